From an optimization exercise on the open Yosys and OpenROAD flow, aimed at small area; shortcuts taken in it are not production practice.
In this exercise RTL edits were held to simulation tests only and were not proved equivalent to the original.
Order is by start time. A run may have started before the one above it ended, and the first run may already hold edits.
The series may have gaps, and a smaller design here may also do less where the tests do not look.
In runs 8 to 19 the design's own scripts or RTL, not TritonCTS, make the clock network.
The clock port is modelled as an ideal driver, which makes a skipped or thinned clock tree look cheaper than it is; a real chip needs a root buffer or a tree.
No activity file was given, so power comes from the tool's default toggle rates.

`flow/run.sh`:
```
#!/bin/bash
# synth_recipe.tcl (not shown) runs the flow's synth.tcl, then flattens the netlist and writes it again
# the make line also repeats each setting of config.mk as NAME=value (left out here)
make -C /OpenROAD-flow-scripts/flow DESIGN_CONFIG=/design/flow/config.mk WORK_HOME=/design/flow/orfs CLKGATE_MAP_FILE= SYNTH_SCRIPT=/design/flow/synth_recipe.tcl finish
```
`flow/config.mk`:
```
export PLATFORM = sky130hd
export DESIGN_NAME = signalProcess
export DESIGN_NICKNAME = signalProcess
export VERILOG_FILES = /design/flow/design.v
export SDC_FILE = /design/flow/constraint.sdc
export NUM_CORES = 4
export LEC_CHECK = 0
export CAP_MARGIN = 20
export CORE_MARGIN = 2
export CORE_UTILIZATION = 40
export SLEW_MARGIN = 20
```
`flow/constraint.sdc`:
```
create_clock -name core_clock -period 10.0 [get_ports {clk}]
set_input_delay 2.0000 -clock core_clock [delete_from_list [all_inputs] [get_ports {clk}]]
set_output_delay 2.0000 -clock core_clock [all_outputs]
set_load 0.01 [all_outputs]
```
`flow/design.v`:
```
`timescale 1ns / 1ps
module signalReceive(clk, rst, SCK, MOSI, byteReceived, dataByte, SSEL);
input clk;
input rst;
input SCK, SSEL, MOSI;
output byteReceived;
output [7:0] dataByte;
reg [2:0] bitcnt;
reg byte_received;   
reg [7:0] byte_data_received;
assign byteReceived = byte_received;
assign dataByte = byte_data_received;
reg [2:0] SCKr;  
reg [2:0] SSELr;  
reg [1:0] MOSIr; 
always @(posedge clk) 
begin
  if (rst)
    SCKr <= 3'b000;
  else
    SCKr <= {SCKr[1:0], SCK};
end
wire SCK_risingedge = (SCKr[2:1]==2'b01);   
wire SCK_fallingedge = (SCKr[2:1]==2'b10);   
always @(posedge clk) 
begin
  if (rst)
    SSELr <= 3'b111;
  else
    SSELr <= {SSELr[1:0], SSEL};
end
wire SSEL_active = ~SSELr[1];   
wire SSEL_startmessage = (SSELr[2:1]==2'b10);   
wire SSEL_endmessage = (SSELr[2:1]==2'b01);   
always @(posedge clk) 
begin
  MOSIr <= {MOSIr[0], MOSI};
end
wire MOSI_data = MOSIr[1];
always @(posedge clk)
begin
  if(rst)
  begin
    bitcnt <= 3'b000;
  end
  else if(~SSEL_active)
  begin
    bitcnt <= 3'b000;
  end
  else
  begin
    if(SCK_risingedge)
    begin
      bitcnt <= bitcnt + 3'b001;
      byte_data_received <= {byte_data_received[6:0], MOSI_data};
    end
  end
end
always @(posedge clk)
begin    
  if (rst)
    byte_received <= 1'b0;
  else
    byte_received <= SSEL_active && SCK_risingedge && (bitcnt==3'b111);
end 
endmodule
module sending(clk, rst, SCK, MISO, SSEL, data, signalReceived, byteSent);
input clk;
input rst;
input SCK;
output MISO;
input SSEL;
input [7:0] data;
input signalReceived;
output byteSent;
reg byte_sent;
assign byteSent = byte_sent;
reg [7:0] byte_data_sent;
reg byte_sent_2clk;
reg [2:0] cnt;
reg [2:0] SCKr;  
always @(posedge clk) 
begin
 if (rst)
   SCKr <= 3'b000;
 else
   SCKr <= {SCKr[1:0], SCK};
end
wire SCK_risingedge = (SCKr[2:1]==2'b01);   
wire SCK_fallingedge = (SCKr[2:1]==2'b10);   
reg [2:0] SSELr;  
always @(posedge clk) 
begin
  if (rst)
    SSELr <= 3'b111;
  else
    SSELr <= {SSELr[1:0], SSEL};
end
wire SSEL_active = ~SSELr[1];   
wire SSEL_startmessage = (SSELr[2:1]==2'b10);   
wire SSEL_endmessage = (SSELr[2:1]==2'b01);   
always @(posedge clk) 
begin
  if(rst)
  begin
    cnt <= 3'b000;
    byte_data_sent <= 8'h00;
  end
  else if(signalReceived)
  begin
    if(~SSEL_active) 
    begin
      cnt<=3'b000;   
    end
    else
    begin
      if(byte_sent_2clk)
      begin
        byte_data_sent <= data;
      end
      if(SCK_risingedge)
      begin
        cnt <= cnt + 3'b001;
        byte_data_sent <= {byte_data_sent[6:0], 1'b0};
      end
    end
  end
end
always @(posedge clk)
begin
  if(rst)
  begin
    byte_sent_2clk <= 1'b0;
    byte_sent <= 1'b0;
  end
  else if(signalReceived)
  begin
    if (byte_sent_2clk)
    begin
      byte_sent_2clk <= 1'b0;
    end
    if (byte_sent)
    begin
      byte_sent_2clk <= 1'b1;
      byte_sent <= SSEL_active && SCK_risingedge && (cnt==3'b111);
    end
    else
    begin
      byte_sent <= SSEL_active && SCK_risingedge && (cnt==3'b111);
    end
  end
end
assign MISO = byte_data_sent[7];   
endmodule
`timescale 1ns / 1ps
module signalProcess(clk, rst, SCK, MOSI, MISO, SSEL);
input clk;
input rst;
input SCK, SSEL, MOSI;
output MISO;
wire [7:0] dataByte;
wire [7:0] sendByte;
reg [7:0] compressedX [63:0];
reg [6:0] inputCounter;
wire byte_received;
reg signalReceived;
wire byteSent;
integer i;
integer j;
assign sendByte = compressedX[j[5:0]];
signalReceive srA(.clk(clk), .rst(rst), .SCK(SCK), .MOSI(MOSI), .byteReceived(byte_received), .dataByte(dataByte), .SSEL(SSEL));
always @(posedge clk)
begin 
  if(rst)
  begin
    i <= 0;
    inputCounter <= 7'b0000000;
  end
  else if(~signalReceived)
  begin
    if(byte_received)
    begin
      i <= i+1;
      inputCounter <= inputCounter + 7'b0000001; 
    end
  end
end
always @(posedge clk)
begin 
  if(~rst && ~signalReceived && byte_received && i >= 0 && i < 64)
    compressedX[i[5:0]] <= dataByte;
end
always @(posedge clk)
begin
  if(rst)
    signalReceived <= 1'b0;
  else
    signalReceived <= (inputCounter == 7'b1000000);
end
sending sB(.clk(clk), .rst(rst), .SCK(SCK), .MISO(MISO), .SSEL(SSEL), .data(sendByte), .signalReceived(signalReceived), .byteSent(byteSent));
always @(posedge clk)
begin
  if(rst)
    j <= -1;
  else if(signalReceived)
  begin
    if(byteSent)
    begin
      j <= j+1;
    end 
  end
end
endmodule
```
==> summary.md, run 1 <==
| Metric | Value |
|---|---|
| Worst-Skew Late Latency | `around 0.64 ns` |
| # hold bufs at CTS | `0` |
| Hold crit path type | `reg2reg` |
| Diodes inserted | `0` |
| Die height | `~250 um` |
| Post-synth EDFFs | `520` |
| Synth warn | `3` |
| Main synth FF type | `edfxtp_1` |
| First-pass GRT wire length | `83930 um` |
| Synthesis-stage register bit count | `596` |
| Worst Hold Depth | `0` |
| Final GP Congestion | `around 0.84` |
| Data arrival, critical path | `between 4 and 5 ns` |
| Final hold violation count | `0` |
| Reg2Reg Depth | `6` |
| FFs w/ async S/R, synth | `0%` |
| Hold_sp | `srA.MOSIr[0]` |
| Die width | `between 200 and 250 um` |
| Crit Reg-Reg Startpoint | `signalReceived` |
| Period utilization | `44.82%` |
| Kind of critical path | `in2reg` |
| Status | `no timing/DRC/antenna violations` |
| Max cap viols | `0` |
| Initial antenna violation count | `0` |
| Post-CTS Repair Setup Buffers | `0` |
| Register area share after synthesis | `between 70% and 80%` |
| Unrepaired setup endpoints after global routing | `false` |
| Cell variety after synth | `54` |
| DR WL/cell | `roughly 27 um` |
| End of the worst register-to-register path | `compressedX[53][4]` |
| Post-Syn Area | `23390 um2` |
| Reg area | `roughly 17000 um2` |
| Setup Skew | `0.02816 ns` |
| Post-Syn Nets | `~1.3k` |
| DR vias/cell | `between 5 and 6` |
| DR iter-0 viols | `approximately 1.1k` |
| Final min period | `roughly 4.5 ns` |
| Slew @ Worst Pin | `about 1 ns` |
| Share of layout cells above drive strength 1 | `between 15 and 20%` |
| CTS max path bufs | `3` |
| Clock root buffer | `clkbuf_16` |
| Starting Density | `between 40% and 50%` |
| Final ANT Viol Nets | `0` |
| CTS-repair resized insts | `0` |
| Pin count of the biggest net entering global routing | `119` |
| Gr usage total | `between 10% and 20%` |
| DRT Wirelength | `approximately 57000 um` |
| CTS tree | `yes` |
| Setup_tns | `0 ns` |
| DRC | `0` |
| TritonCTS Buffers | `58` |
| Hold EP | `srA.MOSIr[1]` |
| Worst Path Required | `a little over 10 ns` |
| # fillers | `between 4k and 5k` |
| Worst setup SP type | `input port` |
| Multi-input logic area | `5841 um2` |
| Most common cell after layout, fill and taps aside | `edfxtp_1` |
| Most frequent cells in the layout | `edfxtp_1 (520), nor2_1 (131), mux4_2 (126), nand2_1 (83), dfxtp_1 (72)` |
| Via count | `12.32k` |
| Fmax | `roughly 220 MHz` |
| Final setup viols | `0` |
| Core region area | `around 58000 um2` |
| Post-Syn Instances | `between 1k and 1.5k` |
| Pre-antenna DRT Iters | `5` |
| Rel. slew slack | `33.13%` |
| Clock-pin slew on the worst setup and hold paths | `around 0.060 ns` |
| H-tree depth | `2` |
| Dpl hpwl | `33110 um` |
| Max-slew violations | `0` |
| Number of global-route vias before repair | `12.30k` |
| Num Clock Sinks | `between 500 and 600` |
| Input/output buffers | `5` |
| Core Rows | `88` |
| IO Count | `6` |
| Average cell area after synthesis | `between 15 and 20 um2` |
| Reg2reg setup slack | `about 6.4 ns` |
| Die ar. | `approximately 60000 um2` |
| Setup crit end kind | `register` |
| Layout area overhead | `11.72%` |
| Max FO, Critical Path | `8` |
| Final #Nets | `around 1.3k` |
| Gr ovfl total | `0` |
==> logic make-up after synthesis <==
kind of cell / Yosys count / synth area share, %
compound gates: 90 / 2.686
xor+xnor: 34 / 1.273
fa+ha+maj: 9 / 0.4815
buf+inv: 80 / 1.760
flops: 596 / 73.27
mux: 156 / 13.43
simple gates: 352 / 7.099
==> cell usage after synthesis (all sizes together) (2+ instances only) <==
cell type  count  area (um2)
edfxtp       520       15610
nor2         131       491.7
mux4         126        2838
nand2         83       311.6
dfxtp         76        1521
buf           40       260.2
nand3         30       155.1
clkbuf        29       110.1
mux2i         27       270.3
o21ai         25       125.1
a21oi         20       100.1
xnor2         19       166.4
nand4         16       100.1
nor4          16       100.1
xor2          15       131.4
nor2b         12       75.07
nor3          12       60.06
or3           12       75.07
and3           9       56.30
ha             9       112.6
inv            9       33.78
o221ai         8       70.07
a221o          7       70.07
a221oi         7       61.31
a311o          7       70.07
a311oi         7       61.31
nand2b         7       43.79
nand3b         5       37.54
and4           4       35.03
or4            4       33.78
mux2           3       33.78
or2            3       18.77
or3b           3       26.28
a211o          2       17.52
and2           2       12.51
clkinv         2       7.510
o211ai         2       15.01
==> sequential cells by signal (all words and copies together), names as in the netlist, named ones only <==
register                flops
sB.byte_sent                1
sB.byte_data_sent           8
srA.byte_received           1
srA.MOSIr                   2
srA.SCKr                    3
srA.bitcnt                  3
inputCounter                7
srA.byte_data_received      8
sB.cnt                      3
signalReceived              1
srA.SSELr                   2
compressedX               512
sB.byte_sent_2clk           1
j                           6
i                          32
==> worst max path at each step <==
stage	start	endpoint	cells past startpoint
after floorplan	rst	compressedX[58][0]	5
after global placement	rst	compressedX[36][6]	6
after detailed placement	rst	compressedX[53][3]	6
after CTS	rst	compressedX[53][3]	6
after global routing	rst	compressedX[45][6]	6
final	rst	compressedX[53][4]	6
==> area by class of cell <==
cell class,instances,area share (%)
clock inverters,33,1.642
flip-flops and latches,596,65.62
repair buffers,23,0.7374
clock buffers,71,5.823
multi-input cells,641,22.35
well taps,765,3.663
inverters,11,0.1580
==> per-layer routing <==
metal / routed length (um) / GRT usage (%) / up-vias
met5: 0 / 0 / -
met4: 1531 / 6.203 / 0
met3: 4769 / 4.049 / 96
met2: 26830 / 29.98 / 579
met1: 23860 / 26.80 / 6400
li1: - / - / 5249
==> stage by stage <==
stage	hold WS, ns	setup WS, ns	util [%]	std cells	cell area, um2
after floorplan	0.3096	6.307	-	1317	23390
after global placement	0.3107	5.024	41.83	2036	24180
after detailed placement	0.3185	4.961	41.83	2036	24180
after CTS	0.3325	5.608	45.20	2140	26130
after global routing	0.3350	5.343	45.20	2140	26130
final	0.3300	5.518	45.20	2140	26130
==> critical path, cell delays in order <==
cell	delay, ns
buf_2	0.13
nor4_1	0.17
nand4_1	0.12
nor2_1	0.53
nand3_1	0.88
nor2_1	0.89
Power of run 1 is not shown: the default activity estimate is doubtful for this run.
==> inputs of run 2 (changes only) <==
==> flow/design.v (replaced) <==
module signalProcess(clk, rst, SCK, MOSI, MISO, SSEL);
input clk;
input rst;
input SCK, SSEL, MOSI;
output MISO;
reg [2:0] sck_r;
reg [1:0] ssel_r;
reg [1:0] mosi_r;
always @(posedge clk) begin
  sck_r  <= {sck_r[1:0], SCK};
  ssel_r <= {ssel_r[0], SSEL};
  mosi_r <= {mosi_r[0], MOSI};
end
wire act  = ~ssel_r[1];
wire mosi = mosi_r[1];
wire rise = act & sck_r[1] & ~sck_r[2];
reg [2:0] bitcnt;
always @(posedge clk)
  if (rst | ~act)
    bitcnt <= 3'd0;
  else if (rise)
    bitcnt <= bitcnt + 3'd1;
wire last = rise & (&bitcnt);    
reg rd;           
reg wpend;        
reg rfull;        
reg ld;           
reg [5:0] ptr;    
reg [5:0] d;      
reg [7:0] sr;     
reg [7:0] bf;
reg [511:0] ring;   
wire hit   = (d == 6'd0);    
wire fetch = hit & (wpend | (rd & (~rfull | ld)));
wire ins   = hit & wpend;
wire [5:0] ptr_n = ptr + {5'd0, fetch};
wire recv  = last & ~rd;
wire recv_last = recv & (&ptr_n);    
always @(posedge clk) begin
  ring <= {ring[503:0], ins ? bf : ring[511:504]};
  if (!fetch)
    d <= d - 6'd1;
  if (recv)
    bf <= {sr[6:0], mosi};
  else if (fetch)
    bf <= ring[503:496];
  if (ld)
    sr <= bf;
  else if (recv_last)
    sr <= 8'h00;                        
  else if (rise)
    sr <= {sr[6:0], mosi & ~rd};
end
always @(posedge clk)
  if (rst) begin
    rd    <= 1'b0;
    wpend <= 1'b0;
    rfull <= 1'b0;
    ld    <= 1'b0;
    ptr   <= 6'd0;
  end else begin
    ptr   <= ptr_n;
    if (recv_last)
      rd <= 1'b1;
    wpend <= recv | (wpend & ~hit);
    rfull <= (fetch & rd) | (rfull & ~ld);
    ld    <= last & rd;
  end
assign MISO = sr[7];   
endmodule
==> run 2 against run 1 <==
Against the previous run: via count fell by 66%; sequential share of layout area is 14 points higher; critical path depth is 5 lower; highest routed layer unchanged; utilization up 2.4 points; first-iteration DRC count shrank 85%; synthesized cell count down 51%; critical path type is now reg2out; still clean on timing, DRC and antenna; final cell count down 48%; area after synthesis fell by 49%.
==> summary.md, run 2 <==
| Metric | Value |
|---|---|
| Final Cell Area | `14120 um2 (-46%)` |
| DR vias/cell | `3.774 (-34%)` |
| Fmax | `295.6 MHz (+32%)` |
| Die ar. | `31500 um2 (-48%)` |
| Post-Synth Simple-Gate Area | `1.580% (-5.5 points)` |
| Main synth FF type | `dfxtp_1` |
| Die height | `177.5 um (-28%)` |
| # hold bufs at CTS | `0 (unchanged)` |
| Pre-antenna DRT Iters | `3 (-2)` |
| Yosys top cell area share | `88.45% (+22 points)` |
| Hold crit path type | `reg2reg` |
| Layout area overhead | `17.28%` |
| Power per cell area | `approximately 290 nW/um2` |
| Most common cell after layout, fill and taps aside | `dfxtp_1` |
| Complex-gate fraction of the synthesized area | `0.8521% (-1.8 points)` |
| Slew @ Worst Pin | `0.6038 ns (-0.3993 ns)` |
| Crit-path cells | `clkdlybuf4s50_1` |
| Most frequent cells in the layout | `dfxtp_1 (532), clkbuf_16 (46), edfxtp_1 (22), mux2_2 (16), clkbuf_8 (14)` |
| XOR/XNOR share of the synthesized area | `0.5819% (-0.69 points)` |
| Max-slew violations | `0 (unchanged)` |
| Setup_tns | `0 ns (unchanged)` |
| Worst setup SP type | `register` |
| Post-Place Setup Slack | `6.730 ns (+1.769 ns)` |
| Area leader, netlist | `dfxtp_1` |
| Setup Skew | `0.01371 ns (-0.01445 ns)` |
| Crit path largest cell delay | `0.53 ns (-0.36 ns)` |
| Final WS setup | `6.617 ns (+1.099 ns)` |
| Gr usage total | `8.292% (-11 points)` |
| Max cap viols | `0 (unchanged)` |
| Worst-Skew Late Latency | `0.53 ns (-0.11 ns)` |
| DR WL/cell | `11.09 um (-58%)` |
| DRC | `0 (unchanged)` |
| Via count | `4238 (-66%)` |
| Placed cells | `1043 (-49%)` |
| Diodes inserted | `0 (unchanged)` |
| Area of placed instances | `12570 um2 (-48%)` |
| FFs w/ async S/R, synth | `0% (unchanged)` |
| Dpl hpwl | `5826 um (-82%)` |
| Synth Area in Adders | `0.5196% (+0.038 points)` |
| Synthesis-stage register bit count | `554 (-7.0%)` |
| Area contributors post-synth | `dfxtp_1 (88%), edfxtp_1 (5.5%), mux2_2 (1.5%)` |
| DR iter-0 viols | `167 (-85%)` |
| Die width | `177.5 um (-28%)` |
| Input/output buffers | `5 (unchanged)` |
| CTS max path bufs | `3 (unchanged)` |
| Core region area | `29640 um2 (-49%)` |
| Peak VDD IR | `0.1836 mV` |
| Fin cells | `1123 (-48%)` |
| TritonCTS Buffers | `45 (-22%)` |
| Initial antenna violation count | `0 (unchanged)` |
| Static Leak | `between 5 and 6 nW` |
| Setup crit end kind | `output port` |
| Final Util | `47.64% (+2.4 points)` |
| Synth warn | `1 (-2)` |
| Num Clock Sinks | `554 (-7.0%)` |
| Cell variety after synth | `25 (-54%)` |
| Final min period | `3.383 ns (-1.099 ns)` |
| Share of layout cells above drive strength 1 | `12.82% (-4.8 points)` |
| Unrepaired setup endpoints after global routing | `false` |
| Most common cell in the netlist | `dfxtp_1` |
| Data arrival, critical path | `1.38 ns (-3.35 ns)` |
| DRT Wirelength | `12450 um (-78%)` |
| Status | `no timing/DRC/antenna violations` |
| Post-Syn Area | `12040 um2 (-49%)` |
| Pin count of the biggest net entering global routing | `18 (-85%)` |
| Tot Pwr | `slightly above 4 mW` |
| Post-Syn Instances | `651 (-51%)` |
| Final ANT Viol Nets | `0 (unchanged)` |
| Final #Nets | `710 (-47%)` |
| Average cell area after synthesis | `18.50 um2 (+4.1%)` |
| Gr ovfl total | `0 (unchanged)` |
| Rel. slew slack | `59.75% (+27 points)` |
| Post-synth EDFFs | `22 (-96%)` |
| Final setup viols | `0 (unchanged)` |
| Hold Slack | `0.3191 ns (-0.01090 ns)` |
| First-pass GRT wire length | `20980 um (-75%)` |
| Top delay family on crit path | `buffers and inverters` |
| Final hold violation count | `0 (unchanged)` |
| Max FO, Critical Path | `1 (-7)` |
| Main combinational cell family by area after synthesis | `multiplexers` |
| Mux share of post-synthesis cell area | `2.245% (-11 points)` |
| CTS tree | `yes` |
| Period utilization | `33.83% (-11 points)` |
| CTS-repair resized insts | `0 (unchanged)` |
| Final GP Congestion | `0.6483 (-23%)` |
| Kind of critical path | `reg2out` |
| Most instantiated cells after synthesis | `dfxtp_1 (532), edfxtp_1 (22), mux2_2 (16)` |
| Crit-path slowest cell | `clkdlybuf4s50_1` |
| Register area share after synthesis | `93.94% (+21 points)` |
| Core Rows | `63 (-28%)` |
| Max reg flops | `512 (unchanged)` |
| Post-Syn Nets | `661 (-50%)` |
| IO Count | `6 (unchanged)` |
| Crit path buf inv count | `1 (unchanged)` |
| Post-CTS Repair Setup Buffers | `0 (unchanged)` |
| Clock-pin slew on the worst setup and hold paths | `0.06 ns (about the same)` |
| Number of global-route vias before repair | `4279 (-65%)` |
| Clock root buffer | `clkbuf_16` |
| H-tree depth | `2 (unchanged)` |
| Starting Density | `40.62% (+0.16 points)` |
| Worst Path Required | `8.00 ns (-2.25 ns)` |
==> run 2: report_power, final <==
part | switching [mW] | internal [mW] | leakage, nW
logic | 0.0136 | 0.0141 | 0.329
clock network | 0.729 | 1.05 | 0.775
registers | 0.0101 | 2.24 | 4.48
==> run 2: kinds of logic (layout without fill, tap and decap cells) <==
group / after synthesis / count (layout)
AO/OA/AOI/OAI: 15 / 15
flip-flops: 554 / 554
AND/OR/NAND/NOR: 35 / 35
XOR/XNOR: 8 / 8
multiplexers: 25 / 25
adder cells (fa/ha/maj): 5 / 5
buffers and inverters: 9 / 91
==> run 2: worst paths after layout <==
check / from / to / slack [ns] / cells after the start
setup / recovery: sr[7] / MISO / 6.62 / 1
hold / removal: ring[469] / ring[477] / 0.32 / 0
setup reg to reg: ld / sr[4] / 6.74 / 10
hold reg to reg: ring[469] / ring[477] / 0.32 / 0
==> run 2: per-layer routing <==
layer / wire length [um] / global-route usage [%]
met1: 7074 / 12.53
met2: 4467 / 10.47
met3: 533 / 2.763
met4: 377 / 3.928
met5: 0 / 0
==> run 2: area by class of cell <==
| type | count | area, um2 |
|---|---|---|
| Clock buffer | 65 | 1363 |
| Timing Repair Buffer | 5 | 50.05 |
| Tap cell | 390 | 488.0 |
| Fill cell | 2520 | 15520 |
| Sequential cell | 554 | 11310 |
| Multi-Input combinational cell | 88 | 695.7 |
| Clock inverter | 15 | 191.4 |
| Inverter | 6 | 22.52 |
==> run 2: worst reg2reg max path: stages (launching register included) <==
cell,delay (ns)
dfxtp_1,0.47
nand2b_1,0.25
a21oi_1,0.13
nand2b_1,0.33
inv_1,0.08
ha_1,0.21
ha_1,0.21
xnor2_1,0.14
or4b_4,0.54
a2111oi_4,0.49
a21oi_1,0.14
==> inputs of run 3 (changes only) <==
==> flow/flow/run.sh (new file) <==
#!/bin/bash
set -euo pipefail
export CTS_ARGS="-sink_clustering_enable -repair_clock_nets -dont_use_dummy_load -buf_list sky130_fd_sc_hd__clkbuf_8 -sink_clustering_size 20 -sink_clustering_max_diameter 80"
bash standard.sh > flow.log 2>&1
==> flow/standard.sh (new file) <==
#!/bin/bash
# synth_recipe.tcl (not shown) runs the flow's synth.tcl, then flattens the netlist and writes it again
# the make line also repeats each setting of config.mk as NAME=value (left out here)
make -C /OpenROAD-flow-scripts/flow DESIGN_CONFIG=/design/flow/config.mk WORK_HOME=/design/flow/orfs CLKGATE_MAP_FILE= SYNTH_SCRIPT=/design/flow/synth_recipe.tcl "${@:-finish}"
--- a/flow/config.mk
+++ b/flow/config.mk
@@ -7,5 +7,5 @@
 export LEC_CHECK = 0
 export CAP_MARGIN = 20
 export CORE_MARGIN = 2
-export CORE_UTILIZATION = 40
+export CORE_UTILIZATION = 60
 export SLEW_MARGIN = 20
removed: flow/run.sh
==> run 3 against run 2 <==
Against the previous run: via count fell by 2.2%; first-iteration DRC count fell by 15%; die area shrank 33%; wire length decreased by 3.0%; largest power group unchanged; non-clock buffer count is the same; critical path type unchanged; register-to-register slack lost 0.07 ns; count of clock-buffer cells in the layout fell by 34; critical path depth is the same; synthesized cell count unchanged.
==> summary.md, run 3 <==
| Metric | Value |
|---|---|
| Most instantiated cells after synthesis | `dfxtp_1 (532), edfxtp_1 (22), mux2_2 (16)` |
| Final #Nets | `696 (-2.0%)` |
| Main synth FF type | `dfxtp_1` |
| Input/output buffers | `5 (unchanged)` |
| Kind of critical path | `reg2out` |
| Most common cell after layout, fill and taps aside | `dfxtp_1` |
| Hold crit path type | `reg2reg` |
| Peak VDD IR | `0.1485 mV (-19%)` |
| First-pass GRT wire length | `21000 um (about the same)` |
| Clock-pin slew on the worst setup and hold paths | `0.11 ns (+0.05 ns)` |
| Layout area overhead | `6.619%` |
| Area leader, netlist | `dfxtp_1` |
| Top delay family on crit path | `buffers and inverters` |
| Setup Skew | `0.02765 ns (+0.01393 ns)` |
| Most frequent cells in the layout | `dfxtp_1 (532), clkbuf_8 (31), edfxtp_1 (22), mux2_2 (16), a21oi_1 (11)` |
| Max-slew violations | `0 (unchanged)` |
| Max reg flops | `512 (unchanged)` |
| Register area share after synthesis | `93.94% (unchanged)` |
| IO Count | `6 (unchanged)` |
| Final GP Congestion | `0.6893 (+6.3%)` |
| Pin count of the biggest net entering global routing | `21 (+3)` |
| Data arrival, critical path | `1.48 ns (+0.10 ns)` |
| Core region area | `19590 um2 (-34%)` |
| Gr usage total | `11.97% (+3.7 points)` |
| Setup crit end kind | `output port` |
| DR vias/cell | `4.368 (+16%)` |
| Area contributors post-synth | `dfxtp_1 (88%), edfxtp_1 (5.5%), mux2_2 (1.5%)` |
| Max cap viols | `0 (unchanged)` |
| Share of layout cells above drive strength 1 | `7.310% (-5.5 points)` |
| Final setup viols | `0 (unchanged)` |
| Hold Slack | `0.3075 ns (-0.01162 ns)` |
| Die height | `145.7 um (-18%)` |
| Post-Syn Nets | `661 (unchanged)` |
| Crit path buf inv count | `1 (unchanged)` |
| DRT Wirelength | `12080 um (-3.0%)` |
| Synth warn | `1 (unchanged)` |
| Crit-path slowest cell | `clkdlybuf4s50_1` |
| Clock root buffer | `clkbuf_8` |
| Dpl hpwl | `6442 um (+11%)` |
| CTS max path bufs | `3 (unchanged)` |
| Unrepaired setup endpoints after global routing | `false` |
| Worst-Skew Late Latency | `0.59 ns (+0.06 ns)` |
| Final min period | `3.481 ns (+0.09757 ns)` |
| Power per cell area | `243.0 nW/um2 (-15%)` |
| Initial antenna violation count | `0 (unchanged)` |
| CTS tree | `yes` |
| Fin cells | `949 (-15%)` |
| Post-CTS Repair Setup Buffers | `0 (unchanged)` |
| FFs w/ async S/R, synth | `0% (unchanged)` |
| Post-synth EDFFs | `22 (unchanged)` |
| TritonCTS Buffers | `31 (-31%)` |
| Crit path largest cell delay | `0.54 ns (about the same)` |
| Most common cell in the netlist | `dfxtp_1` |
| CTS-repair resized insts | `0 (unchanged)` |
| Static Leak | `5.034 nW (-9.9%)` |
| Setup_tns | `0 ns (unchanged)` |
| Status | `no timing/DRC/antenna violations` |
| Diodes inserted | `0 (unchanged)` |
| Slew @ Worst Pin | `0.5880 ns (-0.01577 ns)` |
| Die ar. | `21220 um2 (-33%)` |
| Average cell area after synthesis | `18.50 um2 (unchanged)` |
| Final hold violation count | `0 (unchanged)` |
| # fillers | `1383 (-45%)` |
| DR iter-0 viols | `142 (-15%)` |
| Core Rows | `51 (-19%)` |
| Reg area | `11310 um2 (unchanged)` |
| Starting Density | `61.46% (+21 points)` |
| Die width | `145.7 um (-18%)` |
| H-tree depth | `1 (-1)` |
| Synthesis-stage register bit count | `554 (unchanged)` |
| Number of global-route vias before repair | `4287 (+0.19%)` |
| Period utilization | `34.81% (+0.98 points)` |
| # hold bufs at CTS | `0 (unchanged)` |
| Cell variety after synth | `25 (unchanged)` |
| Crit-path cells | `clkdlybuf4s50_1` |
| Multi-input logic area | `695.7 um2 (unchanged)` |
| Rel. slew slack | `60.80% (+1.1 points)` |
| Max FO, Critical Path | `1 (unchanged)` |
| Worst setup SP type | `register` |
| Worst Path Required | `8.00 ns (about the same)` |
| DRC | `0 (unchanged)` |
| Pre-antenna DRT Iters | `4 (+1)` |
| Tot Pwr | `3.119 mW (-23%)` |
| Gr ovfl total | `0 (unchanged)` |
| Final ANT Viol Nets | `0 (unchanged)` |
| Yosys top cell area share | `88.45% (unchanged)` |
| Post-Syn Instances | `651 (unchanged)` |
| Placed cells | `918 (-12%)` |
| Final Util | `65.53% (+18 points)` |
| Post-Syn Area | `12040 um2 (unchanged)` |
| Via count | `4145 (-2.2%)` |
| Num Clock Sinks | `554 (unchanged)` |
| Fmax | `287.3 MHz (-2.8%)` |
| DR WL/cell | `12.72 um (+15%)` |
==> run 3: cell counts after synthesis <==
Identical to the previous run, type by type.
==> run 3: logic make-up after synthesis <==
kind of cell	after synthesis	share of synthesized area [%]
muxes	25	2.245
buffers and inverters	9	0.2806
AOI/OAI and AO/OA	15	0.8521
adders and majority gates	5	0.5196
and+or+nand+nor	35	1.580
xor gates and xnor gates	8	0.5819
DFF	554	93.94
==> run 3: area by class of cell <==
type / count / share of cell area, %
Clock buffer: 31 / 3.324
Timing Repair Buffer: 5 / 0.3899
Sequential cell: 554 / 88.11
Multi-Input combinational cell: 88 / 5.419
Tap cell: 265 / 2.583
Inverter: 6 / 0.1754
==> run 3: layer usage <==
layer	vias to the layer above	wire length [um]	GRT usage, %
li1	2109	-	-
met1	1963	6586	18.06
met2	40	4698	16.98
met3	33	425	2.790
met4	0	364	4.559
met5	-	0	0
==> run 3: path summary, 6_finish.rpt <==
kind | startpoint | end | slack [ns] | depth (start not counted)
max | sr[7] | MISO | 6.52 | 1
min | ring[250] | ring[258] | 0.31 | 0
max reg2reg | d[2] | sr[7] | 6.67 | 10
min reg2reg | ring[250] | ring[258] | 0.31 | 0
==> run 3: report_power, final <==
group / internal (mW) / switching, mW / leakage, nW
clock network: 0.279 / 0.561 / 0.223
logic: 0.0141 / 0.0147 / 0.329
registers: 2.24 / 0.0118 / 4.48
total: 2.53 / 0.588 / 5.03
==> run 3: stage by stage <==
step                setup slack [ns]  instance area (um2)
floorplan                      7.022                12040
global placement               6.868                12410
detailed placement             6.695                12410
CTS                            6.453                12840
global route                   6.406                12840
finish                         6.519                12840
==> inputs of run 4 (changes only) <==
==> flow/flow/run.sh (replaced) <==
#!/bin/bash
set -euo pipefail
export CTS_ARGS="-sink_clustering_enable -repair_clock_nets -dont_use_dummy_load -buf_list sky130_fd_sc_hd__clkbuf_16 -sink_clustering_size 25 -sink_clustering_max_diameter 80"
bash standard.sh > flow.log 2>&1
==> run 4 against run 3 <==
Against the previous run: critical path depth unchanged; power up 6.4%; design area up 1.7%; via count up 0.43%; setup slack better by 0.081 ns; wire length down 0.33%; clock skew up 0.019 ns; area after synthesis unchanged; global-route usage about the same; critical endpoint unchanged; highest routed layer unchanged.
==> summary.md, run 4 <==
| Metric | Value |
|---|---|
| Status | `no timing/DRC/antenna violations` |
| H-tree depth | `1 (unchanged)` |
| Cell variety after synth | `25 (unchanged)` |
| Num Clock Sinks | `554 (unchanged)` |
| DR iter-0 viols | `144 (+1.4%)` |
| Synth warn | `1 (unchanged)` |
| Max FO, Critical Path | `1 (unchanged)` |
| Final Cell Area | `13060 um2 (+1.7%)` |
| Pin count of the biggest net entering global routing | `26 (+24%)` |
| Main synth FF type | `dfxtp_1` |
| Crit-path cells | `clkdlybuf4s50_1` |
| DRC | `0 (unchanged)` |
| Layout area overhead | `8.480%` |
| Post-Syn Area | `12040 um2 (unchanged)` |
| Share of layout cells above drive strength 1 | `6.627% (-0.68 points)` |
| Setup_tns | `0 ns (unchanged)` |
| Crit path largest cell delay | `0.54 ns (about the same)` |
| Kind of critical path | `reg2out` |
| CTS max path bufs | `3 (unchanged)` |
| Area contributors post-synth | `dfxtp_1 (88%), edfxtp_1 (5.5%), mux2_2 (1.5%)` |
| Gr ovfl total | `0 (unchanged)` |
| Top delay family on crit path | `buffers and inverters` |
| Period utilization | `34.00% (-0.81 points)` |
| Gr usage total | `11.99% (+0.015 points)` |
| Die ar. | `21220 um2 (unchanged)` |
| Post-Syn Instances | `651 (unchanged)` |
| Most common cell after layout, fill and taps aside | `dfxtp_1` |
| Final setup viols | `0 (unchanged)` |
| CTS tree | `yes` |
| Unrepaired setup endpoints after global routing | `false` |
| DR WL/cell | `12.75 um (+0.20%)` |
| CTS-repair resized insts | `0 (unchanged)` |
| Rel. slew slack | `60.79% (about the same)` |
| Starting Density | `61.46% (unchanged)` |
| Area of placed instances | `12410 um2 (unchanged)` |
| FFs w/ async S/R, synth | `0% (unchanged)` |
| Peak VDD IR | `0.1738 mV (+17%)` |
| Fmax | `294.1 MHz (+2.4%)` |
| Max-slew violations | `0 (unchanged)` |
| Diodes inserted | `0 (unchanged)` |
| Dpl hpwl | `6442 um (unchanged)` |
| Setup crit end kind | `output port` |
| Hold crit path type | `reg2reg` |
| Post-Syn Nets | `661 (unchanged)` |
| Setup Skew | `0.04647 ns (+0.01882 ns)` |
| Crit-path slowest cell | `clkdlybuf4s50_1` |
| Data arrival, critical path | `1.40 ns (-0.08 ns)` |
| Most common cell in the netlist | `dfxtp_1` |
| Worst-Skew Late Latency | `0.54 ns (-0.05 ns)` |
| Final min period | `3.400 ns (-0.08058 ns)` |
| # hold bufs at CTS | `0 (unchanged)` |
| Input/output buffers | `5 (unchanged)` |
| Worst Path Required | `8.00 ns (about the same)` |
| Final ANT Viol Nets | `0 (unchanged)` |
| Post-synth EDFFs | `22 (unchanged)` |
| Most instantiated cells after synthesis | `dfxtp_1 (532), edfxtp_1 (22), mux2_2 (16)` |
| Clock-pin slew on the worst setup and hold paths | `0.09 ns (-0.02 ns)` |
| Final GP Congestion | `0.6893 (unchanged)` |
| Max reg flops | `512 (unchanged)` |
| Max cap viols | `0 (unchanged)` |
| Core Rows | `51 (unchanged)` |
| Final hold violation count | `0 (unchanged)` |
| Die width | `145.7 um (unchanged)` |
| Yosys top cell area share | `88.45% (unchanged)` |
| TritonCTS Buffers | `26 (-16%)` |
| Clock root buffer | `clkbuf_16` |
| DR vias/cell | `4.410 (+0.97%)` |
| Static Leak | `5.131 nW (+1.9%)` |
| Number of global-route vias before repair | `4328 (+0.96%)` |
| Core region area | `19590 um2 (unchanged)` |
| Final WS setup | `6.600 ns (+0.08058 ns)` |
| IO Count | `6 (unchanged)` |
| Die height | `145.7 um (unchanged)` |
| Hold Slack | `0.2709 ns (-0.03660 ns)` |
| DRT Wirelength | `12040 um (-0.33%)` |
| Post-CTS Repair Setup Buffers | `0 (unchanged)` |
| Power per cell area | `254.1 nW/um2 (+4.6%)` |
| Final Util | `66.67% (+1.1 points)` |
| Register area share after synthesis | `93.94% (unchanged)` |
| Synthesis-stage register bit count | `554 (unchanged)` |
| Initial antenna violation count | `0 (unchanged)` |
| Most frequent cells in the layout | `dfxtp_1 (532), clkbuf_16 (26), edfxtp_1 (22), mux2_2 (16), a21oi_1 (11)` |
| First-pass GRT wire length | `21130 um (+0.62%)` |
| Via count | `4163 (+0.43%)` |
| Final #Nets | `691 (-0.72%)` |
| Area leader, netlist | `dfxtp_1` |
| Post-Place Setup Slack | `6.695 ns (unchanged)` |
| Worst setup SP type | `register` |
| Crit path buf inv count | `1 (unchanged)` |
| Average cell area after synthesis | `18.50 um2 (unchanged)` |
| Pre-antenna DRT Iters | `4 (unchanged)` |
| Slew @ Worst Pin | `0.5881 ns (+0.00008792 ns)` |
## run 4: final cells by class
| cell class | instances | area, um2 |
|---|---|---|
| Sequential cell | 554 | 11310 |
| Fill cell | 1366 | 6529 |
| Multi-Input combinational cell | 88 | 695.7 |
| Clock buffer | 26 | 650.6 |
| Tap cell | 265 | 331.6 |
| Timing Repair Buffer | 5 | 50.05 |
| Inverter | 6 | 22.52 |
## run 4: path summary, 6_finish.rpt
path,from,to,slack [ns],cells past startpoint
min reg2reg,ring[378],ring[386],0.27,0
min,ring[378],ring[386],0.27,0
max reg2reg,d[2],sr[4],6.66,10
max,sr[7],MISO,6.60,1
## run 4: logic make-up after synthesis
kind of cell	after synthesis	share of synthesized area, %
DFF	554	93.94
and+or+nand+nor	35	1.580
muxes	25	2.245
AOI/OAI and AO/OA	15	0.8521
buffers and inverters	9	0.2806
xor gates and xnor gates	8	0.5819
adders and majority gates	5	0.5196
## run 4: stage by stage
stage,std cells,power (mW)
6_report,944,3.319
5_1_grt,944,3.442
4_1_cts,944,3.355
3_5_place_dp,918,2.330
3_3_place_gp,918,2.324
2_1_floorplan,651,2.318
## run 4: where the power goes
group | switching [mW] | internal (mW)
clock | 0.577 | 0.464
sequential | 0.0117 | 2.24
combinational | 0.0146 | 0.0141
## run 4: routing by layer
layer	vias to the layer above	track usage [%]	part of all wire, %
li1	2108	-	-
met1	1990	18.36	54
met2	37	17.22	40
met3	28	2.633	3.2
met4	0	3.725	2.5
met5	-	0	0
==> inputs of run 5 (changes only) <==
==> flow/flow/run.sh (replaced) <==
#!/bin/bash
set -euo pipefail
export CTS_ARGS="-sink_clustering_enable -repair_clock_nets -dont_use_dummy_load -buf_list sky130_fd_sc_hd__clkbuf_8 -sink_clustering_size 20 -sink_clustering_max_diameter 80"
export BUFFER_PORTS_ARGS="-buffer_cell sky130_fd_sc_hd__buf_1"
bash standard.sh > flow.log 2>&1
--- a/flow/config.mk
+++ b/flow/config.mk
@@ -7,5 +7,5 @@
 export LEC_CHECK = 0
 export CAP_MARGIN = 20
 export CORE_MARGIN = 2
-export CORE_UTILIZATION = 60
+export CORE_UTILIZATION = 80
 export SLEW_MARGIN = 20
==> run 5 against run 4 <==
Against the previous run: the run now fails in 3_5_place_dp; synthesized cell count stayed put; area after synthesis unchanged.
==> summary.md, run 5 <==
| Metric | Value |
|---|---|
| Status | `did not finish` |
| Fail Step | `3_5_place_dp` |
| Log Error | `[ERROR DPL-0033] detailed placement checks failed during check placement.` |
| Most instantiated cells after synthesis | `dfxtp_1 (532), edfxtp_1 (22), mux2_2 (16)` |
| Area leader, netlist | `dfxtp_1` |
| Final GP Congestion | `0.7465 (+8.3%)` |
| FFs w/ async S/R, synth | `0% (unchanged)` |
| Synth warn | `1 (unchanged)` |
| Input/output buffers | `5 (unchanged)` |
| Post-Syn Nets | `661 (unchanged)` |
| Core Rows | `44 (-14%)` |
| Average cell area after synthesis | `18.50 um2 (unchanged)` |
| Register area share after synthesis | `93.94% (unchanged)` |
| IO Count | `6 (unchanged)` |
| Area contributors post-synth | `dfxtp_1 (88%), edfxtp_1 (5.5%), mux2_2 (1.5%)` |
| Die width | `126.7 um (-13%)` |
| Synthesis-stage register bit count | `554 (unchanged)` |
| Most common cell in the netlist | `dfxtp_1` |
| Dpl hpwl | `10490 um (+63%)` |
| Starting Density | `82.22% (+21 points)` |
| Yosys top cell area share | `88.45% (unchanged)` |
| Post-synth EDFFs | `22 (unchanged)` |
| Post-Syn Instances | `651 (unchanged)` |
| Main synth FF type | `dfxtp_1` |
| Die height | `126.7 um (-13%)` |
| Cell variety after synth | `25 (unchanged)` |
| Post-Syn Area | `12040 um2 (unchanged)` |
[run 5: cell counts after synthesis]
Identical to the previous run, type by type.
[run 5: power by group through the flow]
stage	clock network [mW]	registers, mW	logic [mW]
floorplan	0	2.30	0.0213
global placement	0	2.30	0.0245
[run 5: stage by stage]
step	std cells	hold WS (ns)	setup WS (ns)	cell area (um2)	power, mW
2_1_floorplan	651	0.3096	7.022	12040	2.318
3_3_place_gp	837	0.3116	6.922	12280	2.323
[run 5: worst max path at each step]
stage	to	slack, ns	cells past startpoint
floorplan	sr[1]	7.02	11
global placement	sr[7]	6.92	11
[run 5: kinds of logic after synthesis]
| group | synth area share (%) |
|---|---|
| buf+inv | 0.2806 |
| xor+xnor | 0.5819 |
| compound gates | 0.8521 |
| fa+ha+maj | 0.5196 |
| simple gates | 1.580 |
| flops | 93.94 |
| mux | 2.245 |
==> inputs of run 6 (changes only) <==
==> flow/flow/run.sh (replaced) <==
#!/bin/bash
set -euo pipefail
export CTS_ARGS="-sink_clustering_enable -repair_clock_nets -dont_use_dummy_load -buf_list sky130_fd_sc_hd__clkbuf_4 -sink_clustering_size 12 -sink_clustering_max_diameter 60"
export BUFFER_PORTS_ARGS="-buffer_cell sky130_fd_sc_hd__buf_1"
bash standard.sh > flow.log 2>&1
--- a/flow/config.mk
+++ b/flow/config.mk
@@ -7,5 +7,5 @@
 export LEC_CHECK = 0
 export CAP_MARGIN = 20
 export CORE_MARGIN = 2
-export CORE_UTILIZATION = 80
+export CORE_UTILIZATION = 60
 export SLEW_MARGIN = 20
==> run 6 against run 5 <==
Against the previous run: now clean on timing, DRC and antenna; area after synthesis unchanged; synthesized cell count stayed put.
==> summary.md, run 6 <==
| Metric | Value |
|---|---|
| Post-Syn Instances | `651 (unchanged)` |
| Final min period | `3.283 ns` |
| Unrepaired setup endpoints after global routing | `false` |
| Core region area | `just under 20000 um2` |
| Average cell area after synthesis | `18.50 um2 (unchanged)` |
| Input/output buffers | `5 (unchanged)` |
| Die width | `145.7 um (+15%)` |
| Final GP Congestion | `0.7164 (-4.0%)` |
| Complex-gate fraction of the synthesized area | `0.8521% (unchanged)` |
| Post-CTS Repair Setup Buffers | `0` |
| DR WL/cell | `between 10 and 15 um` |
| Crit path largest cell delay | `roughly 0.53 ns` |
| Die ar. | `~21000 um2` |
| Area leader, netlist | `dfxtp_1` |
| Seq pwr share | `approximately 73%` |
| Num Clock Sinks | `roughly 550` |
| Period utilization | `roughly a third` |
| Final ANT Viol Nets | `0` |
| DRT Wirelength | `12180 um` |
| Pin count of the biggest net entering global routing | `14` |
| Clock-pin slew on the worst setup and hold paths | `0.12 ns` |
| Fin cells | `971` |
| Fmax | `approximately 300 MHz` |
| Static Leak | `roughly 5.0 nW` |
| Final setup viols | `0` |
| Final Cell Area | `roughly 13000 um2` |
| Main synth FF type | `dfxtp_1` |
| Post-synth EDFFs | `22 (unchanged)` |
| Pre-antenna DRT Iters | `4` |
| # hold bufs at CTS | `0` |
| Via count | `between 4k and 5k` |
| Worst Hold Depth | `0` |
| Max reg flops | `approximately 500` |
| Gr ovfl total | `0` |
| Mux share of post-synthesis cell area | `2.245% (unchanged)` |
| Post-Syn Area | `12040 um2 (unchanged)` |
| Sw Share | `19.20%` |
| Top delay family on crit path | `simple AND/OR/NAND/NOR gates` |
| Final hold violation count | `0` |
| Rel. slew slack | `~62%` |
| XOR/XNOR share of the synthesized area | `0.5819% (unchanged)` |
| Initial antenna violation count | `1` |
| Area contributors post-synth | `dfxtp_1 (88%), edfxtp_1 (5.5%), mux2_2 (1.5%)` |
| Core Rows | `51 (+16%)` |
| Power per cell area | `241.5 nW/um2` |
| Share of layout cells above drive strength 1 | `slightly above 10%` |
| Crit path depth | `11` |
| Dpl hpwl | `6234 um (-41%)` |
| Synthesis-stage register bit count | `554 (unchanged)` |
| Slew @ Worst Pin | `0.5670 ns` |
| CTS-repair resized insts | `0` |
| TritonCTS Buffers | `52` |
| Most common cell in the netlist | `dfxtp_1` |
| Number of global-route vias before repair | `approximately 4.5k` |
| Yosys top cell area share | `88.45% (unchanged)` |
| Post-Syn Nets | `661 (unchanged)` |
| Status | `no timing/DRC/antenna violations` |
| Data arrival, critical path | `about 3.6 ns` |
| First-pass GRT wire length | `approximately 22000 um` |
| Setup_tns | `0 ns` |
| Peak VDD IR | `between 0.1 and 0.15 mV` |
| FFs w/ async S/R, synth | `0% (unchanged)` |
| # fillers | `between 1k and 1.5k` |
| Setup Skew | `0.05983 ns` |
| DRC | `0` |
| Max cap viols | `0` |
| Die height | `145.7 um (+15%)` |
| Hold crit path type | `reg2reg` |
| Clk pwr share | `26.2%` |
| Area of placed instances | `12380 um2` |
| Crit-path slowest cell | `or4b_4` |
| Max FO, Critical Path | `9` |
| Synth Area in Adders | `0.5196% (unchanged)` |
| DR iter-0 viols | `171` |
| Worst-Skew Late Latency | `about 0.65 ns` |
| Reg2Reg Depth | `11` |
| Most frequent cells in the layout | `dfxtp_1 (532), clkbuf_4 (52), edfxtp_1 (22), mux2_2 (16), a21oi_1 (11)` |
| H-tree depth | `2` |
| Crit path buf inv count | `2` |
| Layout area overhead | `6.079%` |
| Top sig layer | `met4` |
| Part of the power in combinational logic | `less than 1%` |
| Setup crit end kind | `register` |
| Internal power | `2.492 mW` |
| Crit-path cells | `inv_1, ha_1, and3b_1, nand2b_1, inv_1, ha_1, ha_1, xnor2_1, or4b_4, a2111oi_4, a21oi_1` |
| DR vias/cell | `about 4.3` |
| Placed cells | `918` |
| Most instantiated cells after synthesis | `dfxtp_1 (532), edfxtp_1 (22), mux2_2 (16)` |
| Clock root buffer | `clkbuf_4` |
| Register area share after synthesis | `93.94% (unchanged)` |
| Most common cell after layout, fill and taps aside | `dfxtp_1` |
| Cell variety after synth | `25 (unchanged)` |
| Starting Density | `61.46% (-21 points)` |
| Met2 WL | `approximately 4800 um` |
| Worst setup SP type | `register` |
| Sw power | `~590 uW` |
| Max-slew violations | `0` |
| CTS max path bufs | `3` |
| Synth warn | `1 (unchanged)` |
| CTS tree | `yes` |
| Metal-1 WL | `~6500 um` |
| Crit-path most repeated cell | `ha_1` |
| Main combinational cell family by area after synthesis | `multiplexers` |
| IO Count | `6 (unchanged)` |
| Met3 wire len | `around 570 um` |
| Kind of critical path | `reg2reg` |
| Final WS setup | `roughly 6.7 ns` |
| Final #Nets | `about 720` |
| Gr usage total | `roughly an eighth` |
| Post-Place Setup Slack | `6.714 ns` |
| Post-Synth Simple-Gate Area | `1.580% (unchanged)` |
| Worst Path Required | `between 10 and 15 ns` |
-- run 6: cell counts after synthesis --
Identical to the previous run, type by type.
-- run 6: cell type report --
type                       instances  area, um2  share of cell area (%)
sequential                       554      11310                   88.56
multi-input combinational         88      695.7                   5.447
clock buffer                      52      390.4                   3.056
tap                              265      331.6                   2.596
inverter                           6      22.52                  0.1763
timing repair buffer               5      18.77                  0.1469
antenna                            1      2.502                 0.01959
-- run 6: final timing paths --
path / from / end / slack (ns)
worst max-delay path: d[0] / sr[7] / 6.72
worst min-delay path: ring[257] / ring[265] / 0.26
worst max register to register: d[0] / sr[7] / 6.72
worst min register to register: ring[257] / ring[265] / 0.26
-- run 6: power by group through the flow --
stage                     combinational (mW)  clock, mW  sequential (mW)
after global placement                0.0248          0             2.30
after detailed placement              0.0274          0             2.30
after floorplan                       0.0213          0             2.30
after CTS                             0.0277      0.854             2.25
after global routing                  0.0311      0.946             2.25
final                                 0.0270      0.809             2.25
-- run 6: logic make-up after synthesis --
group,Yosys count
muxes,25
AOI/OAI and AO/OA,15
xor gates and xnor gates,8
adders and majority gates,5
buffers and inverters,9
and+or+nand+nor,35
DFF,554
-- run 6: metal layers --
layer	global-route usage [%]	vias to the layer above
met1	18.73	1976
met3	3.981	26
met4	5.490	0
met2	16.67	57
met5	0	-
li1	-	2160
-- run 6: through the flow --
stage               power [mW]  hold WS, ns  util [%]
global placement         2.323       0.3108     63.19
detailed placement       2.327       0.3121     63.19
floorplan                2.318       0.3096         -
global route             3.230       0.2583     65.20
finish                   3.085       0.2616     65.20
CTS                      3.132       0.2634     65.18
==> inputs of run 7 (changes only) <==
==> flow/design.v (replaced) <==
module signalProcess(clk, rst, SCK, MOSI, MISO, SSEL);
input clk;
input rst;
input SCK, SSEL, MOSI;
output MISO;
reg [2:0] sck_r;
reg [1:0] ssel_r;
reg [1:0] mosi_r;
always @(posedge clk) begin
  sck_r  <= {sck_r[1:0], SCK};
  ssel_r <= {ssel_r[0], SSEL};
  mosi_r <= {mosi_r[0], MOSI};
end
wire act  = ~ssel_r[1];
wire mosi = mosi_r[1];
wire rise = act & sck_r[1] & ~sck_r[2];
reg [2:0] bitcnt;
always @(posedge clk)
  if (rst | ~act)
    bitcnt <= 3'd1;
  else if (rise)
    bitcnt <= {bitcnt[1:0], bitcnt[2] ^ bitcnt[1] ^ (bitcnt[1:0] == 2'd0)};
wire last = rise & (bitcnt == 3'd0);    
reg rd;           
reg wpend;        
reg ld;           
reg [5:0] ptr;    
reg [5:0] d;      
reg [7:0] sr;     
reg [7:0] bf;
reg [511:0] ring;   
wire d_low = (d[4:0] == 5'd0);
wire hit  = d_low & ~d[5];         
wire ins  = hit & wpend;
wire step = rd ? last : ins;     
wire p_low = (ptr[4:0] == 5'd0);
wire [5:0] ptr_n = step ? {ptr[4:0], ptr[5] ^ ptr[4] ^ p_low} : ptr;   
wire recv = last & ~rd;
wire recv_last = recv & (ptr_n == 6'd0);    
always @(posedge clk) begin
  ring <= {ring[503:0], ins ? bf : ring[511:504]};
  if (!step)
    d <= {d[4:0], d[5] ^ d[4] ^ d_low};    
  if (recv)
    bf <= {sr[6:0], mosi};
  else if (hit)
    bf <= ring[503:496];
  if (ld)
    sr <= bf;
  else if (recv_last)
    sr <= 8'h00;                        
  else if (rise)
    sr <= {sr[6:0], mosi & ~rd};
end
always @(posedge clk)
  if (rst) begin
    rd    <= 1'b0;
    wpend <= 1'b0;
    ld    <= 1'b0;
    ptr   <= 6'd1;
  end else begin
    ptr <= ptr_n;
    if (recv_last)
      rd <= 1'b1;
    wpend <= recv | (wpend & ~hit);
    ld    <= last & rd;
  end
assign MISO = sr[7];   
endmodule
==> run 7 against run 6 <==
Against the previous run: still clean; utilization is 0.22 points lower; final cell count is 0.41% higher; wire length is 2.8% higher; critical endpoint is now MISO; largest cell class unchanged; highest routed layer unchanged.
==> summary.md, run 7 <==
| Metric | Value |
|---|---|
| Clock root buffer | `clkbuf_4` |
| Final GP Congestion | `0.7016 (-2.1%)` |
| H-tree depth | `2 (unchanged)` |
| CTS tree | `yes` |
| Die width | `145.2 um (-0.34%)` |
| Crit path buf inv count | `1 (-1)` |
| CTS max path bufs | `3 (unchanged)` |
| Crit path largest cell delay | `0.38 ns (-0.15 ns)` |
| Share of layout cells above drive strength 1 | `10.58% (+0.51 points)` |
| Setup_tns | `0 ns (unchanged)` |
| Register area share after synthesis | `94.43% (+0.49 points)` |
| Gr usage total | `12.69% (+0.19 points)` |
| Max-slew violations | `0 (unchanged)` |
| Max reg flops | `512 (unchanged)` |
| Setup Skew | `0.07393 ns (+0.01409 ns)` |
| Most common cell after layout, fill and taps aside | `dfxtp_1` |
| Number of global-route vias before repair | `4511 (+1.2%)` |
| Max cap viols | `0 (unchanged)` |
| Clock-pin slew on the worst setup and hold paths | `0.11 ns (about the same)` |
| Rel. slew slack | `57.28% (-4.9 points)` |
| Main synth FF type | `dfxtp_1` |
| Hold crit path type | `reg2reg` |
| DR iter-0 viols | `186 (+8.8%)` |
| Core Rows | `51 (unchanged)` |
| Top delay family on crit path | `flip-flops` |
| Cell variety after synth | `27 (+8.0%)` |
| Final ANT Viol Nets | `0 (unchanged)` |
| Post-Syn Area | `11960 um2 (-0.70%)` |
| CTS-repair resized insts | `0 (unchanged)` |
| Post-CTS Repair Setup Buffers | `0 (unchanged)` |
| Final hold violation count | `0 (unchanged)` |
| Yosys top cell area share | `88.91% (+0.45 points)` |
| Pin count of the biggest net entering global routing | `18 (+4)` |
| Post-synth EDFFs | `22 (unchanged)` |
| Layout area overhead | `6.122% (about the same)` |
| Worst setup SP type | `register` |
| Max FO, Critical Path | `1 (-8)` |
| Final #Nets | `716 (-0.14%)` |
| Slew @ Worst Pin | `0.6389 ns (+0.07189 ns)` |
| Most common cell in the netlist | `dfxtp_1` |
| Gr ovfl total | `0 (unchanged)` |
| Num Clock Sinks | `553 (-0.18%)` |
| Most frequent cells in the layout | `dfxtp_1 (531), clkbuf_4 (52), nand2_1 (25), edfxtp_1 (22), mux2_2 (17)` |
| Worst-Skew Late Latency | `0.69 ns (+0.04 ns)` |
| TritonCTS Buffers | `52 (unchanged)` |
| DR WL/cell | `12.84 um (+2.4%)` |
| Area contributors post-synth | `dfxtp_1 (89%), edfxtp_1 (5.5%), mux2_2 (1.6%)` |
| Period utilization | `31.85% (-0.98 points)` |
| Die height | `145.2 um (-0.34%)` |
| Data arrival, critical path | `1.18 ns (-2.46 ns)` |
| Crit-path slowest cell | `edfxtp_1` |
| Via count | `4333 (+2.7%)` |
| Average cell area after synthesis | `18.25 um2 (-1.3%)` |
| Synthesis-stage register bit count | `553 (-0.18%)` |
| Unrepaired setup endpoints after global routing | `false` |
| Worst Path Required | `8.00 ns (-2.36 ns)` |
| DRT Wirelength | `12520 um (+2.8%)` |
| Post-Syn Nets | `660 (-0.15%)` |
| Setup crit end kind | `output port` |
| Die ar. | `21070 um2 (-0.68%)` |
| Area leader, netlist | `dfxtp_1` |
| Status | `no timing/DRC/antenna violations` |
| Fmax | `314.0 MHz (+3.1%)` |
| Pre-antenna DRT Iters | `5 (+1)` |
| Kind of critical path | `reg2out` |
| Initial antenna violation count | `1 (unchanged)` |
| # hold bufs at CTS | `0 (unchanged)` |
| IO Count | `6 (unchanged)` |
| DR vias/cell | `4.444 (+2.3%)` |
| Synth warn | `1 (unchanged)` |
| Crit-path cells | `buf_1` |
| Final min period | `3.185 ns (-0.09842 ns)` |
| First-pass GRT wire length | `21940 um (+1.5%)` |
| FFs w/ async S/R, synth | `0% (unchanged)` |
| Dpl hpwl | `6133 um (-1.6%)` |
| Post-Syn Instances | `655 (+0.61%)` |
| Core region area | `19530 um2 (-0.33%)` |
| DRC | `0 (unchanged)` |
| Input/output buffers | `5 (unchanged)` |
| Starting Density | `61.23% (-0.23 points)` |
| Most instantiated cells after synthesis | `dfxtp_1 (531), nand2_1 (25), edfxtp_1 (22)` |
| Final setup viols | `0 (unchanged)` |
run 7: metrics by stage:
stage	hold slack, ns	util (%)	std cells	instance area (um2)	setup slack, ns
after floorplan	0.3096	-	655	11960	7.516
after CTS	0.2556	64.97	974	12690	6.748
after detailed placement	0.3121	62.97	922	12300	7.256
final	0.2617	64.98	975	12690	6.815
after global routing	0.2635	64.98	975	12690	6.730
after global placement	0.3113	62.97	922	12300	7.290
run 7: layout make-up:
type	instances	area, um2
Antenna cell	1	2.502
Clock buffer	52	390.4
Fill cell	1413	6838
Inverter	1	3.754
Multi-Input combinational cell	98	650.6
Sequential cell	553	11290
Tap cell	265	331.6
Timing Repair Buffer	5	18.77
run 7: kinds of logic (layout without fill, tap and decap cells):
family | Yosys count | count (layout) | share of synthesized area [%]
flops | 553 | 553 | 94.43
simple gates | 55 | 55 | 2.407
compound gates | 22 | 22 | 1.130
mux | 18 | 18 | 1.685
buf+inv | 4 | 58 | 0.1255
xor+xnor | 3 | 3 | 0.2198
other cells | 0 | 1 | 0
run 7: path summary, 6_finish.rpt:
path,from,end,slack (ns),depth (start not counted)
max,sr[7],MISO,6.82,1
min,ring[329],ring[337],0.26,0
max reg2reg,d[1],sr[3],7.61,5
min reg2reg,ring[329],ring[337],0.26,0
run 7: metal layers:
metal / routed length (um) / vias to the layer above / part of all wire (%) / global-route usage (%)
met4: 378 / 0 / 3.0 / 6.422
met1: 6597 / 2042 / 53 / 18.88
met3: 611 / 34 / 4.9 / 3.742
met2: 4933 / 82 / 39 / 16.88
li1: - / 2175 / - / -
met5: 0 / - / 0 / 0
Power of run 7 is not shown: the default activity estimate is doubtful for this run.
==> inputs of run 8 (changes only) <==
==> flow/flow/run.sh (replaced) <==
#!/bin/bash
# The standard layout, except for the clock tree: after placement, flow/tree.tcl
# builds a two-level inverter tree over clusters of flip-flops (flow/cluster.py) in place
# of ORFS's CTS, and the standard flow then routes and finishes the design.
# Each tool's output goes to its own log file here; ORFS's per-step logs stay in orfs/logs.
set -euo pipefail
export BUFFER_PORTS_ARGS="-buffer_cell sky130_fd_sc_hd__buf_1"
R=orfs/results/sky130hd/signalProcess/base
bash standard.sh place > flow_place.log 2>&1
ODB=$R/3_place.odb OUT=flops.txt openroad -no_init -exit flow/dump.tcl > dump.log 2>&1
python3 flow/cluster.py flops.txt 23 sky130_fd_sc_hd__inv_8 sky130_fd_sc_hd__inv_12 2 > plan.txt 2> cluster.log
ODB=$R/3_place.odb SDC=$R/3_place.sdc PLAN=plan.txt OUTODB=$R/4_1_cts.odb OUTSDC=$R/4_cts.sdc \
  openroad -no_init -exit flow/tree.tcl > tree.log 2>&1
bash standard.sh finish > flow_finish.log 2>&1
==> flow/flow/cluster.py (new file) <==
import sys, math, random
# usage: cluster.py flops.txt K leafmaster rootmaster nroot > plan.txt
fl=[l.split() for l in open(sys.argv[1]) if not l.startswith('DIE')]
die=[l.split() for l in open(sys.argv[1]) if l.startswith('DIE')][0]
K=int(sys.argv[2]); leafm=sys.argv[3]; rootm=sys.argv[4]; nroot=int(sys.argv[5]) if len(sys.argv)>5 else 1
pts=[(int(f[2]),int(f[3]),f[0]) for f in fl]
N=len(pts); cap=math.ceil(N/K)
random.seed(1)
# k-means++ init
cent=[pts[random.randrange(N)][:2]]
while len(cent)<K:
    d=[min((p[0]-c[0])**2+(p[1]-c[1])**2 for c in cent) for p in pts]
    s=sum(d); r=random.random()*s; a=0
    for i,x in enumerate(d):
        a+=x
        if a>=r: cent.append(pts[i][:2]); break
for it in range(60):
    # capacitated assignment: greedy by distance
    pairs=sorted(((abs(p[0]-c[0])+abs(p[1]-c[1]),i,j) for i,p in enumerate(pts) for j,c in enumerate(cent)))
    asg=[-1]*N; cnt=[0]*K
    for d,i,j in pairs:
        if asg[i]<0 and cnt[j]<cap:
            asg[i]=j; cnt[j]+=1
    new=[]
    for j in range(K):
        m=[pts[i] for i in range(N) if asg[i]==j]
        new.append((sorted(p[0] for p in m)[len(m)//2], sorted(p[1] for p in m)[len(m)//2]) if m else cent[j])
    if new==cent: break
    cent=new
# roots: split leaves into nroot groups by angle around center
# roots: k-means of the leaves into nroot groups
rc=[cent[int(i*K/nroot)] for i in range(nroot)]
for it in range(50):
    ra=[min(range(nroot),key=lambda r:abs(c[0]-rc[r][0])+abs(c[1]-rc[r][1])) for c in cent]
    rc=[(int(sum(c[0] for c,a in zip(cent,ra) if a==r)/max(1,ra.count(r))),int(sum(c[1] for c,a in zip(cent,ra) if a==r)/max(1,ra.count(r)))) for r in range(nroot)]
for r in range(nroot):
    print(f"ROOT root{r} {rc[r][0]} {rc[r][1]} {rootm}")
for j,c in enumerate(cent):
    print(f"LEAF leaf{j} {c[0]} {c[1]} {leafm} root{ra[j]}")
for i,p in enumerate(pts):
    print(f"SINK leaf{asg[i]} {p[2]}")
import collections
rad=collections.defaultdict(int)
for i,p in enumerate(pts):
    c=cent[asg[i]]; rad[asg[i]]=max(rad[asg[i]],abs(p[0]-c[0])+abs(p[1]-c[1]))
print("# max cluster radius um", max(rad.values())/1000, "cap", cap, file=sys.stderr)
==> flow/flow/dump.tcl (new file) <==
set P $::env(FLOW_HOME)/platforms/sky130hd
read_lef $P/lef/sky130_fd_sc_hd.tlef
read_lef $P/lef/sky130_fd_sc_hd_merged.lef
read_db $::env(ODB)
set block [ord::get_db_block]
set f [open $::env(OUT) w]
set die [$block getDieArea]
puts $f "DIE [$die xMin] [$die yMin] [$die xMax] [$die yMax]"
foreach it [[$block findNet clk] getITerms] {
  set inst [$it getInst]
  set bb [$inst getBBox]
  puts $f "[$inst getName] [$it getMTerm] [expr {([$bb xMin]+[$bb xMax])/2}] [expr {([$bb yMin]+[$bb yMax])/2}] [[$inst getMaster] getName]"
}
close $f
==> flow/flow/tree.tcl (new file) <==
# Clock tree in place of ORFS's CTS step: two root inverters on clk, each driving
# leaf inverters placed at the centres of flip-flop clusters (plan from cluster.py),
# so every flip-flop sees clk through two inversions. Writes 4_1_cts.odb and 4_cts.sdc.
set P $::env(FLOW_HOME)/platforms/sky130hd
read_lef $P/lef/sky130_fd_sc_hd.tlef
read_lef $P/lef/sky130_fd_sc_hd_merged.lef
read_liberty $P/lib/sky130_fd_sc_hd__tt_025C_1v80.lib
read_db $::env(ODB)
read_sdc $::env(SDC)
source $P/setRC.tcl
set db [ord::get_db]
set block [ord::get_db_block]
set clknet [$block findNet clk]
set f [open $::env(PLAN)]
while {[gets $f line] >= 0} {
  if {[string index $line 0] eq "#"} continue
  set w [split $line " "]
  switch [lindex $w 0] {
    ROOT - LEAF {
      lassign $w kind name x y m parent
      set inst [odb::dbInst_create $block [$db findMaster $m] $name]
      $inst setLocation $x $y
      $inst setPlacementStatus PLACED
      if {$kind eq "ROOT"} { [$inst findITerm A] connect $clknet } else { [$inst findITerm A] connect $nets($parent) }
      set n [odb::dbNet_create $block "clknet_${name}"]
      $n setSigType CLOCK
      [$inst findITerm Y] connect $n
      set nets($name) $n
    }
    SINK {
      lassign $w _ leaf iname
      set it [[$block findInst $iname] findITerm CLK]
      $it disconnect
      $it connect $nets($leaf)
    }
  }
}
close $f
detailed_placement
check_placement -verbose
set_propagated_clock [all_clocks]
estimate_parasitics -placement
report_clock_skew
report_check_types -max_slew -max_capacitance -violators
report_worst_slack -min
report_worst_slack -max
write_db $::env(OUTODB)
write_sdc -no_timestamp $::env(OUTSDC)
==> run 8 against run 7 <==
Against the previous run: wire length down 5.6%; maximum frequency up 17%; register-to-register slack about the same; critical path type unchanged; critical endpoint unchanged; clock skew down 0.035 ns; still clean; utilization down 0.52 points.
==> summary.md, run 8 <==
| Metric | Value |
|---|---|
| Status | `no timing/DRC/antenna violations` |
| Fmax | `366.4 MHz (+17%)` |
| Initial antenna violation count | `0 (-1)` |
| Die ar. | `21070 um2 (unchanged)` |
| Max cap viols | `0 (unchanged)` |
| Crit-path cells | `buf_1` |
| Final hold violation count | `0 (unchanged)` |
| Rel. slew slack | `56.99% (-0.29 points)` |
| Pre-antenna DRT Iters | `4 (-1)` |
| Number of global-route vias before repair | `4091 (-9.3%)` |
| Gr usage total | `11.24% (-1.5 points)` |
| Top delay family on crit path | `flip-flops` |
| Most frequent cells in the layout | `dfxtp_1 (531), nand2_1 (25), inv_8 (23), edfxtp_1 (22), mux2_2 (17)` |
| Crit path largest cell delay | `0.37 ns (about the same)` |
| Max reg flops | `512 (unchanged)` |
| Worst setup SP type | `register` |
| Via count | `4142 (-4.4%)` |
| DRT Wirelength | `11820 um (-5.6%)` |
| Most common cell after layout, fill and taps aside | `dfxtp_1` |
| Final GP Congestion | `0.7016 (unchanged)` |
| Starting Density | `61.23% (unchanged)` |
| DRC | `0 (unchanged)` |
| Complex-gate fraction of the synthesized area | `1.130% (unchanged)` |
| Final min period | `2.729 ns (-0.4556 ns)` |
| Most common cell in the netlist | `dfxtp_1` |
| Setup crit end kind | `output port` |
| Final Util | `64.46% (-0.52 points)` |
| Final #Nets | `689 (-3.8%)` |
| Crit-path slowest cell | `edfxtp_1` |
| Gr ovfl total | `0 (unchanged)` |
| Crit path buf inv count | `1 (unchanged)` |
| Synth Area in Adders | `0% (unchanged)` |
| Clock-pin slew on the worst setup and hold paths | `0.11 ns (about the same)` |
| Core Rows | `51 (unchanged)` |
| Area contributors post-synth | `dfxtp_1 (89%), edfxtp_1 (5.5%), mux2_2 (1.6%)` |
| Worst-Skew Late Latency | `0.24 ns (-0.45 ns)` |
| XOR/XNOR share of the synthesized area | `0.2198% (unchanged)` |
| Cell variety after synth | `27 (unchanged)` |
| Worst Path Required | `8.00 ns (about the same)` |
| Mux share of post-synthesis cell area | `1.685% (unchanged)` |
| Area leader, netlist | `dfxtp_1` |
| Diodes inserted | `0 (-1)` |
| Data arrival, critical path | `0.73 ns (-0.45 ns)` |
| Final setup viols | `0 (unchanged)` |
| Post-Syn Nets | `660 (unchanged)` |
| Unrepaired setup endpoints after global routing | `false` |
| Kind of critical path | `reg2out` |
| Post-Synth Simple-Gate Area | `2.407% (unchanged)` |
| Max FO, Critical Path | `1 (unchanged)` |
| Reg2reg setup slack | `7.60 ns (about the same)` |
| Post-Syn Instances | `655 (unchanged)` |
| Average cell area after synthesis | `18.25 um2 (unchanged)` |
| # fillers | `1399 (-0.99%)` |
| First-pass GRT wire length | `20260 um (-7.7%)` |
| Synth warn | `1 (unchanged)` |
| Pin count of the biggest net entering global routing | `26 (+8)` |
| Dpl hpwl | `6133 um (unchanged)` |
| Register area share after synthesis | `94.43% (unchanged)` |
| Core region area | `19530 um2 (unchanged)` |
| Hold crit path type | `reg2reg` |
| Post-synth EDFFs | `22 (unchanged)` |
| Final ANT Viol Nets | `0 (unchanged)` |
| Die width | `145.2 um (unchanged)` |
| DR iter-0 viols | `170 (-8.6%)` |
| Yosys top cell area share | `88.91% (unchanged)` |
| Max-slew violations | `0 (unchanged)` |
| Share of layout cells above drive strength 1 | `7.038% (-3.5 points)` |
| Hold Slack | `0.2997 ns (+0.03797 ns)` |
| Main combinational cell family by area after synthesis | `simple AND/OR/NAND/NOR gates` |
| Input/output buffers | `5 (unchanged)` |
| Die height | `145.2 um (unchanged)` |
| Post-Syn Area | `11960 um2 (unchanged)` |
| Setup_tns | `0 ns (unchanged)` |
| Main synth FF type | `dfxtp_1` |
| DR vias/cell | `4.374 (-1.6%)` |
| Period utilization | `27.29% (-4.6 points)` |
| Slew @ Worst Pin | `0.6432 ns (+0.004319 ns)` |
| Synthesis-stage register bit count | `553 (unchanged)` |
| Layout area overhead | `5.274%` |
| DR WL/cell | `12.48 um (-2.8%)` |
| Most instantiated cells after synthesis | `dfxtp_1 (531), nand2_1 (25), edfxtp_1 (22)` |
| FFs w/ async S/R, synth | `0% (unchanged)` |
| IO Count | `6 (unchanged)` |
| Setup Skew | `0.03908 ns (-0.03485 ns)` |
==> run 8: cell counts after synthesis <==
Identical to the previous run, type by type.
==> run 8: cells by family (layout without fill, tap and decap cells) <==
logic type             Yosys count  count (layout)
multiplexers                    18              18
buffers and inverters            4              31
AO/OA/AOI/OAI                   22              22
XOR/XNOR                         3               3
AND/OR/NAND/NOR                 55              55
flip-flops                     553             553
==> run 8: layout make-up <==
class / count / area, um2 / area share, %
inverters: 26 / 295.3 / 2.346
multi-input cells: 98 / 650.6 / 5.169
flip-flops and latches: 553 / 11290 / 89.70
well taps: 265 / 331.6 / 2.634
repair buffers: 5 / 18.77 / 0.1491
==> run 8: worst paths after layout <==
| check | start | endpoint | cells after the start |
|---|---|---|---|
| worst max-delay path | sr[7] | MISO | 1 |
| worst min-delay path | ring[460] | ring[468] | 0 |
| worst min register to register | ring[460] | ring[468] | 0 |
| worst max register to register | d[1] | sr[7] | 5 |
==> run 8: layer usage <==
layer	part of all wire, %	track usage (%)	wire length [um]	vias up
li1	-	-	-	2116
met2	39	16.10	4633	47
met3	3.8	1.887	454	28
met1	54	17.81	6392	1951
met5	0	0	0	-
met4	2.9	3.088	340	0
==> run 8: through the flow <==
stage / setup slack [ns] / instance area [um2] / std cells
6_report: 7.271 / 12590 / 947
3_3_place_gp: 7.290 / 12300 / 922
3_5_place_dp: 7.256 / 12300 / 922
2_1_floorplan: 7.516 / 11960 / 655
5_1_grt: 7.225 / 12590 / 947
Power of run 8 is not shown: the default activity estimate is doubtful for this run.
==> inputs of run 9 (changes only) <==
==> flow/flow/run.sh (replaced) <==
#!/bin/bash
# The standard layout with two changes:
#  - synthesis maps the logic with an area-oriented ABC script (flow/my_synth.tcl,
#    flow/area.abc); the flip-flops are mapped as in the standard synthesis;
#  - after placement, flow/tree.tcl builds a two-level inverter clock tree over
#    clusters of flip-flops (flow/cluster.py) in place of ORFS's CTS.
# Each tool's output goes to its own log file here; ORFS's per-step logs stay in orfs/logs.
set -euo pipefail
export FLOW_WORK=$PWD
export FLOW_ABC_SCRIPT=$PWD/flow/area.abc
export BUFFER_PORTS_ARGS="-buffer_cell sky130_fd_sc_hd__buf_1"
SYN="SYNTH_SCRIPT=$PWD/flow/my_synth.tcl"
R=orfs/results/sky130hd/signalProcess/base
bash standard.sh "$SYN" place > flow_place.log 2>&1
ODB=$R/3_place.odb OUT=flops.txt openroad -no_init -exit flow/dump.tcl > dump.log 2>&1
python3 flow/cluster.py flops.txt 23 sky130_fd_sc_hd__inv_8 sky130_fd_sc_hd__inv_12 2 > plan.txt 2> cluster.log
ODB=$R/3_place.odb SDC=$R/3_place.sdc PLAN=plan.txt OUTODB=$R/4_1_cts.odb OUTSDC=$R/4_cts.sdc \
  openroad -no_init -exit flow/tree.tcl > tree.log 2>&1
bash standard.sh "$SYN" finish > flow_finish.log 2>&1
==> flow/flow/area.abc (new file) <==
strash
dch -f
amap
==> flow/flow/my_synth.tcl (new file) <==
# The standard flow's synthesis script (synth_recipe.tcl, in the work folder), with ABC's
# technology mapping run by flow/area.abc (an area-oriented mapping) in place of
# ORFS's speed script. Flip-flops are mapped before ABC runs, so they are the same.
proc abc {args} {
  set i [lsearch -exact $args -script]
  if {$i >= 0} { lset args [expr {$i + 1}] $::env(FLOW_ABC_SCRIPT) }
  puts "abc with script $::env(FLOW_ABC_SCRIPT)"
  yosys abc {*}$args
}
source $::env(FLOW_WORK)/synth_recipe.tcl
==> run 9 against run 8 <==
Against the previous run: wire length decreased by 2.8%; critical path depth increased by 8; area after synthesis decreased by 1.5%; register-to-register slack got worse by 2.0 ns; setup slack got worse by 1.7 ns; maximum frequency decreased by 39%; worst hold slack improved by 0.0096 ns; utilization decreased by 0.23 points; flip-flop and latch count unchanged; first-iteration DRC count decreased by 9.4%; still clean; critical path type is now reg2reg; critical endpoint is now sr[4]; global-route usage decreased by 0.056 points; final cell count decreased by 2.0%.
==> summary.md, run 9 <==
| Metric | Value |
|---|---|
| DRC | `0 (unchanged)` |
| Power per cell area | `241.8 nW/um2` |
| Setup_tns | `0 ns (unchanged)` |
| Core region area | `19330 um2 (-0.98%)` |
| Hold crit path type | `reg2reg` |
| Max reg flops | `512 (unchanged)` |
| Final ANT Viol Nets | `0 (unchanged)` |
| Share of layout cells above drive strength 1 | `3.771% (-3.3 points)` |
| Post-synth EDFFs | `22 (unchanged)` |
| DRT Wirelength | `11490 um (-2.8%)` |
| Data arrival, critical path | `4.44 ns (+3.71 ns)` |
| Kind of critical path | `reg2reg` |
| Crit-path slowest cell | `o21ai_0` |
| Setup Skew | `0.02170 ns (-0.01738 ns)` |
| Tot Pwr | `3.003 mW` |
| Gr ovfl total | `0 (unchanged)` |
| Peak VDD IR | `0.1807 mV` |
| Worst Path Required | `9.99 ns (+1.99 ns)` |
| Main synth FF type | `dfxtp_1` |
| DR iter-0 viols | `154 (-9.4%)` |
| Hold Slack | `0.3093 ns (+0.009563 ns)` |
| Crit path largest cell delay | `0.75 ns (+0.38 ns)` |
| Rel. slew slack | `44.76% (-12 points)` |
| Fmax | `224.8 MHz (-39%)` |
| Die ar. | `20770 um2 (-1.5%)` |
| DR vias/cell | `4.394 (+0.47%)` |
| Final #Nets | `670 (-2.8%)` |
| Pre-antenna DRT Iters | `4 (unchanged)` |
| Synthesis-stage register bit count | `553 (unchanged)` |
| Most frequent cells in the layout | `dfxtp_1 (531), inv_8 (23), edfxtp_1 (22), nor2_1 (17), o22a_1 (17)` |
| Status | `no timing/DRC/antenna violations` |
| Average cell area after synthesis | `18.61 um2 (+1.9%)` |
| First-pass GRT wire length | `19060 um (-5.9%)` |
| Die height | `144.1 um (-0.73%)` |
| Core Rows | `51 (unchanged)` |
| Starting Density | `60.91% (-0.32 points)` |
| Pin count of the biggest net entering global routing | `26 (unchanged)` |
| Final Util | `64.23% (-0.23 points)` |
| Final min period | `4.449 ns (+1.720 ns)` |
| # fillers | `1427 (+2.0%)` |
| Area contributors post-synth | `dfxtp_1 (90%), edfxtp_1 (5.6%), o22a_1 (1.3%)` |
| Input/output buffers | `5 (unchanged)` |
| Post-Syn Instances | `633 (-3.4%)` |
| Area leader, netlist | `dfxtp_1` |
| Diodes inserted | `0 (unchanged)` |
| Synth warn | `1 (unchanged)` |
| Slew @ Worst Pin | `0.8256 ns (+0.1824 ns)` |
| Gr usage total | `11.18% (-0.056 points)` |
| Dpl hpwl | `5933 um (-3.3%)` |
| Post-Place Setup Slack | `5.520 ns (-1.736 ns)` |
| Yosys top cell area share | `90.26% (+1.4 points)` |
| Worst-Skew Late Latency | `0.23 ns (about the same)` |
| DR WL/cell | `12.38 um (-0.78%)` |
| Layout area overhead | `5.450%` |
| Top delay family on crit path | `compound AO/OA/AOI/OAI gates` |
| Final hold violation count | `0 (unchanged)` |
| Register area share after synthesis | `95.87% (+1.4 points)` |
| Most common cell in the netlist | `dfxtp_1` |
| Unrepaired setup endpoints after global routing | `false` |
| Clock-pin slew on the worst setup and hold paths | `0.11 ns (about the same)` |
| Number of global-route vias before repair | `3877 (-5.2%)` |
| Post-Syn Area | `11780 um2 (-1.5%)` |
| Initial antenna violation count | `0 (unchanged)` |
| FFs w/ async S/R, synth | `0% (unchanged)` |
| Max-slew violations | `0 (unchanged)` |
| Period utilization | `44.49% (+17 points)` |
| Cell variety after synth | `17 (-37%)` |
| Post-Syn Nets | `638 (-3.3%)` |
| Worst setup SP type | `register` |
| Most common cell after layout, fill and taps aside | `dfxtp_1` |
| Via count | `4078 (-1.5%)` |
| Crit path buf inv count | `2 (+1)` |
| Final WS setup | `5.551 ns (-1.720 ns)` |
| Max FO, Critical Path | `12 (+11)` |
| Most instantiated cells after synthesis | `dfxtp_1 (531), edfxtp_1 (22), nor2_1 (17), o22a_1 (17)` |
| Setup crit end kind | `register` |
| Final setup viols | `0 (unchanged)` |
| Final GP Congestion | `0.7241 (+3.2%)` |
| Static Leak | `around 4.8 nW` |
| Die width | `144.1 um (-0.73%)` |
| Crit-path cells | `nor4_1, nand3_1, o21ai_0, clkinv_1, o22ai_1, nand3_1, nor4b_1, clkinv_1, a32o_1` |
| Max cap viols | `0 (unchanged)` |
| IO Count | `6 (unchanged)` |
[run 9: changes by cell type after synthesis, sizes merged, moves of 2 or more]
cell,change
clkbuf,-3
o22ai,+5
a21oi,-6
nor3,-3
or3,-3
clkinv,+6
nor2,+11
nand2b,-8
mux2,-17
a32o,+8
o22a,+17
o21ai,-5
xnor2,-2
nand2,-17
[run 9: path summary, 6_finish.rpt]
path                            slack, ns  cells after the start       end  startpoint
worst min register to register       0.31                      0  ring[99]    ring[91]
worst max-delay path                 5.55                      9     sr[4]        d[3]
worst min-delay path                 0.31                      0  ring[99]    ring[91]
worst max register to register       5.55                      9     sr[4]        d[3]
[run 9: cell type report]
type | count | area [um2] | share of cell area (%)
Sequential cell | 553 | 11290 | 90.91
Multi-Input combinational cell | 73 | 460.4 | 3.707
Tap cell | 265 | 331.6 | 2.670
Inverter | 32 | 317.8 | 2.559
Timing Repair Buffer | 5 | 18.77 | 0.1511
[run 9: cell families (layout without fill, tap and decap cells)]
logic type | Yosys count | after routing | share of synthesized area, %
buffers and inverters | 7 | 37 | 0.2231
AO/OA/AOI/OAI | 39 | 39 | 2.635
flip-flops | 553 | 553 | 95.87
AND/OR/NAND/NOR | 34 | 34 | 1.275
[run 9: through the flow]
step,cells,area (um2)
after global routing,928,12420
final,928,12420
after floorplan,633,11780
after detailed placement,903,12130
after global placement,903,12130
[run 9: per-layer routing]
layer	GRT usage (%)	routed length, um
met3	1.854	473
met5	0	0
met1	17.66	6181
met2	16.09	4526
met4	3.044	311
[run 9: worst reg2reg max path: cells and delay by family, from the launching register on]
family          cells  cell delay, ns
compound gates      3            1.47
simple gates        4            1.44
buf+inv             2            0.89
flops               1            0.42
[run 9: where the power goes]
group          internal (mW)  total, mW  switching [mW]
Clock                 0.0928      0.735           0.643
Combinational        0.00526     0.0151         0.00980
Sequential              2.24       2.25          0.0114
Total                   2.34       3.00           0.664
==> inputs of run 10 (changes only) <==
==> flow/flow/run.sh (replaced) <==
#!/bin/bash
# The standard layout with two changes:
#  - synthesis maps the logic with an area-oriented ABC script (flow/my_synth.tcl,
#    flow/area.abc); the flip-flops are mapped as in the standard synthesis;
#  - after placement, flow/tree.tcl builds a two-level inverter clock tree over
#    clusters of flip-flops (flow/cluster.py) in place of ORFS's CTS. Several cluster
#    counts are tried on the placed design; the smallest tree whose worst clock-pin
#    slew (placement estimate) is at most SLEW_PS is built.
# Each tool's output goes to its own log file here; ORFS's per-step logs stay in orfs/logs.
set -euo pipefail
export FLOW_WORK=$PWD
export FLOW_ABC_SCRIPT=$PWD/flow/area.abc
export BUFFER_PORTS_ARGS="-buffer_cell sky130_fd_sc_hd__buf_1"
SYN="SYNTH_SCRIPT=$PWD/flow/my_synth.tcl"
SLEW_PS=120
R=orfs/results/sky130hd/signalProcess/base
bash standard.sh "$SYN" place > flow_place.log 2>&1
ODB=$R/3_place.odb OUT=flops.txt openroad -no_init -exit flow/dump.tcl > dump.log 2>&1
mkdir -p trees
cands=()
for m in bisect kmeans; do
  for k in 20 21 22 23 24 26; do
    cands+=("$m $k sky130_fd_sc_hd__inv_8 sky130_fd_sc_hd__inv_12 2")
  done
done
i=0
for c in "${cands[@]}"; do
  (
    python3 flow/cluster.py flops.txt $c > trees/plan$i.txt 2> trees/cluster$i.log
    ODB=$R/3_place.odb SDC=$R/3_place.sdc PLAN=trees/plan$i.txt \
      openroad -no_init -exit flow/tree.tcl > trees/tree$i.log 2>&1
  ) &
  i=$((i + 1))
  if (( i % 4 == 0 )); then wait; fi
done
wait
best=$(for j in $(seq 0 $((i - 1))); do
  awk -v j=$j -v lim=$SLEW_PS '/^TREE area/ { if ($5 <= lim) print $3, j }' trees/tree$j.log
done | sort -n | head -1 | cut -d' ' -f2)
echo "chosen plan $best: $(cat trees/cluster$best.log) $(grep '^TREE' trees/tree$best.log)" > tree_choice.log
ODB=$R/3_place.odb SDC=$R/3_place.sdc PLAN=trees/plan$best.txt OUTODB=$R/4_1_cts.odb OUTSDC=$R/4_cts.sdc \
  openroad -no_init -exit flow/tree.tcl > tree.log 2>&1
bash standard.sh "$SYN" finish > flow_finish.log 2>&1
==> flow/flow/cluster.py (replaced) <==
"""Clock tree plan: flip-flops split into K clusters, a leaf inverter at each
cluster's median point, the leaves split into nroot groups each driven by a root
inverter on clk.

usage: cluster.py flops.txt METHOD K LEAF_MASTER ROOT_MASTER NROOT > plan.txt
METHOD is bisect (recursive bisection into near-equal clusters) or kmeans
(k-means with clusters capped at ceil(N/K) flip-flops).
"""
import math
import random
import sys

lines = [l.split() for l in open(sys.argv[1])]
method, K = sys.argv[2], int(sys.argv[3])
leafm, rootm, nroot = sys.argv[4], sys.argv[5], int(sys.argv[6])
pts = [(int(f[2]), int(f[3]), f[0]) for f in lines if f[0] != "DIE"]
N = len(pts)


def med(p):
    return (sorted(q[0] for q in p)[len(p) // 2], sorted(q[1] for q in p)[len(p) // 2])


def bisect(p, k):
    if k == 1:
        return [p]
    xs = [q[0] for q in p]
    ys = [q[1] for q in p]
    ax = 0 if max(xs) - min(xs) >= max(ys) - min(ys) else 1
    p = sorted(p, key=lambda q: (q[ax], q[1 - ax]))
    k1 = k // 2
    n1 = round(len(p) * k1 / k)
    return bisect(p[:n1], k1) + bisect(p[n1:], k - k1)


def kmeans(p, k):
    cap = math.ceil(len(p) / k)
    random.seed(1)
    cent = [p[random.randrange(len(p))][:2]]
    while len(cent) < k:
        d = [min((q[0] - c[0]) ** 2 + (q[1] - c[1]) ** 2 for c in cent) for q in p]
        r = random.random() * sum(d)
        a = 0
        for i, x in enumerate(d):
            a += x
            if a >= r:
                cent.append(p[i][:2])
                break
    for _ in range(60):
        pairs = sorted((abs(q[0] - c[0]) + abs(q[1] - c[1]), i, j)
                       for i, q in enumerate(p) for j, c in enumerate(cent))
        asg = [-1] * len(p)
        cnt = [0] * k
        for _, i, j in pairs:
            if asg[i] < 0 and cnt[j] < cap:
                asg[i] = j
                cnt[j] += 1
        cl = [[p[i] for i in range(len(p)) if asg[i] == j] for j in range(k)]
        new = [med(c) if c else cent[j] for j, c in enumerate(cl)]
        if new == cent:
            break
        cent = new
    return [c for c in cl if c]


cl = bisect(pts, K) if method == "bisect" else kmeans(pts, K)
cent = [med(c) for c in cl]
groups = bisect([(c[0], c[1], j) for j, c in enumerate(cent)], nroot)
parent = {}
for r, g in enumerate(groups):
    x, y = med(g)
    print(f"ROOT root{r} {x} {y} {rootm}")
    for q in g:
        parent[q[2]] = r
for j, c in enumerate(cent):
    print(f"LEAF leaf{j} {c[0]} {c[1]} {leafm} root{parent[j]}")
for j, c in enumerate(cl):
    for q in c:
        print(f"SINK leaf{j} {q[2]}")
rad = max(max(abs(q[0] - cent[j][0]) + abs(q[1] - cent[j][1]) for q in c) for j, c in enumerate(cl))
print(f"# {method} K={len(cl)} sizes {min(map(len, cl))}-{max(map(len, cl))} max radius {rad / 1000} um",
      file=sys.stderr)
--- a/flow/flow/tree.tcl
+++ b/flow/flow/tree.tcl
@@ -1,6 +1,8 @@
-# Clock tree in place of ORFS's CTS step: two root inverters on clk, each driving
+# Clock tree in place of ORFS's CTS step: root inverters on clk, each driving
 # leaf inverters placed at the centres of flip-flop clusters (plan from cluster.py),
-# so every flip-flop sees clk through two inversions. Writes 4_1_cts.odb and 4_cts.sdc.
+# so every flip-flop sees clk through two inversions. Reports the tree's cell area
+# and the worst flip-flop clock-pin slew (placement parasitics); with OUTODB and
+# OUTSDC set, writes 4_1_cts.odb and 4_cts.sdc.
 set P $::env(FLOW_HOME)/platforms/sky130hd
 read_lef $P/lef/sky130_fd_sc_hd.tlef
 read_lef $P/lef/sky130_fd_sc_hd_merged.lef
@@ -11,6 +13,15 @@
 set db [ord::get_db]
 set block [ord::get_db_block]
 set clknet [$block findNet clk]
+proc core_area {block} {
+  set a 0
+  foreach inst [$block getInsts] {
+    set m [$inst getMaster]
+    if {[$m getType] eq "CORE"} { set a [expr {$a + [$m getWidth] * [$m getHeight]}] }
+  }
+  return $a
+}
+set area0 [core_area $block]
 set f [open $::env(PLAN)]
 while {[gets $f line] >= 0} {
   if {[string index $line 0] eq "#"} continue
@@ -40,9 +51,19 @@
 check_placement -verbose
 set_propagated_clock [all_clocks]
 estimate_parasitics -placement
+set worst 0
+foreach pin [get_pins -hierarchical */CLK] {
+  foreach e {rise fall} {
+    foreach a {min max} { set worst [expr {max($worst, [get_property $pin slew_${a}_$e])}] }
+  }
+}
+set dbu [$block getDbUnitsPerMicron]
+puts "TREE area [expr {([core_area $block] - $area0) / double($dbu * $dbu)}] slew_ps [expr {$worst * 1000}]"
 report_clock_skew
 report_check_types -max_slew -max_capacitance -violators
 report_worst_slack -min
 report_worst_slack -max
-write_db $::env(OUTODB)
-write_sdc -no_timestamp $::env(OUTSDC)
+if {[info exists ::env(OUTODB)]} {
+  write_db $::env(OUTODB)
+  write_sdc -no_timestamp $::env(OUTSDC)
+}
==> run 10 against run 9 <==
Against the previous run: still clean on timing, DRC and antenna; clock power about the same; critical path depth did not move; maximum frequency grew 0.30%; first-iteration DRC count is 7.1% lower; largest cell class unchanged.
==> summary.md, run 10 <==
| Metric | Value |
|---|---|
| Yosys top cell area share | `90.26% (unchanged)` |
| IO Count | `6 (unchanged)` |
| Fin cells | `928 (unchanged)` |
| Period utilization | `44.35% (-0.13 points)` |
| Hold_sp | `ring[178]` |
| Status | `no timing/DRC/antenna violations` |
| Main synth FF type | `dfxtp_1` |
| Final hold violation count | `0 (unchanged)` |
| Rel. slew slack | `45.63% (+0.87 points)` |
| Setup crit start | `d[0]` |
| Die width | `144.1 um (unchanged)` |
| Core region area | `19330 um2 (unchanged)` |
| Post-Syn Nets | `638 (unchanged)` |
| Most frequent cells in the layout | `dfxtp_1 (531), inv_8 (23), edfxtp_1 (22), nor2_1 (17), o22a_1 (17)` |
| Data arrival, critical path | `4.43 ns (about the same)` |
| M1 GR Usage | `17.76% (+0.098 points)` |
| Met3 Use GR | `1.722% (-0.13 points)` |
| Static Leak | `4.792 nW (unchanged)` |
| Worst-Skew Late Latency | `0.23 ns (about the same)` |
| Power per cell area | `241.7 nW/um2 (about the same)` |
| Initial antenna violation count | `0 (unchanged)` |
| DR vias/cell | `4.355 (-0.91%)` |
| Synth warn | `1 (unchanged)` |
| Post-synth EDFFs | `22 (unchanged)` |
| Max FO, Critical Path | `12 (unchanged)` |
| Fmax | `225.5 MHz (+0.30%)` |
| DR WL/cell | `12.32 um (-0.53%)` |
| Diodes inserted | `0 (unchanged)` |
| Reg2reg setup slack | `5.56 ns (about the same)` |
| Area leader, netlist | `dfxtp_1` |
| Kind of critical path | `reg2reg` |
| Setup crit end kind | `register` |
| Max cap viols | `0 (unchanged)` |
| Final #Nets | `670 (unchanged)` |
| Number of global-route vias before repair | `3833 (-1.1%)` |
| M2 GR Usage | `15.16% (-0.93 points)` |
| Peak VDD IR | `0.1667 mV (-7.8%)` |
| Max-slew violations | `0 (unchanged)` |
| Gr usage total | `10.89% (-0.30 points)` |
| First-pass GRT wire length | `18670 um (-2.0%)` |
| Crit Reg-Reg Startpoint | `d[0]` |
| Die height | `144.1 um (unchanged)` |
| Placed cells | `903 (unchanged)` |
| Final GP Congestion | `0.7241 (unchanged)` |
| # fillers | `1418 (-0.63%)` |
| Register area share after synthesis | `95.87% (unchanged)` |
| Input/output buffers | `5 (unchanged)` |
| Most common cell after layout, fill and taps aside | `dfxtp_1` |
| Post-Syn Area | `11780 um2 (unchanged)` |
| Area contributors post-synth | `dfxtp_1 (90%), edfxtp_1 (5.6%), o22a_1 (1.3%)` |
| Slew @ Worst Pin | `0.8126 ns (-0.01300 ns)` |
| Gr ovfl total | `0 (unchanged)` |
| Via count | `4041 (-0.91%)` |
| FFs w/ async S/R, synth | `0% (unchanged)` |
| Clock-pin slew on the worst setup and hold paths | `0.11 ns (about the same)` |
| Final setup viols | `0 (unchanged)` |
| Final min period | `4.435 ns (-0.01349 ns)` |
| Max reg flops | `512 (unchanged)` |
| DRT Wirelength | `11430 um (-0.53%)` |
| DR iter-0 viols | `143 (-7.1%)` |
| Pin count of the biggest net entering global routing | `26 (unchanged)` |
| Synthesis-stage register bit count | `553 (unchanged)` |
| Setup Skew | `0.01718 ns (-0.004521 ns)` |
| Starting Density | `60.91% (unchanged)` |
| Post-Syn Instances | `633 (unchanged)` |
| DRC | `0 (unchanged)` |
| Hold crit path type | `reg2reg` |
| Cell variety after synth | `17 (unchanged)` |
| Most instantiated cells after synthesis | `dfxtp_1 (531), edfxtp_1 (22), nor2_1 (17), o22a_1 (17)` |
| Average cell area after synthesis | `18.61 um2 (unchanged)` |
| Worst Path Required | `9.99 ns (about the same)` |
| Dpl hpwl | `5933 um (unchanged)` |
| Die ar. | `20770 um2 (unchanged)` |
| Most common cell in the netlist | `dfxtp_1` |
| Worst setup SP type | `register` |
| Grt peak-use layer | `met1` |
| Share of layout cells above drive strength 1 | `3.771% (unchanged)` |
| Setup_tns | `0 ns (unchanged)` |
| Layout area overhead | `5.450% (unchanged)` |
| Pre-antenna DRT Iters | `4 (unchanged)` |
| Final ANT Viol Nets | `0 (unchanged)` |
| Unrepaired setup endpoints after global routing | `false` |
| Core Rows | `51 (unchanged)` |
run 10: cells by family (layout without fill, tap and decap cells):
| kind of cell | count (synthesis) | count (layout) | synth area share, % |
|---|---|---|---|
| simple gates | 34 | 34 | 1.275 |
| compound gates | 39 | 39 | 2.635 |
| buf+inv | 7 | 37 | 0.2231 |
| flops | 553 | 553 | 95.87 |
run 10: final timing paths:
check / endpoint / depth (start not counted)
max: sr[4] / 9
min reg2reg: ring[186] / 0
min: ring[186] / 0
max reg2reg: sr[4] / 9
run 10: where the power goes:
group          total, mW  internal, mW  switching, mW
Combinational     0.0153       0.00526         0.0101
Sequential          2.25          2.24         0.0113
Clock              0.734        0.0929          0.641
run 10: layout make-up:
cell class | instances | area, um2 | share of cell area (%)
inverters | 32 | 317.8 | 2.559
multi-input cells | 73 | 460.4 | 3.707
flip-flops and latches | 553 | 11290 | 90.91
well taps | 265 | 331.6 | 2.670
repair buffers | 5 | 18.77 | 0.1511
run 10: through the flow:
| stage | area [um2] | utilization, % | power [mW] | setup slack (ns) | hold slack (ns) |
|---|---|---|---|---|---|
| global placement | 12130 | 62.73 | 2.315 | 5.775 | 0.3121 |
| detailed placement | 12130 | 62.73 | 2.318 | 5.520 | 0.3121 |
| finish | 12420 | 64.23 | 3.001 | 5.565 | 0.3234 |
| floorplan | 11780 | - | 2.309 | 6.436 | 0.3096 |
| global route | 12420 | 64.23 | 3.115 | 4.982 | 0.3341 |
run 10: critical path, cell delays in order, from the launching register on:
cell	delay, ns
edfxtp_1	0.41
nor4_1	0.45
nand3_1	0.44
o21ai_0	0.76
clkinv_1	0.55
o22ai_1	0.36
nand3_1	0.13
nor4b_1	0.43
clkinv_1	0.34
a32o_1	0.35
run 10: metal layers:
| metal | part of all wire (%) | vias up |
|---|---|---|
| met2 | 38 | 40 |
| met3 | 4.0 | 23 |
| met4 | 2.2 | 0 |
| met5 | 0 | - |
| met1 | 56 | 1888 |
| li1 | - | 2090 |
==> inputs of run 11 (changes only) <==
--- a/flow/config.mk
+++ b/flow/config.mk
@@ -7,5 +7,5 @@
 export LEC_CHECK = 0
 export CAP_MARGIN = 20
 export CORE_MARGIN = 2
-export CORE_UTILIZATION = 60
+export CORE_UTILIZATION = 70
 export SLEW_MARGIN = 20
==> run 11 against run 10 <==
Against the previous run: setup slack worse by 0.096 ns; largest cell class unchanged; via count about the same; wire length up 9.5%; critical path depth unchanged.
==> summary.md, run 11 <==
| Metric | Value |
|---|---|
| Seq pwr share | `74.9% (about the same)` |
| End of the worst register-to-register path | `sr[7]` |
| Hold_sp | `ring[285]` |
| Final #Nets | `670 (unchanged)` |
| Final GP Congestion | `0.6882 (-5.0%)` |
| Hold crit path type | `reg2reg` |
| Setup Skew | `0.01383 ns (-0.003352 ns)` |
| Yosys top cell area share | `90.26% (unchanged)` |
| Post-Syn Nets | `638 (unchanged)` |
| IO Count | `6 (unchanged)` |
| Rel. slew slack | `48.08% (+2.5 points)` |
| Crit path buf inv count | `2 (unchanged)` |
| Slew @ Worst Pin | `0.7759 ns (-0.03668 ns)` |
| Worst Hold Depth | `0 (unchanged)` |
| Crit-path cells | `nor4_1, nand3_1, o21ai_0, clkinv_1, o22ai_1, nand3_1, nor4b_1, clkinv_1, a32o_1` |
| Cell variety after synth | `17 (unchanged)` |
| Power per cell area | `243.4 nW/um2 (+0.71%)` |
| Worst-Skew Late Latency | `0.22 ns (about the same)` |
| Fmax | `220.7 MHz (-2.1%)` |
| DR vias/cell | `4.580 (+5.2%)` |
| DR WL/cell | `14.18 um (+15%)` |
| Number of global-route vias before repair | `4136 (+7.9%)` |
| Gr usage total | `14.18% (+3.3 points)` |
| Final Util | `74.82% (+11 points)` |
| Pin count of the biggest net entering global routing | `26 (unchanged)` |
| Peak VDD IR | `0.1599 mV (-4.1%)` |
| Unrepaired setup endpoints after global routing | `false` |
| Most common cell after layout, fill and taps aside | `dfxtp_1` |
| Core region area | `16520 um2 (-15%)` |
| Worst setup SP type | `register` |
| Metal-1 WL | `6629 um (+3.8%)` |
| Main synth FF type | `dfxtp_1` |
| Final setup viols | `0 (unchanged)` |
| Max-slew violations | `0 (unchanged)` |
| Area contributors post-synth | `dfxtp_1 (90%), edfxtp_1 (5.6%), o22a_1 (1.3%)` |
| Die height | `133.7 um (-7.2%)` |
| Diodes inserted | `0 (unchanged)` |
| Most frequent cells in the layout | `dfxtp_1 (531), inv_8 (23), edfxtp_1 (22), nor2_1 (17), o22a_1 (17)` |
| Post-Syn Area | `11780 um2 (unchanged)` |
| Die width | `133.7 um (-7.2%)` |
| Kind of critical path | `reg2reg` |
| Final min period | `4.532 ns (+0.09619 ns)` |
| Initial antenna violation count | `0 (unchanged)` |
| Synthesis-stage register bit count | `553 (unchanged)` |
| Gr ovfl total | `0 (unchanged)` |
| Met3 wire len | `420 um (-8.1%)` |
| Final hold violation count | `0 (unchanged)` |
| Worst Path Required | `9.98 ns (about the same)` |
| Met2 WL | `5163 um (+19%)` |
| Share of layout cells above drive strength 1 | `3.771% (unchanged)` |
| Reg2reg setup slack | `5.47 ns (-0.10 ns)` |
| Top delay family on crit path | `simple AND/OR/NAND/NOR gates` |
| Part of the power in combinational logic | `0.5% (about the same)` |
| Max reg flops | `512 (unchanged)` |
| Post-Place Setup Slack | `5.496 ns (-0.02422 ns)` |
| Most common cell in the netlist | `dfxtp_1` |
| Max cap viols | `0 (unchanged)` |
| Crit path largest cell delay | `0.74 ns (-0.02 ns)` |
| First-pass GRT wire length | `20590 um (+10%)` |
| Dpl hpwl | `7061 um (+19%)` |
| FFs w/ async S/R, synth | `0% (unchanged)` |
| Data arrival, critical path | `4.52 ns (+0.09 ns)` |
| Status | `no timing/DRC/antenna violations` |
| Layout area overhead | `4.972%` |
| Sw power | `669.5 uW (+1.1%)` |
| Final ANT Viol Nets | `0 (unchanged)` |
| Post-Syn Instances | `633 (unchanged)` |
| Area leader, netlist | `dfxtp_1` |
| Starting Density | `71.27% (+10 points)` |
| Clk pwr share | `24.6% (+0.2 points)` |
| Reg2Reg Depth | `9 (unchanged)` |
| Final WS setup | `5.468 ns (-0.09619 ns)` |
| Top sig layer | `met4` |
| Max FO, Critical Path | `12 (unchanged)` |
| Post-synth EDFFs | `22 (unchanged)` |
| Clock-pin slew on the worst setup and hold paths | `0.11 ns (about the same)` |
| Setup crit end kind | `register` |
| Tot Pwr | `3.009 mW (+0.26%)` |
| Crit Reg-Reg Startpoint | `d[0]` |
| Register area share after synthesis | `95.87% (unchanged)` |
| Period utilization | `45.32% (+0.96 points)` |
| Die ar. | `17880 um2 (-14%)` |
| Most instantiated cells after synthesis | `dfxtp_1 (531), edfxtp_1 (22), nor2_1 (17), o22a_1 (17)` |
| Average cell area after synthesis | `18.61 um2 (unchanged)` |
| Sw Share | `22.25% (+0.19 points)` |
| Crit-path slowest cell | `o21ai_0` |
| Input/output buffers | `5 (unchanged)` |
| DR iter-0 viols | `134 (-6.3%)` |
| Synth warn | `1 (unchanged)` |
| DRC | `0 (unchanged)` |
| Internal power | `2.340 mW (about the same)` |
| Hold EP | `ring[293]` |
| Via count | `4044 (+0.074%)` |
| Setup_tns | `0 ns (unchanged)` |
| Static Leak | `4.792 nW (unchanged)` |
| Core Rows | `47 (-7.8%)` |
| Pre-antenna DRT Iters | `4 (unchanged)` |
| DRT Wirelength | `12520 um (+9.5%)` |
[run 11: cell counts in the layout (fill, tap and decap cells not counted)]
Identical to the previous run, type by type.
[run 11: final cells by class]
class                           count  area, um2
Inverter                           32      317.8
Multi-Input combinational cell     73      460.4
Timing Repair Buffer                5      18.77
Fill cell                         942       4161
Tap cell                          220      275.3
Sequential cell                   553      11290
[run 11: how the worst max path moves through the flow]
stage,cells after the start,slack [ns],endpoint,from
2_1_floorplan,9,6.44,sr[0],d[0]
3_3_place_gp,9,5.88,sr[7],d[0]
3_5_place_dp,9,5.50,sr[2],d[0]
5_1_grt,9,4.88,sr[7],d[0]
6_report,9,5.47,sr[7],d[0]
[run 11: kinds of logic (layout without fill, tap and decap cells)]
kind of cell	count (synthesis)	in the layout	synth area share, %
flops	553	553	95.87
compound gates	39	39	2.635
simple gates	34	34	1.275
buf+inv	7	37	0.2231
[run 11: per-stage QoR]
stage	area (um2)	hold slack [ns]	cells
after global placement	12070	0.3125	858
after detailed placement	12070	0.3121	858
after global routing	12360	0.3334	883
after floorplan	11780	0.3096	633
final	12360	0.3282	883
[run 11: power by group through the flow]
stage	Sequential, mW	Clock, mW	Combinational (mW)
after global placement	2.30	0	0.0146
after floorplan	2.30	0	0.0112
final	2.25	0.740	0.0160
after detailed placement	2.30	0	0.0157
after global routing	2.26	0.833	0.0178
[run 11: per-layer routing]
| layer | track usage, % | vias to the layer above |
|---|---|---|
| li1 | - | 2092 |
| met1 | 22.42 | 1871 |
| met2 | 21.17 | 54 |
| met3 | 1.865 | 27 |
| met4 | 3.605 | 0 |
| met5 | 0 | - |
==> inputs of run 12 (changes only) <==
--- a/flow/flow/run.sh
+++ b/flow/flow/run.sh
@@ -12,15 +12,15 @@
 export FLOW_ABC_SCRIPT=$PWD/flow/area.abc
 export BUFFER_PORTS_ARGS="-buffer_cell sky130_fd_sc_hd__buf_1"
 SYN="SYNTH_SCRIPT=$PWD/flow/my_synth.tcl"
-SLEW_PS=120
+SLEW_PS=123.5
 R=orfs/results/sky130hd/signalProcess/base
 bash standard.sh "$SYN" place > flow_place.log 2>&1
 ODB=$R/3_place.odb OUT=flops.txt openroad -no_init -exit flow/dump.tcl > dump.log 2>&1
 mkdir -p trees
 cands=()
-for m in bisect kmeans; do
+for p in med box; do
   for k in 20 21 22 23 24 26; do
-    cands+=("$m $k sky130_fd_sc_hd__inv_8 sky130_fd_sc_hd__inv_12 2")
+    cands+=("bisect $k sky130_fd_sc_hd__inv_8 sky130_fd_sc_hd__inv_12 2 $p")
   done
 done
 i=0
@@ -37,6 +37,7 @@
 best=$(for j in $(seq 0 $((i - 1))); do
   awk -v j=$j -v lim=$SLEW_PS '/^TREE area/ { if ($5 <= lim) print $3, j }' trees/tree$j.log
 done | sort -n | head -1 | cut -d' ' -f2)
+best=${best:-5}   # none within SLEW_PS: the most leaves
 echo "chosen plan $best: $(cat trees/cluster$best.log) $(grep '^TREE' trees/tree$best.log)" > tree_choice.log
 ODB=$R/3_place.odb SDC=$R/3_place.sdc PLAN=trees/plan$best.txt OUTODB=$R/4_1_cts.odb OUTSDC=$R/4_cts.sdc \
   openroad -no_init -exit flow/tree.tcl > tree.log 2>&1
--- a/flow/flow/cluster.py
+++ b/flow/flow/cluster.py
@@ -2,9 +2,10 @@
 cluster's median point, the leaves split into nroot groups each driven by a root
 inverter on clk.
 
-usage: cluster.py flops.txt METHOD K LEAF_MASTER ROOT_MASTER NROOT > plan.txt
+usage: cluster.py flops.txt METHOD K LEAF_MASTER ROOT_MASTER NROOT [PLACE] > plan.txt
 METHOD is bisect (recursive bisection into near-equal clusters) or kmeans
-(k-means with clusters capped at ceil(N/K) flip-flops).
+(k-means with clusters capped at ceil(N/K) flip-flops). PLACE puts each leaf at
+its cluster's median point (med, the default) or bounding-box centre (box).
 """
 import math
 import random
@@ -13,6 +14,7 @@
 lines = [l.split() for l in open(sys.argv[1])]
 method, K = sys.argv[2], int(sys.argv[3])
 leafm, rootm, nroot = sys.argv[4], sys.argv[5], int(sys.argv[6])
+place = sys.argv[7] if len(sys.argv) > 7 else "med"
 pts = [(int(f[2]), int(f[3]), f[0]) for f in lines if f[0] != "DIE"]
 N = len(pts)
 
@@ -64,7 +66,14 @@
 
 
 cl = bisect(pts, K) if method == "bisect" else kmeans(pts, K)
-cent = [med(c) for c in cl]
+
+
+def box(p):
+    return ((min(q[0] for q in p) + max(q[0] for q in p)) // 2,
+            (min(q[1] for q in p) + max(q[1] for q in p)) // 2)
+
+
+cent = [box(c) if place == "box" else med(c) for c in cl]
 groups = bisect([(c[0], c[1], j) for j, c in enumerate(cent)], nroot)
 parent = {}
 for r, g in enumerate(groups):
@@ -78,5 +87,5 @@
     for q in c:
         print(f"SINK leaf{j} {q[2]}")
 rad = max(max(abs(q[0] - cent[j][0]) + abs(q[1] - cent[j][1]) for q in c) for j, c in enumerate(cl))
-print(f"# {method} K={len(cl)} sizes {min(map(len, cl))}-{max(map(len, cl))} max radius {rad / 1000} um",
+print(f"# {method} {place} K={len(cl)} sizes {min(map(len, cl))}-{max(map(len, cl))} max radius {rad / 1000} um",
       file=sys.stderr)
==> run 12 against run 11 <==
Against the previous run: setup slack lost 0.049 ns; global-route usage grew 0.14 points; first-iteration DRC count grew 48%.
==> summary.md, run 12 <==
| Metric | Value |
|---|---|
| Status | `no timing/DRC/antenna violations` |
| Slew @ Worst Pin | `0.7817 ns (+0.005742 ns)` |
| Met3 wire len | `413 um (-1.7%)` |
| Worst setup SP type | `register` |
| Starting Density | `71.27% (unchanged)` |
| Max reg flops | `512 (unchanged)` |
| Rel. slew slack | `47.70% (-0.38 points)` |
| Kind of critical path | `reg2reg` |
| Number of global-route vias before repair | `4131 (-0.12%)` |
| Peak VDD IR | `0.1980 mV (+24%)` |
| Input/output buffers | `5 (unchanged)` |
| Register area share after synthesis | `95.87% (unchanged)` |
| Core Rows | `47 (unchanged)` |
| Part of the power in combinational logic | `0.5% (about the same)` |
| Most common cell after layout, fill and taps aside | `dfxtp_1` |
| Hold Slack | `0.3275 ns (-0.0007380 ns)` |
| Final Util | `74.68% (-0.14 points)` |
| Area leader, netlist | `dfxtp_1` |
| DR iter-0 viols | `198 (+48%)` |
| Synth warn | `1 (unchanged)` |
| FFs w/ async S/R, synth | `0% (unchanged)` |
| Layout area overhead | `4.781%` |
| Setup crit end kind | `register` |
| Post-Place Setup Slack | `5.496 ns (unchanged)` |
| Hold crit path type | `reg2reg` |
| Die width | `133.7 um (unchanged)` |
| Met2 WL | `5194 um (+0.60%)` |
| Gr ovfl total | `0 (unchanged)` |
| Final GP Congestion | `0.6882 (unchanged)` |
| Final min period | `4.581 ns (+0.04924 ns)` |
| Final setup viols | `0 (unchanged)` |
| Diodes inserted | `0 (unchanged)` |
| Data arrival, critical path | `4.56 ns (+0.04 ns)` |
| Unrepaired setup endpoints after global routing | `false` |
| Power per cell area | `242.9 nW/um2 (-0.20%)` |
| Final #Nets | `668 (-0.30%)` |
| Final WS setup | `5.419 ns (-0.04924 ns)` |
| Crit Reg-Reg Startpoint | `d[0]` |
| Pin count of the biggest net entering global routing | `28 (+7.7%)` |
| Post-synth EDFFs | `22 (unchanged)` |
| Worst-Skew Late Latency | `0.23 ns (about the same)` |
| Internal power | `2.335 mW (-0.20%)` |
| Fmax | `218.3 MHz (-1.1%)` |
| Sw Share | `22.11% (-0.14 points)` |
| Average cell area after synthesis | `18.61 um2 (unchanged)` |
| Seq pwr share | `75.2% (+0.3 points)` |
| Setup_tns | `0 ns (unchanged)` |
| Core region area | `16520 um2 (unchanged)` |
| Most instantiated cells after synthesis | `dfxtp_1 (531), edfxtp_1 (22), nor2_1 (17), o22a_1 (17)` |
| Fin cells | `881 (-0.23%)` |
| DRT Wirelength | `12660 um (+1.1%)` |
| Sw power | `662.7 uW (-1.0%)` |
| Final hold violation count | `0 (unchanged)` |
| Hold_sp | `ring[37]` |
| Static Leak | `4.779 nW (-0.25%)` |
| Main synth FF type | `dfxtp_1` |
| Max cap viols | `0 (unchanged)` |
| Dpl hpwl | `7061 um (unchanged)` |
| Setup Skew | `0.01571 ns (+0.001881 ns)` |
| Max-slew violations | `0 (unchanged)` |
| Yosys top cell area share | `90.26% (unchanged)` |
| Period utilization | `45.81% (+0.49 points)` |
| Die ar. | `17880 um2 (unchanged)` |
| First-pass GRT wire length | `20790 um (+0.97%)` |
| Most common cell in the netlist | `dfxtp_1` |
| Placed cells | `858 (unchanged)` |
| Post-Syn Nets | `638 (unchanged)` |
| Via count | `4044 (unchanged)` |
| DRC | `0 (unchanged)` |
| Max FO, Critical Path | `12 (unchanged)` |
| Area contributors post-synth | `dfxtp_1 (90%), edfxtp_1 (5.6%), o22a_1 (1.3%)` |
| Pre-antenna DRT Iters | `4 (unchanged)` |
| IO Count | `6 (unchanged)` |
| Top sig layer | `met4` |
| DR WL/cell | `14.36 um (+1.3%)` |
| Initial antenna violation count | `0 (unchanged)` |
| Most frequent cells in the layout | `dfxtp_1 (531), edfxtp_1 (22), inv_8 (21), nor2_1 (17), o22a_1 (17)` |
| Final ANT Viol Nets | `0 (unchanged)` |
| Post-Syn Instances | `633 (unchanged)` |
| Share of layout cells above drive strength 1 | `3.480% (-0.29 points)` |
| Clock-pin slew on the worst setup and hold paths | `0.12 ns (about the same)` |
| Synthesis-stage register bit count | `553 (unchanged)` |
| Post-Syn Area | `11780 um2 (unchanged)` |
| Setup crit start | `d[0]` |
| Die height | `133.7 um (unchanged)` |
| Metal-1 WL | `6829 um (+3.0%)` |
| Worst Path Required | `9.98 ns (about the same)` |
| DR vias/cell | `4.590 (+0.23%)` |
| Cell variety after synth | `17 (unchanged)` |
| Clk pwr share | `24.3% (-0.3 points)` |
| Gr usage total | `14.32% (+0.14 points)` |
[run 12: power groups by stage]
stage / Sequential [mW] / Combinational [mW] / Clock, mW
finish: 2.25 / 0.0162 / 0.728
global route: 2.26 / 0.0178 / 0.820
detailed placement: 2.30 / 0.0157 / 0
global placement: 2.30 / 0.0146 / 0
floorplan: 2.30 / 0.0112 / 0
[run 12: critical path, stage by stage (launching register included)]
cell and delay, ns:
edfxtp_1 0.41, nor4_1 0.45, nand3_1 0.47, o21ai_0 0.76
clkinv_1 0.56, o22ai_1 0.39, nand3_1 0.11, nor4b_1 0.49
clkinv_1 0.35, a32o_1 0.35
[run 12: cell families (layout without fill, tap and decap cells)]
| logic type | after synthesis | after routing | synth area share, % |
|---|---|---|---|
| flip-flops | 553 | 553 | 95.87 |
| AO/OA/AOI/OAI | 39 | 39 | 2.635 |
| AND/OR/NAND/NOR | 34 | 34 | 1.275 |
| buffers and inverters | 7 | 35 | 0.2231 |
[run 12: through the flow]
step	instance area [um2]	power, mW
after floorplan	11780	2.309
after global routing	12340	3.095
after detailed placement	12070	2.319
after global placement	12070	2.315
final	12340	2.997
[run 12: metal layers]
metal	vias up	track usage (%)
li1	2077	-
met1	1900	22.63
met2	49	21.74
met3	18	2.169
met4	0	2.482
met5	-	0
[run 12: worst paths after layout]
check,end,slack [ns],depth (start not counted)
worst max-delay path,sr[2],5.42,9
worst min-delay path,ring[45],0.33,0
worst max register to register,sr[2],5.42,9
worst min register to register,ring[45],0.33,0
[run 12: area by class of cell]
cell class / count / area (um2)
Fill cell: 953 / 4184
Inverter: 30 / 295.3
Multi-Input combinational cell: 73 / 460.4
Sequential cell: 553 / 11290
Tap cell: 220 / 275.3
Timing Repair Buffer: 5 / 18.77
==> inputs of run 13 (changes only) <==
==> flow/design.v (replaced) <==
module signalProcess(clk, rst, SCK, MOSI, MISO, SSEL);
input clk;
input rst;
input SCK, SSEL, MOSI;
output MISO;
reg [2:0] sck_r;
reg [1:0] ssel_r;
reg [1:0] mosi_r;
always @(posedge clk) begin
  sck_r  <= {sck_r[1:0], SCK};
  ssel_r <= {ssel_r[0], SSEL};
  mosi_r <= {mosi_r[0], MOSI};
end
wire act  = ~ssel_r[1];
wire mosi = mosi_r[1];
wire rise = act & sck_r[1] & ~sck_r[2];
reg rd;           
reg z;            
reg wpend;        
reg [5:0] ptr;    
reg [5:0] d;      
reg [7:0] sr;     
reg [7:0] bf;
reg [495:0] ring;   
reg [2:0] bitcnt;
always @(posedge clk)
  if (rst | (~act & ~rd))
    bitcnt <= 3'd1;
  else if (rise)
    bitcnt <= {bitcnt[1:0], bitcnt[2] ^ bitcnt[1] ^ (bitcnt[1:0] == 2'd0)};
wire last = rise & (bitcnt == 3'd0);    
wire [7:0] sr_sh = {sr[6:0], rd ? sr[7] : mosi};
wire hit   = (d == 6'd0);
wire rswap = hit & wpend;                
wire sswap = last & ~z;                  
wire start = last & ~rd & (ptr == 6'd0);   
always @(posedge clk) begin
  ring <= {ring[487:0], rswap ? bf : ring[495:488]};
  if (sswap)
    bf <= sr_sh;
  else if (rswap)
    bf <= ring[495:488];
  if (sswap)
    sr <= bf;
  else if (rise)
    sr <= sr_sh;
end
always @(posedge clk)
  if (rst) begin
    rd    <= 1'b0;
    z     <= 1'b0;
    wpend <= 1'b0;
    ptr   <= 6'd1;
    d     <= 6'd0;
  end else begin
    if (last & ~rd)
      ptr <= {ptr[4:0], ptr[5] ^ ptr[4] ^ (ptr[4:0] == 5'd0)};
    if (start)
      rd <= 1'b1;
    z     <= start | (z & ~last);
    wpend <= sswap | (wpend & ~hit);
    if (!rswap)
      d <= {d[4:0], ~(d[5] ^ d[1] ^ d[0])};    
  end
assign MISO = sr[7] & ~z;   
endmodule
==> flow/flow/run.sh (replaced) <==
#!/bin/bash
# The standard layout with two changes:
#  - synthesis maps the logic with an area-oriented ABC script (flow/my_synth.tcl,
#    flow/area.abc); the flip-flops are mapped as in the standard synthesis;
#  - after placement, flow/tree.tcl builds a two-level inverter clock tree over
#    clusters of flip-flops (flow/cluster.py) in place of ORFS's CTS.
# Each tool's output goes to its own log file here; ORFS's per-step logs stay in orfs/logs.
set -euo pipefail
export FLOW_WORK=$PWD
export FLOW_ABC_SCRIPT=$PWD/flow/area.abc
export BUFFER_PORTS_ARGS="-buffer_cell sky130_fd_sc_hd__buf_1"
SYN="SYNTH_SCRIPT=$PWD/flow/my_synth.tcl"
R=orfs/results/sky130hd/signalProcess/base
bash standard.sh "$SYN" place > flow_place.log 2>&1
ODB=$R/3_place.odb OUT=flops.txt openroad -no_init -exit flow/dump.tcl > dump.log 2>&1
python3 flow/cluster.py flops.txt 23 sky130_fd_sc_hd__inv_8 sky130_fd_sc_hd__inv_12 2 > plan.txt 2> cluster.log
ODB=$R/3_place.odb SDC=$R/3_place.sdc PLAN=plan.txt OUTODB=$R/4_1_cts.odb OUTSDC=$R/4_cts.sdc \
  openroad -no_init -exit flow/tree.tcl > tree.log 2>&1
bash standard.sh "$SYN" finish > flow_finish.log 2>&1
==> flow/flow/cluster.py (replaced) <==
import sys, math, random
# usage: cluster.py flops.txt K leafmaster rootmaster nroot > plan.txt
fl=[l.split() for l in open(sys.argv[1]) if not l.startswith('DIE')]
die=[l.split() for l in open(sys.argv[1]) if l.startswith('DIE')][0]
K=int(sys.argv[2]); leafm=sys.argv[3]; rootm=sys.argv[4]; nroot=int(sys.argv[5]) if len(sys.argv)>5 else 1
pts=[(int(f[2]),int(f[3]),f[0]) for f in fl]
N=len(pts); cap=math.ceil(N/K)
random.seed(1)
# k-means++ init
cent=[pts[random.randrange(N)][:2]]
while len(cent)<K:
    d=[min((p[0]-c[0])**2+(p[1]-c[1])**2 for c in cent) for p in pts]
    s=sum(d); r=random.random()*s; a=0
    for i,x in enumerate(d):
        a+=x
        if a>=r: cent.append(pts[i][:2]); break
for it in range(60):
    # capacitated assignment: greedy by distance
    pairs=sorted(((abs(p[0]-c[0])+abs(p[1]-c[1]),i,j) for i,p in enumerate(pts) for j,c in enumerate(cent)))
    asg=[-1]*N; cnt=[0]*K
    for d,i,j in pairs:
        if asg[i]<0 and cnt[j]<cap:
            asg[i]=j; cnt[j]+=1
    new=[]
    for j in range(K):
        m=[pts[i] for i in range(N) if asg[i]==j]
        new.append((sorted(p[0] for p in m)[len(m)//2], sorted(p[1] for p in m)[len(m)//2]) if m else cent[j])
    if new==cent: break
    cent=new
# roots: split leaves into nroot groups by angle around center
# roots: k-means of the leaves into nroot groups
rc=[cent[int(i*K/nroot)] for i in range(nroot)]
for it in range(50):
    ra=[min(range(nroot),key=lambda r:abs(c[0]-rc[r][0])+abs(c[1]-rc[r][1])) for c in cent]
    rc=[(int(sum(c[0] for c,a in zip(cent,ra) if a==r)/max(1,ra.count(r))),int(sum(c[1] for c,a in zip(cent,ra) if a==r)/max(1,ra.count(r)))) for r in range(nroot)]
for r in range(nroot):
    print(f"ROOT root{r} {rc[r][0]} {rc[r][1]} {rootm}")
for j,c in enumerate(cent):
    print(f"LEAF leaf{j} {c[0]} {c[1]} {leafm} root{ra[j]}")
for i,p in enumerate(pts):
    print(f"SINK leaf{asg[i]} {p[2]}")
import collections
rad=collections.defaultdict(int)
for i,p in enumerate(pts):
    c=cent[asg[i]]; rad[asg[i]]=max(rad[asg[i]],abs(p[0]-c[0])+abs(p[1]-c[1]))
print("# max cluster radius um", max(rad.values())/1000, "cap", cap, file=sys.stderr)
==> flow/flow/tree.tcl (replaced) <==
# Clock tree in place of ORFS's CTS step: two root inverters on clk, each driving
# leaf inverters placed at the centres of flip-flop clusters (plan from cluster.py),
# so every flip-flop sees clk through two inversions. Writes 4_1_cts.odb and 4_cts.sdc.
set P $::env(FLOW_HOME)/platforms/sky130hd
read_lef $P/lef/sky130_fd_sc_hd.tlef
read_lef $P/lef/sky130_fd_sc_hd_merged.lef
read_liberty $P/lib/sky130_fd_sc_hd__tt_025C_1v80.lib
read_db $::env(ODB)
read_sdc $::env(SDC)
source $P/setRC.tcl
set db [ord::get_db]
set block [ord::get_db_block]
set clknet [$block findNet clk]
set f [open $::env(PLAN)]
while {[gets $f line] >= 0} {
  if {[string index $line 0] eq "#"} continue
  set w [split $line " "]
  switch [lindex $w 0] {
    ROOT - LEAF {
      lassign $w kind name x y m parent
      set inst [odb::dbInst_create $block [$db findMaster $m] $name]
      $inst setLocation $x $y
      $inst setPlacementStatus PLACED
      if {$kind eq "ROOT"} { [$inst findITerm A] connect $clknet } else { [$inst findITerm A] connect $nets($parent) }
      set n [odb::dbNet_create $block "clknet_${name}"]
      $n setSigType CLOCK
      [$inst findITerm Y] connect $n
      set nets($name) $n
    }
    SINK {
      lassign $w _ leaf iname
      set it [[$block findInst $iname] findITerm CLK]
      $it disconnect
      $it connect $nets($leaf)
    }
  }
}
close $f
detailed_placement
check_placement -verbose
set_propagated_clock [all_clocks]
estimate_parasitics -placement
report_clock_skew
report_check_types -max_slew -max_capacitance -violators
report_worst_slack -min
report_worst_slack -max
write_db $::env(OUTODB)
write_sdc -no_timestamp $::env(OUTSDC)
--- a/flow/config.mk
+++ b/flow/config.mk
@@ -7,5 +7,5 @@
 export LEC_CHECK = 0
 export CAP_MARGIN = 20
 export CORE_MARGIN = 2
-export CORE_UTILIZATION = 70
+export CORE_UTILIZATION = 60
 export SLEW_MARGIN = 20
==> run 13 against run 12 <==
Against the previous run: critical endpoint is now bf[3]; sequential power down 4%; worst hold slack got worse by 0.040 ns; wire length is 9.8% lower; first-iteration DRC count rose by 3.0%; sequential share of layout area is 1.0 points lower; critical path type unchanged; register-to-register slack improved by 0.21 ns; via count grew 0.15%.
==> summary.md, run 13 <==
| Metric | Value |
|---|---|
| Hold_sp | `ring[173]` |
| Crit-path most repeated cell | `clkinv_1` |
| Synthesis-stage register bit count | `537 (-2.9%)` |
| Pre-antenna DRT Iters | `4 (unchanged)` |
| Diodes inserted | `0 (unchanged)` |
| Input/output buffers | `5 (unchanged)` |
| Die width | `142.2 um (+6.3%)` |
| Period utilization | `43.69% (-2.1 points)` |
| Max FO, Critical Path | `18 (+6)` |
| Peak VDD IR | `0.1650 mV (-17%)` |
| Post-Syn Area | `11460 um2 (-2.7%)` |
| Gr usage total | `11.51% (-2.8 points)` |
| Layout area overhead | `5.263%` |
| End of the worst register-to-register path | `bf[3]` |
| Share of layout cells above drive strength 1 | `3.811% (+0.33 points)` |
| Average cell area after synthesis | `18.30 um2 (-1.6%)` |
| Most common cell in the netlist | `dfxtp_1` |
| Area leader, netlist | `dfxtp_1` |
| IO Count | `6 (unchanged)` |
| Crit-path slowest cell | `nor2_1` |
| Status | `no timing/DRC/antenna violations` |
| Crit-path cells | `clkinv_1, nand2_1, nor2_1, clkinv_1, or2_0, or3_1, nor2_1, clkinv_1, nand2_1` |
| Crit path largest cell delay | `0.83 ns (+0.07 ns)` |
| Max reg flops | `496 (-3.1%)` |
| Setup crit start | `ssel_r[1]` |
| DRC | `0 (unchanged)` |
| Core Rows | `50 (+6.4%)` |
| Number of global-route vias before repair | `3961 (-4.1%)` |
| Slew @ Worst Pin | `1.085 ns (+0.3034 ns)` |
| Most instantiated cells after synthesis | `dfxtp_1 (521), o22a_1 (24), nor2_1 (17)` |
| Data arrival, critical path | `4.24 ns (-0.32 ns)` |
| Worst-Skew Late Latency | `0.25 ns (+0.02 ns)` |
| Part of the power in combinational logic | `0.3% (-0.2 points)` |
| Post-synth EDFFs | `16 (-27%)` |
| Reg2reg setup slack | `5.63 ns (+0.21 ns)` |
| DRT Wirelength | `11410 um (-9.8%)` |
| Final GP Congestion | `0.7870 (+14%)` |
| Post-Syn Instances | `626 (-1.1%)` |
| Max-slew violations | `0 (unchanged)` |
| Unrepaired setup endpoints after global routing | `false` |
| Power per cell area | `240.6 nW/um2 (-0.94%)` |
| Pin count of the biggest net entering global routing | `25 (-11%)` |
| Seq pwr share | `74.5% (-0.7 points)` |
| Max cap viols | `0 (unchanged)` |
| Main synth FF type | `dfxtp_1` |
| Initial antenna violation count | `0 (unchanged)` |
| Die height | `142.2 um (+6.3%)` |
| Most common cell after layout, fill and taps aside | `dfxtp_1` |
| Fmax | `228.9 MHz (+4.8%)` |
| Worst Setup EP | `bf[3]` |
| DR vias/cell | `4.551 (-0.86%)` |
| Yosys top cell area share | `91.02% (+0.77 points)` |
| Final #Nets | `664 (-0.60%)` |
| Rel. slew slack | `27.40% (-20 points)` |
| Dpl hpwl | `6071 um (-14%)` |
| FFs w/ async S/R, synth | `0% (unchanged)` |
| Crit Reg-Reg Startpoint | `ssel_r[1]` |
| Die ar. | `20220 um2 (+13%)` |
| Area contributors post-synth | `dfxtp_1 (91%), edfxtp_1 (4.2%), o22a_1 (1.8%)` |
| Internal power | `2.256 mW (-3.4%)` |
| Setup Skew | `0.04681 ns (+0.03110 ns)` |
| Starting Density | `61.26% (-10 points)` |
| Setup_tns | `0 ns (unchanged)` |
| Via count | `4050 (+0.15%)` |
| Final ANT Viol Nets | `0 (unchanged)` |
| Worst setup SP type | `register` |
| Final setup viols | `0 (unchanged)` |
| Gr ovfl total | `0 (unchanged)` |
| Kind of critical path | `reg2reg` |
| Synth warn | `1 (unchanged)` |
| Register area share after synthesis | `95.22% (-0.65 points)` |
| Tot Pwr | `2.902 mW (-3.2%)` |
| Cell variety after synth | `23 (+6)` |
| Worst Path Required | `9.88 ns (-0.10 ns)` |
| Final hold violation count | `0 (unchanged)` |
| First-pass GRT wire length | `19260 um (-7.4%)` |
| DR iter-0 viols | `204 (+3.0%)` |
| Core region area | `18710 um2 (+13%)` |
| Hold crit path type | `reg2reg` |
| DR WL/cell | `12.82 um (-11%)` |
| Most frequent cells in the layout | `dfxtp_1 (521), o22a_1 (24), inv_8 (23), nor2_1 (17)` |
| Final min period | `4.369 ns (-0.2117 ns)` |
| Static Leak | `4.663 nW (-2.4%)` |
| Sw power | `646.1 uW (-2.5%)` |
| Post-Syn Nets | `632 (-0.94%)` |
| Setup crit end kind | `register` |
| Clock-pin slew on the worst setup and hold paths | `0.11 ns (about the same)` |
| Sw Share | `22.26% (+0.16 points)` |
| Clk pwr share | `25.1% (+0.8 points)` |
| Reg2Reg Depth | `9 (unchanged)` |
-- run 13: area by class of cell --
class | count | area [um2]
fill | 1375 | 6644
inverter | 41 | 351.6
multi-input combinational | 73 | 488.0
sequential | 537 | 10910
tap | 234 | 292.8
timing repair buffer | 5 | 18.77
-- run 13: worst max-delay path, delay by kind of cell, from the launching register on --
kind                   cells  cell delay (ns)
buffers and inverters      3             1.09
DFF                        1             0.31
and+or+nand+nor            6             2.61
-- run 13: power groups by stage --
stage | combinational, mW | clock, mW | sequential (mW)
6_report | 0.00944 | 0.730 | 2.16
5_1_grt | 0.0106 | 0.844 | 2.17
3_3_place_gp | 0.00854 | 0 | 2.21
2_1_floorplan | 0.00663 | 0 | 2.21
3_5_place_dp | 0.00944 | 0 | 2.21
-- run 13: worst min-delay path by stage --
stage | end | slack [ns] | cells after the start
after floorplan | mosi_r[1] | 0.31 | 0
after global placement | mosi_r[1] | 0.31 | 0
after detailed placement | ring[101] | 0.31 | 0
after global routing | ring[181] | 0.29 | 0
final | ring[181] | 0.29 | 0
-- run 13: kinds of logic after synthesis --
| logic type | Yosys count | share of synthesized area, % |
|---|---|---|
| xor gates and xnor gates | 1 | 0.07645 |
| AOI/OAI and AO/OA | 41 | 2.872 |
| and+or+nand+nor | 30 | 1.201 |
| adders and majority gates | 1 | 0.1092 |
| DFF | 537 | 95.22 |
| buffers and inverters | 16 | 0.5242 |
-- run 13: per-stage QoR --
step	instance area [um2]	utilization (%)	setup WS (ns)	cells	hold WS [ns]
6_report	12060	64.48	5.631	890	0.2879
3_5_place_dp	11770	62.92	5.702	865	0.3121
5_1_grt	12060	64.48	5.244	890	0.2910
3_3_place_gp	11770	62.92	6.054	865	0.3106
2_1_floorplan	11460	-	6.518	626	0.3096
-- run 13: metal layers --
metal	global-route usage, %	routed length [um]
met5	0	0
met4	3.526	349
met3	1.952	474
met2	17.09	4508
met1	17.54	6077
==> inputs of run 14 (changes only) <==
==> flow/flow/run.sh (replaced) <==
#!/bin/bash
# The standard layout with two changes:
#  - synthesis maps the logic with an area-oriented ABC script (flow/my_synth.tcl,
#    flow/area.abc); the flip-flops are mapped as in the standard synthesis;
#  - after placement, flow/tree.tcl builds a two-level inverter clock tree over
#    clusters of flip-flops (flow/cluster.py) in place of ORFS's CTS. Several cluster
#    counts are tried on the placed design; the smallest tree whose worst clock-pin
#    slew (placement estimate) is at most SLEW_PS is built.
# Each tool's output goes to its own log file here; ORFS's per-step logs stay in orfs/logs.
set -euo pipefail
export FLOW_WORK=$PWD
export FLOW_ABC_SCRIPT=$PWD/flow/area.abc
export BUFFER_PORTS_ARGS="-buffer_cell sky130_fd_sc_hd__buf_1"
SYN="SYNTH_SCRIPT=$PWD/flow/my_synth.tcl"
SLEW_PS=118
R=orfs/results/sky130hd/signalProcess/base
bash standard.sh "$SYN" place > flow_place.log 2>&1
ODB=$R/3_place.odb OUT=flops.txt openroad -no_init -exit flow/dump.tcl > dump.log 2>&1
mkdir -p trees
cands=()
for p in med box; do
  for k in 20 21 22 23 24 26; do
    cands+=("bisect $k sky130_fd_sc_hd__inv_8 sky130_fd_sc_hd__inv_12 2 $p")
  done
done
i=0
for c in "${cands[@]}"; do
  (
    python3 flow/cluster.py flops.txt $c > trees/plan$i.txt 2> trees/cluster$i.log
    ODB=$R/3_place.odb SDC=$R/3_place.sdc PLAN=trees/plan$i.txt \
      openroad -no_init -exit flow/tree.tcl > trees/tree$i.log 2>&1
  ) &
  i=$((i + 1))
  if (( i % 4 == 0 )); then wait; fi
done
wait
best=$(for j in $(seq 0 $((i - 1))); do
  awk -v j=$j -v lim=$SLEW_PS '/^TREE area/ { if ($5 <= lim) print $3, j }' trees/tree$j.log
done | sort -n | head -1 | cut -d' ' -f2)
best=${best:-5}   # none within SLEW_PS: the most leaves
echo "chosen plan $best: $(cat trees/cluster$best.log) $(grep '^TREE' trees/tree$best.log)" > tree_choice.log
ODB=$R/3_place.odb SDC=$R/3_place.sdc PLAN=trees/plan$best.txt OUTODB=$R/4_1_cts.odb OUTSDC=$R/4_cts.sdc \
  openroad -no_init -exit flow/tree.tcl > tree.log 2>&1
bash standard.sh "$SYN" finish > flow_finish.log 2>&1
==> flow/flow/cluster.py: back to that of run 12 <==
--- a/flow/flow/tree.tcl
+++ b/flow/flow/tree.tcl
@@ -1,6 +1,8 @@
-# Clock tree in place of ORFS's CTS step: two root inverters on clk, each driving
+# Clock tree in place of ORFS's CTS step: root inverters on clk, each driving
 # leaf inverters placed at the centres of flip-flop clusters (plan from cluster.py),
-# so every flip-flop sees clk through two inversions. Writes 4_1_cts.odb and 4_cts.sdc.
+# so every flip-flop sees clk through two inversions. Reports the tree's cell area
+# and the worst flip-flop clock-pin slew (placement parasitics); with OUTODB and
+# OUTSDC set, writes 4_1_cts.odb and 4_cts.sdc.
 set P $::env(FLOW_HOME)/platforms/sky130hd
 read_lef $P/lef/sky130_fd_sc_hd.tlef
 read_lef $P/lef/sky130_fd_sc_hd_merged.lef
@@ -11,6 +13,15 @@
 set db [ord::get_db]
 set block [ord::get_db_block]
 set clknet [$block findNet clk]
+proc core_area {block} {
+  set a 0
+  foreach inst [$block getInsts] {
+    set m [$inst getMaster]
+    if {[$m getType] eq "CORE"} { set a [expr {$a + [$m getWidth] * [$m getHeight]}] }
+  }
+  return $a
+}
+set area0 [core_area $block]
 set f [open $::env(PLAN)]
 while {[gets $f line] >= 0} {
   if {[string index $line 0] eq "#"} continue
@@ -40,9 +51,19 @@
 check_placement -verbose
 set_propagated_clock [all_clocks]
 estimate_parasitics -placement
+set worst 0
+foreach pin [get_pins -hierarchical */CLK] {
+  foreach e {rise fall} {
+    foreach a {min max} { set worst [expr {max($worst, [get_property $pin slew_${a}_$e])}] }
+  }
+}
+set dbu [$block getDbUnitsPerMicron]
+puts "TREE area [expr {([core_area $block] - $area0) / double($dbu * $dbu)}] slew_ps [expr {$worst * 1000}]"
 report_clock_skew
 report_check_types -max_slew -max_capacitance -violators
 report_worst_slack -min
 report_worst_slack -max
-write_db $::env(OUTODB)
-write_sdc -no_timestamp $::env(OUTSDC)
+if {[info exists ::env(OUTODB)]} {
+  write_db $::env(OUTODB)
+  write_sdc -no_timestamp $::env(OUTSDC)
+}
--- a/flow/config.mk
+++ b/flow/config.mk
@@ -7,5 +7,5 @@
 export LEC_CHECK = 0
 export CAP_MARGIN = 20
 export CORE_MARGIN = 2
-export CORE_UTILIZATION = 60
+export CORE_UTILIZATION = 70
 export SLEW_MARGIN = 20
==> run 14 against run 13 <==
Against the previous run: die area down 14%; area after synthesis is the same; setup slack gained 0.51 ns; sequential power barely moved; maximum frequency rose by 13%; still clean on timing, DRC and antenna; via count fell by 1.2%; worst hold slack improved by 0.036 ns; first-iteration DRC count is 18% lower; highest routed layer unchanged.
==> summary.md, run 14 <==
| Metric | Value |
|---|---|
| Hold crit path type | `reg2reg` |
| Crit path largest cell delay | `0.60 ns (-0.23 ns)` |
| Post-synth EDFFs | `16 (unchanged)` |
| Gr ovfl total | `0 (unchanged)` |
| First-pass GRT wire length | `19600 um (+1.8%)` |
| Fmax | `259.4 MHz (+13%)` |
| Setup crit end kind | `register` |
| DR iter-0 viols | `167 (-18%)` |
| Average cell area after synthesis | `18.30 um2 (unchanged)` |
| Core region area | `15940 um2 (-15%)` |
| Most frequent cells in the layout | `dfxtp_1 (521), o22a_1 (24), inv_8 (23)` |
| FFs w/ async S/R, synth | `0% (unchanged)` |
| Setup_tns | `0 ns (unchanged)` |
| Yosys top cell area share | `91.02% (unchanged)` |
| Post-Syn Area | `11460 um2 (unchanged)` |
| Die width | `131.9 um (-7.2%)` |
| Rel. slew slack | `51.35% (+24 points)` |
| Most common cell in the netlist | `dfxtp_1` |
| Register area share after synthesis | `95.22% (unchanged)` |
| Diodes inserted | `0 (unchanged)` |
| Pre-antenna DRT Iters | `4 (unchanged)` |
| Static Leak | `4.663 nW (about the same)` |
| DRT Wirelength | `11540 um (+1.1%)` |
| Crit-path cells | `clkinv_1, nand2_1, nor2_1, clkinv_1, or2_0, or3_1, nor2_2, clkinv_1, nand2_1` |
| Reg2Reg Depth | `9 (unchanged)` |
| Final Util | `75.53% (+11 points)` |
| Max FO, Critical Path | `18 (unchanged)` |
| Final ANT Viol Nets | `0 (unchanged)` |
| Pin count of the biggest net entering global routing | `25 (unchanged)` |
| Final #Nets | `664 (unchanged)` |
| Input/output buffers | `5 (unchanged)` |
| Starting Density | `71.87% (+11 points)` |
| Met3 wire len | `460 um (-3.0%)` |
| Max-slew violations | `0 (unchanged)` |
| Period utilization | `38.55% (-5.1 points)` |
| Main synth FF type | `dfxtp_1` |
| Worst-Skew Late Latency | `0.22 ns (-0.03 ns)` |
| IO Count | `6 (unchanged)` |
| Post-Syn Instances | `626 (unchanged)` |
| Setup Skew | `0.01445 ns (-0.03235 ns)` |
| Cell variety after synth | `23 (unchanged)` |
| Most instantiated cells after synthesis | `dfxtp_1 (521), o22a_1 (24), nor2_1 (17)` |
| Initial antenna violation count | `0 (unchanged)` |
| Reg area | `10910 um2 (unchanged)` |
| Worst Hold Depth | `0 (unchanged)` |
| Data arrival, critical path | `3.75 ns (-0.49 ns)` |
| Synth warn | `1 (unchanged)` |
| Most common cell after layout, fill and taps aside | `dfxtp_1` |
| Final hold violation count | `0 (unchanged)` |
| Unrepaired setup endpoints after global routing | `false` |
| Number of global-route vias before repair | `4035 (+1.9%)` |
| Die ar. | `17410 um2 (-14%)` |
| Slew @ Worst Pin | `0.7271 ns (-0.3580 ns)` |
| Worst Path Required | `9.90 ns (+0.02 ns)` |
| Area contributors post-synth | `dfxtp_1 (91%), edfxtp_1 (4.2%), o22a_1 (1.8%)` |
| Die height | `131.9 um (-7.2%)` |
| Synthesis-stage register bit count | `537 (unchanged)` |
| Reg2reg setup slack | `6.14 ns (+0.51 ns)` |
| Crit-path slowest cell | `clkinv_1` |
| Fin cells | `872 (-2.0%)` |
| Kind of critical path | `reg2reg` |
| Crit-path most repeated cell | `clkinv_1` |
| Final min period | `3.855 ns (-0.5137 ns)` |
| Met2 WL | `4747 um (+5.3%)` |
| Max cap viols | `0 (unchanged)` |
| Peak VDD IR | `0.1670 mV (+1.2%)` |
| Dpl hpwl | `6468 um (+6.5%)` |
| DRC | `0 (unchanged)` |
| Top sig layer | `met4` |
| Placed cells | `847 (-2.1%)` |
| Hold Slack | `0.3237 ns (+0.03581 ns)` |
| Metal-1 WL | `6091 um (+0.23%)` |
| Max reg flops | `496 (unchanged)` |
| Core Rows | `46 (-8.0%)` |
| DR vias/cell | `4.588 (+0.83%)` |
| Multi-input logic area | `490.5 um2 (+0.51%)` |
| Post-Syn Nets | `632 (unchanged)` |
| Gr usage total | `13.50% (+2.0 points)` |
| Via count | `4001 (-1.2%)` |
| # fillers | `915 (-33%)` |
| Clock-pin slew on the worst setup and hold paths | `0.10 ns (about the same)` |
| Status | `no timing/DRC/antenna violations` |
| Layout area overhead | `5.088%` |
| Share of layout cells above drive strength 1 | `3.963% (+0.15 points)` |
| Power per cell area | `240.1 nW/um2 (-0.19%)` |
| Final GP Congestion | `0.7896 (+0.33%)` |
| Worst setup SP type | `register` |
| Area leader, netlist | `dfxtp_1` |
| Final setup viols | `0 (unchanged)` |
| DR WL/cell | `13.23 um (+3.2%)` |
## run 14: report_power, final
part / internal [mW] / switching (mW)
registers: 2.16 / 0.00389
clock network: 0.0927 / 0.626
logic: 0.00381 / 0.00593
total: 2.26 / 0.636
## run 14: logic make-up after synthesis
group                      Yosys count  share of synthesized area (%)
adders and majority gates            1                         0.1092
AOI/OAI and AO/OA                   41                          2.872
DFF                                537                          95.22
xor gates and xnor gates             1                        0.07645
buffers and inverters               16                         0.5242
and+or+nand+nor                     30                          1.201
## run 14: path summary, 6_finish.rpt
check / end / startpoint
min reg2reg: ring[458] / ring[450]
min: ring[458] / ring[450]
max: bf[6] / ssel_r[1]
max reg2reg: bf[6] / ssel_r[1]
## run 14: per-layer routing
metal / track usage (%) / vias up
li1: - / 2057
met1: 21.06 / 1876
met2: 20.05 / 46
met3: 2.422 / 22
met4: 3.200 / 0
met5: 0 / -
## run 14: cell type report
cell class	count	share of cell area (%)
tap	216	2.244
timing repair buffer	5	0.1559
multi-input combinational	73	4.073
sequential	537	90.61
inverter	41	2.920
## run 14: metrics by stage
step,total power [mW],instance area [um2],setup slack (ns)
6_report,2.892,12040,6.145
5_1_grt,2.993,12040,5.738
3_5_place_dp,2.221,11750,5.769
3_3_place_gp,2.219,11750,6.089
2_1_floorplan,2.216,11460,6.518
## run 14: critical path: cells and delay by family (launching register included)
| kind | cells | cell delay [ns] |
|---|---|---|
| buf+inv | 3 | 0.94 |
| flops | 1 | 0.32 |
| simple gates | 6 | 2.27 |
==> inputs of run 15 (changes only) <==
--- a/flow/flow/run.sh
+++ b/flow/flow/run.sh
@@ -1,7 +1,8 @@
 #!/bin/bash
 # The standard layout with two changes:
 #  - synthesis maps the logic with an area-oriented ABC script (flow/my_synth.tcl,
-#    flow/area.abc); the flip-flops are mapped as in the standard synthesis;
+#    flow/area.abc: AIG resynthesis, then area mapping); the flip-flops are mapped as
+#    in the standard synthesis;
 #  - after placement, flow/tree.tcl builds a two-level inverter clock tree over
 #    clusters of flip-flops (flow/cluster.py) in place of ORFS's CTS. Several cluster
 #    counts are tried on the placed design; the smallest tree whose worst clock-pin
@@ -12,7 +13,7 @@
 export FLOW_ABC_SCRIPT=$PWD/flow/area.abc
 export BUFFER_PORTS_ARGS="-buffer_cell sky130_fd_sc_hd__buf_1"
 SYN="SYNTH_SCRIPT=$PWD/flow/my_synth.tcl"
-SLEW_PS=118
+SLEW_PS=119
 R=orfs/results/sky130hd/signalProcess/base
 bash standard.sh "$SYN" place > flow_place.log 2>&1
 ODB=$R/3_place.odb OUT=flops.txt openroad -no_init -exit flow/dump.tcl > dump.log 2>&1
==> flow/flow/area.abc (replaced) <==
strash
&get -n
&deepsyn -T 20 -S 2
&put
dch -f
amap
==> run 15 against run 14 <==
Against the previous run: setup slack lost 0.059 ns; still clean; critical path type unchanged; flip-flop and latch count did not move; via count shrank 0.37%; utilization fell by 0.15 points.
==> summary.md, run 15 <==
| Metric | Value |
|---|---|
| Setup_tns | `0 ns (unchanged)` |
| Power per cell area | `240.1 nW/um2 (about the same)` |
| Area contributors post-synth | `dfxtp_1 (91%), edfxtp_1 (4.2%), o22a_1 (1.8%)` |
| Setup crit start | `ssel_r[1]` |
| Gr usage total | `13.52% (+0.019 points)` |
| Hold EP | `ring[274]` |
| Hold crit path type | `reg2reg` |
| Hold_sp | `ring[266]` |
| Peak VDD IR | `0.1694 mV (+1.4%)` |
| Most common cell in the netlist | `dfxtp_1` |
| Clock-pin slew on the worst setup and hold paths | `0.11 ns (about the same)` |
| Max-slew violations | `0 (unchanged)` |
| Post-Syn Nets | `631 (-0.16%)` |
| Worst setup SP type | `register` |
| Multi-input logic area | `485.5 um2 (-1.0%)` |
| Initial antenna violation count | `0 (unchanged)` |
| Register area share after synthesis | `95.36% (+0.15 points)` |
| Post-synth EDFFs | `16 (unchanged)` |
| Post-Syn Area | `11440 um2 (-0.15%)` |
| Data arrival, critical path | `3.79 ns (+0.04 ns)` |
| Status | `no timing/DRC/antenna violations` |
| Synth warn | `1 (unchanged)` |
| DR WL/cell | `13.50 um (+2.1%)` |
| Most frequent cells in the layout | `dfxtp_1 (521), o22a_1 (23), inv_8 (22), edfxtp_1 (16), clkinv_1 (14)` |
| Final Cell Area | `12020 um2 (-0.20%)` |
| Post-Syn Instances | `625 (-0.16%)` |
| Fmax | `255.5 MHz (-1.5%)` |
| Final #Nets | `662 (-0.30%)` |
| Static Leak | `4.687 nW (+0.51%)` |
| Yosys top cell area share | `91.16% (+0.14 points)` |
| Max FO, Critical Path | `19 (+1)` |
| Cell variety after synth | `20 (-13%)` |
| Synthesis-stage register bit count | `537 (unchanged)` |
| Final ANT Viol Nets | `0 (unchanged)` |
| Dpl hpwl | `6469 um (about the same)` |
| # fillers | `916 (+0.11%)` |
| End of the worst register-to-register path | `bf[7]` |
| Reg2Reg Depth | `8 (-1)` |
| Pin count of the biggest net entering global routing | `26 (+4.0%)` |
| Core region area | `15940 um2 (unchanged)` |
| Area of placed instances | `11740 um2 (-0.11%)` |
| Starting Density | `71.76% (-0.11 points)` |
| Final min period | `3.914 ns (+0.05855 ns)` |
| Area leader, netlist | `dfxtp_1` |
| Core Rows | `46 (unchanged)` |
| Most instantiated cells after synthesis | `dfxtp_1 (521), o22a_1 (23), edfxtp_1 (16)` |
| Share of layout cells above drive strength 1 | `3.976% (+0.012 points)` |
| Die height | `131.8 um (about the same)` |
| Layout area overhead | `5.042% (about the same)` |
| FFs w/ async S/R, synth | `0% (unchanged)` |
| Rel. slew slack | `48.64% (-2.7 points)` |
| DR iter-0 viols | `154 (-7.8%)` |
| Final hold violation count | `0 (unchanged)` |
| Die width | `131.8 um (about the same)` |
| Input/output buffers | `5 (unchanged)` |
| Final GP Congestion | `0.7600 (-3.7%)` |
| Kind of critical path | `reg2reg` |
| Reg2reg setup slack | `6.09 ns (-0.06 ns)` |
| Hold Slack | `0.3280 ns (+0.004207 ns)` |
| Worst Path Required | `9.88 ns (-0.02 ns)` |
| Die ar. | `17380 um2 (-0.14%)` |
| Main synth FF type | `dfxtp_1` |
| Via count | `3986 (-0.37%)` |
| DRC | `0 (unchanged)` |
| IO Count | `6 (unchanged)` |
| Average cell area after synthesis | `18.31 um2 (about the same)` |
| Setup Skew | `0.009911 ns (-0.004541 ns)` |
| Setup crit end kind | `register` |
| Final setup viols | `0 (unchanged)` |
| Slew @ Worst Pin | `0.7671 ns (+0.04000 ns)` |
| Worst Hold Depth | `0 (unchanged)` |
| Pre-antenna DRT Iters | `4 (unchanged)` |
| Reg area | `10910 um2 (unchanged)` |
| Number of global-route vias before repair | `3958 (-1.9%)` |
| DRT Wirelength | `11750 um (+1.8%)` |
| Max reg flops | `496 (unchanged)` |
| Crit Reg-Reg Startpoint | `ssel_r[1]` |
| First-pass GRT wire length | `19700 um (+0.49%)` |
| Max cap viols | `0 (unchanged)` |
| Gr ovfl total | `0 (unchanged)` |
| Diodes inserted | `0 (unchanged)` |
| DR vias/cell | `4.582 (-0.15%)` |
| Period utilization | `39.14% (+0.59 points)` |
| Most common cell after layout, fill and taps aside | `dfxtp_1` |
| Worst-Skew Late Latency | `0.22 ns (about the same)` |
| Unrepaired setup endpoints after global routing | `false` |
-- run 15: changes by cell type after synthesis, sizes merged, moves of 3 or more --
cell / previous run / this run
nand2: 3 / 7
o221a: 3 / 0
a21oi: 6 / 3
nor2: 17 / 11
nor2b: 1 / 5
o22ai: 0 / 6
-- run 15: worst max-delay path by stage --
stage / endpoint / slack, ns / cells after the start
floorplan: bf[0] / 6.25 / 8
global placement: bf[6] / 5.45 / 8
detailed placement: bf[5] / 5.70 / 8
global route: bf[6] / 5.73 / 8
finish: bf[7] / 6.09 / 8
-- run 15: report_power, final --
group | switching (mW) | leakage (nW) | internal [mW]
Clock | 0.622 | 0.148 | 0.0901
Combinational | 0.00520 | 0.181 | 0.00346
Sequential | 0.00431 | 4.36 | 2.16
Total | 0.631 | 4.69 | 2.25
-- run 15: logic make-up after synthesis --
group / after synthesis / synth area share, %
flip-flops: 537 / 95.36
buffers and inverters: 14 / 0.4593
adder cells (fa/ha/maj): 1 / 0.1093
AO/OA/AOI/OAI: 41 / 2.701
AND/OR/NAND/NOR: 32 / 1.367
-- run 15: layout make-up --
cell class	instances	share of cell area (%)
multi-input combinational	74	4.040
inverter	38	2.769
timing repair buffer	5	0.1562
tap	216	2.249
sequential	537	90.79
-- run 15: per-layer routing --
metal	share of wire [%]	GRT usage, %	up-vias
met5	0	0	-
met4	2.3	3.080	0
met3	3.6	1.884	23
met2	41	20.04	59
met1	53	21.57	1853
li1	-	-	2051
-- run 15: through the flow --
step                      util, %  std cells  setup slack [ns]  power (mW)
after floorplan                 -        625             6.248       2.217
after global placement      73.58        846             5.448       2.220
after detailed placement    73.61        846             5.703       2.222
after global routing        75.38        870             5.734       2.983
final                       75.38        870             6.086       2.885
-- run 15: worst max-delay path, stage by stage, from the launching register on --
cell	delay [ns]
dfxtp_1	0.34
nor3b_2	0.65
clkinv_1	0.32
o21ai_0	0.25
and2_0	0.18
nand2_1	0.11
nor2_2	0.59
clkinv_1	0.61
nand2_1	0.50
==> inputs of run 16 (changes only) <==
--- a/flow/flow/run.sh
+++ b/flow/flow/run.sh
@@ -13,7 +13,7 @@
 export FLOW_ABC_SCRIPT=$PWD/flow/area.abc
 export BUFFER_PORTS_ARGS="-buffer_cell sky130_fd_sc_hd__buf_1"
 SYN="SYNTH_SCRIPT=$PWD/flow/my_synth.tcl"
-SLEW_PS=119
+SLEW_PS=122
 R=orfs/results/sky130hd/signalProcess/base
 bash standard.sh "$SYN" place > flow_place.log 2>&1
 ODB=$R/3_place.odb OUT=flops.txt openroad -no_init -exit flow/dump.tcl > dump.log 2>&1
==> run 16 against run 15 <==
Against the previous run: critical path depth stayed put; worst hold slack worse by 0.0032 ns; maximum frequency is 0.79% higher; clock skew is 0.0086 ns higher; critical path type unchanged; global-route usage is 0.14 points higher; die area stayed put; still clean on timing, DRC and antenna; wire length is 1.1% higher; power is 0.14% lower; sequential power hardly changed; utilization is 0.071 points lower; first-iteration DRC count is 1.3% higher; setup slack better by 0.031 ns.
==> summary.md, run 16 <==
| Metric | Value |
|---|---|
| Area leader, netlist | `dfxtp_1` |
| Max cap viols | `0 (unchanged)` |
| Top sig layer | `met4` |
| Starting Density | `71.76% (unchanged)` |
| Power per cell area | `240.0 nW/um2 (about the same)` |
| Diodes inserted | `0 (unchanged)` |
| Cell variety after synth | `20 (unchanged)` |
| Pin count of the biggest net entering global routing | `27 (+3.8%)` |
| DR WL/cell | `13.67 um (+1.3%)` |
| Rel. slew slack | `49.29% (+0.65 points)` |
| Final ANT Viol Nets | `0 (unchanged)` |
| Period utilization | `38.83% (-0.31 points)` |
| # fillers | `917 (+0.11%)` |
| Multi-input logic area | `485.5 um2 (unchanged)` |
| Complex-gate fraction of the synthesized area | `2.701% (unchanged)` |
| Post-Syn Nets | `631 (unchanged)` |
| Share of layout cells above drive strength 1 | `3.828% (-0.15 points)` |
| IO Count | `6 (unchanged)` |
| Yosys top cell area share | `91.16% (unchanged)` |
| Main synth FF type | `dfxtp_1` |
| Initial antenna violation count | `0 (unchanged)` |
| Most frequent cells in the layout | `dfxtp_1 (521), o22a_1 (23), inv_8 (21), edfxtp_1 (16), clkinv_1 (14)` |
| Peak VDD IR | `0.1594 mV (-5.9%)` |
| Synthesis-stage register bit count | `537 (unchanged)` |
| Worst Hold Depth | `0 (unchanged)` |
| Kind of critical path | `reg2reg` |
| Crit Reg-Reg Startpoint | `ssel_r[1]` |
| Final GP Congestion | `0.7600 (unchanged)` |
| Metal-1 WL | `6317 um (+1.4%)` |
| DRC | `0 (unchanged)` |
| End of the worst register-to-register path | `bf[5]` |
| Die ar. | `17380 um2 (unchanged)` |
| Slew @ Worst Pin | `0.7573 ns (-0.009777 ns)` |
| Gr usage total | `13.66% (+0.14 points)` |
| Post-synth EDFFs | `16 (unchanged)` |
| Post-Place Setup Slack | `5.703 ns (unchanged)` |
| Final hold violation count | `0 (unchanged)` |
| Final #Nets | `661 (-0.15%)` |
| Die height | `131.8 um (unchanged)` |
| Clock-pin slew on the worst setup and hold paths | `0.11 ns (about the same)` |
| Status | `no timing/DRC/antenna violations` |
| Die width | `131.8 um (unchanged)` |
| Core Rows | `46 (unchanged)` |
| First-pass GRT wire length | `19860 um (+0.81%)` |
| Setup Skew | `0.01850 ns (+0.008588 ns)` |
| Gr ovfl total | `0 (unchanged)` |
| Final min period | `3.883 ns (-0.03055 ns)` |
| Most common cell after layout, fill and taps aside | `dfxtp_1` |
| Hold crit path type | `reg2reg` |
| Unrepaired setup endpoints after global routing | `false` |
| Input/output buffers | `5 (unchanged)` |
| Data arrival, critical path | `3.77 ns (-0.02 ns)` |
| Met3 wire len | `271 um (-36%)` |
| Met2 WL | `4881 um (+1.2%)` |
| Synth warn | `1 (unchanged)` |
| DR vias/cell | `4.579 (about the same)` |
| DRT Wirelength | `11880 um (+1.1%)` |
| Post-Syn Area | `11440 um2 (unchanged)` |
| Register area share after synthesis | `95.36% (unchanged)` |
| Max reg flops | `496 (unchanged)` |
| FFs w/ async S/R, synth | `0% (unchanged)` |
| Max-slew violations | `0 (unchanged)` |
| Core region area | `15940 um2 (unchanged)` |
| Max FO, Critical Path | `19 (unchanged)` |
| Most common cell in the netlist | `dfxtp_1` |
| Worst Setup EP | `bf[5]` |
| Setup_tns | `0 ns (unchanged)` |
| XOR/XNOR share of the synthesized area | `0% (unchanged)` |
| Post-Syn Instances | `625 (unchanged)` |
| Reg area | `10910 um2 (unchanged)` |
| Synth Area in Adders | `0.1094% (unchanged)` |
| Pre-antenna DRT Iters | `4 (unchanged)` |
| Hold_sp | `ring[98]` |
| Number of global-route vias before repair | `3986 (+0.71%)` |
| Worst Path Required | `9.89 ns (about the same)` |
| Average cell area after synthesis | `18.31 um2 (unchanged)` |
| Via count | `3979 (-0.18%)` |
| Reg2reg setup slack | `6.12 ns (+0.03 ns)` |
| Fmax | `257.5 MHz (+0.79%)` |
| DR iter-0 viols | `156 (+1.3%)` |
| Final setup viols | `0 (unchanged)` |
| Setup crit end kind | `register` |
| Worst-Skew Late Latency | `0.22 ns (about the same)` |
| Layout area overhead | `4.943% (about the same)` |
| Post-Synth Simple-Gate Area | `1.367% (unchanged)` |
| Static Leak | `4.681 nW (-0.13%)` |
| Setup crit start | `ssel_r[1]` |
| Worst setup SP type | `register` |
| Reg2Reg Depth | `8 (unchanged)` |
| Main combinational cell family by area after synthesis | `compound AO/OA/AOI/OAI gates` |
| Most instantiated cells after synthesis | `dfxtp_1 (521), o22a_1 (23), edfxtp_1 (16)` |
| Area contributors post-synth | `dfxtp_1 (91%), edfxtp_1 (4.2%), o22a_1 (1.8%)` |
| Final WS setup | `6.117 ns (+0.03055 ns)` |
| Dpl hpwl | `6469 um (unchanged)` |
| Mux share of post-synthesis cell area | `0% (unchanged)` |
-- run 16: cell type report --
class                           count  area share [%]
Sequential cell                   537           90.87
Multi-Input combinational cell     74           4.043
Inverter                           37           2.678
Tap cell                          216           2.251
Timing Repair Buffer                5          0.1563
-- run 16: logic make-up (layout without fill, tap and decap cells) --
group	count (synthesis)	in the layout
AOI/OAI and AO/OA	41	41
adders and majority gates	1	1
buffers and inverters	14	42
and+or+nand+nor	32	32
DFF	537	537
-- run 16: layer usage --
layer / up-vias / track usage, %
met5: - / 0
met1: 1856 / 21.83
met4: 0 / 4.046
met2: 56 / 20.36
met3: 29 / 1.115
li1: 2038 / -
-- run 16: how the worst min path moves through the flow --
stage                      endpoint  slack [ns]
after floorplan           mosi_r[1]        0.31
after global placement    ring[304]        0.31
after detailed placement  ring[201]        0.31
after global routing       ring[74]        0.33
final                     ring[106]        0.32
-- run 16: critical path: stages (launching register included) --
cell and delay (ns):
dfxtp_1 0.34, nor3b_2 0.64, clkinv_1 0.32, o21ai_0 0.27, and2_0 0.19, nand2_1 0.11, nor2_2 0.58, clkinv_1 0.60
nand2_1 0.48
-- run 16: where the power goes --
part / internal, mW / switching (mW)
Sequential: 2.16 / 0.00430
Combinational: 0.00346 / 0.00517
Clock: 0.0874 / 0.620
Total: 2.25 / 0.630
-- run 16: stage by stage --
stage	instance area (um2)	instances	util, %	hold WS (ns)	power [mW]
floorplan	11440	625	-	0.3096	2.217
global placement	11730	846	73.58	0.3109	2.220
detailed placement	11740	846	73.61	0.3121	2.222
global route	12010	869	75.31	0.3256	2.972
finish	12010	869	75.31	0.3248	2.881
==> inputs of run 17 (changes only) <==
==> flow/design.v (replaced) <==
module signalProcess(clk, rst, SCK, MOSI, MISO, SSEL);
input clk;
input rst;
input SCK, SSEL, MOSI;
output MISO;
reg [2:0] sck_r;
reg [1:0] ssel_r;
reg [1:0] mosi_r;
always @(posedge clk) begin
  sck_r  <= {sck_r[1:0], SCK};
  ssel_r <= {ssel_r[0], SSEL};
  mosi_r <= {mosi_r[0], MOSI};
end
wire act  = ~ssel_r[1];
wire mosi = mosi_r[1];
wire rise = act & sck_r[1] & ~sck_r[2];
reg [2:0] bitcnt;
always @(posedge clk)
  if (rst | ~act)
    bitcnt <= 3'd1;
  else if (rise)
    bitcnt <= {bitcnt[1:0], bitcnt[2] ^ bitcnt[1] ^ (bitcnt[1:0] == 2'd0)};
wire last = rise & (bitcnt == 3'd0);    
reg rd;           
reg wpend;        
reg ld;           
reg [5:0] ptr;    
reg [5:0] d;      
reg [7:0] sr;     
reg [7:0] bf;
reg [511:0] ring;   
wire d_low = (d[4:0] == 5'd0);
wire hit  = d_low & ~d[5];         
wire ins  = hit & wpend;
wire step = rd ? last : ins;     
wire p_low = (ptr[4:0] == 5'd0);
wire [5:0] ptr_n = step ? {ptr[4:0], ptr[5] ^ ptr[4] ^ p_low} : ptr;   
wire recv = last & ~rd;
wire recv_last = recv & (ptr_n == 6'd0);    
always @(posedge clk) begin
  ring <= {ring[503:0], ins ? bf : ring[511:504]};
  if (!step)
    d <= {d[4:0], d[5] ^ d[4] ^ d_low};    
  if (recv)
    bf <= {sr[6:0], mosi};
  else if (hit)
    bf <= ring[503:496];
  if (ld)
    sr <= bf;
  else if (recv_last)
    sr <= 8'h00;                        
  else if (rise)
    sr <= {sr[6:0], mosi & ~rd};
end
always @(posedge clk)
  if (rst) begin
    rd    <= 1'b0;
    wpend <= 1'b0;
    ld    <= 1'b0;
    ptr   <= 6'd1;
  end else begin
    ptr <= ptr_n;
    if (recv_last)
      rd <= 1'b1;
    wpend <= recv | (wpend & ~hit);
    ld    <= last & rd;
  end
assign MISO = sr[7];   
endmodule
==> run 17 against run 16 <==
Against the previous run: still clean; maximum frequency is 17% higher; die area up 2.9%; clock skew shrank 0.0063 ns; first-iteration DRC count rose by 95%; sequential power rose by 5%; power increased by 5.2%; worst hold slack better by 0.0041 ns; largest cell class unchanged.
==> summary.md, run 17 <==
| Metric | Value |
|---|---|
| DR vias/cell | `4.569 (-0.21%)` |
| Die height | `133.7 um (+1.4%)` |
| Post-Syn Instances | `633 (+1.3%)` |
| Setup Skew | `0.01222 ns (-0.006280 ns)` |
| Status | `no timing/DRC/antenna violations` |
| Register area share after synthesis | `95.86% (+0.49 points)` |
| Number of global-route vias before repair | `4017 (+0.78%)` |
| Crit path depth | `11 (+3)` |
| Clock-pin slew on the worst setup and hold paths | `0.12 ns (about the same)` |
| Crit-path cells | `nor2b_1, clkinv_1, o21ai_0, nand2_1, or3_1, nand2b_1, o21ai_0, clkinv_1, a221oi_1, nor2_1, a22o_1` |
| Yosys top cell area share | `90.25% (-0.92 points)` |
| Layout area overhead | `4.876% (about the same)` |
| Post-Place Setup Slack | `6.667 ns (+0.9645 ns)` |
| Area contributors post-synth | `dfxtp_1 (90%), edfxtp_1 (5.6%), o22a_1 (1.3%)` |
| Dpl hpwl | `6319 um (-2.3%)` |
| FFs w/ async S/R, synth | `0% (unchanged)` |
| Final #Nets | `669 (+1.2%)` |
| Max FO, Critical Path | `8 (-11)` |
| Tot Pwr | `3.031 mW (+5.2%)` |
| Crit path largest cell delay | `0.46 ns (-0.18 ns)` |
| DR iter-0 viols | `304 (+95%)` |
| Crit path buf inv count | `2 (unchanged)` |
| Most frequent cells in the layout | `dfxtp_1 (531), edfxtp_1 (22), inv_8 (22), o22a_1 (17), clkinv_1 (15)` |
| Core Rows | `47 (+2.2%)` |
| Unrepaired setup endpoints after global routing | `false` |
| Max-slew violations | `0 (unchanged)` |
| Hold crit path type | `reg2reg` |
| Post-synth EDFFs | `22 (+6)` |
| Starting Density | `71.28% (-0.48 points)` |
| Most common cell after layout, fill and taps aside | `dfxtp_1` |
| Rel. slew slack | `49.42% (+0.12 points)` |
| Pin count of the biggest net entering global routing | `27 (unchanged)` |
| DR WL/cell | `13.52 um (-1.1%)` |
| Main synth FF type | `dfxtp_1` |
| Gr ovfl total | `0 (unchanged)` |
| Fmax | `300.0 MHz (+17%)` |
| Area leader, netlist | `dfxtp_1` |
| IO Count | `6 (unchanged)` |
| Die width | `133.7 um (+1.4%)` |
| Synth warn | `1 (unchanged)` |
| Peak VDD IR | `0.1715 mV (+7.6%)` |
| DRC | `0 (unchanged)` |
| Setup crit end kind | `register` |
| Final ANT Viol Nets | `0 (unchanged)` |
| Data arrival, critical path | `3.32 ns (-0.45 ns)` |
| Slew @ Worst Pin | `0.7537 ns (-0.003609 ns)` |
| Most instantiated cells after synthesis | `dfxtp_1 (531), edfxtp_1 (22), o22a_1 (17)` |
| Power per cell area | `245.3 nW/um2 (+2.2%)` |
| Static Leak | `4.791 nW (+2.4%)` |
| Gr usage total | `13.64% (-0.019 points)` |
| Reg2Reg Depth | `11 (+3)` |
| Cell variety after synth | `22 (+10%)` |
| Post-Syn Nets | `638 (+1.1%)` |
| Worst setup SP type | `register` |
| Die ar. | `17880 um2 (+2.9%)` |
| Setup_tns | `0 ns (unchanged)` |
| Share of layout cells above drive strength 1 | `3.625% (-0.20 points)` |
| First-pass GRT wire length | `20110 um (+1.2%)` |
| Initial antenna violation count | `0 (unchanged)` |
| Top delay family on crit path | `compound AO/OA/AOI/OAI gates` |
| Synthesis-stage register bit count | `553 (+3.0%)` |
| Final WS setup | `6.667 ns (+0.5503 ns)` |
| Worst Path Required | `9.99 ns (+0.10 ns)` |
| Final min period | `3.333 ns (-0.5503 ns)` |
| Crit-path slowest cell | `a221oi_1` |
| Final hold violation count | `0 (unchanged)` |
| Diodes inserted | `0 (unchanged)` |
| Final setup viols | `0 (unchanged)` |
| Most common cell in the netlist | `dfxtp_1` |
| Final GP Congestion | `0.7242 (-4.7%)` |
| Max cap viols | `0 (unchanged)` |
| Core region area | `16520 um2 (+3.6%)` |
| Max reg flops | `512 (+3.2%)` |
| Post-Syn Area | `11780 um2 (+3.0%)` |
| Input/output buffers | `5 (unchanged)` |
| Via count | `4030 (+1.3%)` |
| Kind of critical path | `reg2reg` |
| Pre-antenna DRT Iters | `4 (unchanged)` |
| Period utilization | `33.33% (-5.5 points)` |
| Worst-Skew Late Latency | `0.23 ns (about the same)` |
| Worst Hold Depth | `0 (unchanged)` |
| # fillers | `961 (+4.8%)` |
| Average cell area after synthesis | `18.61 um2 (+1.7%)` |
| DRT Wirelength | `11920 um (+0.35%)` |
-- run 17: changes by cell type after synthesis, sizes merged, moves of 3 or more --
cell,before,now
a22o,0,7
dfxtp,521,531
edfxtp,16,22
nor2,11,8
nor2b,5,1
o22a,23,17
-- run 17: per-layer routing --
layer	track usage, %	vias up	share of wire, %
met5	0	-	0
met4	4.314	0	3.8
met3	1.636	30	3.3
met2	18.58	62	38
met1	22.98	1860	55
li1	-	2078	-
-- run 17: final timing paths --
check	from	end	slack [ns]
worst max register to register	sck_r[1]	sr[1]	6.67
worst min register to register	ring[1]	ring[9]	0.33
worst min-delay path	ring[1]	ring[9]	0.33
worst max-delay path	sck_r[1]	sr[1]	6.67
-- run 17: logic make-up after synthesis --
group,synth area share [%]
flops,95.86
compound gates,2.719
simple gates,0.9454
buf+inv,0.4780
-- run 17: final cells by class --
type                    count  area, um2  share of cell area (%)
inverters                  39      336.6                   2.725
multi-input cells          65      431.7                   3.494
flip-flops and latches    553      11290                   91.40
well taps                 220      275.3                   2.228
repair buffers              5      18.77                  0.1519
-- run 17: worst reg2reg max path: stages (launching register included) --
cell and delay, ns:
dfxtp_1 0.34, nor2b_1 0.21, clkinv_1 0.18, o21ai_0 0.27
nand2_1 0.10, or3_1 0.36, nand2b_1 0.16, o21ai_0 0.17
clkinv_1 0.36, a221oi_1 0.46, nor2_1 0.20, a22o_1 0.28
-- run 17: through the flow --
step | std cells | utilization (%) | cell area, um2 | hold WS [ns]
global route | 882 | 74.76 | 12350 | 0.3338
floorplan | 633 | - | 11780 | 0.3096
detailed placement | 858 | 73.06 | 12070 | 0.3121
finish | 882 | 74.76 | 12350 | 0.3289
global placement | 858 | 73.06 | 12070 | 0.3128
-- run 17: power by group --
group	internal, mW	switching (mW)	total, mW
clock	0.0901	0.641	0.731
combinational	0.00715	0.0157	0.0229
sequential	2.26	0.0170	2.28
total	2.36	0.674	3.03
==> inputs of run 18 (changes only) <==
==> flow/design.v (replaced) <==
module signalProcess(clk, rst, SCK, MOSI, MISO, SSEL);
input clk;
input rst;
input SCK, SSEL, MOSI;
output MISO;
reg [2:0] sck_r;
reg [1:0] ssel_r;
reg [1:0] mosi_r;
always @(posedge clk) begin
  sck_r  <= {sck_r[1:0], SCK};
  ssel_r <= {ssel_r[0], SSEL};
  mosi_r <= {mosi_r[0], MOSI};
end
wire act  = ~ssel_r[1];
wire mosi = mosi_r[1];
wire rise = act & sck_r[1] & ~sck_r[2];
reg rd;           
reg z;            
reg wpend;        
reg [5:0] ptr;    
reg [5:0] d;      
reg [7:0] sr;     
reg [7:0] bf;
reg [495:0] ring;   
reg [2:0] bitcnt;
always @(posedge clk)
  if (rst | (~act & ~rd))
    bitcnt <= 3'd1;
  else if (rise)
    bitcnt <= {bitcnt[1:0], bitcnt[2] ^ bitcnt[1] ^ (bitcnt[1:0] == 2'd0)};
wire last = rise & (bitcnt == 3'd0);    
wire [7:0] sr_sh = {sr[6:0], rd ? sr[7] : mosi};
wire hit   = (d == 6'd0);
wire rswap = hit & wpend;                
wire sswap = last & ~z;                  
wire start = last & ~rd & (ptr == 6'd0);   
always @(posedge clk) begin
  ring <= {ring[487:0], rswap ? bf : ring[495:488]};
  bf <= ({8{sswap}} & sr_sh) | ({8{rswap & ~sswap}} & ring[495:488]) | ({8{~sswap & ~rswap}} & bf);
  sr <= ({8{sswap}} & bf) | ({8{rise & ~sswap}} & sr_sh) | ({8{~sswap & ~rise}} & sr);
end
always @(posedge clk)
  if (rst) begin
    rd    <= 1'b0;
    z     <= 1'b0;
    wpend <= 1'b0;
    ptr   <= 6'd1;
    d     <= 6'd0;
  end else begin
    if (last & ~rd)
      ptr <= {ptr[4:0], ptr[5] ^ ptr[4] ^ (ptr[4:0] == 5'd0)};
    if (start)
      rd <= 1'b1;
    z     <= start | (z & ~last);
    wpend <= sswap | (wpend & ~hit);
    if (!rswap)
      d <= {d[4:0], ~(d[5] ^ d[1] ^ d[0])};    
  end
assign MISO = sr[7] & ~z;   
endmodule
==> run 18 against run 17 <==
Against the previous run: via count up 0.52%; design area shrank 3.4%; first-iteration DRC count decreased by 7.6%; critical endpoint is now bf[2].
==> summary.md, run 18 <==
| Metric | Value |
|---|---|
| Area of placed instances | `11660 um2 (-3.4%)` |
| Unrepaired setup endpoints after global routing | `false` |
| Post-Syn Nets | `650 (+1.9%)` |
| Max-slew violations | `0 (unchanged)` |
| Worst-Skew Late Latency | `0.22 ns (about the same)` |
| Pre-antenna DRT Iters | `5 (+1)` |
| Worst Path Required | `10.10 ns (+0.11 ns)` |
| Input/output buffers | `5 (unchanged)` |
| Number of global-route vias before repair | `3940 (-1.9%)` |
| Yosys top cell area share | `94.51% (+4.3 points)` |
| Fin cells | `888 (+0.68%)` |
| Crit-path slowest cell | `nor2_2` |
| DR vias/cell | `4.562 (-0.16%)` |
| DR iter-0 viols | `281 (-7.6%)` |
| Final GP Congestion | `0.7738 (+6.8%)` |
| Final hold violation count | `0 (unchanged)` |
| Average cell area after synthesis | `17.66 um2 (-5.1%)` |
| Post-synth EDFFs | `0 (-100%)` |
| Reg2Reg Depth | `11 (unchanged)` |
| Crit-path most repeated cell | `clkinv_1` |
| XOR/XNOR share of the synthesized area | `0% (unchanged)` |
| Cell variety after synth | `21 (-4.5%)` |
| DR WL/cell | `13.11 um (-3.0%)` |
| Hold crit path type | `reg2reg` |
| Share of layout cells above drive strength 1 | `3.571% (-0.054 points)` |
| Complex-gate fraction of the synthesized area | `3.014% (+0.29 points)` |
| Initial antenna violation count | `0 (unchanged)` |
| DRC | `0 (unchanged)` |
| Kind of critical path | `reg2reg` |
| Crit-path cells | `clkinv_1, nand2_1, nor2_1, clkinv_1, o21a_1, nor3_1, nand2_1, nor2_2, nor2_1, a222oi_1, clkinv_1` |
| First-pass GRT wire length | `19560 um (-2.7%)` |
| Most common cell in the netlist | `dfxtp_1` |
| Die width | `131.5 um (-1.7%)` |
| Max FO, Critical Path | `20 (+12)` |
| Area contributors post-synth | `dfxtp_1 (95%), a222oi_1 (1.1%), clkinv_1 (0.92%)` |
| Die ar. | `17290 um2 (-3.3%)` |
| Area leader, netlist | `dfxtp_1` |
| Fmax | `316.9 MHz (+5.6%)` |
| DRT Wirelength | `11640 um (-2.3%)` |
| Die height | `131.5 um (-1.7%)` |
| Dpl hpwl | `6230 um (-1.4%)` |
| IO Count | `6 (unchanged)` |
| Post-Syn Instances | `644 (+1.7%)` |
| Synth warn | `1 (unchanged)` |
| Post-Synth Simple-Gate Area | `1.441% (+0.50 points)` |
| Via count | `4051 (+0.52%)` |
| Final setup viols | `0 (unchanged)` |
| Slew @ Worst Pin | `0.7281 ns (-0.02554 ns)` |
| Top delay family on crit path | `simple AND/OR/NAND/NOR gates` |
| Final #Nets | `680 (+1.6%)` |
| Gr usage total | `13.39% (-0.25 points)` |
| Post-Syn Area | `11370 um2 (-3.4%)` |
| Power per cell area | `243.0 nW/um2 (-0.96%)` |
| Most frequent cells in the layout | `dfxtp_1 (537), clkinv_1 (28), inv_8 (21), nor2_1 (17), a222oi_1 (13)` |
| Setup crit end kind | `register` |
| Gr ovfl total | `0 (unchanged)` |
| FFs w/ async S/R, synth | `0% (unchanged)` |
| Max cap viols | `0 (unchanged)` |
| Max reg flops | `496 (-3.1%)` |
| Core region area | `15890 um2 (-3.9%)` |
| Status | `no timing/DRC/antenna violations` |
| Final Cell Area | `11940 um2 (-3.4%)` |
| Crit path depth | `11 (unchanged)` |
| Synthesis-stage register bit count | `537 (-2.9%)` |
| Worst Hold Depth | `0 (unchanged)` |
| Register area share after synthesis | `94.51% (-1.3 points)` |
| Diodes inserted | `0 (unchanged)` |
| Peak VDD IR | `0.1811 mV (+5.6%)` |
| Period utilization | `31.56% (-1.8 points)` |
| Static Leak | `4.673 nW (-2.5%)` |
| Final min period | `3.156 ns (-0.1771 ns)` |
| Clock-pin slew on the worst setup and hold paths | `0.11 ns (about the same)` |
| Placed cells | `865 (+0.82%)` |
| Core Rows | `46 (-2.1%)` |
| Main combinational cell family by area after synthesis | `compound AO/OA/AOI/OAI gates` |
| Setup Skew | `0.01752 ns (+0.005303 ns)` |
| Data arrival, critical path | `3.26 ns (-0.06 ns)` |
| # fillers | `984 (+2.4%)` |
| Main synth FF type | `dfxtp_1` |
| Pin count of the biggest net entering global routing | `27 (unchanged)` |
| Setup_tns | `0 ns (unchanged)` |
| Crit path buf inv count | `3 (+1)` |
| Layout area overhead | `4.928% (about the same)` |
| Crit path largest cell delay | `0.59 ns (+0.13 ns)` |
| Starting Density | `71.61% (+0.32 points)` |
| Most instantiated cells after synthesis | `dfxtp_1 (537), clkinv_1 (28), nor2_1 (18)` |
| Final ANT Viol Nets | `0 (unchanged)` |
| Most common cell after layout, fill and taps aside | `dfxtp_1` |
| Rel. slew slack | `51.40% (+2.0 points)` |
| Mux share of post-synthesis cell area | `0% (unchanged)` |
| Worst setup SP type | `register` |
| Synth Area in Adders | `0.1100% (+0.11 points)` |
==> run 18: kinds of logic (layout without fill, tap and decap cells) <==
family / Yosys count / after routing
DFF: 537 / 537
buffers and inverters: 28 / 56
adders and majority gates: 1 / 1
and+or+nand+nor: 36 / 36
AOI/OAI and AO/OA: 42 / 42
==> run 18: report_power, final <==
group | leakage, nW | total, mW | switching, mW | internal, mW
Clock | 0.142 | 0.706 | 0.618 | 0.0874
Combinational | 0.199 | 0.0218 | 0.0116 | 0.0102
Sequential | 4.33 | 2.17 | 0.0121 | 2.16
==> run 18: final timing paths <==
check                                from  endpoint  slack (ns)
worst min register to register   ring[46]  ring[54]        0.32
worst max register to register  ssel_r[1]     bf[2]        6.84
worst min-delay path             ring[46]  ring[54]        0.32
worst max-delay path            ssel_r[1]     bf[2]        6.84
==> run 18: stage by stage <==
step	power, mW	hold WS [ns]	worst slack, ns	util, %
floorplan	2.233	0.3096	7.173	-
detailed placement	2.242	0.3121	6.522	73.42
finish	2.900	0.3213	6.844	75.13
global placement	2.240	0.3113	6.830	73.42
global route	2.996	0.3362	6.560	75.13
==> run 18: area by class of cell <==
type | count | area, um2 | share of cell area (%)
Tap cell | 216 | 270.3 | 2.264
Inverter | 51 | 374.1 | 3.135
Sequential cell | 537 | 10750 | 90.07
Multi-Input combinational cell | 79 | 521.8 | 4.372
Timing Repair Buffer | 5 | 18.77 | 0.1572
==> run 18: metal layers <==
layer | part of all wire, % | track usage (%)
met1 | 56 | 22.47
met2 | 38 | 18.62
met3 | 3.8 | 1.775
met4 | 2.1 | 3.140
met5 | 0 | 0
==> inputs of run 19 (changes only) <==
--- a/flow/design.v
+++ b/flow/design.v
@@ -17,7 +17,7 @@
 reg rd;           
 reg z;            
 reg wpend;        
-reg [5:0] ptr;    
+reg [5:0] pn;     
 reg [5:0] d;      
 reg [7:0] sr;     
 reg [7:0] bf;
@@ -33,7 +33,7 @@
 wire hit   = (d == 6'd0);
 wire rswap = hit & wpend;                
 wire sswap = last & ~z;                  
-wire start = last & ~rd & (ptr == 6'd0);   
+wire start = last & ~rd & (pn == 6'd63);   
 always @(posedge clk) begin
   ring <= {ring[487:0], rswap ? bf : ring[495:488]};
   bf <= ({8{sswap}} & sr_sh) | ({8{rswap & ~sswap}} & ring[495:488]) | ({8{~sswap & ~rswap}} & bf);
@@ -44,11 +44,11 @@
     rd    <= 1'b0;
     z     <= 1'b0;
     wpend <= 1'b0;
-    ptr   <= 6'd1;
+    pn    <= 6'd62;
     d     <= 6'd0;
   end else begin
     if (last & ~rd)
-      ptr <= {ptr[4:0], ptr[5] ^ ptr[4] ^ (ptr[4:0] == 5'd0)};
+      pn <= {pn[4:0], ~(pn[5] ^ pn[4] ^ (pn[4:0] == 5'h1f))};
     if (start)
       rd <= 1'b1;
     z     <= start | (z & ~last);
==> flow/flow/area.abc (replaced) <==
strash
&get -n
&deepsyn -T 20 -S 3
&put
dch -f
amap
==> run 19 against run 18 <==
Against the previous run: still clean on timing, DRC and antenna; maximum frequency fell by 1.8%; die area fell by 0.14%; clock skew fell by 0.0066 ns; setup slack got worse by 0.058 ns; sequential share of layout area rose by 0.21 points; critical path type unchanged; critical endpoint is now bf[4]; highest routed layer unchanged.
==> summary.md, run 19 <==
| Metric | Value |
|---|---|
| Most frequent cells in the layout | `dfxtp_1 (537), clkinv_1 (22), inv_8 (20), a222oi_1 (14), o22a_1 (13)` |
| Area leader, netlist | `dfxtp_1` |
| Synth Area in Adders | `0.1102% (+0.00016 points)` |
| Most common cell after layout, fill and taps aside | `dfxtp_1` |
| Gr ovfl total | `0 (unchanged)` |
| Setup Skew | `0.01089 ns (-0.006635 ns)` |
| Dpl hpwl | `6216 um (-0.23%)` |
| Average cell area after synthesis | `17.94 um2 (+1.6%)` |
| Post-synth EDFFs | `0 (unchanged)` |
| Max-slew violations | `0 (unchanged)` |
| Die ar. | `17260 um2 (-0.14%)` |
| Hold crit path type | `reg2reg` |
| IO Count | `6 (unchanged)` |
| Starting Density | `71.50% (-0.10 points)` |
| Initial antenna violation count | `0 (unchanged)` |
| DR WL/cell | `12.96 um (-1.1%)` |
| Gr usage total | `13.49% (+0.098 points)` |
| Worst setup SP type | `register` |
| Main combinational cell family by area after synthesis | `compound AO/OA/AOI/OAI gates` |
| Number of global-route vias before repair | `3948 (+0.20%)` |
| Input/output buffers | `5 (unchanged)` |
| Setup_tns | `0 ns (unchanged)` |
| Final setup viols | `0 (unchanged)` |
| # fillers | `932 (-5.3%)` |
| Share of layout cells above drive strength 1 | `3.485% (-0.087 points)` |
| Max cap viols | `0 (unchanged)` |
| Worst-Skew Late Latency | `0.21 ns (about the same)` |
| Most instantiated cells after synthesis | `dfxtp_1 (537), clkinv_1 (22), a222oi_1 (14)` |
| Power per cell area | `242.5 nW/um2 (-0.21%)` |
| Yosys top cell area share | `94.65% (+0.14 points)` |
| Clock-pin slew on the worst setup and hold paths | `0.12 ns (about the same)` |
| Post-Syn Nets | `639 (-1.7%)` |
| Post-Syn Instances | `633 (-1.7%)` |
| Rel. slew slack | `51.17% (-0.23 points)` |
| Layout area overhead | `4.836% (about the same)` |
| Reg area | `10750 um2 (unchanged)` |
| Cell variety after synth | `22 (+4.8%)` |
| Pin count of the biggest net entering global routing | `28 (+3.7%)` |
| Setup crit end kind | `register` |
| First-pass GRT wire length | `19750 um (+0.95%)` |
| Multi-input logic area | `528.0 um2 (+1.2%)` |
| Max FO, Critical Path | `20 (unchanged)` |
| Via count | `4024 (-0.67%)` |
| Final ANT Viol Nets | `0 (unchanged)` |
| Diodes inserted | `0 (unchanged)` |
| Status | `no timing/DRC/antenna violations` |
| Area contributors post-synth | `dfxtp_1 (95%), a222oi_1 (1.2%), o22a_1 (1.0%)` |
| Final GP Congestion | `0.7578 (-2.1%)` |
| Worst Path Required | `10.09 ns (about the same)` |
| Data arrival, critical path | `3.30 ns (+0.04 ns)` |
| Max reg flops | `496 (unchanged)` |
| Static Leak | `4.658 nW (-0.32%)` |
| Final hold violation count | `0 (unchanged)` |
| DRT Wirelength | `11360 um (-2.5%)` |
| Register area share after synthesis | `94.65% (+0.14 points)` |
| Mux share of post-synthesis cell area | `0% (unchanged)` |
| DR vias/cell | `4.594 (+0.69%)` |
| Post-Syn Area | `11360 um2 (-0.14%)` |
| Synth warn | `1 (unchanged)` |
| Tot Pwr | `2.887 mW (-0.44%)` |
| DRC | `0 (unchanged)` |
| Slew @ Worst Pin | `0.7316 ns (+0.003445 ns)` |
| Complex-gate fraction of the synthesized area | `3.195% (+0.18 points)` |
| Synthesis-stage register bit count | `537 (unchanged)` |
| Unrepaired setup endpoints after global routing | `false` |
| Core Rows | `46 (unchanged)` |
| Post-Synth Simple-Gate Area | `1.322% (-0.12 points)` |
| Main synth FF type | `dfxtp_1` |
| Peak VDD IR | `0.1589 mV (-12%)` |
| Die width | `131.4 um (about the same)` |
| Kind of critical path | `reg2reg` |
| Pre-antenna DRT Iters | `5 (unchanged)` |
| Fmax | `311.1 MHz (-1.8%)` |
| Period utilization | `32.14% (+0.58 points)` |
| Most common cell in the netlist | `dfxtp_1` |
| XOR/XNOR share of the synthesized area | `0% (unchanged)` |
| Core region area | `15890 um2 (unchanged)` |
| FFs w/ async S/R, synth | `0% (unchanged)` |
| Final #Nets | `668 (-1.8%)` |
| Die height | `131.4 um (about the same)` |
| DR iter-0 viols | `260 (-7.5%)` |
| Final min period | `3.214 ns (+0.05819 ns)` |
-- run 19: path summary, 6_finish.rpt --
path | start | end | slack (ns) | cells past startpoint
worst min register to register | ring[440] | ring[448] | 0.33 | 0
worst max-delay path | sck_r[1] | bf[4] | 6.79 | 8
worst max register to register | sck_r[1] | bf[4] | 6.79 | 8
worst min-delay path | ring[440] | ring[448] | 0.33 | 0
-- run 19: layer usage --
metal | routed length (um) | global-route usage (%) | share of wire, % | up-vias
met5 | 0 | 0 | 0 | -
met4 | 260 | 2.778 | 2.3 | 0
met3 | 449 | 2.006 | 4.0 | 24
met2 | 4366 | 18.36 | 38 | 63
met1 | 6280 | 23.06 | 55 | 1861
li1 | - | - | - | 2076
-- run 19: final cells by class --
class / count / share of cell area [%]
timing repair buffer: 5 / 0.1576
multi-input combinational: 74 / 4.434
sequential: 537 / 90.28
tap: 216 / 2.270
inverter: 44 / 2.858
-- run 19: stage by stage --
stage          instance area [um2]  util, %  instances  setup slack (ns)  hold slack [ns]
3_5_place_dp                 11650    73.32        854             6.515           0.3121
3_3_place_gp                 11650    73.32        854             6.759           0.3098
2_1_floorplan                11360        -        633             7.138           0.3096
5_1_grt                      11910    74.96        876             6.332           0.3338
6_report                     11910    74.96        876             6.786           0.3280
-- run 19: cell families after synthesis --
group	Yosys count
fa+ha+maj	1
flops	537
simple gates	30
compound gates	43
buf+inv	22
-- run 19: power breakdown --
| group | switching, mW | total [mW] | internal, mW |
|---|---|---|---|
| Clock | 0.610 | 0.694 | 0.0847 |
| Combinational | 0.0106 | 0.0207 | 0.0101 |
| Sequential | 0.0121 | 2.17 | 2.16 |
-- run 19: worst max-delay path, stage by stage (launching register included) --
cell      delay [ns]
dfxtp_1         0.35
nor3b_1         0.25
clkinv_1        0.37
o21ai_0         0.38
nand3_1         0.25
nor2_2          0.63
nor2_1          0.29
a222oi_1        0.43
clkinv_1        0.14

-- port drivers added, routing unchanged --
In the flow no input, the clock included, has a driving cell. The finished layouts below were timed again as built, in two steps.
Step 1, drivers: a clkbuf_16 drives clk and a buf_2 each remaining input, both assumed.
Step 2, shift: input delay + t, output delay - t, t = (earliest + latest rising clock arrival at the registers) / 2. This alone moves slack from input paths to output paths.
Three values: no drivers, after step 1, after step 2; two values: the first two.
| run | t (ns) | setup slack, ns | worst hold slack (ns) | worst setup path after step 2 |
|---|---|---|---|---|
| run 1 | 0.679 | 5.518 / 5.554 / 4.875 | 0.330 / 0.330 / 0.330 | input to register |
| run 2 | 0.566 | 6.617 / 6.576 / 6.736 | 0.319 / 0.319 / 0.319 | register to register |
| run 3 | 0.614 | 6.519 / 6.481 / 6.668 | 0.308 / 0.308 / 0.308 | register to register |
| run 4 | 0.561 | 6.600 / 6.557 / 6.664 | 0.271 / 0.271 / 0.271 | register to register |
| run 6 | 0.667 | 6.717 / 6.717 / 6.717 | 0.262 / 0.262 / 0.262 | register to register |
| run 7 | 0.691 | 6.815 / 6.776 / 7.243 | 0.262 / 0.262 / 0.262 | input to register |
| run 8 | 0.330 | 7.271 / 7.166 / 7.270 | 0.300 / 0.300 / 0.300 | input to register |
| run 9 | 0.312 | 5.551 / 5.551 / 5.551 | 0.309 / 0.309 / 0.309 | register to register |
| run 10 | 0.316 | 5.565 / 5.565 / 5.565 | 0.323 / 0.324 / 0.324 | register to register |
| run 11 | 0.320 | 5.468 / 5.468 / 5.468 | 0.328 / 0.328 / 0.328 | register to register |
| run 12 | 0.312 | 5.419 / 5.419 / 5.419 | 0.328 / 0.328 / 0.328 | register to register |
| run 13 | 0.317 | 5.631 / 5.631 / 5.631 | 0.288 / 0.288 / 0.288 | register to register |
| run 14 | 0.312 | 6.145 / 6.145 / 6.145 | 0.324 / 0.324 / 0.324 | register to register |
| run 15 | 0.317 | 6.086 / 6.086 / 6.086 | 0.328 / 0.328 / 0.328 | register to register |
| run 16 | 0.312 | 6.117 / 6.117 / 6.117 | 0.325 / 0.325 / 0.325 | register to register |
| run 17 | 0.323 | 6.667 / 6.667 / 6.667 | 0.329 / 0.329 / 0.329 | register to register |
| run 18 | 0.307 | 6.844 / 6.844 / 6.844 | 0.321 / 0.321 / 0.321 | register to register |
| run 19 | 0.307 | 6.786 / 6.786 / 6.786 | 0.328 / 0.328 / 0.328 | register to register |
After both steps every run listed still meets setup and hold. The setup slack of run 1, which loses most, moves by +0.036 ns with the drivers and by -0.643 ns with both steps.
